Background: an optimization exercise with open tools, aiming at small area. Do not read the settings as production practice.
Where RTL was checked, it was by simulation tests only, not by an equivalence proof against the original.
Runs are listed by start time; runs that overlapped did not see each other's results, and the first one shown may already differ from the original design.
The series may have gaps, and a smaller design here may also do less where the tests do not look.
The RTL of runs 3 and 4 was laid out without a check of its function.
Power and IR drop assume default switching activity.

## run.sh

```bash
#!/bin/bash
# synth_recipe.tcl (not shown) runs the flow's synth.tcl, then flattens the netlist and writes it again
# the make line also repeats each setting of config.mk as NAME=value (left out here)
make -C /OpenROAD-flow-scripts/flow DESIGN_CONFIG=/design/flow/config.mk WORK_HOME=/design/flow/orfs CLKGATE_MAP_FILE= SYNTH_SCRIPT=/design/flow/synth_recipe.tcl finish
```

## config.mk

```make
export PLATFORM = sky130hd
export DESIGN_NAME = top
export DESIGN_NICKNAME = top
export VERILOG_FILES = /design/flow/design.v
export SDC_FILE = /design/flow/constraint.sdc
export NUM_CORES = 8
export LEC_CHECK = 0
export CAP_MARGIN = 20
export CORE_MARGIN = 2
export CORE_UTILIZATION = 40
export SLEW_MARGIN = 20
```

## constraint.sdc

```tcl
create_clock -name core_clock -period 10.0 [get_ports {clk}]
set_input_delay 2.0000 -clock core_clock [delete_from_list [all_inputs] [get_ports {clk}]]
set_output_delay 2.0000 -clock core_clock [all_outputs]
set_load 0.01 [all_outputs]
```

## design.v

```verilog
module flex_counter
#(
    parameter  NUM_CNT_BITS = 4
)
(
    input logic clk, n_rst, clear, count_enable,
    input logic [NUM_CNT_BITS-1 : 0] rollover_val,
    output logic [NUM_CNT_BITS-1 : 0] count_out,
    output logic rollover_flag
);
    logic next_rollover_flag;
    logic [NUM_CNT_BITS-1 : 0] next_count_out;
    always_ff @ (posedge clk, negedge n_rst) begin
        if(n_rst == 0) begin
            count_out <= 0;
            rollover_flag <= 0;
        end
        else begin
            count_out <= next_count_out;
            rollover_flag <= next_rollover_flag;
        end
    end
    always_comb begin
        if(clear) begin
            next_count_out = 0;
        end
        else begin
            if(count_enable) begin
                if(count_out == rollover_val) begin
                    next_count_out = 1;
                end
                else begin
                    next_count_out = count_out + 1;
                end
            end
            else begin
                next_count_out = count_out;
            end
        end
    end
    always_comb begin
        if(clear) begin
            next_rollover_flag = 0;
        end
        else begin
            if(rollover_val == next_count_out) begin
                next_rollover_flag = 1;
            end
            else begin
                next_rollover_flag = 0;
            end
        end
    end
endmodule
module flex_stp_sr
#(
    parameter NUM_BITS = 8,
    parameter SHIFT_MSB = 1
)
(
    input logic clk, n_rst, shift_enable, serial_in,
    output logic [NUM_BITS-1:0] parallel_out
);
    logic [NUM_BITS - 1:0] nxt_parallel_out;
    always_ff @( posedge clk, negedge n_rst ) begin
        if(n_rst == 0) begin
            parallel_out <= '1;
        end
        else begin
            parallel_out <= nxt_parallel_out;
        end
    end
    always_comb begin 
        if(shift_enable) begin
            if(SHIFT_MSB) begin
                nxt_parallel_out = {parallel_out[NUM_BITS - 2:0], serial_in};
            end
            else begin
                nxt_parallel_out = {serial_in, parallel_out[NUM_BITS - 1:1]};
            end
        end
        else begin
            nxt_parallel_out = parallel_out;
        end
    end
endmodule
module flex_pts_sr
#(
    parameter NUM_BITS = 4,
    parameter SHIFT_MSB = 1
)
(
    input logic clk, n_rst, shift_enable, load_enable,
    input logic [NUM_BITS-1 : 0] parallel_in,
    output logic serial_out
);
    logic [NUM_BITS-1 : 0] next_parallel;
    logic [NUM_BITS-1 : 0] parallel_out;
    always_ff @ (posedge clk, negedge n_rst) begin
        if(n_rst == 0) begin
            parallel_out <= '1;
        end
        else begin
            parallel_out <= next_parallel;
        end
    end
    always_comb begin
        if(load_enable) begin
            next_parallel = parallel_in;
        end
        else if(shift_enable) begin
            if(SHIFT_MSB) begin
                next_parallel = {parallel_out[NUM_BITS-2 : 0], 1'b1};
            end
            else begin
                next_parallel = {1'b1, parallel_out[NUM_BITS-1 : 1]};
            end       
        end
        else begin
            next_parallel = parallel_out;
        end
    end
    always_comb begin
        if(!SHIFT_MSB) begin
            serial_out = parallel_out[0];
        end
        else begin
            serial_out = parallel_out[NUM_BITS - 1];
        end
    end
endmodule
module sync_high
(
    input logic clk, n_rst, async_in,
    output logic sync_out
);
    logic temp;
    always_ff @( posedge clk, negedge n_rst ) begin : Synchronizer
        if(n_rst == 1'b0) begin
            sync_out <= 1'b1;
            temp <= 1'b1;
        end
        else begin
            temp <= async_in;
            sync_out <= temp;
        end
    end
endmodule
module sync_low
(
    input logic clk, n_rst, async_in,
    output logic sync_out
);
    logic temp;
    always_ff @( posedge clk, negedge n_rst ) begin : Synchronizer
        if(n_rst == 1'b0) begin
            sync_out <= 1'b0;
            temp <= 1'b0;
        end
        else begin
            temp <= async_in;
            sync_out <= temp;
        end
    end
endmodule
module eop_detector
(
    input logic clk, n_rst, dp_sync, dm_sync,
    output logic eop
);
    assign eop = (!dm_sync && !dp_sync);
endmodule
module edge_detector
(
    input logic clk, n_rst, dp_sync,
    output logic d_edge
);
    logic dp_temp;
    assign d_edge = (!dp_sync & dp_temp);
    always_ff @( posedge clk, negedge n_rst ) begin : Synchronizer
        if(n_rst == 1'b0) begin
            dp_temp <= 1'b1;
        end
        else begin
            dp_temp <= dp_sync;
        end
    end
endmodule
module decoder
(
    input logic clk, n_rst, dp_sync, eop, shift_enable,
    output logic d_orig
);
    logic temp_mid, temp_end, next_temp_end;
    assign d_orig = !(temp_mid ^ temp_end);
    always_ff @( posedge clk, negedge n_rst ) begin : Synchronizer
        if(n_rst == 1'b0) begin
            temp_mid <= 1'b1;
            temp_end <= 1'b1;
        end
        else begin
            temp_mid <= dp_sync;
            temp_end <= next_temp_end;
        end
    end
    always_comb begin
        if(shift_enable) begin
            if(eop) begin
                next_temp_end = 1'b1;
            end
            else begin
                next_temp_end = temp_mid;
            end
        end
        else begin
            next_temp_end = temp_end;
        end
    end
endmodule
module timer
(   
    input logic clk, n_rst, d_edge, rcving,
    output logic shift_enable, byte_received
);
    logic nxt_shift_enable;
    logic [3:0] count, nxt_count;
    always_ff @( posedge clk, negedge n_rst ) begin
        if(!n_rst) begin
            count <= 4'd5;
            shift_enable <= 1'b0;
        end
        else begin
            count <= nxt_count;
            shift_enable <= nxt_shift_enable;
        end
    end
    always_comb begin
        nxt_count = count;
        if(d_edge) begin
            nxt_count = 4'd5;
        end
        else if(rcving) begin
            if(count == 4'd8)begin
                nxt_count = 4'd1;
            end
            else begin
                nxt_count = count + 4'd1;
            end
        end
    end
    always_comb begin
        nxt_shift_enable = 1'b0;
        if(d_edge) begin
            nxt_shift_enable = 1'b0;
        end
        else if(nxt_count == 4'd8) begin
            nxt_shift_enable = 1'b1;
        end
        else begin
            nxt_shift_enable = 1'b0;
        end
    end
    flex_counter #( .NUM_CNT_BITS(4)) bit_counter (.clk(clk), .n_rst(n_rst), .clear(byte_received || !rcving), .count_enable(shift_enable), .rollover_val(4'd8), 
                                .rollover_flag(byte_received), .count_out());
endmodule
module shift_register
(   
    input logic clk, n_rst, d_orig, shift_enable,
    output logic [7:0] data
);
    flex_stp_sr #(.NUM_BITS(8), .SHIFT_MSB(0)) sr0 ( .clk(clk), .n_rst(n_rst), .shift_enable(shift_enable),
                                                    .serial_in(d_orig), .parallel_out(data));
endmodule
module rcu (
    input logic clk, n_rst, d_edge, eop, shift_enable, byte_received, buff_full,
    input logic [5:0] buffer_occupancy,
    input logic [7:0] data, 
    output logic rcving, w_enable, r_error, flush, data_en, buff_clear, data_ready,
    output logic [2:0] pid
);
    localparam SYNC_BYTE = 8'b10000000;
    typedef enum logic [4:0] { IDLE, EIDLE, SYNC, PID_CHK, DATA_RCV, DATA_LOAD, LOAD_WAIT, BUFF_CLEAR, INC_PCKT, ERR, EOP_WAIT, EEOP_WAIT, ADDR_CHK, ENDP1, ENDP2, ENDP_CHK, CRC_RCV, DATA_READY, PRE_EOP_WAIT } states;
    states state, nxt_state;
    logic nxt_w_enable, nxt_r_error, nxt_flush, nxt_data_en, nxt_buff_clear, nxt_data_ready;
    logic [2:0] nxt_pid;
    always_ff @( posedge clk, negedge n_rst ) begin
        if(!n_rst) begin
            state <= IDLE;
            w_enable <= 0;
            r_error <= 0;
            flush <= 0;
            data_en <= 0;
            buff_clear <= 0;
            data_ready <= 0;
            pid <= 3'b0;
        end
        else begin
            state <= nxt_state;
            w_enable <= nxt_w_enable;
            r_error <= nxt_r_error;
            flush <= nxt_flush;
            data_en <= nxt_data_en;
            buff_clear <= nxt_buff_clear;
            data_ready <= nxt_data_ready;
            pid <= nxt_pid;
        end
    end
    always_comb begin
        nxt_state = state;
        case(state) 
            IDLE: if(d_edge) nxt_state = SYNC;
            EIDLE: if(d_edge) nxt_state = SYNC;
            SYNC: begin
                if((eop && shift_enable)) nxt_state = EOP_WAIT;
                else if((data == SYNC_BYTE) && byte_received) nxt_state = PID_CHK;
                else if((data != SYNC_BYTE) && byte_received) nxt_state = ERR;
            end
            PID_CHK: begin
                if(byte_received) begin
                    if((data[3:0] == 4'b0011) || (data[3:0] == 4'b1011)) nxt_state = DATA_RCV;
                    else if((data[3:0] == 4'b0001) || (data[3:0] == 4'b1001)) nxt_state = ADDR_CHK;
                    else if((data[3:0] == 4'b0010) || (data[3:0] == 4'b1010) || (data[3:0] == 4'b1110)) nxt_state = PRE_EOP_WAIT;
                    else nxt_state = ERR;
                end
            end
            DATA_RCV:begin
                if(eop && byte_received) nxt_state = DATA_LOAD;
                else if(eop && shift_enable) nxt_state = INC_PCKT;
                else if(buff_full) nxt_state = DATA_LOAD;
            end
            DATA_LOAD: begin
                if(eop && shift_enable) nxt_state = EOP_WAIT;
                else nxt_state = LOAD_WAIT;
            end
            LOAD_WAIT: if(shift_enable) nxt_state = BUFF_CLEAR;
            BUFF_CLEAR: begin
                if(eop) nxt_state = EOP_WAIT;
                else if(shift_enable) nxt_state = DATA_RCV;
            end
            INC_PCKT: if(eop && shift_enable) nxt_state = EIDLE;
            ERR: if(eop && shift_enable) nxt_state = EEOP_WAIT;
            PRE_EOP_WAIT: begin
                if(!eop && shift_enable) nxt_state = ERR;
                else if(eop && shift_enable) nxt_state = EOP_WAIT;
            end
            EOP_WAIT: begin
                if(!eop && shift_enable) nxt_state = ERR;
                else if(eop && shift_enable) nxt_state = DATA_READY;
            end
            EEOP_WAIT: begin
                if(!eop && shift_enable) nxt_state = ERR;
                else if(eop && shift_enable) nxt_state = EIDLE;
            end
            ADDR_CHK: begin
                if(byte_received && (data == 8'b0)) nxt_state = ENDP1;
                else if(byte_received && !(data == 8'b0)) nxt_state = ERR;
            end
            ENDP1: if(shift_enable) nxt_state = ENDP2;
            ENDP2: if(shift_enable) nxt_state = ENDP_CHK;
            ENDP_CHK: begin
                if(shift_enable) begin
                    if((data[7:5] == 3'b0)) nxt_state = CRC_RCV;
                    else nxt_state = ERR;
                end 
            end
            CRC_RCV: if(eop && shift_enable) nxt_state = EOP_WAIT;
            DATA_READY: nxt_state = IDLE;
        endcase
    end
    always_comb begin
        nxt_data_en = 1'b0;
        nxt_buff_clear = 1'b0;
        nxt_data_ready = 1'b0;
        nxt_pid = pid;
        rcving = 1'b1;
        nxt_w_enable = w_enable;
        nxt_r_error = r_error;
        nxt_flush = flush;
        case(state)
            IDLE: begin
                rcving = 1'b0;
                nxt_w_enable = 1'b0;
                nxt_r_error = 1'b0;
                nxt_flush = 1'b0;
                nxt_pid = 3'b0;
            end
            EIDLE: begin
                rcving = 1'b0;
                nxt_w_enable = 1'b0;
                nxt_r_error = 1'b1;
                nxt_flush = 1'b0;
                nxt_pid = 3'b0;
            end
            SYNC: begin
                rcving = 1'b1;
                nxt_w_enable = 1'b0;
                nxt_r_error = 1'b0;
                nxt_flush = 1'b1;
                nxt_pid = 3'b0;
            end
            PID_CHK: begin
                rcving = 1'b1;
                nxt_w_enable = 1'b0;
                nxt_r_error = 1'b0;
                nxt_flush = 1'b0;
                if(byte_received) begin
                    case(data[3:0])
                        4'b0001: nxt_pid = 3'b001;
                        4'b1001: nxt_pid = 3'b010;
                        4'b0011: nxt_pid = 3'b011;
                        4'b1011: nxt_pid = 3'b100;
                        4'b0010: nxt_pid = 3'b101;
                        4'b1010: nxt_pid = 3'b110;
                        4'b1110: nxt_pid = 3'b111;
                        default: nxt_pid = 3'b000;
                    endcase
                end
            end
            DATA_RCV: begin
                rcving = 1'b1;
                nxt_w_enable = 1'b0;
                nxt_r_error = 1'b0;
                nxt_flush = 1'b0;
                nxt_pid = pid;
                nxt_data_en = 1'b1;
            end
            DATA_LOAD: begin
                rcving = 1'b1;
                nxt_w_enable = 1'b1;
                nxt_r_error = 1'b0;
                nxt_flush = 1'b0;
                nxt_pid = pid;
                nxt_data_en = 1'b1;
            end
            LOAD_WAIT: nxt_w_enable = 1'b0;
            BUFF_CLEAR: nxt_buff_clear = 1'b1;
            ERR: begin
                rcving = 1'b1;
                nxt_w_enable = 1'b0;
                nxt_r_error = 1'b1;
                nxt_flush = 1'b0;
                nxt_pid = pid;
            end
            INC_PCKT: begin
                rcving = 1'b1;
                nxt_w_enable = 1'b1;
                nxt_r_error = 1'b1;
                nxt_flush = 1'b0;
                nxt_pid = pid;
            end
            EOP_WAIT: begin
                rcving = 1'b1;
                nxt_w_enable = 1'b0;
                nxt_r_error = 1'b0;
                nxt_flush = 1'b0;
                nxt_pid = pid;
            end
            EEOP_WAIT: begin
                rcving = 1'b1;
                nxt_w_enable = 1'b0;
                nxt_r_error = 1'b1;
                nxt_flush = 1'b0;
                nxt_pid = pid;
            end
            CRC_RCV: begin
                rcving = 1'b1;
                nxt_w_enable = 1'b0;
                nxt_r_error = 1'b0;
                nxt_flush = 1'b0;
                nxt_pid = pid;
            end
            DATA_READY: nxt_data_ready = 1'b1;
        endcase
    end
endmodule
module rx_data_buffer
(
    input logic clk, n_rst, byte_received, data_en, buff_clear,
    input logic [7:0] data,
    output logic buff_full,
    output logic [31:0] rcv_data
);
    logic [2:0] count, nxt_count;
    logic [31:0] nxt_rcv_data;
    always_ff @( posedge clk, negedge n_rst ) begin : Synchronizer
        if(n_rst == 1'b0) begin
            rcv_data <= 32'b0;
            count <= 3'b0;
        end
        else begin
            rcv_data <= nxt_rcv_data;
            count <= nxt_count;
        end
    end
    always_comb begin
        nxt_rcv_data = rcv_data;
        if(byte_received && data_en) begin
            nxt_rcv_data = {data, rcv_data[31:8]};
        end
        else if(buff_clear) begin
            nxt_rcv_data = 32'b0;
        end
    end
    always_comb begin
        buff_full = 1'b0;
        if(count == 3'd4) begin
            buff_full = 1'b1;
        end
    end
    always_comb begin
        nxt_count = count;
        if(byte_received && data_en) begin
            nxt_count = count + 1;
        end
        else if(count == 3'd4) begin
            nxt_count = 2'b0;
        end
    end
endmodule
module usb_receiver(
    input logic clk, n_rst, dp_i, dm_i, 
    input logic [5:0] buffer_occupancy,
    output logic w_enable, rcving, r_error, flush, data_ready,
    output logic [2:0] pid,
    output logic [31:0] rcv_data
);
    logic dp_sync, dm_sync, eop, d_orig, d_edge, shift_enable, byte_received, buff_full, data_en, buff_clear;
    logic [7:0] data;
    sync_high high_synchonizer ( .clk(clk), .n_rst(n_rst), .async_in(dp_i), .sync_out(dp_sync) );
    sync_low low_synchonizer ( .clk(clk), .n_rst(n_rst), .async_in(dm_i), .sync_out(dm_sync) );
    eop_detector eop_detc ( .clk(clk), .n_rst(n_rst), .dp_sync(dp_sync), .dm_sync(dm_sync), .eop(eop) );
    edge_detector edge_detc ( .clk(clk), .n_rst(n_rst), .dp_sync(dp_sync), .d_edge(d_edge) );
    decoder decode ( .clk(clk), .n_rst(n_rst), .dp_sync(dp_sync), .eop(eop), .shift_enable(shift_enable), .d_orig(d_orig) );
    timer time_block ( .clk(clk), .n_rst(n_rst), .d_edge(d_edge), .rcving(rcving), .shift_enable(shift_enable), .byte_received(byte_received) );
    shift_register shift_reg ( .clk(clk), .n_rst(n_rst), .d_orig(d_orig), .shift_enable(shift_enable), .data(data) );
    rcu controller ( .clk(clk), .n_rst(n_rst), .d_edge(d_edge), .eop(eop), .shift_enable(shift_enable), .byte_received(byte_received), .buff_full(buff_full), .data(data), .data_ready(data_ready),
                     .buffer_occupancy(buffer_occupancy), .rcving(rcving), .w_enable(w_enable), .buff_clear(buff_clear), .r_error(r_error), .flush(flush), .data_en(data_en), .pid(pid) );
    rx_data_buffer data_buffer ( .clk(clk), .n_rst(n_rst), .byte_received(byte_received), .data_en(data_en), .buff_clear(buff_clear), .data(data), .buff_full(buff_full), .rcv_data(rcv_data) );
endmodule
module timer_tx (
    input logic enable_timer, clk, n_rst,
    output logic byte_complete, clk12
);
    logic [3:0] count_out1;
    logic [3:0] count_out2;
    flex_counter CNT1(.clk(clk), .n_rst(n_rst), .clear(!enable_timer),
                    .count_enable(enable_timer), .rollover_val(4'b1000), 
                    .count_out(count_out1), .rollover_flag(clk12));
    flex_counter CNT2(.clk(clk), .n_rst(n_rst), .clear(!enable_timer),
                    .count_enable(clk12), .rollover_val(4'b1000), 
                    .count_out(count_out2), .rollover_flag(byte_complete));
endmodule
module timer2_tx (
    input logic enable_timer_bits8, clk, n_rst,
    output logic bits8
);
    logic [3:0] count_out1;
    flex_counter CNT1(.clk(clk), .n_rst(n_rst), .clear(!enable_timer_bits8),
                    .count_enable(enable_timer_bits8), .rollover_val(4'b1001), 
                    .count_out(count_out1), .rollover_flag(bits8));
endmodule
module timer3_tx (
    input logic enable_timer_bits54, enable_timer_bits52, clk, n_rst,
    output logic bits54
);
    logic [5:0] tmp_rollover_val;
    logic tmp_count_enable;
    always_comb begin
        if(enable_timer_bits52) begin
            tmp_rollover_val = 6'd52;
        end
        else if(enable_timer_bits54) begin
            tmp_rollover_val = 6'd54;
        end
        else begin
            tmp_rollover_val = '0;
        end    
    end
    assign tmp_count_enable = enable_timer_bits54 || enable_timer_bits52;
    logic [5:0] count_out1;
    flex_counter #(.NUM_CNT_BITS(6)) CNT1(.clk(clk), .n_rst(n_rst), .clear(!tmp_count_enable),
                    .count_enable(tmp_count_enable), .rollover_val(tmp_rollover_val), 
                    .count_out(count_out1), .rollover_flag(bits54));
endmodule
module timer4_tx (
    input logic enable_timer_bits51, clk, n_rst,
    output logic bits51
);
    logic [5:0] count_out1;
    flex_counter #(.NUM_CNT_BITS(6)) CNT1(.clk(clk), .n_rst(n_rst), .clear(!enable_timer_bits51),
                    .count_enable(enable_timer_bits51), .rollover_val(6'd51), 
                    .count_out(count_out1), .rollover_flag(bits51));
endmodule
module shift_register_tx (
    input logic enable_pts, clk12, clk, n_rst,
    input logic [1:0] send_data,
    input logic [2:0] tx_packet,
    input logic [7:0] tx_packet_data,
    output logic serial_out
);
    logic [7:0] data;
    logic [3:0] tx_packet_out;
    logic [3:0] tx_packet_out_held;
    logic [6:0] counter;
    always_comb begin
        case(tx_packet)
            1: begin
                tx_packet_out = 4'b0011;
            end
            2: begin
                tx_packet_out = 4'b0010;
            end
            3: begin
                tx_packet_out = 4'b1010;
            end
            4: begin
                tx_packet_out = 4'b1110;
            end
            default: tx_packet_out = '0;
        endcase
    end
    always_ff @(posedge clk, negedge n_rst) begin
        if(!n_rst) begin
            counter <= 6'b0;
            tx_packet_out_held <= 4'b0;
        end
        else begin
            if(counter == 0 &&(tx_packet_out == 4'b0011 ||
                tx_packet_out == 4'b0010 || tx_packet_out == 4'b1010 ||
                tx_packet_out == 4'b1110)) begin
                tx_packet_out_held <= tx_packet_out;
                counter <= counter + 1;
            end
            else if (counter > 0 && counter < 70) begin
                counter <= counter + 1;
            end
            else if(counter == 70)begin
                counter <= 0;
            end
        end
    end
    always_comb begin
        case (send_data)
            1: begin
                data = {8'b10000000}; 
            end
            2: begin
                data = {4'b0, tx_packet_out_held};
            end
            3: begin
                data = tx_packet_data;
            end
            default: 
                data = 0;
        endcase       
    end
    flex_pts_sr #(.NUM_BITS(8), .SHIFT_MSB(0))
        SR8(.clk(clk), .n_rst(n_rst), .shift_enable(clk12), 
        .load_enable(enable_pts), .parallel_in(data), .serial_out(serial_out));
endmodule
module encoder (
    input logic serial_out, send_EOP, clk, n_rst, clk12, enable_pts,
    output logic D_plus, D_minus
);
    typedef enum logic [1:0] {IDLE, ZERO, ONE, EOP} state_type;
    state_type curr_state, next_state;
    logic clk12_sync1;
    logic clk12_sync;
    logic enable_pts1;
    always_ff @(posedge clk, negedge n_rst) begin 
        if(!n_rst) begin
            clk12_sync1 <= 0;
            enable_pts1 <= 0;
        end
        else begin
            clk12_sync1 <= clk12;
            enable_pts1 <= enable_pts;
        end
    end
    always_ff @(posedge clk, negedge n_rst) begin 
        if(!n_rst) begin
            clk12_sync <= 0;
        end
        else begin
            clk12_sync <= clk12_sync1 || enable_pts1;
        end
    end
    always_ff @(posedge clk, negedge n_rst) begin
        if(!n_rst) begin
            curr_state <= IDLE;
        end
        else begin
            curr_state <= next_state;
        end
    end
    always_comb begin
        next_state = curr_state;
        D_minus = 0;
        D_plus = 0;
        case (curr_state)
            IDLE: begin
                D_plus = 1;
                D_minus = 0;
                if(serial_out == 0 && clk12_sync) begin
                    next_state = ZERO;
                end
                else if(serial_out == 1 && clk12_sync) begin
                    next_state = ONE;
                end
            end
            ZERO: begin
                D_plus = 0;
                D_minus = 1;
                if(send_EOP == 1) begin
                    next_state = EOP;
                end
                else if(serial_out == 0 && clk12_sync) begin
                    next_state = ONE;
                end
            end
            ONE: begin
                D_plus = 1;
                D_minus = 0;
                if(send_EOP == 1) begin
                    next_state = EOP;
                end
                else if(serial_out == 0 && clk12_sync) begin
                    next_state = ZERO;
                end
            end
            EOP: begin
                D_plus = 0;
                D_minus = 0;
                if(send_EOP == 1) begin
                    next_state = EOP;
                end
                else begin
                    next_state = IDLE;
                end
            end
        endcase
    end
endmodule
module controller_tx (
    input logic [2:0] tx_packet, 
    input logic byte_complete, clk, n_rst,
    input logic bits8, bits54, bits51, 
    input logic [5:0] buffer_occupancy,
    output logic enable_timer, send_EOP, enable_pts, tx_transfer_active, tx_error, get_tx_packet_data,
    output logic [1:0] send_data,
    output logic enable_timer_bits8,
    output logic enable_timer_bits54,
    output logic enable_timer_bits52,
    output logic enable_timer_bits51 
);
    typedef enum logic [4:0] {IDLE, SYNC1, SYNC2, PID, DISABLE_EN1, DISABLE_EN2, EOP1, EOP2, DISABLE_EN3, DISABLE_EN4, DISABLE_EN5, DATA, PID1, 
                            WAIT1, WAIT2, WAIT3, WAIT4, PTS, PTS1, PTS2, PTS3, GET1, GET2, ERROR} state_type;
    state_type curr_state, next_state;
    always_ff @(posedge clk, negedge n_rst) begin
        if(!n_rst) begin
            curr_state <= IDLE;
        end
        else begin
            curr_state <= next_state;
        end
    end
    always_comb begin
        next_state = curr_state;
        enable_timer = 0;
        send_EOP = 0;
        enable_pts = 0;
        tx_transfer_active = 0;
        tx_error = 0;
        send_data = '0;
        get_tx_packet_data = 0;
        enable_timer_bits8 = 0;
        enable_timer_bits54 = 0;
        enable_timer_bits52 = 0; 
        enable_timer_bits51 = 0; 
        case(curr_state)
            IDLE: begin
                if(tx_packet == 2 || tx_packet == 3 || tx_packet == 4) begin
                    next_state = SYNC1;
                end
                else if(tx_packet == 1) begin
                    next_state = SYNC2;               
                end
            end
            SYNC1: begin
                send_data = 2'b1;
                enable_timer = 1;
                enable_pts = 1;
                tx_transfer_active = 1;
                enable_timer_bits8 = 1;
                next_state = DISABLE_EN1;
            end
            DISABLE_EN1: begin
                enable_timer = 1;
                send_data = 2'd1;
                tx_transfer_active = 1;
                enable_timer_bits8 = 1;
                if(bits8) begin
                    next_state = WAIT4;
                end
            end
            WAIT4: begin
                enable_timer = 1;
                enable_timer_bits54 = 1;
                tx_transfer_active = 1;
                if(bits54) begin
                    next_state = PTS3;
                    enable_pts = 1;
                    send_data = 2'd2;
                end
            end
            PTS3: begin
                enable_timer = 1;
                send_data = 2'd2;
                tx_transfer_active = 1;
                if(byte_complete) begin
                    next_state = PID;
                end
            end
            PID: begin
                send_data = 2'd2;
                enable_timer_bits8 = 1;
                enable_timer = 1;
                tx_transfer_active = 1;
                next_state = DISABLE_EN2;
            end
            DISABLE_EN2: begin
                enable_timer = 1;
                tx_transfer_active = 1;
                enable_timer_bits8 = 1;
                if(bits8) begin
                    next_state = WAIT3;
                end
            end
            EOP1: begin
                send_EOP = 1;
                tx_transfer_active = 1;
                next_state = IDLE;
            end 
            EOP2: begin
                tx_transfer_active = 1;
                next_state = IDLE;
            end
            SYNC2: begin
                send_data = 2'd1;
                enable_timer = 1;
                enable_pts = 1;
                tx_transfer_active = 1;
                enable_timer_bits8 = 1;  
                next_state = DISABLE_EN3;
            end
            DISABLE_EN3: begin
                enable_timer = 1;
                send_data = 2'd1;
                tx_transfer_active = 1;
                enable_timer_bits8 = 1;
                if(bits8) begin
                    next_state = WAIT1;
                end
            end
            WAIT1: begin
                enable_timer = 1;
                enable_timer_bits54 = 1;
                tx_transfer_active = 1;
                if(bits54) begin
                    next_state = PTS;
                    enable_pts = 1;
                    send_data = 2'd2;
                end
            end
            PTS: begin
                enable_timer = 1;
                send_data = 2'd2;
                tx_transfer_active = 1;
                if(byte_complete) begin
                    next_state = PID1;
                end
            end
            PID1: begin
                send_data = 2'd2;
                enable_timer_bits8 = 1;  
                tx_transfer_active = 1;
                next_state = DISABLE_EN4;
                enable_timer = 1;
            end
            DISABLE_EN4: begin
                enable_timer = 1;
                tx_transfer_active = 1;
                enable_timer_bits8 = 1;
                if(bits8) begin
                    next_state = WAIT2;
                end
            end
            WAIT2: begin
                enable_timer = 1;
                enable_timer_bits52 = 1;
                enable_timer_bits51 = 1;
                tx_transfer_active = 1;
                if(bits51) begin
                    next_state = GET1;
                    get_tx_packet_data = 1;
                end
            end
            GET1: begin
                enable_timer = 1;
                tx_transfer_active = 1;
                if(bits54) begin
                    next_state = PTS1;
                    enable_pts = 1;
                    send_data = 2'd3;
                end
            end
            PTS1: begin
                enable_timer = 1;
                send_data = 2'd3;
                tx_transfer_active = 1;
                if(byte_complete) begin
                    next_state = DATA;
                end
            end
            DATA: begin
                send_data = 2'd3;
                tx_transfer_active = 1;
                enable_timer_bits8 = 1;
                if(buffer_occupancy == 0) begin
                    next_state = ERROR;
                end
                next_state = DISABLE_EN5;
                enable_timer = 1;
            end
            DISABLE_EN5: begin
                enable_timer = 1;
                tx_transfer_active = 1;
                enable_timer_bits8 = 1;
                if(bits8) begin
                    next_state = WAIT3;
                end
            end
            WAIT3: begin
                enable_timer = 1;
                enable_timer_bits52 = 1;
                tx_transfer_active = 1;
                enable_timer_bits51 = 1;
                if(bits51) begin
                    next_state = GET2;
                    get_tx_packet_data = 1;
                end
            end
            GET2: begin
                enable_timer = 1;
                tx_transfer_active = 1;
                if(bits54) begin
                    enable_pts = 1;
                    next_state = PTS2;
                    send_data = 2'd3;
                end
            end
            PTS2: begin
                enable_timer = 1;
                tx_transfer_active = 1;            
                if(byte_complete) begin
                    if(buffer_occupancy == 0) begin
                        send_EOP = 1;
                        next_state = EOP1;
                    end
                    else begin
                        send_data = 2'd3;
                        next_state = DATA;
                    end
                end
            end
            ERROR: begin
                tx_error = 1;
                next_state = IDLE;
            end
        endcase
    end
endmodule
module usb_tx (
    input logic [5:0] buffer_occupancy, 
    input logic clk, n_rst,
    input logic [7:0] tx_packet_data, 
    input logic [2:0] tx_packet, 
    output logic tx_transfer_active, tx_error, dplus_out, dminus_out, get_tx_packet_data
);
    logic enable_timer;
    logic byte_complete;
    logic [1:0] send_data;
    logic enable_pts;
    logic send_EOP;
    logic clk12;
    logic [7:0] data;
    logic serial_out;
    logic enable_timer_bits8;  
    logic bits8;  
    logic enable_timer_bits54;
    logic bits54;
    logic enable_timer_bits52;
    logic bits51;
    logic enable_timer_bits51;
    controller_tx CONTROLLER(.tx_packet(tx_packet),
                            .byte_complete(byte_complete), 
                            .clk(clk), 
                            .n_rst(n_rst),
                            .enable_timer(enable_timer),
                            .send_EOP(send_EOP),
                            .enable_pts(enable_pts),
                            .tx_transfer_active(tx_transfer_active), 
                            .tx_error(tx_error), 
                            .get_tx_packet_data(get_tx_packet_data),
                            .send_data(send_data),
                            .bits8(bits8),
                            .enable_timer_bits8(enable_timer_bits8),
                            .bits54(bits54),
                            .enable_timer_bits54(enable_timer_bits54),
                            .bits51(bits51),
                            .enable_timer_bits51(enable_timer_bits51),
                            .enable_timer_bits52(enable_timer_bits52),
                            .buffer_occupancy(buffer_occupancy));
    timer_tx TIMER(.clk(clk),
                    .n_rst(n_rst),
                    .enable_timer(enable_timer),
                    .byte_complete(byte_complete),
                    .clk12(clk12));
    timer2_tx TIMER2(.clk(clk),
                    .n_rst(n_rst),
                    .enable_timer_bits8(enable_timer_bits8),
                    .bits8(bits8));
    timer3_tx TIMER3(.clk(clk),
                    .n_rst(n_rst),
                    .enable_timer_bits54(enable_timer_bits54),
                    .enable_timer_bits52(enable_timer_bits52),
                    .bits54(bits54));
    timer4_tx TIMER4(.clk(clk),
                    .n_rst(n_rst),
                    .enable_timer_bits51(enable_timer_bits51),
                    .bits51(bits51));
    shift_register_tx SHIFT_REG(.clk(clk), .n_rst(n_rst),
                            .clk12(clk12), 
                            .enable_pts(enable_pts),
                            .send_data(send_data),
                            .tx_packet(tx_packet),
                            .tx_packet_data(tx_packet_data),
                            .serial_out(serial_out));
    encoder ENCODER_TX(.clk(clk), .n_rst(n_rst),
                        .serial_out(serial_out), 
                        .send_EOP(send_EOP),
                        .D_plus(dplus_out),
                        .D_minus(dminus_out),
                        .clk12(clk12),
                        .enable_pts(enable_pts));
endmodule
module data_buffer_tx (
    input logic store_tx_data, clear, get_tx_packet_data, clk, n_rst,
    input logic [31:0] tx_data,
    input logic [1:0] hsize,
    output logic [7:0] tx_packet_data, 
    output logic [5:0] buffer_occupancy
);
    logic [6:0] write_ptr1;
    logic [5:0] read_ptr;
    logic [5:0] write_addr;
    logic empty;
    logic full;
    logic [6:0] next_write_ptr1;
    logic [5:0] next_read_ptr;
    logic [7:0] mem [64];
    logic [31:0] data_in;
    logic [7:0] data_out;
    logic [7:0] next_tx_packet_data;
    logic [5:0] next_buffer_occupancy;
    logic [5:0] buffer_occupancy1;
    always_ff @(posedge clk, negedge n_rst) begin
        if(!n_rst) begin
            read_ptr <= 0;
            write_ptr1[0] <= 0;
            write_ptr1[1] <= 0;
            write_ptr1[2] <= 0;
            write_ptr1[3] <= 0;
            write_ptr1[4] <= 0;
            write_ptr1[5] <= 0;
            write_ptr1[6] <= 0;
            tx_packet_data <= 0;
            buffer_occupancy1 <= 0;
        end
        else begin
            read_ptr <= next_read_ptr;
            write_ptr1 <= next_write_ptr1;
            tx_packet_data <= next_tx_packet_data;
            buffer_occupancy1 <= next_buffer_occupancy;
        end      
    end
    always_ff @(posedge clk, negedge n_rst) begin : write_data
        if(!n_rst) begin
            integer j;
            data_out <= 0;
            for (j = 0; j <= 63; j = j + 1) begin
                mem[j] <= 0;
            end
        end
        else if(clear) begin
            integer i;
            for (i = 0; i <= 63; i = i + 1) begin
                mem[i] <= 0;
            end
        end
        else begin
            case (hsize)
                3'd1: begin
                    mem[write_addr] <= data_in[7:0];
                end
                3'd2: begin
                    mem[write_addr] <= data_in[7:0];
                    mem[write_addr + 1] <= data_in[15:8];
                end
                3'd3: begin
                    mem[write_addr] <= data_in[7:0];
                    mem[write_addr + 1] <= data_in[15:8];
                    mem[write_addr + 2] <= data_in[23:16];
                    mem[write_addr + 3] <= data_in[31:24];
                end
                default: begin
                    mem[write_addr] <= 8'b0;
                end
            endcase
            data_out <= mem[read_ptr];
        end
    end
    always_comb begin : data_in_data_out_handle
        data_in = 0;
        next_tx_packet_data = tx_packet_data;
        if(store_tx_data == 1) begin
            data_in = tx_data;
        end
        if(get_tx_packet_data == 1) begin
            next_tx_packet_data = data_out;
        end
    end
    always_comb begin : write_ptr1_handle
        integer i;
        next_write_ptr1 = write_ptr1;
        if(clear) begin
            next_write_ptr1 = 0;
        end
        else begin
            if(store_tx_data) begin
                if(!full) begin
                    case(hsize) 
                        3'b1: begin
                            next_write_ptr1 = write_ptr1 + 6'b1;
                        end
                        3'd2: begin
                            next_write_ptr1 = write_ptr1 + 6'd2;
                        end
                        3'd3: begin
                            next_write_ptr1 = write_ptr1 + 6'd4;
                        end
                        default: begin
                            next_write_ptr1 = write_ptr1;
                        end
                    endcase
                end
            end
        end
    end 
    always_comb begin : read_ptr_handle
        next_read_ptr = read_ptr;
        if(clear) begin
            next_read_ptr = 0;
        end
        else begin
            if(get_tx_packet_data) begin
                if(!full && !empty) begin
                    next_read_ptr = read_ptr + 1;
                end
            end
        end
    end
    always_comb begin : full_empty_handle
        if(write_ptr1 == 0) begin
            empty = 1;
        end
        else begin
            empty = 0;
        end
        if(read_ptr == 63) begin
            full = 1;
        end
        else begin
            full = 0;
        end
    end
    assign write_addr = write_ptr1[5:0];
    assign next_buffer_occupancy = write_ptr1[5:0] - read_ptr;
    logic [5:0] shift_reg[62:0];
    always_ff @(posedge clk, negedge n_rst) begin
        if (!n_rst) begin
            integer i;
            for (i = 0; i < 64; i = i + 1) begin
                shift_reg[i] <= 6'b0;
            end
        end
        else begin
            integer j;
            shift_reg[0] <= buffer_occupancy1;
            for (j = 1; j < 63; j = j + 1) begin
                shift_reg[j] <= shift_reg[j - 1];
            end
        end
    end
    always_ff @(posedge clk, negedge n_rst) begin
        if(!n_rst) begin
            buffer_occupancy <= '0;
        end
        else begin
            buffer_occupancy <= shift_reg[62];
        end
    end
endmodule
module data_buffer_rx (
    input logic get_rx_data, store_rx_packet_data, flush, clk, n_rst,
    input logic [31:0] rx_packet_data,
    output logic [31:0] rx_data,
    output logic [5:0] buffer_occupancy_rx
);
    logic [6:0] write_ptr;
    logic [5:0] read_ptr;
    logic [5:0] write_addr;
    logic empty;
    logic full;
    logic [6:0] next_write_ptr;
    logic [5:0] next_read_ptr;
    logic [31:0] mem [64];
    logic [31:0] data_in;
    logic [31:0] data_out;
    logic [31:0] next_rx_data;
    logic [5:0] next_buffer_occupancy_rx;
    always_ff @(posedge clk, negedge n_rst) begin
        if(!n_rst) begin
            read_ptr <= 0;
            write_ptr <= 0;
            rx_data <= 0;  
            buffer_occupancy_rx <= 0;
        end
        else begin
            read_ptr <= next_read_ptr;
            write_ptr <= next_write_ptr;
            rx_data <= next_rx_data;
            buffer_occupancy_rx <= next_buffer_occupancy_rx;
        end      
    end
    always_ff @(posedge clk, negedge n_rst) begin : write_data
        if(!n_rst) begin
            integer j;
            data_out <= 0;
            for (j = 0; j <= 63; j = j + 1) begin
                mem[j] <= 0;
            end
        end
        else if(flush) begin
            integer i;
            for (i = 0; i <= 63; i = i + 1) begin
                mem[i] <= 0;
            end
        end
        else begin
            mem[write_addr] <= data_in;
            data_out <= mem[read_ptr];
        end
    end
    always_comb begin : data_in_data_out_handle
        data_in = 0;
        next_rx_data = rx_packet_data;
        if(store_rx_packet_data == 1) begin
            data_in = rx_packet_data;
        end
        if(get_rx_data) begin
            next_rx_data = data_out;
        end
    end
    always_comb begin : write_ptr_handle
        integer i;
        next_write_ptr = write_ptr;
        if(flush) begin
            next_write_ptr = 0;
        end
        else begin
            if(store_rx_packet_data) begin
                if(!full) begin
                    next_write_ptr = write_ptr + 1;
                end
            end
        end
    end 
    always_comb begin : read_ptr_handle
        next_read_ptr = read_ptr;
        if(flush) begin
            next_read_ptr = 0;
        end
        else begin
            if(get_rx_data) begin
                if(!full && !empty) begin
                    next_read_ptr = read_ptr + 1;
                end
            end
        end
    end
    always_comb begin : full_empty_handle
        if(write_ptr == 0) begin
            empty = 1;
        end
        else begin
            empty = 0;
        end
        if(read_ptr == 63) begin
            full = 1;
        end
        else begin
            full = 0;
        end
    end
    assign write_addr = write_ptr[5:0];
    assign next_buffer_occupancy_rx = write_ptr[5:0] - read_ptr;
endmodule
module ahb_lite_slave
(
	input logic clk, 
    input logic n_rst, 
    input logic hsel, hwrite, 
    input logic [1:0] hsize, htrans,
    input logic [3:0] haddr, 
    input logic [31:0] hwdata,
    input logic [2:0] rx_packet,
    input logic rx_data_ready, rx_transfer_active, rx_error,
    input logic tx_transfer_active, tx_error,
    input logic [5:0] buffer_occupancy,
    input logic [31:0] rx_data,
    output logic [31:0] hrdata,
    output logic hresp,  
    output logic [1:0] hsize_out,
    output logic [2:0] tx_packet,
    output logic get_rx_data, store_tx_data, clear, 
    output logic [31:0] tx_data,
    output logic d_mode  
);
logic reg_hsel, reg_hwrite;
logic [1:0] reg_hsize, reg_htrans;
logic [3:0] reg_haddr;
logic [31:0] reg_hwdata;
logic [2:0] reg_rx_packet;
logic reg_rx_data_ready, reg_rx_transfer_active, reg_rx_error;
logic reg_tx_transfer_active, reg_tx_error;
logic [5:0] reg_buffer_occupancy;
logic [31:0] reg_rx_data;
logic [31:0] next_hrdata;
logic [2:0] next_tx_packet;
logic next_get_rx_data, next_store_tx_data, next_clear; 
logic [31:0] next_tx_data;
logic next_d_mode;
logic [3:0] rx_pid_status;
logic [3:0] reg_rx_pid_status;
logic [1:0] hsize_1;
always_ff @(posedge clk, negedge n_rst)begin
    if (n_rst == 0)begin
        reg_hsel <= '0;
        reg_hwrite <= '0;
        reg_hsize <= '0;
        reg_htrans <= '0;
        reg_haddr <= '0;
        reg_hwdata <= '0;
        reg_rx_packet <= '0;
        reg_rx_data_ready <= '0;
        reg_rx_transfer_active <= '0; 
        reg_rx_error <= '0;
        reg_tx_transfer_active <= '0;
        reg_tx_error <= '0;
        reg_buffer_occupancy <= '0;
        reg_rx_data <= '0;
        reg_rx_pid_status <= '0;
        hrdata <= '0;
        tx_packet <= '0;
        get_rx_data <= '0; 
        store_tx_data <= '0; 
        clear <= '0; 
        tx_data <= '0;
        d_mode <= '0;
        hsize_out <= '0;
        hsize_1 <= '0;
    end
    else begin
        reg_hsel <= hsel;
        reg_hwrite <= hwrite;
        reg_hsize <= hsize;
        reg_htrans <= htrans;
        reg_haddr <= haddr;
        reg_hwdata <= hwdata;
        reg_rx_packet <= rx_packet;
        reg_rx_data_ready <= rx_data_ready;
        reg_rx_transfer_active <= rx_transfer_active; 
        reg_rx_error <= rx_error;
        reg_tx_transfer_active <= tx_transfer_active;
        reg_tx_error <= tx_error;
        reg_buffer_occupancy <= buffer_occupancy;
        reg_rx_data <= rx_data; 
        reg_rx_pid_status <= rx_pid_status;
        hrdata <= next_hrdata;
        tx_packet <= next_tx_packet;
        get_rx_data <= next_get_rx_data; 
        store_tx_data <= next_store_tx_data;  
        clear <= next_clear;  
        tx_data <= next_tx_data;
        d_mode <= next_d_mode;
        hsize_1 <= hsize;
        hsize_out <= hsize_1;      
    end
end
always_comb begin
    next_hrdata = 0;  
    next_tx_packet = '0;
    next_get_rx_data = 0; 
    next_store_tx_data = 0; 
    next_clear = clear;  
    next_tx_data = tx_data;
    next_d_mode = d_mode; 
    hresp = 0;
    rx_pid_status = '0;
    case (rx_packet)
    3'b010: rx_pid_status[0] = 1'b1;
    3'b001: rx_pid_status[1] = 1'b1;
    3'b101: rx_pid_status[2] = 1'b1;
    3'b110: rx_pid_status[3] = 1'b1;
    endcase
    if (reg_hsel) begin
        if (reg_hwrite)begin
            if(reg_hsize == 3)begin  
                case (reg_haddr)
                    0: next_tx_data = hwdata;
                    1: next_tx_data = hwdata;
                    2: next_tx_data = hwdata;
                    3: next_tx_data = hwdata;
                    12: begin
                        if (hwdata == 'd1)begin
                            next_store_tx_data = hwdata;
                            next_tx_packet = hwdata;
                        end
                        if (hwdata == 'd2)begin
                            next_tx_packet = hwdata;
                        end
                        if (hwdata == 'd3)begin
                            next_tx_packet = hwdata;
                        end
                        if (hwdata == 'd4)begin
                            next_tx_packet = hwdata;
                        end
                    end
                    13: next_clear = hwdata[0];  
                endcase
            end
            else if(reg_hsize == 2)begin
                case (reg_haddr)
                    0: next_tx_data[15:0]= hwdata[15:0];
                    1: next_tx_data[15:0] = hwdata[15:0];
                    2: next_tx_data[31:16] = hwdata[15:0];
                    3: next_tx_data[31:16] = hwdata[15:0];
                    12: begin
                        if (hwdata == 'd1)begin
                            next_store_tx_data = '1;
                            next_tx_packet = hwdata;
                        end
                        if (hwdata == 'd2)begin
                            next_tx_packet = hwdata;
                        end
                        if (hwdata == 'd3)begin
                            next_tx_packet = hwdata;
                        end
                        if (hwdata == 'd4)begin
                            next_tx_packet = hwdata;
                        end
                    end
                    13: next_clear = hwdata[0];
                endcase
            end
            else if(reg_hsize == 1)begin  
                case (reg_haddr)
                    0: next_tx_data[7:0] = hwdata[7:0];
                    1: next_tx_data[15:8] = hwdata[7:0];
                    2: next_tx_data[23:16] = hwdata[7:0];
                    3: next_tx_data [31:24]= hwdata[7:0];
                    12: begin
                        if (hwdata == 'd1)begin
                            next_store_tx_data = '1;
                            next_tx_packet = hwdata;
                        end
                        if (hwdata == 'd2)begin
                            next_tx_packet = hwdata;
                        end
                        if (hwdata == 'd3)begin
                            next_tx_packet = hwdata;
                        end
                        if (hwdata == 'd4)begin
                            next_tx_packet = hwdata;
                        end
                    end
                    13: begin
                        next_clear = hwdata[0]; 
                    end
                endcase
            end
        end
    end
    if (hsel)begin
        if(!hwrite)begin
            if ((reg_haddr == haddr) && (reg_hwrite == 1))begin  
                if(hsize == 3)begin  
                    case (haddr)
                        4'd0: next_hrdata = hwdata;
                        4'd1: next_hrdata = hwdata; 
                        4'd2: next_hrdata = hwdata;
                        4'd3: next_hrdata = hwdata;
                        4'd12: next_hrdata = hwdata;  
                        4'd13: next_hrdata = hwdata;  
                    endcase
                end
                else if(hsize == 2)begin  
                    case (haddr)
                        0: next_hrdata[15:0] = hwdata[15:0];
                        1: next_hrdata[15:0] = hwdata[31:16]; 
                        2: next_hrdata[15:0] = hwdata[15:0];
                        3: next_hrdata[15:0] = hwdata[31:16];
                        12: next_hrdata = hwdata;  
                        13: next_hrdata = hwdata;
                    endcase
                end
                else if(hsize == 1)begin  
                    case (haddr)
                        0: next_hrdata[7:0] = hwdata[7:0];
                        1: next_hrdata[7:0] = hwdata[15:8];
                        2: next_hrdata[7:0] = hwdata[23:16];
                        3: next_hrdata[7:0] = hwdata[31:24]; 
                        12: next_hrdata = hwdata;  
                        13: next_hrdata = hwdata;
                    endcase
                end
            end
            else begin 
                if(hsize == 3)begin  
                case (haddr)
                    0: next_hrdata = rx_data; 
                    1: next_hrdata = rx_data;
                    2: next_hrdata = rx_data;
                    3: next_hrdata = rx_data;
                    4: next_hrdata = {22'b0, tx_transfer_active, rx_transfer_active, 3'b0, rx_pid_status, rx_data_ready};
                    5: next_hrdata = {22'b0, tx_transfer_active, rx_transfer_active, 3'b0, rx_pid_status, rx_data_ready};
                    6: next_hrdata = {24'b0, tx_error, 6'b0, rx_error};
                    7: next_hrdata = {24'b0, tx_error, 6'b0, rx_error};
                    8: next_hrdata = {26'b0, buffer_occupancy};  
                    12: next_hrdata = tx_packet;  
                    13: next_hrdata = clear;
                endcase
                end
                if(hsize == 2)begin  
                    case (haddr)
                        0: next_hrdata[15:0] = rx_data[15:0];
                        1: next_hrdata[15:0] = rx_data[31:16]; 
                        2: next_hrdata[15:0] = rx_data[15:0];
                        3: next_hrdata[15:0] = rx_data[31:16];
                        4: next_hrdata[15:0] = {6'b0, tx_transfer_active, rx_transfer_active, 3'b0, rx_pid_status, rx_data_ready};
                        5: next_hrdata[15:0] = {6'b0, tx_transfer_active, rx_transfer_active, 3'b0, rx_pid_status, rx_data_ready};
                        6: next_hrdata = {8'b0, tx_error, 6'b0, rx_error};
                        7: next_hrdata = {8'b0, tx_error, 6'b0, rx_error};
                        8: next_hrdata = {10'b0, buffer_occupancy};  
                        12: next_hrdata = tx_packet;  
                        13: next_hrdata = clear;
                    endcase
                end
                if(hsize == 1)begin  
                    case (haddr)
                        0: next_hrdata[7:0] = rx_data[7:0];
                        1: next_hrdata[7:0] = rx_data[15:8];
                        2: next_hrdata[7:0] = rx_data[23:16];
                        3: next_hrdata[7:0] = rx_data[31:24]; 
                        4: next_hrdata[7:0] = {rx_transfer_active, 3'b0, rx_pid_status, rx_data_ready};
                        5: next_hrdata[7:0] = {6'b0, tx_transfer_active};
                        6: next_hrdata[7:0] = {tx_error, 6'b0, rx_error};
                        7: next_hrdata[7:0] = {8'b0};
                        8: next_hrdata[7:0] = {2'b0, buffer_occupancy};  
                        12: next_hrdata = tx_packet;  
                        13: next_hrdata = clear;
                    endcase
                end
            end
        end
    end
    if (hsel && !hwrite && ((haddr==0)||(haddr==1)||(haddr == 2)||(haddr == 3)))begin
        next_get_rx_data = 1;
    end
    if ((haddr>=4 && haddr<=8) && hwrite)begin
        hresp = 1;
    end
    if (haddr < 0 || haddr > 13)begin  
        hresp = 1;
    end
    if (haddr == 9 || haddr == 10 || haddr == 11)begin  
        hresp = 1;
    end
end
endmodule
module top
(
	input logic clk, 
    input logic n_rst,
    input logic hsel, hwrite, 
    input logic [1:0] hsize, htrans,
    input logic [3:0] haddr, 
    input logic [31:0] hwdata,
    input logic dplus_i, dminus_i,
    output logic [31:0] hrdata,
    output logic hresp, d_mode,
    output logic dplus_o, dminus_o
);
logic [2:0] rx_packet;
logic rx_data_ready, rx_transfer_active, rx_error;
logic store_rx_packet, flush_rx2ahb;
logic [31:0] rx_packet_data;  
logic tx_error, tx_transfer_active;
logic get_tx_packet_data;
logic [2:0] tx_packet;
logic get_rx_data, store_tx_data;
logic [31:0] tx_data;
logic clear_ahb2buffer;
logic [31:0] rx_data;
logic [7:0] tx_packet_data;
logic [5:0] buffer_occupancy_rx;
logic [5:0] buffer_occupancy_tx;
logic [1:0] hsize_out;
ahb_lite_slave BUS( 
                .clk(clk), 
                .n_rst(n_rst), 
                .hsel(hsel), 
                .haddr(haddr), 
                .hsize(hsize), 
                .htrans(htrans), 
                .hwrite(hwrite), 
                .hwdata(hwdata), 
                .hrdata(hrdata), 
                .hresp(hresp),
                .rx_packet(rx_packet),
                .rx_data_ready(rx_data_ready),
                .rx_transfer_active(rx_transfer_active),
                .rx_error(rx_error),
                .tx_packet(tx_packet),
                .tx_transfer_active(tx_transfer_active),
                .tx_error(tx_error),
                .buffer_occupancy(buffer_occupancy_tx),
                .rx_data(rx_data),
                .get_rx_data(get_rx_data),
                .store_tx_data(store_tx_data),
                .tx_data(tx_data),
                .clear(clear_ahb2buffer),
                .hsize_out(hsize_out),
                .d_mode(d_mode)
                );
usb_receiver RX(    
                .clk(clk), 
                .n_rst(n_rst), 
                .dp_i(dplus_i), 
                .dm_i(dminus_i),
                .buffer_occupancy(buffer_occupancy_rx),
                .pid(rx_packet),
                .data_ready(rx_data_ready),
                .rcving(rx_transfer_active),
                .r_error(rx_error),                  
                .flush(flush_rx2ahb),
                .w_enable(store_rx_packet),
                .rcv_data(rx_packet_data)
                );
usb_tx TX(  
            .clk(clk), 
            .n_rst(n_rst),
            .dplus_out(dplus_o),
            .dminus_out(dminus_o),
            .tx_transfer_active(tx_transfer_active),
            .tx_error(tx_error),
            .tx_packet(tx_packet),
            .tx_packet_data(tx_packet_data),
            .get_tx_packet_data(get_tx_packet_data),
            .buffer_occupancy(buffer_occupancy_tx)
        );
data_buffer_tx TXDBUFF(       
                    .clk(clk), 
                    .n_rst(n_rst),
                    .store_tx_data(store_tx_data), 
                    .clear(clear_ahb2buffer), 
                    .get_tx_packet_data(get_tx_packet_data), 
                    .tx_packet_data(tx_packet_data),
                    .tx_data(tx_data),
                    .hsize(hsize_out),
                    .buffer_occupancy(buffer_occupancy_tx)
                    );
data_buffer_rx RXDBUFF(       
                    .clk(clk), 
                    .n_rst(n_rst),
                    .rx_data(rx_data),
                    .get_rx_data(get_rx_data), 
                    .store_rx_packet_data(store_rx_packet), 
                    .flush(flush_rx2ahb), 
                    .rx_packet_data(rx_packet_data),
                    .buffer_occupancy_rx(buffer_occupancy_rx)
                    );
endmodule
```

==> metrics.md, run 1 <==
| Metric | Value |
|---|---|
| CTS tree | `done` |
| Final Total Pwr | `31.34 mW` |
| Period utilization | `60.97%` |
| Cell Int Power | `22.68 mW` |
| Max Cap Viol | `0` |
| CP Launch Type | `input pin` |
| End of the worst register-to-register path | `RXDBUFF.data_out[14]` |
| Main combinational cell family by area after synthesis | `compound AO/OA/AOI/OAI gates` |
| CTS resizes | `0` |
| Sw frac | `27.63%` |
| Placer Congestion | `1.103` |
| Die H | `662.9 µm` |
| First-pass GRT wire length | `1215000 µm` |
| Final max-slew violation count | `0` |
| Cts hold-fix bufs | `0` |
| Peak VDD IR | `0.1968 mV` |
| Part of the power in registers | `43.4%` |
| Post-synthesis simple-gate area fraction | `18.92%` |
| Layout Skew | `0.07038 ns` |
| Arrival time of the worst setup path | `4.10 ns` |
| Largest register FFs | `2048` |
| Cell variety after synth | `90` |
| Max-slew headroom | `6.524%` |
| Primary FF master, synth | `dfrtp_1` |
| Reg clk slew, reported paths | `0.06 ns` |
| Vias/cell | `7.043` |
| Final HPWL DP | `504500 µm` |
| CTS max path bufs | `4` |
| Setup_tns | `0 ns` |
| Status | `finished clean` |
| Initial antenna violation count | `101` |
| Syn Area/Cell | `9.356 µm²` |
| Mux cell area share after synthesis | `5.648%` |
| Die area | `439500 µm²` |
| RSZ-0062 raised after global routing | `false` |
| Num rows | `241` |
| Largest net degree at the start of global routing | `294` |
| Crit Path Class | `in2out` |
| Fmax | `164.0 MHz` |
| First-pass DRT Iterations | `9` |
| TritonCTS buffer count | `354` |
| Complex-gate fraction of the synthesized area | `22.92%` |
| Utilization after layout | `44.46%` |
| Crit. End Element | `primary output` |
| DRC Markers | `0` |
| Syn_nets | `18664` |
| Vias | `165608` |
| Worst-path fanout max | `17` |
| I/O pin cnt | `82` |
| HP Start | `TXDBUFF.shift_reg[60][5]` |
| Setup slack, reg-to-reg | `4.62 ns` |
| Synth Instances | `18562` |
| Clk pwr share | `44.7%` |
| Post-layout min period | `6.097 ns` |
| Starting Density | `40.25%` |
| CTS root buf | `clkbuf_16` |
| Total wire length | `876300 µm` |
| Grt total ovfl | `0` |
| Switch Pwr | `8.659 mW` |
| Post-synthesis cell area | `173700 µm²` |
| Combinational Power Share | `11.9%` |
| Filler cell count | `41014` |
| Fraction of layout cells with a size suffix above 1 | `8.401%` |
| Seq cells post-synth | `3267` |
| Synthesis Warnings | `22` |
| Chip Width | `662.9 µm` |
| Iter 0 DRT Violations | `29023` |
| Post-Synth XOR/XNOR Area | `0.3509%` |
| Final setup viols | `0` |
| Num Clock Sinks | `3267` |
| Worst-Skew Late Latency | `1.07 ns` |
| Register area share after synthesis | `47.09%` |
| Final hold slack | `0.3313 ns` |
| Setup Buffers After CTS | `0` |
| Total Routing Usage GR | `38.34%` |
| Hold/Removal Path Class | `reg2reg` |
| Post-DR wirelength/cell | `37.27 µm` |
| Post-synthesis adder-cell area fraction | `0.4135%` |
| RR Startpoint | `RXDBUFF.read_ptr[4]` |
| CTS H-Tree Depth | `5` |
| Power Density | `163.3 nW/µm²` |
| Worst slew pin tran | `1.402 ns` |
| Final-report hold violation count | `0` |
| Layout Nets | `17546` |
| Synth-to-layout area growth | `10.48%` |
| Vias in the first global route | `150228` |
| Final ANT Viol Nets | `0` |
| Asr flop ratio synth | `100.0%` |
| P_leak | `77.00 nW` |
| Core Area | `431500 µm²` |
| Port Buf Inserts | `78` |
| Worst Hold End | `TXDBUFF.shift_reg[61][5]` |
| Hold Path Cell Cnt | `0` |
| Required @ worst endpoint | `8.00 ns` |
| Reg2reg path depth | `9` |
| EDFF count, synth | `0` |
[synth_stat cells (122+ instances only)]
library cell / instances / share of area, %
nor2_1: 1020 / 2.2
clkbuf_1: 1762 / 3.8
a21oi_1: 1166 / 3.4
buf_2: 122 / 0.35
o211ai_1: 397 / 1.7
nand3b_1: 2118 / 9.2
o2bb2ai_1: 298 / 1.5
buf_1: 145 / 0.31
a221o_1: 138 / 0.80
o21ai_0: 2867 / 8.3
nand2_1: 885 / 1.9
nor3_1: 202 / 0.58
mux2i_1: 873 / 5.0
dfrtp_1: 3245 / 47
nand4_1: 251 / 0.90
nand3_1: 502 / 1.4
a221oi_1: 218 / 1.1
a22o_1: 209 / 1.1
a22oi_1: 746 / 3.2
[layout make-up]
type                       count  area (µm²)  share of cell area, %
sequential                  3267       81800                  42.63
multi-input combinational  13187       85540                  44.58
timing repair buffer         563        4846                  2.526
clock buffer                 513       10440                  5.441
tap                         5710        7144                  3.724
antenna                       80       200.2                 0.1043
clock inverter               123        1625                 0.8471
inverter                      71       274.0                 0.1428
[power by group through the flow]
stage | sequential [mW] | clock, mW | combinational [mW]
CTS | 13.6 | 14.0 | 3.58
finish | 13.6 | 14.0 | 3.73
detailed placement | 13.8 | 0 | 3.57
global placement | 13.8 | 0 | 3.59
floorplan | 13.7 | 0 | 2.40
global route | 13.6 | 14.5 | 3.84
[through the flow]
stage / setup slack (ns) / cells / instance area [µm²]
final: 3.903 / 23514 / 191900
after global routing: 3.831 / 23448 / 191700
after CTS: 3.984 / 23431 / 191500
after detailed placement: 3.984 / 22795 / 179500
after global placement: 3.985 / 22793 / 179400
after floorplan: 4.925 / 18562 / 173700
[how the worst max path moves through the flow]
stage | slack [ns] | cells after the start | to | start
after detailed placement | 3.98 | 5 | hresp | haddr[2]
after global placement | 3.98 | 5 | hresp | haddr[2]
after floorplan | 4.93 | 4 | hresp | haddr[0]
after global routing | 3.83 | 5 | hresp | haddr[2]
final | 3.90 | 5 | hresp | haddr[2]
after CTS | 3.98 | 5 | hresp | haddr[2]
[kinds of logic (layout without fill, tap and decap cells)]
| logic type | after synthesis | after routing |
|---|---|---|
| AO/OA/AOI/OAI | 6450 | 6450 |
| AND/OR/NAND/NOR | 5649 | 5649 |
| flip-flops | 3267 | 3267 |
| buffers and inverters | 2108 | 1270 |
| multiplexers | 963 | 963 |
| XOR/XNOR | 67 | 67 |
| adder cells (fa/ha/maj) | 57 | 57 |
| other | 1 | 81 |
[layout by cell type, fill, tap and decap left out, drive strengths merged, types with 397 or more instances in the layout]
master,instances
clkbuf,513
a22oi,746
nand3,502
dfrtp,3245
o21ai,2869
nand2,885
mux2i,873
o211ai,397
nor2,1021
nand3b,2118
a21oi,1166
buf,486
[routing by layer]
metal / vias up / track usage, % / wire, µm
li1: 66604 / - / -
met1: 81287 / 48.18 / 315200
met2: 13457 / 52.76 / 349800
met3: 4192 / 13.30 / 119400
met4: 68 / 31.79 / 91120
met5: - / 0.2062 / 767
[critical path: stages]
cell and delay [ns]:
clkdlybuf4s50_1 0.83, nand2_1 0.34, o21ai_0 0.12, a21oi_1 0.22, clkdlybuf4s50_1 0.57
==> run 2: changes to the inputs <==
--- a/design.v
+++ b/design.v
@@ -1054,170 +1054,91 @@
                         .clk12(clk12),
                         .enable_pts(enable_pts));
 endmodule
-module data_buffer_tx (
+module data_buffer_tx #(parameter BW = 8) (
     input logic store_tx_data, clear, get_tx_packet_data, clk, n_rst,
-    input logic [31:0] tx_data,
+    input logic [4*BW-1:0] tx_data,
     input logic [1:0] hsize,
-    output logic [7:0] tx_packet_data, 
+    output logic [BW-1:0] tx_packet_data,
     output logic [5:0] buffer_occupancy
 );
-    logic [6:0] write_ptr1;
-    logic [5:0] read_ptr;
-    logic [5:0] write_addr;
-    logic empty;
-    logic full;
-    logic [6:0] next_write_ptr1;
-    logic [5:0] next_read_ptr;
-    logic [7:0] mem [64];
-    logic [31:0] data_in;
-    logic [7:0] data_out;
-    logic [7:0] next_tx_packet_data;
-    logic [5:0] next_buffer_occupancy;
-    logic [5:0] buffer_occupancy1;
-    always_ff @(posedge clk, negedge n_rst) begin
-        if(!n_rst) begin
-            read_ptr <= 0;
-            write_ptr1[0] <= 0;
-            write_ptr1[1] <= 0;
-            write_ptr1[2] <= 0;
-            write_ptr1[3] <= 0;
-            write_ptr1[4] <= 0;
-            write_ptr1[5] <= 0;
-            write_ptr1[6] <= 0;
-            tx_packet_data <= 0;
-            buffer_occupancy1 <= 0;
+    logic [6:0] wp;
+    logic [5:0] rp;
+    logic lapped;
+    logic [3:0] wf;
+    logic [BW-1:0] data_out;
+    logic [BW-1:0] mem [64];
+    wire [5:0] wa = wp[5:0];
+    wire full  = (rp == 6'd63);
+    wire empty = (wp == 7'd0);
+    wire wr_data = store_tx_data && (hsize != 2'd0);
+    wire adv = wr_data && !full;
+    wire rget = get_tx_packet_data && !full && !empty;
+    wire [2:0] k = (hsize == 2'd3) ? 3'd4 : (hsize == 2'd2) ? 3'd2 : 3'd1;
+    wire [6:0] wa_sum = {1'b0, wa} + {4'd0, k};
+    wire lapped_n = lapped || wa_sum[6];
+    logic [BW-1:0] lane [4];
+    always_comb begin
+        for (int m = 0; m < 4; m++) lane[m] = tx_data[BW * ((m - wa[1:0]) & 3) +: BW];
+    end
+    always_ff @(posedge clk) begin
+        for (int j = 0; j < 64; j++) begin
+            if (wr_data && ((6'(j) - wa) < 6'({3'd0, k}))) mem[j] <= lane[j & 3];
         end
-        else begin
-            read_ptr <= next_read_ptr;
-            write_ptr1 <= next_write_ptr1;
-            tx_packet_data <= next_tx_packet_data;
-            buffer_occupancy1 <= next_buffer_occupancy;
-        end      
     end
-    always_ff @(posedge clk, negedge n_rst) begin : write_data
-        if(!n_rst) begin
-            integer j;
-            data_out <= 0;
-            for (j = 0; j <= 63; j = j + 1) begin
-                mem[j] <= 0;
-            end
-        end
-        else if(clear) begin
-            integer i;
-            for (i = 0; i <= 63; i = i + 1) begin
-                mem[i] <= 0;
-            end
-        end
-        else begin
-            case (hsize)
-                3'd1: begin
-                    mem[write_addr] <= data_in[7:0];
-                end
-                3'd2: begin
-                    mem[write_addr] <= data_in[7:0];
-                    mem[write_addr + 1] <= data_in[15:8];
-                end
-                3'd3: begin
-                    mem[write_addr] <= data_in[7:0];
-                    mem[write_addr + 1] <= data_in[15:8];
-                    mem[write_addr + 2] <= data_in[23:16];
-                    mem[write_addr + 3] <= data_in[31:24];
-                end
-                default: begin
-                    mem[write_addr] <= 8'b0;
-                end
-            endcase
-            data_out <= mem[read_ptr];
-        end
-    end
-    always_comb begin : data_in_data_out_handle
-        data_in = 0;
-        next_tx_packet_data = tx_packet_data;
-        if(store_tx_data == 1) begin
-            data_in = tx_data;
-        end
-        if(get_tx_packet_data == 1) begin
-            next_tx_packet_data = data_out;
-        end
-    end
-    always_comb begin : write_ptr1_handle
-        integer i;
-        next_write_ptr1 = write_ptr1;
-        if(clear) begin
-            next_write_ptr1 = 0;
-        end
-        else begin
-            if(store_tx_data) begin
-                if(!full) begin
-                    case(hsize) 
-                        3'b1: begin
-                            next_write_ptr1 = write_ptr1 + 6'b1;
-                        end
-                        3'd2: begin
-                            next_write_ptr1 = write_ptr1 + 6'd2;
-                        end
-                        3'd3: begin
-                            next_write_ptr1 = write_ptr1 + 6'd4;
-                        end
-                        default: begin
-                            next_write_ptr1 = write_ptr1;
-                        end
-                    endcase
-                end
-            end
-        end
-    end 
-    always_comb begin : read_ptr_handle
-        next_read_ptr = read_ptr;
-        if(clear) begin
-            next_read_ptr = 0;
-        end
-        else begin
-            if(get_tx_packet_data) begin
-                if(!full && !empty) begin
-                    next_read_ptr = read_ptr + 1;
+    wire [5:0] ro = rp - wa;
+    wire rvalid = (ro < 6'd4) ? wf[ro[1:0]] : (lapped || (rp < wa));
+    always_ff @(posedge clk, negedge n_rst) begin
+        if (!n_rst) begin
+            wp <= '0;
+            rp <= '0;
+            lapped <= 1'b0;
+            wf <= '0;
+            data_out <= '0;
+            tx_packet_data <= '0;
+        end else begin
+            if (get_tx_packet_data) tx_packet_data <= data_out;
+            if (clear) begin
+                wp <= '0;
+                rp <= '0;
+                lapped <= 1'b0;
+                wf <= '0;
+            end else begin
+                data_out <= rvalid ? mem[rp] : '0;
+                if (rget) rp <= rp + 6'd1;
+                if (adv) begin
+                    wp <= wp + {4'd0, k};
+                    lapped <= lapped_n;
+                    for (int o = 0; o < 4; o++) begin
+                        if (o + k < 4) wf[o] <= wf[o + k];
+                        else wf[o] <= lapped_n || ({1'b0, wa_sum[5:0]} + 7'(o) >= 7'd64);
+                    end
+                end else begin
+                    for (int o = 0; o < 4; o++) if (o < k) wf[o] <= wr_data;
                 end
             end
         end
     end
-    always_comb begin : full_empty_handle
-        if(write_ptr1 == 0) begin
-            empty = 1;
-        end
-        else begin
-            empty = 0;
-        end
-        if(read_ptr == 63) begin
-            full = 1;
-        end
-        else begin
-            full = 0;
-        end
+    logic [2:0] ev;
+    always_comb begin
+        if (clear) ev = 3'd6;
+        else ev = (adv ? k : 3'd0) - {2'd0, rget};
+    end
+    localparam int DLY = 65;
+    logic [2:0] dline [DLY];
+    always_ff @(posedge clk) begin
+        dline[0] <= ev;
+        for (int i = 1; i < DLY; i++) dline[i] <= dline[i - 1];
     end
-    assign write_addr = write_ptr1[5:0];
-    assign next_buffer_occupancy = write_ptr1[5:0] - read_ptr;
-    logic [5:0] shift_reg[62:0];
+    logic [6:0] cnt;
+    wire [2:0] old_ev = dline[DLY - 1];
     always_ff @(posedge clk, negedge n_rst) begin
         if (!n_rst) begin
-            integer i;
-            for (i = 0; i < 64; i = i + 1) begin
-                shift_reg[i] <= 6'b0;
-            end
-        end
-        else begin
-            integer j;
-            shift_reg[0] <= buffer_occupancy1;
-            for (j = 1; j < 63; j = j + 1) begin
-                shift_reg[j] <= shift_reg[j - 1];
-            end
-        end
-    end
-    always_ff @(posedge clk, negedge n_rst) begin
-        if(!n_rst) begin
+            cnt <= '0;
             buffer_occupancy <= '0;
-        end
-        else begin
-            buffer_occupancy <= shift_reg[62];
+        end else begin
+            if (cnt != 7'(DLY)) cnt <= cnt + 7'd1;
+            else if (old_ev == 3'd6) buffer_occupancy <= '0;
+            else buffer_occupancy <= buffer_occupancy + ((old_ev == 3'd7) ? 6'h3f : {3'd0, old_ev});
         end
     end
 endmodule
@@ -1227,104 +1148,48 @@
     output logic [31:0] rx_data,
     output logic [5:0] buffer_occupancy_rx
 );
-    logic [6:0] write_ptr;
-    logic [5:0] read_ptr;
-    logic [5:0] write_addr;
-    logic empty;
-    logic full;
-    logic [6:0] next_write_ptr;
-    logic [5:0] next_read_ptr;
-    logic [31:0] mem [64];
-    logic [31:0] data_in;
+    logic [6:0] wp;
+    logic [5:0] rp;
+    logic lapped, wvalid;
     logic [31:0] data_out;
-    logic [31:0] next_rx_data;
-    logic [5:0] next_buffer_occupancy_rx;
-    always_ff @(posedge clk, negedge n_rst) begin
-        if(!n_rst) begin
-            read_ptr <= 0;
-            write_ptr <= 0;
-            rx_data <= 0;  
-            buffer_occupancy_rx <= 0;
-        end
-        else begin
-            read_ptr <= next_read_ptr;
-            write_ptr <= next_write_ptr;
-            rx_data <= next_rx_data;
-            buffer_occupancy_rx <= next_buffer_occupancy_rx;
-        end      
-    end
-    always_ff @(posedge clk, negedge n_rst) begin : write_data
-        if(!n_rst) begin
-            integer j;
-            data_out <= 0;
-            for (j = 0; j <= 63; j = j + 1) begin
-                mem[j] <= 0;
-            end
-        end
-        else if(flush) begin
-            integer i;
-            for (i = 0; i <= 63; i = i + 1) begin
-                mem[i] <= 0;
-            end
-        end
-        else begin
-            mem[write_addr] <= data_in;
-            data_out <= mem[read_ptr];
-        end
-    end
-    always_comb begin : data_in_data_out_handle
-        data_in = 0;
-        next_rx_data = rx_packet_data;
-        if(store_rx_packet_data == 1) begin
-            data_in = rx_packet_data;
-        end
-        if(get_rx_data) begin
-            next_rx_data = data_out;
-        end
+    logic [31:0] mem [64];
+    wire full  = (rp == 6'd63);
+    wire empty = (wp == 7'd0);
+    wire [5:0] wa = wp[5:0];
+    wire advance = store_rx_packet_data && !full;
+    wire rvalid = (rp == wa) ? wvalid : (lapped || (rp < wa));
+    always_ff @(posedge clk) begin
+        if (store_rx_packet_data) mem[wa] <= rx_packet_data;
     end
-    always_comb begin : write_ptr_handle
-        integer i;
-        next_write_ptr = write_ptr;
-        if(flush) begin
-            next_write_ptr = 0;
-        end
-        else begin
-            if(store_rx_packet_data) begin
-                if(!full) begin
-                    next_write_ptr = write_ptr + 1;
-                end
-            end
-        end
-    end 
-    always_comb begin : read_ptr_handle
-        next_read_ptr = read_ptr;
-        if(flush) begin
-            next_read_ptr = 0;
-        end
-        else begin
-            if(get_rx_data) begin
-                if(!full && !empty) begin
-                    next_read_ptr = read_ptr + 1;
+    always_ff @(posedge clk, negedge n_rst) begin
+        if (!n_rst) begin
+            wp <= '0;
+            rp <= '0;
+            lapped <= 1'b0;
+            wvalid <= 1'b0;
+            data_out <= '0;
+            rx_data <= '0;
+        end else begin
+            rx_data <= get_rx_data ? data_out : rx_packet_data;
+            if (flush) begin
+                wp <= '0;
+                rp <= '0;
+                lapped <= 1'b0;
+                wvalid <= 1'b0;
+            end else begin
+                data_out <= rvalid ? mem[rp] : 32'd0;
+                if (advance) begin
+                    wp <= wp + 7'd1;
+                    lapped <= lapped || (wa == 6'd63);
+                    wvalid <= lapped || (wa == 6'd63);
+                end else begin
+                    wvalid <= store_rx_packet_data;
                 end
+                if (get_rx_data && !full && !empty) rp <= rp + 6'd1;
             end
         end
     end
-    always_comb begin : full_empty_handle
-        if(write_ptr == 0) begin
-            empty = 1;
-        end
-        else begin
-            empty = 0;
-        end
-        if(read_ptr == 63) begin
-            full = 1;
-        end
-        else begin
-            full = 0;
-        end
-    end
-    assign write_addr = write_ptr[5:0];
-    assign next_buffer_occupancy_rx = write_ptr[5:0] - read_ptr;
+    assign buffer_occupancy_rx = wa - rp;
 endmodule
 module ahb_lite_slave
 (
==> run 2 against run 1 <==
  * Register-to-register slack gained 0.43 ns
  * Routed wire length shrank 58%
  * Critical endpoint unchanged
  * Sequential share of layout area grew 21 points
  * Die area shrank 29%
  * Sequential power grew 7%
  * Critical path depth is the same
  * Worst hold slack lost 0.014 ns
  * Final cell count shrank 50%
  * Combinational power shrank 21%
  * Worst setup slack lost 0.24 ns
  * Maximum frequency shrank 3.8%
==> metrics.md, run 2 <==
| Metric | Value |
|---|---|
| Status | `finished clean` |
| CTS root buf | `clkbuf_16` |
| Vias/cell | `6.006 (-15%)` |
| Syn Area/Cell | `17.28 µm² (+85%)` |
| Layout Nets | `7439 (-58%)` |
| CTS max path bufs | `4 (unchanged)` |
| RSZ-0062 raised after global routing | `false` |
| Reg clk slew, reported paths | `0.06 ns (about the same)` |
| Library cell with the largest summed area after synthesis | `edfxtp_1` |
| Chip Width | `556.9 µm (-16%)` |
| CP max stage delay | `0.86 ns (+0.03 ns)` |
| Period utilization | `63.35% (+2.4 points)` |
| Synth-to-layout area growth | `14.31%` |
| Placer Congestion | `0.9927 (-10%)` |
| Synthesis Warnings | `22 (unchanged)` |
| Setup Buffers After CTS | `0 (unchanged)` |
| Crit-path slowest cell | `clkdlybuf4s50_1` |
| Worst-path fanout max | `14 (-3)` |
| Synth Instances | `7074 (-62%)` |
| Part of the power in registers | `49.5% (+6.1 points)` |
| Sw frac | `24.61% (-3.0 points)` |
| Hold/Removal Path Class | `reg2reg` |
| Required @ worst endpoint | `8.00 ns (about the same)` |
| Grt total ovfl | `0 (unchanged)` |
| Final setup viols | `0 (unchanged)` |
| Post-DR wirelength/cell | `31.51 µm (-15%)` |
| Max-slew headroom | `9.412% (+2.9 points)` |
| CTS tree | `done` |
| I/O pin cnt | `82 (unchanged)` |
| Switch Pwr | `7.241 mW (-16%)` |
| Most flops, register | `RXDBUFF.mem` |
| CP Launch Type | `input pin` |
| Cell Int Power | `22.19 mW (-2.2%)` |
| First-pass GRT wire length | `513800 µm (-58%)` |
| Largest net degree at the start of global routing | `142 (-52%)` |
| Worst-Skew Late Latency | `0.94 ns (-0.13 ns)` |
| Total wire length | `367700 µm (-58%)` |
| Cts hold-fix bufs | `0 (unchanged)` |
| Fraction of layout cells with a size suffix above 1 | `19.20% (+11 points)` |
| Crit. End Element | `primary output` |
| Final Instance Count excl. Fillers | `11671 (-50%)` |
| Final HPWL DP | `213600 µm (-58%)` |
| EDFF count, synth | `2560 (+2560)` |
| Setup slack, reg-to-reg | `5.05 ns (+0.43 ns)` |
| Fmax | `157.9 MHz (-3.8%)` |
| Crit Path Class | `in2out` |
| Starting Density | `40.28% (about the same)` |
| Most common cell on crit path | `clkdlybuf4s50_1` |
| Syn_nets | `7206 (-61%)` |
| Num Clock Sinks | `3092 (-5.4%)` |
| Final max-slew violation count | `0 (unchanged)` |
| Commonest non-fill, non-tap cell in the layout | `edfxtp_1` |
| Arrival time of the worst setup path | `4.33 ns (+0.23 ns)` |
| Cells along the critical path | `clkdlybuf4s50_1, nand2_1, o21ai_0, a21oi_1, clkdlybuf4s50_1` |
| DRC Markers | `0 (unchanged)` |
| Total Routing Usage GR | `23.30% (-15 points)` |
| Setup_tns | `0 ns (unchanged)` |
| Layout Skew | `0.1161 ns (+0.04571 ns)` |
| TritonCTS buffer count | `324 (-8.5%)` |
| CTS resizes | `0 (unchanged)` |
| P_leak | `44.19 nW (-43%)` |
| CTS H-Tree Depth | `5 (unchanged)` |
| Filler cell count | `25675 (-37%)` |
| Register area share after synthesis | `72.99% (+26 points)` |
| Seq cells post-synth | `3092 (-5.4%)` |
| Largest register FFs | `2048 (unchanged)` |
| Final hold slack | `0.3175 ns (-0.01379 ns)` |
| Cell variety after synth | `87 (-3.3%)` |
| Vias in the first global route | `68323 (-55%)` |
| Max Cap Viol | `0 (unchanged)` |
| Clk pwr share | `40.5% (-4.2 points)` |
| Port Buf Inserts | `78 (unchanged)` |
| Primary FF master, synth | `edfxtp_1` |
| Die H | `556.9 µm (-16%)` |
| Worst slew pin tran | `1.354 ns (-0.04832 ns)` |
| Iter 0 DRT Violations | `9287 (-68%)` |
| Top cells by count, synth | `edfxtp_1, mux4_2, nor2_1, mux2i_1, nand2_1` |
| Die area | `310100 µm² (-29%)` |
| First-pass DRT Iterations | `7 (-2)` |
| Commonest non-fill, non-tap cells in the layout | `edfxtp_1, mux4_2, mux2i_1` |
| Final ANT Viol Nets | `0 (unchanged)` |
| Post-synth top area share | `62.88% (+16 points)` |
| Dominant cells by area after synthesis | `edfxtp_1, mux4_2, dfrtp_1` |
| Peak VDD IR | `0.1607 mV (-18%)` |
| Asr flop ratio synth | `10.90% (-89 points)` |
| DP Cell Count | `11057 (-51%)` |
| Num rows | `202 (-16%)` |
| Post-layout min period | `6.335 ns (+0.2380 ns)` |
| Final-report hold violation count | `0 (unchanged)` |
| Power Density | `210.6 nW/µm² (+29%)` |
| Post-synthesis cell area | `122300 µm² (-30%)` |
| Initial antenna violation count | `50 (-50%)` |
| Vias | `70099 (-58%)` |
| Combinational Power Share | `10.0% (-1.9 points)` |
| Core Area | `303500 µm² (-30%)` |
| Count leader, synth | `edfxtp_1` |
[run 2: layer usage]
layer  track usage [%]  part of all wire, %
met3             5.125                  9.8
met4             9.709                  4.7
met5                 0                0.039
met1             31.80                   40
met2             36.13                   46
[run 2: worst paths after layout]
path	end	from	cells past startpoint
worst min-delay path	TXDBUFF.dline[62][0]	TXDBUFF.dline[61][0]	0
worst min register to register	TXDBUFF.dline[62][0]	TXDBUFF.dline[61][0]	0
max in group asynchronous	RX.data_buffer.rcv_data[28]	n_rst	3
min in group asynchronous	TX.TIMER.CNT2.count_out[2]	n_rst	1
worst max register to register	RXDBUFF.data_out[19]	RXDBUFF.rp[0]	8
worst max-delay path	hresp	haddr[3]	5
[run 2: final cells by class]
class / count / area (µm²) / share of cell area [%]
diodes: 19 / 47.55 / 0.03402
well taps: 4080 / 5105 / 3.653
clock buffers: 402 / 8579 / 6.139
inverters: 99 / 379.1 / 0.2713
repair buffers: 305 / 2541 / 1.818
flip-flops and latches: 3092 / 89310 / 63.91
multi-input cells: 3485 / 31870 / 22.81
clock inverters: 189 / 1918 / 1.373
[run 2: critical path, delay by kind of cell]
| family | cells | cell delay, ns |
|---|---|---|
| buf+inv | 2 | 1.43 |
| compound gates | 2 | 0.35 |
| simple gates | 1 | 0.54 |
[run 2: kinds of logic after synthesis]
group	share of synthesized area (%)
DFF	72.99
muxes	12.08
other	0.003067
buffers and inverters	1.619
AOI/OAI and AO/OA	6.697
xor gates and xnor gates	0.8453
adders and majority gates	0.8985
and+or+nand+nor	4.869
[run 2: stage by stage]
step	util, %	total power, mW	setup slack, ns	cell area (µm²)
after CTS	46.00	29.57	3.699	139600
after global routing	46.03	30.28	3.611	139700
after global placement	42.54	17.72	3.736	129100
after floorplan	-	16.63	4.646	122300
after detailed placement	42.55	17.76	3.710	129100
final	46.04	29.43	3.665	139800
[run 2: power by group through the flow]
stage	registers, mW	logic, mW	clock network [mW]
6_report	14.6	2.94	11.9
3_3_place_gp	14.8	2.91	0
3_5_place_dp	14.8	2.92	0
4_1_cts	14.6	2.93	12.1
5_1_grt	14.6	3.10	12.6
2_1_floorplan	14.6	1.99	0
==> run 3: changes to the inputs <==
--- a/design.v
+++ b/design.v
@@ -1080,13 +1080,27 @@
     always_comb begin
         for (int m = 0; m < 4; m++) lane[m] = tx_data[BW * ((m - wa[1:0]) & 3) +: BW];
     end
+    logic [63:0] woh, wen;
+    always_comb begin
+        woh = 64'd1 << wa;
+        for (int j = 0; j < 64; j++)
+            wen[j] = wr_data && (woh[j] || (hsize[1] && woh[(j + 63) % 64])
+                                 || (hsize == 2'd3 && (woh[(j + 62) % 64] || woh[(j + 61) % 64])));
+    end
     always_ff @(posedge clk) begin
         for (int j = 0; j < 64; j++) begin
-            if (wr_data && ((6'(j) - wa) < 6'({3'd0, k}))) mem[j] <= lane[j & 3];
+            if (wen[j]) mem[j] <= lane[j & 3];
         end
     end
     wire [5:0] ro = rp - wa;
     wire rvalid = (ro < 6'd4) ? wf[ro[1:0]] : (lapped || (rp < wa));
+    logic [63:0] rsel;
+    logic [BW-1:0] rbyte;
+    always_comb begin
+        rsel = rvalid ? (64'd1 << rp) : 64'd0;
+        rbyte = '0;
+        for (int i = 0; i < 64; i++) rbyte = rbyte | ({BW{rsel[i]}} & mem[i]);
+    end
     always_ff @(posedge clk, negedge n_rst) begin
         if (!n_rst) begin
             wp <= '0;
@@ -1103,7 +1117,7 @@
                 lapped <= 1'b0;
                 wf <= '0;
             end else begin
-                data_out <= rvalid ? mem[rp] : '0;
+                data_out <= rbyte;
                 if (rget) rp <= rp + 6'd1;
                 if (adv) begin
                     wp <= wp + {4'd0, k};
@@ -1158,6 +1172,13 @@
     wire [5:0] wa = wp[5:0];
     wire advance = store_rx_packet_data && !full;
     wire rvalid = (rp == wa) ? wvalid : (lapped || (rp < wa));
+    logic [63:0] rsel;
+    logic [31:0] rword;
+    always_comb begin
+        rsel = rvalid ? (64'd1 << rp) : 64'd0;
+        rword = '0;
+        for (int i = 0; i < 64; i++) rword = rword | ({32{rsel[i]}} & mem[i]);
+    end
     always_ff @(posedge clk) begin
         if (store_rx_packet_data) mem[wa] <= rx_packet_data;
     end
@@ -1177,7 +1198,7 @@
                 lapped <= 1'b0;
                 wvalid <= 1'b0;
             end else begin
-                data_out <= rvalid ? mem[rp] : 32'd0;
+                data_out <= rword;
                 if (advance) begin
                     wp <= wp + 7'd1;
                     lapped <= lapped || (wa == 6'd63);
@@ -1193,11 +1214,11 @@
 endmodule
 module ahb_lite_slave
 (
-	input logic clk, 
-    input logic n_rst, 
-    input logic hsel, hwrite, 
+    input logic clk,
+    input logic n_rst,
+    input logic hsel, hwrite,
     input logic [1:0] hsize, htrans,
-    input logic [3:0] haddr, 
+    input logic [3:0] haddr,
     input logic [31:0] hwdata,
     input logic [2:0] rx_packet,
     input logic rx_data_ready, rx_transfer_active, rx_error,
@@ -1205,274 +1226,109 @@
     input logic [5:0] buffer_occupancy,
     input logic [31:0] rx_data,
     output logic [31:0] hrdata,
-    output logic hresp,  
+    output logic hresp,
     output logic [1:0] hsize_out,
     output logic [2:0] tx_packet,
-    output logic get_rx_data, store_tx_data, clear, 
+    output logic get_rx_data, store_tx_data, clear,
     output logic [31:0] tx_data,
-    output logic d_mode  
+    output logic d_mode
 );
-logic reg_hsel, reg_hwrite;
-logic [1:0] reg_hsize, reg_htrans;
-logic [3:0] reg_haddr;
-logic [31:0] reg_hwdata;
-logic [2:0] reg_rx_packet;
-logic reg_rx_data_ready, reg_rx_transfer_active, reg_rx_error;
-logic reg_tx_transfer_active, reg_tx_error;
-logic [5:0] reg_buffer_occupancy;
-logic [31:0] reg_rx_data;
-logic [31:0] next_hrdata;
-logic [2:0] next_tx_packet;
-logic next_get_rx_data, next_store_tx_data, next_clear; 
-logic [31:0] next_tx_data;
-logic next_d_mode;
-logic [3:0] rx_pid_status;
-logic [3:0] reg_rx_pid_status;
-logic [1:0] hsize_1;
-always_ff @(posedge clk, negedge n_rst)begin
-    if (n_rst == 0)begin
-        reg_hsel <= '0;
-        reg_hwrite <= '0;
-        reg_hsize <= '0;
-        reg_htrans <= '0;
-        reg_haddr <= '0;
-        reg_hwdata <= '0;
-        reg_rx_packet <= '0;
-        reg_rx_data_ready <= '0;
-        reg_rx_transfer_active <= '0; 
-        reg_rx_error <= '0;
-        reg_tx_transfer_active <= '0;
-        reg_tx_error <= '0;
-        reg_buffer_occupancy <= '0;
-        reg_rx_data <= '0;
-        reg_rx_pid_status <= '0;
-        hrdata <= '0;
-        tx_packet <= '0;
-        get_rx_data <= '0; 
-        store_tx_data <= '0; 
-        clear <= '0; 
-        tx_data <= '0;
-        d_mode <= '0;
-        hsize_out <= '0;
-        hsize_1 <= '0;
-    end
-    else begin
-        reg_hsel <= hsel;
-        reg_hwrite <= hwrite;
-        reg_hsize <= hsize;
-        reg_htrans <= htrans;
-        reg_haddr <= haddr;
-        reg_hwdata <= hwdata;
-        reg_rx_packet <= rx_packet;
-        reg_rx_data_ready <= rx_data_ready;
-        reg_rx_transfer_active <= rx_transfer_active; 
-        reg_rx_error <= rx_error;
-        reg_tx_transfer_active <= tx_transfer_active;
-        reg_tx_error <= tx_error;
-        reg_buffer_occupancy <= buffer_occupancy;
-        reg_rx_data <= rx_data; 
-        reg_rx_pid_status <= rx_pid_status;
-        hrdata <= next_hrdata;
-        tx_packet <= next_tx_packet;
-        get_rx_data <= next_get_rx_data; 
-        store_tx_data <= next_store_tx_data;  
-        clear <= next_clear;  
-        tx_data <= next_tx_data;
-        d_mode <= next_d_mode;
-        hsize_1 <= hsize;
-        hsize_out <= hsize_1;      
-    end
-end
-always_comb begin
-    next_hrdata = 0;  
-    next_tx_packet = '0;
-    next_get_rx_data = 0; 
-    next_store_tx_data = 0; 
-    next_clear = clear;  
-    next_tx_data = tx_data;
-    next_d_mode = d_mode; 
-    hresp = 0;
-    rx_pid_status = '0;
-    case (rx_packet)
-    3'b010: rx_pid_status[0] = 1'b1;
-    3'b001: rx_pid_status[1] = 1'b1;
-    3'b101: rx_pid_status[2] = 1'b1;
-    3'b110: rx_pid_status[3] = 1'b1;
-    endcase
-    if (reg_hsel) begin
-        if (reg_hwrite)begin
-            if(reg_hsize == 3)begin  
-                case (reg_haddr)
-                    0: next_tx_data = hwdata;
-                    1: next_tx_data = hwdata;
-                    2: next_tx_data = hwdata;
-                    3: next_tx_data = hwdata;
-                    12: begin
-                        if (hwdata == 'd1)begin
-                            next_store_tx_data = hwdata;
-                            next_tx_packet = hwdata;
-                        end
-                        if (hwdata == 'd2)begin
-                            next_tx_packet = hwdata;
-                        end
-                        if (hwdata == 'd3)begin
-                            next_tx_packet = hwdata;
-                        end
-                        if (hwdata == 'd4)begin
-                            next_tx_packet = hwdata;
-                        end
-                    end
-                    13: next_clear = hwdata[0];  
-                endcase
-            end
-            else if(reg_hsize == 2)begin
-                case (reg_haddr)
-                    0: next_tx_data[15:0]= hwdata[15:0];
-                    1: next_tx_data[15:0] = hwdata[15:0];
-                    2: next_tx_data[31:16] = hwdata[15:0];
-                    3: next_tx_data[31:16] = hwdata[15:0];
-                    12: begin
-                        if (hwdata == 'd1)begin
-                            next_store_tx_data = '1;
-                            next_tx_packet = hwdata;
-                        end
-                        if (hwdata == 'd2)begin
-                            next_tx_packet = hwdata;
-                        end
-                        if (hwdata == 'd3)begin
-                            next_tx_packet = hwdata;
-                        end
-                        if (hwdata == 'd4)begin
-                            next_tx_packet = hwdata;
-                        end
-                    end
-                    13: next_clear = hwdata[0];
-                endcase
-            end
-            else if(reg_hsize == 1)begin  
-                case (reg_haddr)
-                    0: next_tx_data[7:0] = hwdata[7:0];
-                    1: next_tx_data[15:8] = hwdata[7:0];
-                    2: next_tx_data[23:16] = hwdata[7:0];
-                    3: next_tx_data [31:24]= hwdata[7:0];
-                    12: begin
-                        if (hwdata == 'd1)begin
-                            next_store_tx_data = '1;
-                            next_tx_packet = hwdata;
-                        end
-                        if (hwdata == 'd2)begin
-                            next_tx_packet = hwdata;
-                        end
-                        if (hwdata == 'd3)begin
-                            next_tx_packet = hwdata;
-                        end
-                        if (hwdata == 'd4)begin
-                            next_tx_packet = hwdata;
-                        end
-                    end
-                    13: begin
-                        next_clear = hwdata[0]; 
-                    end
-                endcase
-            end
-        end
+    logic reg_hsel, reg_hwrite;
+    logic [1:0] reg_hsize;
+    logic [3:0] reg_haddr;
+    assign d_mode = 1'b0;
+    wire wr = reg_hsel && reg_hwrite && (reg_hsize != 2'd0);
+    wire wr_data = wr && (reg_haddr[3:2] == 2'b00);
+    wire wr_ctrl = wr && (reg_haddr == 4'd12);
+    wire wr_flush = wr && (reg_haddr == 4'd13);
+    wire hw_hi_zero = (hwdata[31:3] == 29'd0);
+    wire cmd_ok = hw_hi_zero && (hwdata[2:0] != 3'd0) && (hwdata[2:0] <= 3'd4);
+    logic [3:0] lanes;
+    always_comb begin
+        case (reg_hsize)
+            2'd3: lanes = 4'b1111;
+            2'd2: lanes = reg_haddr[1] ? 4'b1100 : 4'b0011;
+            2'd1: lanes = 4'b0001 << reg_haddr[1:0];
+            default: lanes = 4'b0000;
+        endcase
+    end
+    wire [31:0] wdata = (reg_hsize == 2'd3) ? hwdata :
+                        (reg_hsize == 2'd2) ? {2{hwdata[15:0]}} : {4{hwdata[7:0]}};
+    wire rd = hsel && !hwrite;
+    wire raw = (reg_haddr == haddr) && reg_hwrite;
+    wire [31:0] src = raw ? hwdata : rx_data;
+    logic [3:0] pid_status;
+    always_comb begin
+        pid_status = 4'd0;
+        case (rx_packet)
+            3'b010: pid_status[0] = 1'b1;
+            3'b001: pid_status[1] = 1'b1;
+            3'b101: pid_status[2] = 1'b1;
+            3'b110: pid_status[3] = 1'b1;
+            default: ;
+        endcase
     end
-    if (hsel)begin
-        if(!hwrite)begin
-            if ((reg_haddr == haddr) && (reg_hwrite == 1))begin  
-                if(hsize == 3)begin  
-                    case (haddr)
-                        4'd0: next_hrdata = hwdata;
-                        4'd1: next_hrdata = hwdata; 
-                        4'd2: next_hrdata = hwdata;
-                        4'd3: next_hrdata = hwdata;
-                        4'd12: next_hrdata = hwdata;  
-                        4'd13: next_hrdata = hwdata;  
-                    endcase
-                end
-                else if(hsize == 2)begin  
-                    case (haddr)
-                        0: next_hrdata[15:0] = hwdata[15:0];
-                        1: next_hrdata[15:0] = hwdata[31:16]; 
-                        2: next_hrdata[15:0] = hwdata[15:0];
-                        3: next_hrdata[15:0] = hwdata[31:16];
-                        12: next_hrdata = hwdata;  
-                        13: next_hrdata = hwdata;
-                    endcase
-                end
-                else if(hsize == 1)begin  
-                    case (haddr)
-                        0: next_hrdata[7:0] = hwdata[7:0];
-                        1: next_hrdata[7:0] = hwdata[15:8];
-                        2: next_hrdata[7:0] = hwdata[23:16];
-                        3: next_hrdata[7:0] = hwdata[31:24]; 
-                        12: next_hrdata = hwdata;  
-                        13: next_hrdata = hwdata;
-                    endcase
-                end
-            end
-            else begin 
-                if(hsize == 3)begin  
+    logic [31:0] next_hrdata;
+    always_comb begin
+        next_hrdata = '0;
+        if (rd && hsize != 2'd0) begin
+            if (haddr[3:2] == 2'b00) begin
+                case (hsize)
+                    2'd3: next_hrdata = src;
+                    2'd2: next_hrdata[15:0] = haddr[0] ? src[31:16] : src[15:0];
+                    default: next_hrdata[7:0] = src[8 * haddr[1:0] +: 8];
+                endcase
+            end else if (haddr == 4'd12 || haddr == 4'd13) begin
+                if (raw) next_hrdata = hwdata;
+                else if (haddr[0]) next_hrdata[0] = clear;
+                else next_hrdata[2:0] = tx_packet;
+            end else if (!raw) begin
                 case (haddr)
-                    0: next_hrdata = rx_data; 
-                    1: next_hrdata = rx_data;
-                    2: next_hrdata = rx_data;
-                    3: next_hrdata = rx_data;
-                    4: next_hrdata = {22'b0, tx_transfer_active, rx_transfer_active, 3'b0, rx_pid_status, rx_data_ready};
-                    5: next_hrdata = {22'b0, tx_transfer_active, rx_transfer_active, 3'b0, rx_pid_status, rx_data_ready};
-                    6: next_hrdata = {24'b0, tx_error, 6'b0, rx_error};
-                    7: next_hrdata = {24'b0, tx_error, 6'b0, rx_error};
-                    8: next_hrdata = {26'b0, buffer_occupancy};  
-                    12: next_hrdata = tx_packet;  
-                    13: next_hrdata = clear;
+                    4'd4: next_hrdata[9:0] = (hsize == 2'd1) ? {5'b00000, pid_status, rx_data_ready}
+                                                            : {tx_transfer_active, rx_transfer_active, 3'b000, pid_status, rx_data_ready};
+                    4'd5: next_hrdata[9:0] = (hsize == 2'd1) ? {9'd0, tx_transfer_active}
+                                                            : {tx_transfer_active, rx_transfer_active, 3'b000, pid_status, rx_data_ready};
+                    4'd6: next_hrdata[7:0] = {tx_error, 6'b0, rx_error};
+                    4'd7: next_hrdata[7:0] = (hsize == 2'd1) ? 8'd0 : {tx_error, 6'b0, rx_error};
+                    4'd8: next_hrdata[5:0] = buffer_occupancy;
+                    default: ;
                 endcase
-                end
-                if(hsize == 2)begin  
-                    case (haddr)
-                        0: next_hrdata[15:0] = rx_data[15:0];
-                        1: next_hrdata[15:0] = rx_data[31:16]; 
-                        2: next_hrdata[15:0] = rx_data[15:0];
-                        3: next_hrdata[15:0] = rx_data[31:16];
-                        4: next_hrdata[15:0] = {6'b0, tx_transfer_active, rx_transfer_active, 3'b0, rx_pid_status, rx_data_ready};
-                        5: next_hrdata[15:0] = {6'b0, tx_transfer_active, rx_transfer_active, 3'b0, rx_pid_status, rx_data_ready};
-                        6: next_hrdata = {8'b0, tx_error, 6'b0, rx_error};
-                        7: next_hrdata = {8'b0, tx_error, 6'b0, rx_error};
-                        8: next_hrdata = {10'b0, buffer_occupancy};  
-                        12: next_hrdata = tx_packet;  
-                        13: next_hrdata = clear;
-                    endcase
-                end
-                if(hsize == 1)begin  
-                    case (haddr)
-                        0: next_hrdata[7:0] = rx_data[7:0];
-                        1: next_hrdata[7:0] = rx_data[15:8];
-                        2: next_hrdata[7:0] = rx_data[23:16];
-                        3: next_hrdata[7:0] = rx_data[31:24]; 
-                        4: next_hrdata[7:0] = {rx_transfer_active, 3'b0, rx_pid_status, rx_data_ready};
-                        5: next_hrdata[7:0] = {6'b0, tx_transfer_active};
-                        6: next_hrdata[7:0] = {tx_error, 6'b0, rx_error};
-                        7: next_hrdata[7:0] = {8'b0};
-                        8: next_hrdata[7:0] = {2'b0, buffer_occupancy};  
-                        12: next_hrdata = tx_packet;  
-                        13: next_hrdata = clear;
-                    endcase
-                end
             end
         end
     end
-    if (hsel && !hwrite && ((haddr==0)||(haddr==1)||(haddr == 2)||(haddr == 3)))begin
-        next_get_rx_data = 1;
-    end
-    if ((haddr>=4 && haddr<=8) && hwrite)begin
-        hresp = 1;
-    end
-    if (haddr < 0 || haddr > 13)begin  
-        hresp = 1;
+    always_comb begin
+        hresp = 1'b0;
+        if (haddr == 4'd9 || haddr == 4'd10 || haddr == 4'd11 || haddr == 4'd14 || haddr == 4'd15) hresp = 1'b1;
+        if (hwrite && haddr >= 4'd4 && haddr <= 4'd8) hresp = 1'b1;
     end
-    if (haddr == 9 || haddr == 10 || haddr == 11)begin  
-        hresp = 1;
+    always_ff @(posedge clk, negedge n_rst) begin
+        if (!n_rst) begin
+            reg_hsel <= 1'b0;
+            reg_hwrite <= 1'b0;
+            reg_hsize <= 2'd0;
+            reg_haddr <= 4'd0;
+            hsize_out <= 2'd0;
+            hrdata <= '0;
+            tx_packet <= '0;
+            get_rx_data <= 1'b0;
+            store_tx_data <= 1'b0;
+            clear <= 1'b0;
+            tx_data <= '0;
+        end else begin
+            reg_hsel <= hsel;
+            reg_hwrite <= hwrite;
+            reg_hsize <= hsize;
+            reg_haddr <= haddr;
+            hsize_out <= reg_hsize;
+            hrdata <= next_hrdata;
+            tx_packet <= (wr_ctrl && cmd_ok) ? hwdata[2:0] : 3'd0;
+            store_tx_data <= wr_ctrl && hw_hi_zero && (hwdata[2:0] == 3'd1);
+            get_rx_data <= rd && (haddr[3:2] == 2'b00);
+            if (wr_flush) clear <= hwdata[0];
+            for (int i = 0; i < 4; i++)
+                if (wr_data && lanes[i]) tx_data[8 * i +: 8] <= wdata[8 * i +: 8];
+        end
     end
-end
 endmodule
 module top
 (
--- a/config.mk
+++ b/config.mk
@@ -8,4 +8,5 @@
 export CAP_MARGIN = 20
 export CORE_MARGIN = 2
 export CORE_UTILIZATION = 40
+export CTS_BUF_LIST = sky130_fd_sc_hd__clkbuf_4
 export SLEW_MARGIN = 20
==> run 3 against run 2 <==
  * Still clean on timing, DRC and antenna
  * Synthesized cell count grew 5.6%
  * Non-clock buffer count increased by 92
  * Critical path depth is the same
  * Worst setup slack better by 0.13 ns
  * Clock-buffer cell count up 771
  * Utilization up 0.076 points
  * Routed wire length is 28% higher
  * Design area fell by 3.0%
  * Area after synthesis fell by 3.5%
  * Flip-flop and latch count unchanged
  * Combinational power is essentially flat
  * Register-to-register slack lost 0.86 ns
  * Largest cell class unchanged
==> metrics.md, run 3 <==
| Metric | Value |
|---|---|
| Asr flop ratio synth | `10.90% (unchanged)` |
| Switch Pwr | `7.748 mW (+7.0%)` |
| Main combinational cell family by area after synthesis | `compound AO/OA/AOI/OAI gates` |
| Final setup viols | `0 (unchanged)` |
| Delay-heaviest family, CP | `buffers and inverters` |
| Part of the power in registers | `51.1% (+1.6 points)` |
| Largest register FFs | `2048 (unchanged)` |
| First-pass GRT wire length | `635600 µm (+24%)` |
| Die area | `299400 µm² (-3.4%)` |
| TritonCTS buffer count | `778 (+140%)` |
| Library cell with the largest summed area after synthesis | `edfxtp_1` |
| Initial antenna violation count | `39 (-22%)` |
| Sw frac | `27.54% (+2.9 points)` |
| Port Buf Inserts | `78 (unchanged)` |
| Commonest non-fill, non-tap cells in the layout | `edfxtp_1, clkbuf_4, a22oi_1` |
| RSZ-0062 raised after global routing | `false` |
| Setup_tns | `0 ns (unchanged)` |
| Setup Buffers After CTS | `0 (unchanged)` |
| Most flops, register | `RXDBUFF.mem` |
| CTS root buf | `clkbuf_4` |
| Vias/cell | `6.522 (+8.6%)` |
| Fmax | `161.2 MHz (+2.1%)` |
| Layout Skew | `0.2689 ns (+0.1528 ns)` |
| Commonest non-fill, non-tap cell in the layout | `edfxtp_1` |
| Cell Int Power | `20.39 mW (-8.1%)` |
| Cells along the critical path | `clkdlybuf4s50_1, buf_4, clkinv_1, a21oi_1, clkdlybuf4s50_1` |
| Final-report hold violation count | `0 (unchanged)` |
| I/O pin cnt | `82 (unchanged)` |
| Post-synthesis simple-gate area fraction | `6.074% (+1.2 points)` |
| Count leader, synth | `edfxtp_1` |
| Reg clk slew, reported paths | `0.06 ns (about the same)` |
| Num Clock Sinks | `3092 (unchanged)` |
| Post-layout min period | `6.202 ns (-0.1328 ns)` |
| Crit. End Element | `primary output` |
| Worst slew pin tran | `1.307 ns (-0.04635 ns)` |
| Combinational Power Share | `10.5% (+0.5 points)` |
| Peak VDD IR | `0.3272 mV (+100%)` |
| Clk pwr share | `38.3% (-2.2 points)` |
| Num rows | `199 (-1.5%)` |
| Layout Nets | `8299 (+12%)` |
| Largest net degree at the start of global routing | `108 (-24%)` |
| First-pass DRT Iterations | `19 (+12)` |
| Power Density | `207.6 nW/µm² (-1.4%)` |
| CTS H-Tree Depth | `6 (+1)` |
| Post-DR wirelength/cell | `36.92 µm (+17%)` |
| CP Launch Type | `input pin` |
| Post-synth top area share | `65.14% (+2.3 points)` |
| Hold/Removal Path Class | `reg2reg` |
| Register area share after synthesis | `75.61% (+2.6 points)` |
| DRC Markers | `0 (unchanged)` |
| Max-slew headroom | `12.84% (+3.4 points)` |
| Top cells by count, synth | `edfxtp_1, a22oi_1, nand2_1, nor2_1, dfrtp_1` |
| Placer Congestion | `0.9464 (-4.7%)` |
| Die H | `547.2 µm (-1.7%)` |
| Post-synthesis adder-cell area fraction | `0.6849% (-0.21 points)` |
| Worst-Skew Late Latency | `1.73 ns (+0.79 ns)` |
| Total Routing Usage GR | `30.56% (+7.3 points)` |
| Syn_nets | `7576 (+5.1%)` |
| CP max stage delay | `0.63 ns (-0.23 ns)` |
| Complex-gate fraction of the synthesized area | `12.99% (+6.3 points)` |
| Final ANT Viol Nets | `0 (unchanged)` |
| P_leak | `42.80 nW (-3.1%)` |
| Filler cell count | `25690 (+0.058%)` |
| CTS max path bufs | `4 (unchanged)` |
| Placed Area | `125500 µm² (-2.9%)` |
| Final HPWL DP | `263800 µm (+24%)` |
| Vias | `82897 (+18%)` |
| Crit-path slowest cell | `clkdlybuf4s50_1` |
| Synthesis Warnings | `22 (unchanged)` |
| Iter 0 DRT Violations | `15374 (+66%)` |
| Dominant cells by area after synthesis | `edfxtp_1, dfrtp_1, a22oi_1` |
| CP bufs+invs | `4 (+2)` |
| Core Area | `293800 µm² (-3.2%)` |
| Arrival time of the worst setup path | `4.20 ns (-0.13 ns)` |
| Cell variety after synth | `94 (+8.0%)` |
| Synth Instances | `7468 (+5.6%)` |
| Required @ worst endpoint | `8.00 ns (about the same)` |
| Status | `finished clean` |
| Grt total ovfl | `0 (unchanged)` |
| Cts hold-fix bufs | `0 (unchanged)` |
| Syn Area/Cell | `15.80 µm² (-8.6%)` |
| Mux cell area share after synthesis | `2.344% (-9.7 points)` |
| CTS resizes | `0 (unchanged)` |
| Starting Density | `40.17% (-0.11 points)` |
| Vias in the first global route | `78410 (+15%)` |
| Most common cell on crit path | `clkdlybuf4s50_1` |
| Synth-to-layout area growth | `14.81%` |
| Fin area | `135500 µm² (-3.0%)` |
| Worst-path fanout max | `18 (+4)` |
| Period utilization | `62.02% (-1.3 points)` |
| Fraction of layout cells with a size suffix above 1 | `22.44% (+3.2 points)` |
| Post-Synth XOR/XNOR Area | `0.4304% (-0.41 points)` |
| Final max-slew violation count | `0 (unchanged)` |
| EDFF count, synth | `2560 (unchanged)` |
| Max Cap Viol | `0 (unchanged)` |
| Crit Path Class | `in2out` |
| Total wire length | `469300 µm (+28%)` |
| Seq cells post-synth | `3092 (unchanged)` |
| Primary FF master, synth | `edfxtp_1` |
| Chip Width | `547.2 µm (-1.7%)` |
| CTS tree | `done` |
| Post-synthesis cell area | `118000 µm² (-3.5%)` |
[run 3: stage by stage]
stage	hold slack (ns)	total power, mW	std cells	utilization (%)	worst slack, ns
2_1_floorplan	0.3096	16.00	7468	-	4.950
3_3_place_gp	0.3113	17.46	11328	42.69	3.856
3_5_place_dp	0.3121	17.50	11330	42.70	3.862
4_1_cts	0.2900	28.08	12693	46.09	3.854
5_1_grt	0.3034	28.91	12697	46.10	3.786
6_report	0.2366	28.13	12711	46.12	3.798
[run 3: cells by family (layout without fill, tap and decap cells)]
| logic type | Yosys count | after routing |
|---|---|---|
| buffers and inverters | 527 | 1833 |
| AO/OA/AOI/OAI | 2021 | 2021 |
| other | 1 | 19 |
| multiplexers | 213 | 213 |
| AND/OR/NAND/NOR | 1493 | 1493 |
| flip-flops | 3092 | 3092 |
| adder cells (fa/ha/maj) | 63 | 63 |
| XOR/XNOR | 58 | 58 |
[run 3: worst paths after layout]
path / from / end / slack [ns] / cells past startpoint
max: haddr[1] / hresp / 3.80 / 5
min: TXDBUFF.dline[0][0] / TXDBUFF.dline[1][0] / 0.24 / 0
max reg2reg: RXDBUFF.wp[2] / RXDBUFF.data_out[15] / 4.19 / 12
min reg2reg: TXDBUFF.dline[0][0] / TXDBUFF.dline[1][0] / 0.24 / 0
max in group asynchronous: n_rst / TXDBUFF.wf[3] / 7.79 / 2
min in group asynchronous: n_rst / RX.controller.w_enable / 0.58 / 1
[run 3: power by group through the flow]
stage / Sequential, mW / Clock (mW) / Combinational (mW)
2_1_floorplan: 14.5 / 0 / 1.46
3_3_place_gp: 14.7 / 0 / 2.81
3_5_place_dp: 14.7 / 0 / 2.84
4_1_cts: 14.4 / 10.8 / 2.85
5_1_grt: 14.4 / 11.5 / 2.99
6_report: 14.4 / 10.8 / 2.96
[run 3: worst register-to-register path: cells and delay by family (launching register included)]
kind,cells,cell delay (ns)
simple gates,3,0.78
buf+inv,3,1.36
flops,1,0.82
fa+ha+maj,1,0.34
compound gates,5,2.39
[run 3: cell type report]
class | count | area (µm²) | share of cell area [%]
multi-input combinational | 3849 | 27800 | 20.52
tap | 3919 | 4903 | 3.619
timing repair buffer | 397 | 3216 | 2.373
inverter | 73 | 274.0 | 0.2022
clock inverter | 190 | 1155 | 0.8524
antenna | 18 | 45.04 | 0.03324
sequential | 3092 | 89290 | 65.90
clock buffer | 1173 | 8806 | 6.499
[run 3: routing by layer]
metal	track usage, %	up-vias	share of wire, %
li1	-	32105	-
met1	39.59	41625	35
met2	44.73	7605	43
met3	10.85	1530	16
met4	16.87	32	6.4
met5	0	-	0.050
==> run 4: changes to the inputs <==
--- a/config.mk
+++ b/config.mk
@@ -8,5 +8,6 @@
 export CAP_MARGIN = 20
 export CORE_MARGIN = 2
 export CORE_UTILIZATION = 40
-export CTS_BUF_LIST = sky130_fd_sc_hd__clkbuf_4
+export CTS_BUF_LIST = sky130_fd_sc_hd__clkbuf_2 sky130_fd_sc_hd__clkbuf_4 sky130_fd_sc_hd__clkbuf_8
+export CTS_CLUSTER_SIZE = 30
 export SLEW_MARGIN = 20
==> run 4 against run 3 <==
  * Still clean
  * Register-to-register slack worse by 0.05 ns
  * Clock power about the same
  * Worst hold slack better by 0.056 ns
  * Synthesized cell count did not move
  * Non-clock buffer count grew 1
  * Clock skew shrank 0.10 ns
  * Flip-flop and latch count is the same
  * Critical path depth unchanged
  * Clock-buffer cell count is 448 lower
  * Combinational power barely moved
  * Maximum frequency rose by 0.18%
==> metrics.md, run 4 <==
| Metric | Value |
|---|---|
| CP bufs+invs | `4 (unchanged)` |
| Register area share after synthesis | `75.61% (unchanged)` |
| Worst-path fanout max | `18 (unchanged)` |
| CP max stage delay | `0.63 ns (about the same)` |
| Layout Skew | `0.1678 ns (-0.1011 ns)` |
| DRC Markers | `0 (unchanged)` |
| First-pass DRT Iterations | `24 (+5)` |
| Die area | `299400 µm² (unchanged)` |
| Delay-heaviest family, CP | `buffers and inverters` |
| Crit. End Element | `primary output` |
| Hold/Removal Path Class | `reg2reg` |
| Most flops, register | `RXDBUFF.mem` |
| Worst slew pin tran | `1.289 ns (-0.01806 ns)` |
| Crit-path slowest cell | `clkdlybuf4s50_1` |
| Most common cell on crit path | `clkdlybuf4s50_1` |
| Largest net degree at the start of global routing | `108 (unchanged)` |
| Chip Width | `547.2 µm (unchanged)` |
| CTS root buf | `clkbuf_8` |
| Starting Density | `40.17% (unchanged)` |
| Total Routing Usage GR | `30.36% (-0.19 points)` |
| Iter 0 DRT Violations | `14438 (-6.1%)` |
| Setup slack, reg-to-reg | `4.14 ns (-0.05 ns)` |
| Commonest non-fill, non-tap cell in the layout | `edfxtp_1` |
| CP Launch Type | `input pin` |
| Arrival time of the worst setup path | `4.19 ns (about the same)` |
| Grt total ovfl | `0 (unchanged)` |
| RSZ-0062 raised after global routing | `false` |
| Final ANT Viol Nets | `0 (unchanged)` |
| First-pass GRT wire length | `630500 µm (-0.80%)` |
| Placer Congestion | `0.9464 (unchanged)` |
| P_leak | `42.25 nW (-1.3%)` |
| CTS resizes | `0 (unchanged)` |
| Primary FF master, synth | `edfxtp_1` |
| Dominant cells by area after synthesis | `edfxtp_1, dfrtp_1, a22oi_1` |
| Port Buf Inserts | `78 (unchanged)` |
| Asr flop ratio synth | `10.90% (unchanged)` |
| Synthesis Warnings | `22 (unchanged)` |
| Cts hold-fix bufs | `0 (unchanged)` |
| Vias in the first global route | `75979 (-3.1%)` |
| Num rows | `199 (unchanged)` |
| Utilization after layout | `46.15% (about the same)` |
| Worst-Skew Late Latency | `1.21 ns (-0.52 ns)` |
| Vias/cell | `6.599 (+1.2%)` |
| Syn_nets | `7576 (unchanged)` |
| CTS max path bufs | `4 (unchanged)` |
| Layout Nets | `8005 (-3.5%)` |
| Period utilization | `61.91% (-0.11 points)` |
| Num Clock Sinks | `3092 (unchanged)` |
| Final setup viols | `0 (unchanged)` |
| Crit Path Class | `in2out` |
| Peak VDD IR | `0.3187 mV (-2.6%)` |
| Count leader, synth | `edfxtp_1` |
| CTS tree | `done` |
| Fraction of layout cells with a size suffix above 1 | `18.49% (-4.0 points)` |
| Initial antenna violation count | `34 (-13%)` |
| Final max-slew violation count | `0 (unchanged)` |
| Max-slew headroom | `14.04% (+1.2 points)` |
| Vias | `80664 (-2.7%)` |
| Required @ worst endpoint | `8.00 ns (about the same)` |
| Post-synth top area share | `65.14% (unchanged)` |
| Largest register FFs | `2048 (unchanged)` |
| Library cell with the largest summed area after synthesis | `edfxtp_1` |
| Total wire length | `467000 µm (-0.50%)` |
| Top cells by count, synth | `edfxtp_1, a22oi_1, nand2_1, nor2_1, dfrtp_1` |
| Power Density | `210.1 nW/µm² (+1.2%)` |
| Fmax | `161.5 MHz (+0.18%)` |
| Final HPWL DP | `263800 µm (unchanged)` |
| Commonest non-fill, non-tap cells in the layout | `edfxtp_1, a22oi_1, clkbuf_8` |
| Final Total Pwr | `28.48 mW (+1.2%)` |
| Synth Instances | `7468 (unchanged)` |
| Final-report hold violation count | `0 (unchanged)` |
| Fin area | `135600 µm² (about the same)` |
| Core Area | `293800 µm² (unchanged)` |
| Placed Area | `125500 µm² (unchanged)` |
| Final worst setup slack | `3.809 ns (+0.01089 ns)` |
| Setup_tns | `0 ns (unchanged)` |
| I/O pin cnt | `82 (unchanged)` |
| Syn Area/Cell | `15.80 µm² (unchanged)` |
| Synth-to-layout area growth | `14.88% (about the same)` |
| EDFF count, synth | `2560 (unchanged)` |
| Seq cells post-synth | `3092 (unchanged)` |
| Cells along the critical path | `clkdlybuf4s50_1, buf_4, clkinv_1, a21oi_1, clkdlybuf4s50_1` |
| TritonCTS buffer count | `483 (-38%)` |
| CTS H-Tree Depth | `5 (-1)` |
| Filler cell count | `25464 (-0.88%)` |
| Reg clk slew, reported paths | `0.06 ns (about the same)` |
| Die H | `547.2 µm (unchanged)` |
| Status | `finished clean` |
| Setup Buffers After CTS | `0 (unchanged)` |
| Post-layout min period | `6.191 ns (-0.01089 ns)` |
| Cell variety after synth | `94 (unchanged)` |
| Post-DR wirelength/cell | `38.20 µm (+3.5%)` |
| Max Cap Viol | `0 (unchanged)` |
| Post-place setup slack | `3.862 ns (unchanged)` |
| Post-synthesis cell area | `118000 µm² (unchanged)` |
==> run 4: cell counts after synthesis <==
Identical to the previous run, type by type.
==> run 4: final timing paths <==
check / from / end / depth (start not counted)
setup / recovery: haddr[1] / hresp / 5
hold / removal: TXDBUFF.dline[0][0] / TXDBUFF.dline[1][0] / 0
setup reg to reg: RXDBUFF.wp[2] / RXDBUFF.data_out[15] / 12
hold reg to reg: TXDBUFF.dline[0][0] / TXDBUFF.dline[1][0] / 0
max in group asynchronous: n_rst / RX.data_buffer.rcv_data[24] / 2
min in group asynchronous: n_rst / RXDBUFF.wp[3] / 1
==> run 4: cell type report <==
| class | count | area (µm²) | share of cell area, % |
|---|---|---|---|
| flip-flops and latches | 3092 | 89290 | 65.86 |
| multi-input cells | 3849 | 27800 | 20.50 |
| clock buffers | 725 | 8727 | 6.437 |
| well taps | 3919 | 4903 | 3.617 |
| repair buffers | 398 | 3243 | 2.392 |
| clock inverters | 150 | 1300 | 0.9589 |
| inverters | 73 | 274.0 | 0.2021 |
| diodes | 17 | 42.54 | 0.03138 |
==> run 4: cells by family (layout without fill, tap and decap cells) <==
group                    count (synthesis)  count (layout)  synth area share [%]
flip-flops                            3092            3092                 75.61
AO/OA/AOI/OAI                         2021            2021                 12.99
AND/OR/NAND/NOR                       1493            1493                 6.074
buffers and inverters                  527            1346                 1.857
multiplexers                           213             213                 2.344
adder cells (fa/ha/maj)                 63              63                0.6849
XOR/XNOR                                58              58                0.4304
other                                    1              18              0.003178
==> run 4: per-layer routing <==
metal	up-vias	track usage [%]	routed length (µm)	part of all wire [%]
met4	26	16.34	30700	6.6
met1	40945	39.81	165300	35
met5	-	0	170	0.036
met3	1500	9.940	70860	15
li1	31101	-	-	-
met2	7092	44.74	199900	43
==> run 4: power by group <==
part	total (mW)	internal [mW]	leakage [nW]	switching (mW)
sequential	14.4	14.2	26.9	0.205
combinational	2.95	0.724	9.99	2.23
clock	11.1	6.01	5.36	5.12
==> run 4: per-stage QoR <==
stage                     cells  hold slack (ns)
after CTS                 12205           0.3024
after floorplan            7468           0.3096
after detailed placement  11330           0.3121
final                     12223           0.2921
after global routing      12207           0.3151
after global placement    11328           0.3113
==> run 4: worst reg2reg max path, stage by stage (launching register included) <==
cell and delay [ns]:
dfrtp_1 0.82, inv_1 0.23, ha_1 0.34, and4_1 0.23, nor2_1 0.09, o21ai_4 0.48, buf_4 0.80, a21boi_2 0.34
buf_4 0.35, a22o_1 0.29, a2111oi_0 0.90, nand4_1 0.47, o32a_1 0.43
==> run 5: changes to the inputs <==
--- a/design.v
+++ b/design.v
@@ -84,51 +84,6 @@
         end
     end
 endmodule
-module flex_pts_sr
-#(
-    parameter NUM_BITS = 4,
-    parameter SHIFT_MSB = 1
-)
-(
-    input logic clk, n_rst, shift_enable, load_enable,
-    input logic [NUM_BITS-1 : 0] parallel_in,
-    output logic serial_out
-);
-    logic [NUM_BITS-1 : 0] next_parallel;
-    logic [NUM_BITS-1 : 0] parallel_out;
-    always_ff @ (posedge clk, negedge n_rst) begin
-        if(n_rst == 0) begin
-            parallel_out <= '1;
-        end
-        else begin
-            parallel_out <= next_parallel;
-        end
-    end
-    always_comb begin
-        if(load_enable) begin
-            next_parallel = parallel_in;
-        end
-        else if(shift_enable) begin
-            if(SHIFT_MSB) begin
-                next_parallel = {parallel_out[NUM_BITS-2 : 0], 1'b1};
-            end
-            else begin
-                next_parallel = {1'b1, parallel_out[NUM_BITS-1 : 1]};
-            end       
-        end
-        else begin
-            next_parallel = parallel_out;
-        end
-    end
-    always_comb begin
-        if(!SHIFT_MSB) begin
-            serial_out = parallel_out[0];
-        end
-        else begin
-            serial_out = parallel_out[NUM_BITS - 1];
-        end
-    end
-endmodule
 module sync_high
 (
     input logic clk, n_rst, async_in,
@@ -537,522 +492,80 @@
                      .buffer_occupancy(buffer_occupancy), .rcving(rcving), .w_enable(w_enable), .buff_clear(buff_clear), .r_error(r_error), .flush(flush), .data_en(data_en), .pid(pid) );
     rx_data_buffer data_buffer ( .clk(clk), .n_rst(n_rst), .byte_received(byte_received), .data_en(data_en), .buff_clear(buff_clear), .data(data), .buff_full(buff_full), .rcv_data(rcv_data) );
 endmodule
-module timer_tx (
-    input logic enable_timer, clk, n_rst,
-    output logic byte_complete, clk12
-);
-    logic [3:0] count_out1;
-    logic [3:0] count_out2;
-    flex_counter CNT1(.clk(clk), .n_rst(n_rst), .clear(!enable_timer),
-                    .count_enable(enable_timer), .rollover_val(4'b1000), 
-                    .count_out(count_out1), .rollover_flag(clk12));
-    flex_counter CNT2(.clk(clk), .n_rst(n_rst), .clear(!enable_timer),
-                    .count_enable(clk12), .rollover_val(4'b1000), 
-                    .count_out(count_out2), .rollover_flag(byte_complete));
-endmodule
-module timer2_tx (
-    input logic enable_timer_bits8, clk, n_rst,
-    output logic bits8
-);
-    logic [3:0] count_out1;
-    flex_counter CNT1(.clk(clk), .n_rst(n_rst), .clear(!enable_timer_bits8),
-                    .count_enable(enable_timer_bits8), .rollover_val(4'b1001), 
-                    .count_out(count_out1), .rollover_flag(bits8));
-endmodule
-module timer3_tx (
-    input logic enable_timer_bits54, enable_timer_bits52, clk, n_rst,
-    output logic bits54
-);
-    logic [5:0] tmp_rollover_val;
-    logic tmp_count_enable;
-    always_comb begin
-        if(enable_timer_bits52) begin
-            tmp_rollover_val = 6'd52;
-        end
-        else if(enable_timer_bits54) begin
-            tmp_rollover_val = 6'd54;
-        end
-        else begin
-            tmp_rollover_val = '0;
-        end    
-    end
-    assign tmp_count_enable = enable_timer_bits54 || enable_timer_bits52;
-    logic [5:0] count_out1;
-    flex_counter #(.NUM_CNT_BITS(6)) CNT1(.clk(clk), .n_rst(n_rst), .clear(!tmp_count_enable),
-                    .count_enable(tmp_count_enable), .rollover_val(tmp_rollover_val), 
-                    .count_out(count_out1), .rollover_flag(bits54));
-endmodule
-module timer4_tx (
-    input logic enable_timer_bits51, clk, n_rst,
-    output logic bits51
-);
-    logic [5:0] count_out1;
-    flex_counter #(.NUM_CNT_BITS(6)) CNT1(.clk(clk), .n_rst(n_rst), .clear(!enable_timer_bits51),
-                    .count_enable(enable_timer_bits51), .rollover_val(6'd51), 
-                    .count_out(count_out1), .rollover_flag(bits51));
-endmodule
-module shift_register_tx (
-    input logic enable_pts, clk12, clk, n_rst,
-    input logic [1:0] send_data,
-    input logic [2:0] tx_packet,
+module usb_tx (
+    input logic [5:0] buffer_occupancy,
+    input logic clk, n_rst,
     input logic [7:0] tx_packet_data,
-    output logic serial_out
+    input logic [2:0] tx_packet,
+    output logic tx_transfer_active, tx_error, dplus_out, dminus_out, get_tx_packet_data
 );
-    logic [7:0] data;
-    logic [3:0] tx_packet_out;
-    logic [3:0] tx_packet_out_held;
-    logic [6:0] counter;
-    always_comb begin
-        case(tx_packet)
-            1: begin
-                tx_packet_out = 4'b0011;
-            end
-            2: begin
-                tx_packet_out = 4'b0010;
-            end
-            3: begin
-                tx_packet_out = 4'b1010;
-            end
-            4: begin
-                tx_packet_out = 4'b1110;
-            end
-            default: tx_packet_out = '0;
+    logic busy, eop1;             
+    logic dtype;                  
+    logic [1:0] stg;              
+    logic [5:0] ph;               
+    logic [6:0] hcnt;             
+    logic [1:0] held;             
+    logic [1:0] pidc;             
+    logic [1:0] enc;              
+    wire cmd_ok = (tx_packet != 3'd0) && (tx_packet <= 3'd4);
+    wire idle = !busy && !eop1;
+    wire start = idle && cmd_ok;
+    wire check = busy && (ph == 6'd1) && (stg[1] && (stg[0] || !dtype));
+    wire send_eop = (check && (buffer_occupancy == 6'd0)) || eop1;
+    assign tx_error = 1'b0;
+    assign tx_transfer_active = busy || eop1;
+    assign get_tx_packet_data = busy && (ph == 6'd63) && (stg != 2'd0);
+    logic [7:0] cur_byte;
+    always_comb begin
+        case (stg)
+            2'd0: cur_byte = 8'h80;
+            2'd1: case (pidc)
+                      2'd0: cur_byte = 8'b0000_0011;
+                      2'd1: cur_byte = 8'b0000_0010;
+                      2'd2: cur_byte = 8'b0000_1010;
+                      default: cur_byte = 8'b0000_1110;
+                  endcase
+            default: cur_byte = tx_packet_data;
         endcase
     end
-    always_ff @(posedge clk, negedge n_rst) begin
-        if(!n_rst) begin
-            counter <= 6'b0;
-            tx_packet_out_held <= 4'b0;
-        end
-        else begin
-            if(counter == 0 &&(tx_packet_out == 4'b0011 ||
-                tx_packet_out == 4'b0010 || tx_packet_out == 4'b1010 ||
-                tx_packet_out == 4'b1110)) begin
-                tx_packet_out_held <= tx_packet_out;
-                counter <= counter + 1;
-            end
-            else if (counter > 0 && counter < 70) begin
-                counter <= counter + 1;
-            end
-            else if(counter == 70)begin
-                counter <= 0;
-            end
-        end
-    end
-    always_comb begin
-        case (send_data)
-            1: begin
-                data = {8'b10000000}; 
-            end
-            2: begin
-                data = {4'b0, tx_packet_out_held};
-            end
-            3: begin
-                data = tx_packet_data;
-            end
-            default: 
-                data = 0;
-        endcase       
-    end
-    flex_pts_sr #(.NUM_BITS(8), .SHIFT_MSB(0))
-        SR8(.clk(clk), .n_rst(n_rst), .shift_enable(clk12), 
-        .load_enable(enable_pts), .parallel_in(data), .serial_out(serial_out));
-endmodule
-module encoder (
-    input logic serial_out, send_EOP, clk, n_rst, clk12, enable_pts,
-    output logic D_plus, D_minus
-);
-    typedef enum logic [1:0] {IDLE, ZERO, ONE, EOP} state_type;
-    state_type curr_state, next_state;
-    logic clk12_sync1;
-    logic clk12_sync;
-    logic enable_pts1;
-    always_ff @(posedge clk, negedge n_rst) begin 
-        if(!n_rst) begin
-            clk12_sync1 <= 0;
-            enable_pts1 <= 0;
-        end
-        else begin
-            clk12_sync1 <= clk12;
-            enable_pts1 <= enable_pts;
-        end
-    end
-    always_ff @(posedge clk, negedge n_rst) begin 
-        if(!n_rst) begin
-            clk12_sync <= 0;
-        end
-        else begin
-            clk12_sync <= clk12_sync1 || enable_pts1;
-        end
-    end
-    always_ff @(posedge clk, negedge n_rst) begin
-        if(!n_rst) begin
-            curr_state <= IDLE;
-        end
-        else begin
-            curr_state <= next_state;
+    wire sbit = cur_byte[ph[5:3]];
+    wire tick = busy && (ph[2:0] == 3'd2);
+    always_ff @(posedge clk) begin
+        if (start) begin
+            dtype <= (tx_packet == 3'd1);
+            ph <= 6'd0;
+            stg <= 2'd0;
+        end else begin
+            ph <= ph + 6'd1;
+            if (ph == 6'd63 && stg != 2'd3) stg <= stg + 2'd1;
         end
+        if (busy && ph == 6'd0 && stg == 2'd1) pidc <= held;
+        if (cmd_ok && hcnt == 7'd0) held <= tx_packet[1:0] - 2'd1;
     end
-    always_comb begin
-        next_state = curr_state;
-        D_minus = 0;
-        D_plus = 0;
-        case (curr_state)
-            IDLE: begin
-                D_plus = 1;
-                D_minus = 0;
-                if(serial_out == 0 && clk12_sync) begin
-                    next_state = ZERO;
-                end
-                else if(serial_out == 1 && clk12_sync) begin
-                    next_state = ONE;
-                end
-            end
-            ZERO: begin
-                D_plus = 0;
-                D_minus = 1;
-                if(send_EOP == 1) begin
-                    next_state = EOP;
-                end
-                else if(serial_out == 0 && clk12_sync) begin
-                    next_state = ONE;
-                end
-            end
-            ONE: begin
-                D_plus = 1;
-                D_minus = 0;
-                if(send_EOP == 1) begin
-                    next_state = EOP;
-                end
-                else if(serial_out == 0 && clk12_sync) begin
-                    next_state = ZERO;
-                end
-            end
-            EOP: begin
-                D_plus = 0;
-                D_minus = 0;
-                if(send_EOP == 1) begin
-                    next_state = EOP;
-                end
-                else begin
-                    next_state = IDLE;
-                end
-            end
-        endcase
-    end
-endmodule
-module controller_tx (
-    input logic [2:0] tx_packet, 
-    input logic byte_complete, clk, n_rst,
-    input logic bits8, bits54, bits51, 
-    input logic [5:0] buffer_occupancy,
-    output logic enable_timer, send_EOP, enable_pts, tx_transfer_active, tx_error, get_tx_packet_data,
-    output logic [1:0] send_data,
-    output logic enable_timer_bits8,
-    output logic enable_timer_bits54,
-    output logic enable_timer_bits52,
-    output logic enable_timer_bits51 
-);
-    typedef enum logic [4:0] {IDLE, SYNC1, SYNC2, PID, DISABLE_EN1, DISABLE_EN2, EOP1, EOP2, DISABLE_EN3, DISABLE_EN4, DISABLE_EN5, DATA, PID1, 
-                            WAIT1, WAIT2, WAIT3, WAIT4, PTS, PTS1, PTS2, PTS3, GET1, GET2, ERROR} state_type;
-    state_type curr_state, next_state;
     always_ff @(posedge clk, negedge n_rst) begin
-        if(!n_rst) begin
-            curr_state <= IDLE;
+        if (!n_rst) begin
+            busy <= 1'b0;
+            eop1 <= 1'b0;
+            hcnt <= 7'd0;
+            enc <= 2'd0;
+        end else begin
+            eop1 <= check && (buffer_occupancy == 6'd0);
+            if (start) busy <= 1'b1;
+            else if (check && (buffer_occupancy == 6'd0)) busy <= 1'b0;
+            if (hcnt == 7'd0) begin
+                if (cmd_ok) hcnt <= 7'd1;
+            end else if (hcnt == 7'd70) hcnt <= 7'd0;
+            else hcnt <= hcnt + 7'd1;
+            case (enc)
+                2'd0: if (tick) enc <= sbit ? 2'd2 : 2'd1;
+                2'd1: if (send_eop) enc <= 2'd3; else if (!sbit && tick) enc <= 2'd2;
+                2'd2: if (send_eop) enc <= 2'd3; else if (!sbit && tick) enc <= 2'd1;
+                default: if (!send_eop) enc <= 2'd0;
+            endcase
         end
-        else begin
-            curr_state <= next_state;
-        end
-    end
-    always_comb begin
-        next_state = curr_state;
-        enable_timer = 0;
-        send_EOP = 0;
-        enable_pts = 0;
-        tx_transfer_active = 0;
-        tx_error = 0;
-        send_data = '0;
-        get_tx_packet_data = 0;
-        enable_timer_bits8 = 0;
-        enable_timer_bits54 = 0;
-        enable_timer_bits52 = 0; 
-        enable_timer_bits51 = 0; 
-        case(curr_state)
-            IDLE: begin
-                if(tx_packet == 2 || tx_packet == 3 || tx_packet == 4) begin
-                    next_state = SYNC1;
-                end
-                else if(tx_packet == 1) begin
-                    next_state = SYNC2;               
-                end
-            end
-            SYNC1: begin
-                send_data = 2'b1;
-                enable_timer = 1;
-                enable_pts = 1;
-                tx_transfer_active = 1;
-                enable_timer_bits8 = 1;
-                next_state = DISABLE_EN1;
-            end
-            DISABLE_EN1: begin
-                enable_timer = 1;
-                send_data = 2'd1;
-                tx_transfer_active = 1;
-                enable_timer_bits8 = 1;
-                if(bits8) begin
-                    next_state = WAIT4;
-                end
-            end
-            WAIT4: begin
-                enable_timer = 1;
-                enable_timer_bits54 = 1;
-                tx_transfer_active = 1;
-                if(bits54) begin
-                    next_state = PTS3;
-                    enable_pts = 1;
-                    send_data = 2'd2;
-                end
-            end
-            PTS3: begin
-                enable_timer = 1;
-                send_data = 2'd2;
-                tx_transfer_active = 1;
-                if(byte_complete) begin
-                    next_state = PID;
-                end
-            end
-            PID: begin
-                send_data = 2'd2;
-                enable_timer_bits8 = 1;
-                enable_timer = 1;
-                tx_transfer_active = 1;
-                next_state = DISABLE_EN2;
-            end
-            DISABLE_EN2: begin
-                enable_timer = 1;
-                tx_transfer_active = 1;
-                enable_timer_bits8 = 1;
-                if(bits8) begin
-                    next_state = WAIT3;
-                end
-            end
-            EOP1: begin
-                send_EOP = 1;
-                tx_transfer_active = 1;
-                next_state = IDLE;
-            end 
-            EOP2: begin
-                tx_transfer_active = 1;
-                next_state = IDLE;
-            end
-            SYNC2: begin
-                send_data = 2'd1;
-                enable_timer = 1;
-                enable_pts = 1;
-                tx_transfer_active = 1;
-                enable_timer_bits8 = 1;  
-                next_state = DISABLE_EN3;
-            end
-            DISABLE_EN3: begin
-                enable_timer = 1;
-                send_data = 2'd1;
-                tx_transfer_active = 1;
-                enable_timer_bits8 = 1;
-                if(bits8) begin
-                    next_state = WAIT1;
-                end
-            end
-            WAIT1: begin
-                enable_timer = 1;
-                enable_timer_bits54 = 1;
-                tx_transfer_active = 1;
-                if(bits54) begin
-                    next_state = PTS;
-                    enable_pts = 1;
-                    send_data = 2'd2;
-                end
-            end
-            PTS: begin
-                enable_timer = 1;
-                send_data = 2'd2;
-                tx_transfer_active = 1;
-                if(byte_complete) begin
-                    next_state = PID1;
-                end
-            end
-            PID1: begin
-                send_data = 2'd2;
-                enable_timer_bits8 = 1;  
-                tx_transfer_active = 1;
-                next_state = DISABLE_EN4;
-                enable_timer = 1;
-            end
-            DISABLE_EN4: begin
-                enable_timer = 1;
-                tx_transfer_active = 1;
-                enable_timer_bits8 = 1;
-                if(bits8) begin
-                    next_state = WAIT2;
-                end
-            end
-            WAIT2: begin
-                enable_timer = 1;
-                enable_timer_bits52 = 1;
-                enable_timer_bits51 = 1;
-                tx_transfer_active = 1;
-                if(bits51) begin
-                    next_state = GET1;
-                    get_tx_packet_data = 1;
-                end
-            end
-            GET1: begin
-                enable_timer = 1;
-                tx_transfer_active = 1;
-                if(bits54) begin
-                    next_state = PTS1;
-                    enable_pts = 1;
-                    send_data = 2'd3;
-                end
-            end
-            PTS1: begin
-                enable_timer = 1;
-                send_data = 2'd3;
-                tx_transfer_active = 1;
-                if(byte_complete) begin
-                    next_state = DATA;
-                end
-            end
-            DATA: begin
-                send_data = 2'd3;
-                tx_transfer_active = 1;
-                enable_timer_bits8 = 1;
-                if(buffer_occupancy == 0) begin
-                    next_state = ERROR;
-                end
-                next_state = DISABLE_EN5;
-                enable_timer = 1;
-            end
-            DISABLE_EN5: begin
-                enable_timer = 1;
-                tx_transfer_active = 1;
-                enable_timer_bits8 = 1;
-                if(bits8) begin
-                    next_state = WAIT3;
-                end
-            end
-            WAIT3: begin
-                enable_timer = 1;
-                enable_timer_bits52 = 1;
-                tx_transfer_active = 1;
-                enable_timer_bits51 = 1;
-                if(bits51) begin
-                    next_state = GET2;
-                    get_tx_packet_data = 1;
-                end
-            end
-            GET2: begin
-                enable_timer = 1;
-                tx_transfer_active = 1;
-                if(bits54) begin
-                    enable_pts = 1;
-                    next_state = PTS2;
-                    send_data = 2'd3;
-                end
-            end
-            PTS2: begin
-                enable_timer = 1;
-                tx_transfer_active = 1;            
-                if(byte_complete) begin
-                    if(buffer_occupancy == 0) begin
-                        send_EOP = 1;
-                        next_state = EOP1;
-                    end
-                    else begin
-                        send_data = 2'd3;
-                        next_state = DATA;
-                    end
-                end
-            end
-            ERROR: begin
-                tx_error = 1;
-                next_state = IDLE;
-            end
-        endcase
     end
-endmodule
-module usb_tx (
-    input logic [5:0] buffer_occupancy, 
-    input logic clk, n_rst,
-    input logic [7:0] tx_packet_data, 
-    input logic [2:0] tx_packet, 
-    output logic tx_transfer_active, tx_error, dplus_out, dminus_out, get_tx_packet_data
-);
-    logic enable_timer;
-    logic byte_complete;
-    logic [1:0] send_data;
-    logic enable_pts;
-    logic send_EOP;
-    logic clk12;
-    logic [7:0] data;
-    logic serial_out;
-    logic enable_timer_bits8;  
-    logic bits8;  
-    logic enable_timer_bits54;
-    logic bits54;
-    logic enable_timer_bits52;
-    logic bits51;
-    logic enable_timer_bits51;
-    controller_tx CONTROLLER(.tx_packet(tx_packet),
-                            .byte_complete(byte_complete), 
-                            .clk(clk), 
-                            .n_rst(n_rst),
-                            .enable_timer(enable_timer),
-                            .send_EOP(send_EOP),
-                            .enable_pts(enable_pts),
-                            .tx_transfer_active(tx_transfer_active), 
-                            .tx_error(tx_error), 
-                            .get_tx_packet_data(get_tx_packet_data),
-                            .send_data(send_data),
-                            .bits8(bits8),
-                            .enable_timer_bits8(enable_timer_bits8),
-                            .bits54(bits54),
-                            .enable_timer_bits54(enable_timer_bits54),
-                            .bits51(bits51),
-                            .enable_timer_bits51(enable_timer_bits51),
-                            .enable_timer_bits52(enable_timer_bits52),
-                            .buffer_occupancy(buffer_occupancy));
-    timer_tx TIMER(.clk(clk),
-                    .n_rst(n_rst),
-                    .enable_timer(enable_timer),
-                    .byte_complete(byte_complete),
-                    .clk12(clk12));
-    timer2_tx TIMER2(.clk(clk),
-                    .n_rst(n_rst),
-                    .enable_timer_bits8(enable_timer_bits8),
-                    .bits8(bits8));
-    timer3_tx TIMER3(.clk(clk),
-                    .n_rst(n_rst),
-                    .enable_timer_bits54(enable_timer_bits54),
-                    .enable_timer_bits52(enable_timer_bits52),
-                    .bits54(bits54));
-    timer4_tx TIMER4(.clk(clk),
-                    .n_rst(n_rst),
-                    .enable_timer_bits51(enable_timer_bits51),
-                    .bits51(bits51));
-    shift_register_tx SHIFT_REG(.clk(clk), .n_rst(n_rst),
-                            .clk12(clk12), 
-                            .enable_pts(enable_pts),
-                            .send_data(send_data),
-                            .tx_packet(tx_packet),
-                            .tx_packet_data(tx_packet_data),
-                            .serial_out(serial_out));
-    encoder ENCODER_TX(.clk(clk), .n_rst(n_rst),
-                        .serial_out(serial_out), 
-                        .send_EOP(send_EOP),
-                        .D_plus(dplus_out),
-                        .D_minus(dminus_out),
-                        .clk12(clk12),
-                        .enable_pts(enable_pts));
+    assign dplus_out = (enc == 2'd0) || (enc == 2'd2);
+    assign dminus_out = (enc == 2'd1);
 endmodule
 module data_buffer_tx #(parameter BW = 8) (
     input logic store_tx_data, clear, get_tx_packet_data, clk, n_rst,
==> config.mk (replaced) <==
export PLATFORM = sky130hd
export DESIGN_NAME = top
export DESIGN_NICKNAME = top
export VERILOG_FILES = /design/flow/design.v
export SDC_FILE = /design/flow/constraint.sdc
export NUM_CORES = 8
export LEC_CHECK = 0
export CAP_MARGIN = 20
export CORE_MARGIN = 2
export CORE_UTILIZATION = 60
export CTS_CLUSTER_DIAMETER = 60
export CTS_CLUSTER_SIZE = 20
export PLACE_DENSITY = 0.7
export SLEW_MARGIN = 20
==> run 5 against run 4 <==
  * Highest routed layer unchanged
  * Global-route usage is 16 points higher
  * Critical endpoint is now RXDBUFF.data_out[7]
  * Sequential share of layout area is 2.9 points higher
  * Largest power group unchanged
  * Via count is 1.3% lower
  * Combinational power is 2% higher
  * Synthesized cell count is 2.5% lower
  * Largest cell class unchanged
  * Clock power is 25% lower
  * First-iteration DRC count is 19% higher
  * Critical path type is now reg2reg
  * Routed wire length is 0.97% lower
==> metrics.md, run 5 <==
| Metric | Value |
|---|---|
| Status | `finished clean` |
| TritonCTS buffer count | `194 (-60%)` |
| Syn Area/Cell | `15.94 µm² (+0.84%)` |
| Grt total ovfl | `0 (unchanged)` |
| Period utilization | `60.97% (-0.94 points)` |
| Die H | `443.8 µm (-19%)` |
| Die area | `197000 µm² (-34%)` |
| Cell variety after synth | `94 (unchanged)` |
| Layout Skew | `0.06240 ns (-0.1054 ns)` |
| CTS resizes | `0 (unchanged)` |
| First-pass GRT wire length | `618400 µm (-1.9%)` |
| RSZ-0062 raised after global routing | `false` |
| Final max-slew violation count | `0 (unchanged)` |
| Peak VDD IR | `0.2185 mV (-31%)` |
| Num Clock Sinks | `3058 (-1.1%)` |
| Filler cell count | `13164 (-48%)` |
| Layout Nets | `7555 (-5.6%)` |
| Seq cells post-synth | `3058 (-1.1%)` |
| CP startpoint | `RXDBUFF.rp[2]` |
| Iter 0 DRT Violations | `17128 (+19%)` |
| EDFF count, synth | `2565 (+0.20%)` |
| Dominant cells by area after synthesis | `edfxtp_1, dfrtp_1, a22oi_1` |
| Worst slew pin tran | `1.340 ns (+0.05013 ns)` |
| Max Cap Viol | `0 (unchanged)` |
| Fin area | `128500 µm² (-5.2%)` |
| Num rows | `161 (-19%)` |
| First-pass DRT Iterations | `10 (-58%)` |
| Total wire length | `462400 µm (-0.97%)` |
| P_leak | `40.15 nW (-5.0%)` |
| Starting Density | `60.33% (+20 points)` |
| Post-DR wirelength/cell | `45.44 µm (+19%)` |
| Most flops, register | `RXDBUFF.mem` |
| Vias | `79598 (-1.3%)` |
| CTS tree | `done` |
| Arrival time of the worst setup path | `6.86 ns (+2.67 ns)` |
| Synthesis Warnings | `16 (-27%)` |
| Commonest non-fill, non-tap cells in the layout | `edfxtp_1, a22oi_1, nand2_1` |
| Core Area | `192400 µm² (-35%)` |
| Register area share after synthesis | `76.13% (+0.51 points)` |
| DRC Markers | `0 (unchanged)` |
| RR Startpoint | `RXDBUFF.rp[2]` |
| Synth-to-layout area growth | `10.73%` |
| Post-synth top area share | `66.36% (+1.2 points)` |
| CTS max path bufs | `3 (-1)` |
| Setup Buffers After CTS | `0 (unchanged)` |
| Library cell with the largest summed area after synthesis | `edfxtp_1` |
| Count leader, synth | `edfxtp_1` |
| Primary FF master, synth | `edfxtp_1` |
| Largest net degree at the start of global routing | `145 (+34%)` |
| Commonest non-fill, non-tap cell in the layout | `edfxtp_1` |
| Max-slew headroom | `8.388% (-5.7 points)` |
| Asr flop ratio synth | `9.483% (-1.4 points)` |
| Initial antenna violation count | `33 (-2.9%)` |
| HP Start | `TXDBUFF.dline[12][0]` |
| Final Total Pwr | `25.83 mW (-9.3%)` |
| CP Launch Type | `flip-flop` |
| Hold/Removal Path Class | `reg2reg` |
| I/O pin cnt | `82 (unchanged)` |
| Vias in the first global route | `73101 (-3.8%)` |
| Reg clk slew, reported paths | `0.08 ns (+0.02 ns)` |
| Post-synthesis cell area | `116100 µm² (-1.6%)` |
| Port Buf Inserts | `78 (unchanged)` |
| Vias/cell | `7.822 (+19%)` |
| Crit Path Class | `reg2reg` |
| Final-report hold violation count | `0 (unchanged)` |
| CTS H-Tree Depth | `4 (-1)` |
| Post-layout min period | `6.097 ns (-0.09373 ns)` |
| Synth Instances | `7284 (-2.5%)` |
| Placed Area | `122100 µm² (-2.7%)` |
| Total Routing Usage GR | `46.64% (+16 points)` |
| Fraction of layout cells with a size suffix above 1 | `13.54% (-4.9 points)` |
| Final ANT Viol Nets | `0 (unchanged)` |
| Chip Width | `443.8 µm (-19%)` |
| Final HPWL DP | `262000 µm (-0.69%)` |
| Largest register FFs | `2048 (unchanged)` |
| Crit. End Element | `flip-flop` |
| Power Density | `201.0 nW/µm² (-4.3%)` |
| CTS root buf | `clkbuf_16` |
| Cts hold-fix bufs | `0 (unchanged)` |
| Required @ worst endpoint | `10.76 ns (+2.76 ns)` |
| Placer Congestion | `0.9936 (+5.0%)` |
| Top cells by count, synth | `edfxtp_1, a22oi_1, nand2_1, nor2_1, clkbuf_1` |
| Worst-Skew Late Latency | `0.93 ns (-0.28 ns)` |
| Fmax | `164.0 MHz (+1.5%)` |
| Setup_tns | `0 ns (unchanged)` |
| Final setup viols | `0 (unchanged)` |
| Worst-path fanout max | `111 (+93)` |
| Syn_nets | `7397 (-2.4%)` |
[run 5: kinds of logic (layout without fill, tap and decap cells)]
| group | after synthesis | after routing | share of synthesized area, % |
|---|---|---|---|
| AO/OA/AOI/OAI | 1935 | 1935 | 12.65 |
| XOR/XNOR | 46 | 46 | 0.3471 |
| adder cells (fa/ha/maj) | 67 | 67 | 0.7416 |
| buffers and inverters | 523 | 844 | 1.778 |
| flip-flops | 3058 | 3058 | 76.13 |
| multiplexers | 221 | 221 | 2.499 |
| other | 1 | 46 | 0.003231 |
| AND/OR/NAND/NOR | 1433 | 1433 | 5.855 |
[run 5: worst paths after layout]
kind | cells after the start | end | slack (ns)
max | 12 | RXDBUFF.data_out[7] | 3.90
min | 0 | TXDBUFF.dline[13][0] | 0.32
max reg2reg | 12 | RXDBUFF.data_out[7] | 3.90
min reg2reg | 0 | TXDBUFF.dline[13][0] | 0.32
max in group asynchronous | 2 | RX.data_buffer.rcv_data[4] | 7.37
min in group asynchronous | 1 | TXDBUFF.tx_packet_data[7] | 1.14
[run 5: critical path, cell delays in order (launching register included)]
cell	delay (ns)
dfrtp_1	0.33
buf_4	0.48
ha_1	0.34
and4_1	0.22
and4_4	0.22
a21oi_4	0.51
buf_12	0.59
a211oi_4	0.12
buf_4	0.34
a22o_1	0.30
nor3_1	0.81
nand4_1	0.75
o32a_1	0.54
[run 5: report_power, final]
part / switching [mW] / internal [mW]
combinational: 2.30 / 0.718
sequential: 0.358 / 14.1
clock: 4.40 / 3.98
[run 5: layout make-up]
type                    count  area, µm²  area share, %
repair buffers            410       3364          2.618
multi-input cells        3703      26990          21.00
well taps                2526       3161          2.459
diodes                     45      112.6        0.08762
flip-flops and latches   3058      88420          68.80
inverters                  75      281.5         0.2190
clock buffers             288       5384          4.189
clock inverters            71      813.3         0.6328
[run 5: metrics by stage]
step	util [%]	hold WS, ns	std cells	setup slack [ns]
2_1_floorplan	-	0.3096	7284	4.840
3_3_place_gp	63.46	0.3098	9768	4.246
3_5_place_dp	63.49	0.3121	9770	4.196
4_1_cts	66.71	0.3209	10129	4.285
5_1_grt	66.79	0.3277	10160	4.186
6_report	66.81	0.3185	10176	3.903
[run 5: per-layer routing]
layer / share of wire (%) / vias up / GRT usage, %
li1: - / 29657 / -
met1: 30 / 38876 / 57.31
met2: 41 / 8664 / 66.13
met3: 18 / 2377 / 18.36
met4: 11 / 24 / 36.12
met5: 0.062 / - / 2.222
==> run 6: changes to the inputs <==
==> flow/run.sh (new file) <==
#!/bin/bash
# Layout flow: the standard synthesis; its combinational logic re-mapped for
# area with ABC (registers untouched); then the standard layout, with clock tree
# synthesis run without dummy loads and with larger sink clusters.
set -euo pipefail
W=$PWD
R=$W/orfs/results/$FLOW_PLATFORM/top/base
PLAT=$FLOW_HOME/platforms/$FLOW_PLATFORM
YOSYS=$(command -v yosys || echo $FLOW_HOME/../tools/install/yosys/bin/yosys)

# 1. standard synthesis only
bash standard.sh $R/1_2_yosys.v > synth.log 2>&1
cp $R/1_2_yosys.v $W/std_netlist.v

# 2. area re-map of the combinational logic
export LIBFILE=$PLAT/lib/sky130_fd_sc_hd__tt_025C_1v80.lib
export DONT_USE=$(sed -n '/DONT_USE_CELLS +=/,/^$/p' $PLAT/config.mk | grep -o 'sky130_fd_sc_hd__[a-z0-9_]*' | tr '\n' ' ')
export NETLIST=$W/std_netlist.v OUT=$W/remap_netlist.v TOP=$FLOW_TOP ABCSCRIPT=$W/flow/area.abc
$YOSYS -c $W/flow/remap.tcl > remap.log 2>&1
cp $W/remap_netlist.v $R/1_2_yosys.v
touch $R/1_2_yosys.v

# 3. the rest of the standard layout
export CTS_ARGS="-sink_clustering_enable -repair_clock_nets -dont_use_dummy_load -sink_clustering_size 20 -sink_clustering_max_diameter 60"
bash standard.sh > layout.log 2>&1
==> flow/area.abc (new file) <==
&get -n
&st
&dch -f
&nf -p -R 1000 -F 8 -A 4
&put
topo
==> flow/remap.tcl (new file) <==
# Re-map the combinational logic of the standard synthesis netlist with an
# area-oriented ABC script. Register instances (names and cell types) are kept.
set lib $::env(LIBFILE)
yosys read_liberty -ignore_miss_func $lib
yosys blackbox sky130_fd_sc_hd__df* sky130_fd_sc_hd__edf* sky130_fd_sc_hd__sdf* sky130_fd_sc_hd__sedf* sky130_fd_sc_hd__dl*
yosys read_verilog $::env(NETLIST)
yosys hierarchy -top $::env(TOP)
yosys flatten
yosys opt_clean -purge
yosys techmap
yosys opt -fast
set du {}
foreach c $::env(DONT_USE) { lappend du -dont_use $c }
yosys abc -script $::env(ABCSCRIPT) -liberty $lib {*}$du
yosys read_liberty -lib -overwrite $lib
yosys splitnets
yosys opt_clean -purge
yosys hilomap -singleton -hicell sky130_fd_sc_hd__conb_1 HI -locell sky130_fd_sc_hd__conb_1 LO
yosys tee -o $::env(OUT).stat stat -liberty $lib
yosys check -assert -mapped
yosys write_verilog -noattr -nohex -nodec $::env(OUT)
==> standard.sh (new file) <==
#!/bin/bash
# synth_recipe.tcl (not shown) runs the flow's synth.tcl, then flattens the netlist and writes it again
# the make line also repeats each setting of config.mk as NAME=value (left out here)
make -C /OpenROAD-flow-scripts/flow DESIGN_CONFIG=/design/flow/config.mk WORK_HOME=/design/flow/orfs CLKGATE_MAP_FILE= SYNTH_SCRIPT=/design/flow/synth_recipe.tcl "${@:-finish}"
--- a/config.mk
+++ b/config.mk
@@ -8,7 +8,5 @@
 export CAP_MARGIN = 20
 export CORE_MARGIN = 2
 export CORE_UTILIZATION = 60
-export CTS_CLUSTER_DIAMETER = 60
-export CTS_CLUSTER_SIZE = 20
 export PLACE_DENSITY = 0.7
 export SLEW_MARGIN = 20
removed: run.sh
==> run 6 against run 5 <==
  * Sequential power about the same
  * Design area down 3.7%
  * Sequential share of layout area up 2.7 points
  * First-iteration DRC count down 0.36%
  * Register-to-register slack worse by 0.36 ns
  * Final cell count down 3.9%
  * Worst hold slack worse by 0.021 ns
  * Critical path depth up 2
  * Clock-buffer cell count down 99
  * Flip-flop and latch count unchanged
  * Combinational power down 22%
  * Via count down 3.2%
==> metrics.md, run 6 <==
| Metric | Value |
|---|---|
| Status | `finished clean` |
| Placer Congestion | `1.011 (+1.8%)` |
| Final ANT Viol Nets | `0 (unchanged)` |
| CTS H-Tree Depth | `4 (unchanged)` |
| Num Clock Sinks | `3058 (unchanged)` |
| Worst-Skew Late Latency | `0.91 ns (-0.02 ns)` |
| Arrival time of the worst setup path | `7.20 ns (+0.34 ns)` |
| Vias in the first global route | `70604 (-3.4%)` |
| Worst-path fanout max | `39 (-65%)` |
| Num rows | `158 (-1.9%)` |
| Post-place setup slack | `3.828 ns (-0.3680 ns)` |
| Crit Path Class | `reg2reg` |
| Vias/cell | `7.879 (+0.72%)` |
| Fraction of layout cells with a size suffix above 1 | `10.92% (-2.6 points)` |
| Met1 Use GR | `56.11% (-1.2 points)` |
| P_leak | `39.56 nW (-1.5%)` |
| Vias | `77052 (-3.2%)` |
| Synth-to-layout area growth | `11.01%` |
| Setup_tns | `0 ns (unchanged)` |
| CTS resizes | `0 (unchanged)` |
| CTS max path bufs | `3 (unchanged)` |
| Initial antenna violation count | `29 (-12%)` |
| CP Launch Type | `flip-flop` |
| Most flops, register | `RXDBUFF.mem` |
| GR Util met3 | `17.27% (-1.1 points)` |
| Chip Width | `435.0 µm (-2.0%)` |
| Final max-slew violation count | `0 (unchanged)` |
| Reg2reg path depth | `14 (+2)` |
| Final worst setup slack | `3.540 ns (-0.3628 ns)` |
| Total Routing Usage GR | `45.25% (-1.4 points)` |
| GR peak layer | `met2` |
| Die H | `435.0 µm (-2.0%)` |
| Post-synthesis cell area | `111400 µm² (-4.0%)` |
| Synthesis Warnings | `16 (unchanged)` |
| Final HPWL DP | `248200 µm (-5.3%)` |
| Iter 0 DRT Violations | `17067 (-0.36%)` |
| Post-DR wirelength/cell | `44.36 µm (-2.4%)` |
| Syn Area/Cell | `16.71 µm² (+4.9%)` |
| Layout Nets | `7328 (-3.0%)` |
| Final hold slack | `0.2971 ns (-0.02137 ns)` |
| Layout Skew | `0.1049 ns (+0.04247 ns)` |
| Commonest non-fill, non-tap cell in the layout | `edfxtp_1` |
| Port Buf Inserts | `78 (unchanged)` |
| Utilization after layout | `66.86% (about the same)` |
| Period utilization | `64.60% (+3.6 points)` |
| CTS tree | `done` |
| Crit. End Element | `flip-flop` |
| Reg clk slew, reported paths | `0.08 ns (about the same)` |
| Worst slew pin tran | `1.201 ns (-0.1386 ns)` |
| Core Area | `185000 µm² (-3.8%)` |
| CTS root buf | `clkbuf_16` |
| Met2 usage | `64.71% (-1.4 points)` |
| Cts hold-fix bufs | `0 (unchanged)` |
| Hold Path Cell Cnt | `0 (unchanged)` |
| First-pass DRT Iterations | `9 (-1)` |
| Die area | `189200 µm² (-4.0%)` |
| Filler cell count | `12632 (-4.0%)` |
| First-pass GRT wire length | `581900 µm (-5.9%)` |
| Largest register FFs | `2048 (unchanged)` |
| Hold/Removal Path Class | `reg2reg` |
| Synth Instances | `6670 (-8.4%)` |
| Grt total ovfl | `0 (unchanged)` |
| Largest net degree at the start of global routing | `119 (-18%)` |
| DRC Markers | `0 (unchanged)` |
| Required @ worst endpoint | `10.74 ns (-0.02 ns)` |
| Commonest non-fill, non-tap cells in the layout | `edfxtp_1, a22oi_1, nand2_1` |
| Peak VDD IR | `0.1969 mV (-9.9%)` |
| Max-slew headroom | `17.87% (+9.5 points)` |
| Max Cap Viol | `0 (unchanged)` |
| Starting Density | `60.23% (-0.11 points)` |
| Final Total Pwr | `23.97 mW (-7.2%)` |
| Fmax | `154.8 MHz (-5.6%)` |
| Final setup viols | `0 (unchanged)` |
| TritonCTS buffer count | `189 (-2.6%)` |
| Final-report hold violation count | `0 (unchanged)` |
| Post-layout min period | `6.460 ns (+0.3628 ns)` |
| Power Density | `193.8 nW/µm² (-3.6%)` |
| Total wire length | `433900 µm (-6.2%)` |
| Syn_nets | `6716 (-9.2%)` |
| RSZ-0062 raised after global routing | `false` |
| Setup Buffers After CTS | `0 (unchanged)` |
| I/O pin cnt | `82 (unchanged)` |
[run 6: layout make-up]
type | instances | area [µm²] | area share (%)
Antenna cell | 20 | 50.05 | 0.04046
Clock buffer | 189 | 4730 | 3.823
Inverter | 60 | 225.2 | 0.1820
Multi-Input combinational cell | 3552 | 23800 | 19.24
Sequential cell | 3058 | 88420 | 71.48
Tap cell | 2480 | 3103 | 2.508
Timing Repair Buffer | 421 | 3383 | 2.735
[run 6: stage by stage]
stage	instance area (µm²)	std cells
floorplan	111400	6670
detailed placement	118900	9568
global placement	118800	9568
finish	123700	9780
CTS	123600	9757
global route	123700	9769
[run 6: report_power, final]
group / internal, mW / switching, mW / leakage, nW / total [mW]
registers: 14.1 / 0.262 / 28.9 / 14.3
clock network: 3.33 / 3.94 / 2.33 / 7.27
logic: 0.547 / 1.80 / 8.34 / 2.35
[run 6: path summary, 6_finish.rpt]
| path | from | end | slack, ns |
|---|---|---|---|
| min | TXDBUFF.dline[20][2] | TXDBUFF.dline[21][2] | 0.30 |
| min in group asynchronous | n_rst | TX.hcnt[1] | 1.20 |
| max | RXDBUFF.rp[5] | RXDBUFF.data_out[18] | 3.54 |
| max reg2reg | RXDBUFF.rp[5] | RXDBUFF.data_out[18] | 3.54 |
| max in group asynchronous | n_rst | RXDBUFF.rp[5] | 7.18 |
| min reg2reg | TXDBUFF.dline[20][2] | TXDBUFF.dline[21][2] | 0.30 |
[run 6: critical path: stages (launching register included)]
cell and delay (ns):
dfrtp_4 0.88, xnor2_1 0.21, nand4_1 0.14, a2111oi_0 0.58, mux2i_1 0.37, nand2_1 0.10, buf_4 0.31, nand2_2 0.80
nor2_4 0.05, buf_4 0.31, a221o_1 0.47, a2111oi_0 1.00, nand4_1 0.59, nor3_1 0.40, a21oi_1 0.08
[run 6: routing by layer]
layer / share of wire [%] / vias to the layer above
li1: - / 28751
met1: 30 / 37440
met2: 42 / 8628
met3: 18 / 2193
met4: 10 / 40
met5: 0.12 / -
==> run 7: changes to the inputs <==
--- a/design.v
+++ b/design.v
@@ -52,38 +52,6 @@
         end
     end
 endmodule
-module flex_stp_sr
-#(
-    parameter NUM_BITS = 8,
-    parameter SHIFT_MSB = 1
-)
-(
-    input logic clk, n_rst, shift_enable, serial_in,
-    output logic [NUM_BITS-1:0] parallel_out
-);
-    logic [NUM_BITS - 1:0] nxt_parallel_out;
-    always_ff @( posedge clk, negedge n_rst ) begin
-        if(n_rst == 0) begin
-            parallel_out <= '1;
-        end
-        else begin
-            parallel_out <= nxt_parallel_out;
-        end
-    end
-    always_comb begin 
-        if(shift_enable) begin
-            if(SHIFT_MSB) begin
-                nxt_parallel_out = {parallel_out[NUM_BITS - 2:0], serial_in};
-            end
-            else begin
-                nxt_parallel_out = {serial_in, parallel_out[NUM_BITS - 1:1]};
-            end
-        end
-        else begin
-            nxt_parallel_out = parallel_out;
-        end
-    end
-endmodule
 module sync_high
 (
     input logic clk, n_rst, async_in,
@@ -219,12 +187,13 @@
                                 .rollover_flag(byte_received), .count_out());
 endmodule
 module shift_register
-(   
+(
     input logic clk, n_rst, d_orig, shift_enable,
     output logic [7:0] data
 );
-    flex_stp_sr #(.NUM_BITS(8), .SHIFT_MSB(0)) sr0 ( .clk(clk), .n_rst(n_rst), .shift_enable(shift_enable),
-                                                    .serial_in(d_orig), .parallel_out(data));
+    always_ff @(posedge clk) begin
+        if (shift_enable) data <= {d_orig, data[7:1]};
+    end
 endmodule
 module rcu (
     input logic clk, n_rst, d_edge, eop, shift_enable, byte_received, buff_full,
@@ -614,23 +583,23 @@
         rbyte = '0;
         for (int i = 0; i < 64; i++) rbyte = rbyte | ({BW{rsel[i]}} & mem[i]);
     end
+    always_ff @(posedge clk) begin
+        if (!clear) data_out <= rbyte;
+        if (get_tx_packet_data) tx_packet_data <= data_out;
+    end
     always_ff @(posedge clk, negedge n_rst) begin
         if (!n_rst) begin
             wp <= '0;
             rp <= '0;
             lapped <= 1'b0;
             wf <= '0;
-            data_out <= '0;
-            tx_packet_data <= '0;
         end else begin
-            if (get_tx_packet_data) tx_packet_data <= data_out;
             if (clear) begin
                 wp <= '0;
                 rp <= '0;
                 lapped <= 1'b0;
                 wf <= '0;
             end else begin
-                data_out <= rbyte;
                 if (rget) rp <= rp + 6'd1;
                 if (adv) begin
                     wp <= wp + {4'd0, k};
@@ -669,31 +638,35 @@
         end
     end
 endmodule
-module data_buffer_rx (
+module data_buffer_rx #(parameter DW = 32) (
     input logic get_rx_data, store_rx_packet_data, flush, clk, n_rst,
-    input logic [31:0] rx_packet_data,
-    output logic [31:0] rx_data,
+    input logic [DW-1:0] rx_packet_data,
+    output logic [DW-1:0] rx_data,
     output logic [5:0] buffer_occupancy_rx
 );
     logic [6:0] wp;
     logic [5:0] rp;
     logic lapped, wvalid;
-    logic [31:0] data_out;
-    logic [31:0] mem [64];
+    logic [5:0] rp_q;             
+    logic rv_q;                   
+    logic [5:0] wa_q;             
+    logic we_q;                   
+    logic [DW-1:0] mem [64];
     wire full  = (rp == 6'd63);
     wire empty = (wp == 7'd0);
     wire [5:0] wa = wp[5:0];
     wire advance = store_rx_packet_data && !full;
     wire rvalid = (rp == wa) ? wvalid : (lapped || (rp < wa));
+    always_ff @(posedge clk) begin
+        if (we_q) mem[wa_q] <= rx_packet_data;
+        wa_q <= wa;
+    end
     logic [63:0] rsel;
-    logic [31:0] rword;
+    logic [DW-1:0] data_out;
     always_comb begin
-        rsel = rvalid ? (64'd1 << rp) : 64'd0;
-        rword = '0;
-        for (int i = 0; i < 64; i++) rword = rword | ({32{rsel[i]}} & mem[i]);
-    end
-    always_ff @(posedge clk) begin
-        if (store_rx_packet_data) mem[wa] <= rx_packet_data;
+        rsel = rv_q ? (64'd1 << rp_q) : 64'd0;
+        data_out = '0;
+        for (int i = 0; i < 64; i++) data_out = data_out | ({DW{rsel[i]}} & mem[i]);
     end
     always_ff @(posedge clk, negedge n_rst) begin
         if (!n_rst) begin
@@ -701,17 +674,21 @@
             rp <= '0;
             lapped <= 1'b0;
             wvalid <= 1'b0;
-            data_out <= '0;
+            rp_q <= '0;
+            rv_q <= 1'b0;
+            we_q <= 1'b0;
             rx_data <= '0;
         end else begin
             rx_data <= get_rx_data ? data_out : rx_packet_data;
+            we_q <= store_rx_packet_data && !flush;
             if (flush) begin
                 wp <= '0;
                 rp <= '0;
                 lapped <= 1'b0;
                 wvalid <= 1'b0;
             end else begin
-                data_out <= rword;
+                rp_q <= rp;
+                rv_q <= rvalid;
                 if (advance) begin
                     wp <= wp + 7'd1;
                     lapped <= lapped || (wa == 6'd63);
@@ -814,13 +791,15 @@
         if (haddr == 4'd9 || haddr == 4'd10 || haddr == 4'd11 || haddr == 4'd14 || haddr == 4'd15) hresp = 1'b1;
         if (hwrite && haddr >= 4'd4 && haddr <= 4'd8) hresp = 1'b1;
     end
+    always_ff @(posedge clk) begin
+        reg_hsize <= hsize;
+        reg_haddr <= haddr;
+        hsize_out <= reg_hsize;
+    end
     always_ff @(posedge clk, negedge n_rst) begin
         if (!n_rst) begin
             reg_hsel <= 1'b0;
             reg_hwrite <= 1'b0;
-            reg_hsize <= 2'd0;
-            reg_haddr <= 4'd0;
-            hsize_out <= 2'd0;
             hrdata <= '0;
             tx_packet <= '0;
             get_rx_data <= 1'b0;
@@ -830,9 +809,6 @@
         end else begin
             reg_hsel <= hsel;
             reg_hwrite <= hwrite;
-            reg_hsize <= hsize;
-            reg_haddr <= haddr;
-            hsize_out <= reg_hsize;
             hrdata <= next_hrdata;
             tx_packet <= (wr_ctrl && cmd_ok) ? hwdata[2:0] : 3'd0;
             store_tx_data <= wr_ctrl && hw_hi_zero && (hwdata[2:0] == 3'd1);
--- a/flow/run.sh
+++ b/flow/run.sh
@@ -21,5 +21,5 @@
 touch $R/1_2_yosys.v
 
 # 3. the rest of the standard layout
-export CTS_ARGS="-sink_clustering_enable -repair_clock_nets -dont_use_dummy_load -sink_clustering_size 20 -sink_clustering_max_diameter 60"
+export CTS_ARGS="-sink_clustering_enable -repair_clock_nets -dont_use_dummy_load -sink_clustering_size 25 -sink_clustering_max_diameter 80"
 bash standard.sh > layout.log 2>&1
==> flow/area.abc (replaced) <==
&get -n
&st
&dch -f
&nf -p -R 1000 -F 8 -A 4
&st
&dch -f
&nf -p -R 1000 -F 8 -A 4
&put
topo
==> run 7 against run 6 <==
  * Critical path depth decreased by 1
  * Combinational power decreased by 41%
  * Synthesized cell count decreased by 2.0%
  * Critical endpoint is now RXDBUFF.rx_data[2]
  * Area after synthesis decreased by 1.2%
==> metrics.md, run 7 <==
| Metric | Value |
|---|---|
| Vias in the first global route | `67696 (-4.1%)` |
| Largest net degree at the start of global routing | `102 (-14%)` |
| Layout Nets | `7111 (-3.0%)` |
| Final HPWL DP | `233900 µm (-5.8%)` |
| Placed Area | `117100 µm² (-1.5%)` |
| Most common cell on crit path | `buf_4` |
| Final ANT Viol Nets | `0 (unchanged)` |
| Arrival time of the worst setup path | `6.87 ns (-0.33 ns)` |
| CP max stage delay | `0.88 ns (-0.12 ns)` |
| Final setup viols | `0 (unchanged)` |
| Max Cap Viol | `0 (unchanged)` |
| Worst-Skew Late Latency | `0.86 ns (-0.05 ns)` |
| Iter 0 DRT Violations | `14700 (-14%)` |
| CTS tree | `done` |
| First-pass DRT Iterations | `9 (unchanged)` |
| Placer Congestion | `1.008 (-0.35%)` |
| Starting Density | `60.28% (about the same)` |
| Crit Path Class | `reg2reg` |
| CTS root buf | `clkbuf_16` |
| FF+latch area | `88000 µm² (-0.48%)` |
| Filler cell count | `12525 (-0.85%)` |
| Fmax | `161.0 MHz (+4.0%)` |
| HP Start | `TXDBUFF.dline[15][1]` |
| Most flops, register | `RXDBUFF.mem` |
| Layout Skew | `0.07900 ns (-0.02587 ns)` |
| Num Clock Sinks | `3040 (-0.59%)` |
| Fraction of layout cells with a size suffix above 1 | `9.500% (-1.4 points)` |
| RR Startpoint | `RXDBUFF.rp_q[0]` |
| Core Area | `182700 µm² (-1.3%)` |
| Reg clk slew, reported paths | `0.09 ns (about the same)` |
| Peak VDD IR | `0.2106 mV (+7.0%)` |
| Period utilization | `62.12% (-2.5 points)` |
| Largest register FFs | `2048 (unchanged)` |
| Setup Buffers After CTS | `0 (unchanged)` |
| Crit. End Element | `flip-flop` |
| Grt total ovfl | `0 (unchanged)` |
| Cells along the critical path | `buf_4, nand2b_1, or2_0, nor2b_1, and2_1, buf_4, a222oi_1, nand2_1, a21oi_1, nand3_1, nor4_2, buf_4, a21oi_1` |
| Combinational Power Share | `6.4% (-3.4 points)` |
| Syn_nets | `6585 (-2.0%)` |
| Worst slew pin tran | `1.237 ns (+0.03627 ns)` |
| Num rows | `157 (-0.63%)` |
| Vias | `72991 (-5.3%)` |
| Initial antenna violation count | `33 (+14%)` |
| Setup_tns | `0 ns (unchanged)` |
| Status | `finished clean` |
| Commonest non-fill, non-tap cells in the layout | `edfxtp_1, nand2_1, a22oi_1` |
| Synth Instances | `6539 (-2.0%)` |
| Chip Width | `432.4 µm (-0.59%)` |
| First-pass GRT wire length | `548900 µm (-5.7%)` |
| Multi-input gate area | `22940 µm² (-3.6%)` |
| Sw frac | `23.00% (-2.1 points)` |
| Power Density | `181.4 nW/µm² (-6.4%)` |
| Max-slew headroom | `17.21% (-0.65 points)` |
| Die H | `432.4 µm (-0.59%)` |
| DRC Markers | `0 (unchanged)` |
| Part of the power in registers | `64.5% (+4.6 points)` |
| Total Routing Usage GR | `43.37% (-1.9 points)` |
| Post-layout min period | `6.212 ns (-0.2487 ns)` |
| Syn Area/Cell | `16.84 µm² (+0.80%)` |
| Vias/cell | `7.719 (-2.0%)` |
| Post-DR wirelength/cell | `43.02 µm (-3.0%)` |
| Final-report hold violation count | `0 (unchanged)` |
| Fin area | `120900 µm² (-2.3%)` |
| Clk pwr share | `29.2% (-1.1 points)` |
| Final max-slew violation count | `0 (unchanged)` |
| Port Buf Inserts | `78 (unchanged)` |
| Commonest non-fill, non-tap cell in the layout | `edfxtp_1` |
| RSZ-0062 raised after global routing | `false` |
| CP startpoint | `RXDBUFF.rp_q[0]` |
| Crit-path slowest cell | `a21oi_1` |
| Switch Pwr | `5.042 mW (-16%)` |
| TritonCTS buffer count | `147 (-22%)` |
| CTS max path bufs | `3 (unchanged)` |
| CTS H-Tree Depth | `4 (unchanged)` |
| Synthesis Warnings | `16 (unchanged)` |
| I/O pin cnt | `82 (unchanged)` |
| Cell Int Power | `16.88 mW (-6.0%)` |
| Synth-to-layout area growth | `9.753%` |
| CP Launch Type | `flip-flop` |
| Worst-path fanout max | `39 (unchanged)` |
| CTS resizes | `0 (unchanged)` |
| Total wire length | `406800 µm (-6.2%)` |
| Post-synthesis cell area | `110100 µm² (-1.2%)` |
| Die area | `187000 µm² (-1.2%)` |
| Setup slack, reg-to-reg | `3.79 ns (+0.25 ns)` |
| Hold/Removal Path Class | `reg2reg` |
| Required @ worst endpoint | `10.65 ns (-0.09 ns)` |
| P_leak | `36.28 nW (-8.3%)` |
| Cts hold-fix bufs | `0 (unchanged)` |
## run 7: path summary, 6_finish.rpt
kind,end,depth (start not counted)
worst min-delay path,TXDBUFF.dline[16][1],0
min in group asynchronous,BUS.hrdata[8],1
worst max-delay path,RXDBUFF.rx_data[2],13
max in group asynchronous,RXDBUFF.rp_q[0],2
worst min register to register,TXDBUFF.dline[16][1],0
worst max register to register,RXDBUFF.rx_data[2],13
## run 7: power groups by stage
stage,combinational (mW),clock (mW),sequential [mW]
global placement,1.31,0,14.4
detailed placement,1.34,0,14.4
floorplan,0.606,0,14.3
finish,1.39,6.39,14.1
CTS,1.34,6.33,14.1
global route,1.42,6.75,14.2
## run 7: area by class of cell
type	instances	area share [%]
multi-input cells	3445	18.98
well taps	2385	2.469
repair buffers	377	2.513
diodes	8	0.01656
inverters	54	0.1677
flip-flops and latches	3040	72.81
clock buffers	147	3.043
## run 7: critical path: cells and delay by family, from the launching register on
family                 cells  cell delay, ns
AO/OA/AOI/OAI              3            1.18
buffers and inverters      3            1.43
flip-flops                 1            0.69
AND/OR/NAND/NOR            7            2.62
## run 7: routing by layer
layer | track usage (%) | routed length [µm] | up-vias
met5 | 0 | 194 | -
li1 | - | - | 28027
met2 | 63.28 | 175100 | 7149
met3 | 15.03 | 67450 | 1597
met1 | 55.20 | 128400 | 36190
met4 | 29.20 | 35710 | 28
## run 7: metrics by stage
step	power, mW	std cells	hold slack, ns	util [%]	setup slack (ns)
floorplan	14.95	6539	0.3096	-	4.296
global placement	15.71	9295	0.3108	64.07	4.030
detailed placement	15.75	9298	0.3121	64.09	4.027
CTS	21.80	9445	0.3042	66.10	4.015
global route	22.33	9449	0.3129	66.15	3.924
finish	21.92	9456	0.2991	66.16	3.788
==> run 8: changes to the inputs <==
--- a/flow/run.sh
+++ b/flow/run.sh
@@ -21,5 +21,7 @@
 touch $R/1_2_yosys.v
 
 # 3. the rest of the standard layout
+# port buffers: the smallest buffer (repair_design resizes any that need it)
+export BUFFER_PORTS_ARGS="-buffer_cell sky130_fd_sc_hd__buf_1"
 export CTS_ARGS="-sink_clustering_enable -repair_clock_nets -dont_use_dummy_load -sink_clustering_size 25 -sink_clustering_max_diameter 80"
 bash standard.sh > layout.log 2>&1
==> flow/area.abc (replaced) <==
&get -n
&st
&dch -f
&nf -p -R 1000 -F 8 -A 4 -E 100 -C 32
&st
&dch -f
&nf -p -R 1000 -F 8 -A 4 -E 100 -C 32
&put
topo
--- a/config.mk
+++ b/config.mk
@@ -7,6 +7,6 @@
 export LEC_CHECK = 0
 export CAP_MARGIN = 20
 export CORE_MARGIN = 2
-export CORE_UTILIZATION = 60
-export PLACE_DENSITY = 0.7
+export CORE_UTILIZATION = 70
+export PLACE_DENSITY = 0.8
 export SLEW_MARGIN = 20
==> run 8 against run 7 <==
  * Global-route usage up 7.5 points
  * Sequential share of layout area up 0.79 points
  * Die area down 15%
  * Via count up 1.3%
  * Worst setup slack worse by 0.014 ns
  * Area after synthesis down 0.60%
  * Design area down 1.0%
  * Highest routed layer unchanged
  * Worst hold slack better by 0.022 ns
  * Utilization up 11 points
==> metrics.md, run 8 <==
| Metric | Value |
|---|---|
| Starting Density | `70.25% (+10 points)` |
| WL met3 | `74020 µm (+9.7%)` |
| DRC Markers | `0 (unchanged)` |
| Post-layout min period | `6.225 ns (+0.01367 ns)` |
| Crit. End Element | `flip-flop` |
| CTS tree | `done` |
| Clk pwr share | `29.0% (-0.2 points)` |
| Syn Area/Cell | `17.19 µm² (+2.1%)` |
| Vias/cell | `8.242 (+6.8%)` |
| Worst slew pin tran | `1.278 ns (+0.04063 ns)` |
| Final setup viols | `0 (unchanged)` |
| Die area | `159600 µm² (-15%)` |
| Sw frac | `23.23% (+0.23 points)` |
| Period utilization | `62.25% (+0.14 points)` |
| Largest net degree at the start of global routing | `166 (+63%)` |
| Reg clk slew, reported paths | `0.09 ns (about the same)` |
| Worst-path fanout max | `31 (-21%)` |
| Post-place setup slack | `4.645 ns (+0.6184 ns)` |
| Final HPWL DP | `230700 µm (-1.4%)` |
| Placer Congestion | `0.9959 (-1.2%)` |
| Commonest non-fill, non-tap cell in the layout | `edfxtp_1` |
| Arrival time of the worst setup path | `6.84 ns (-0.03 ns)` |
| Fraction of layout cells with a size suffix above 1 | `10.20% (+0.70 points)` |
| Port Buf Inserts | `78 (unchanged)` |
| Final max-slew violation count | `0 (unchanged)` |
| Layout Skew | `0.1215 ns (+0.04248 ns)` |
| Power Density | `184.4 nW/µm² (+1.7%)` |
| Combinational Power Share | `6.8% (+0.4 points)` |
| Synth-to-layout area growth | `9.255%` |
| Wl on met1 | `114500 µm (-11%)` |
| CTS max path bufs | `3 (unchanged)` |
| Initial antenna violation count | `30 (-9.1%)` |
| Hold/Removal Path Class | `reg2reg` |
| Switch Pwr | `5.123 mW (+1.6%)` |
| Most flops, register | `RXDBUFF.mem` |
| Required @ worst endpoint | `10.62 ns (-0.03 ns)` |
| CTS resizes | `0 (unchanged)` |
| Peak VDD IR | `0.2397 mV (+14%)` |
| CP Launch Type | `flip-flop` |
| CTS H-Tree Depth | `4 (unchanged)` |
| Crit Path Class | `reg2reg` |
| Final-report hold violation count | `0 (unchanged)` |
| Final worst setup slack | `3.775 ns (-0.01367 ns)` |
| Syn_nets | `6414 (-2.6%)` |
| Die H | `399.5 µm (-7.6%)` |
| Part of the power in registers | `64.2% (-0.3 points)` |
| Cell Int Power | `16.93 mW (+0.32%)` |
| Grt total ovfl | `0 (unchanged)` |
| Synth Instances | `6368 (-2.6%)` |
| Final ANT Viol Nets | `0 (unchanged)` |
| Final hold slack | `0.3211 ns (+0.02203 ns)` |
| Fmax | `160.6 MHz (-0.22%)` |
| First-pass DRT Iterations | `14 (+5)` |
| Post-synthesis cell area | `109500 µm² (-0.60%)` |
| Total wire length | `404900 µm (-0.47%)` |
| Setup Buffers After CTS | `0 (unchanged)` |
| CTS root buf | `clkbuf_16` |
| Setup_tns | `0 ns (unchanged)` |
| Iter 0 DRT Violations | `17331 (+18%)` |
| RSZ-0062 raised after global routing | `false` |
| Commonest non-fill, non-tap cells in the layout | `edfxtp_1, nand2_1, a222oi_1` |
| Max-slew headroom | `14.15% (-3.1 points)` |
| First-pass GRT wire length | `546000 µm (-0.53%)` |
| Chip Width | `399.5 µm (-7.6%)` |
| I/O pin cnt | `82 (unchanged)` |
| Vias in the first global route | `69440 (+2.6%)` |
| Num Clock Sinks | `3040 (unchanged)` |
| Largest register FFs | `2048 (unchanged)` |
| Layout Nets | `6948 (-2.3%)` |
| Top Metal Used | `met5` |
| Total Routing Usage GR | `50.85% (+7.5 points)` |
| Cts hold-fix bufs | `0 (unchanged)` |
| Status | `finished clean` |
| Max Cap Viol | `0 (unchanged)` |
| Post-DR wirelength/cell | `45.14 µm (+4.9%)` |
| Synthesis Warnings | `16 (unchanged)` |
| Core Area | `155800 µm² (-15%)` |
| Routed wl met2 | `171700 µm (-1.9%)` |
| Vias | `73932 (+1.3%)` |
| TritonCTS buffer count | `148 (+0.68%)` |
| Worst-Skew Late Latency | `0.85 ns (about the same)` |
| P_leak | `35.07 nW (-3.4%)` |
| Num rows | `145 (-7.6%)` |
-- run 8: changes by cell type in the layout (fill, tap and decap cells not counted), sizes merged, moves of 77 or more --
| cell | delta |
|---|---|
| a222oi | +215 |
| a22oi | -143 |
| a22o | -95 |
| buf | +84 |
| a21oi | -83 |
| clkdlybuf4s50 | -77 |
-- run 8: power by group through the flow --
| stage | Combinational (mW) | Sequential [mW] | Clock, mW |
|---|---|---|---|
| after CTS | 1.39 | 14.2 | 6.27 |
| final | 1.50 | 14.2 | 6.39 |
| after global routing | 1.52 | 14.2 | 6.67 |
| after floorplan | 0.631 | 14.4 | 0 |
| after global placement | 1.36 | 14.4 | 0 |
| after detailed placement | 1.38 | 14.4 | 0 |
-- run 8: critical path, cell delays in order, from the launching register on --
cell	delay [ns]
dfrtp_4	0.76
clkinv_1	0.80
nand2_1	0.71
buf_4	0.41
nor2_2	0.25
buf_4	0.38
a222oi_1	0.28
nand2_1	0.11
nor4_1	0.94
nand4_1	0.67
o32a_1	0.64
-- run 8: area by class of cell --
cell class	count	area (µm²)
antenna	12	30.03
clock buffer	148	3704
fill	8600	36240
inverter	68	255.2
multi-input combinational	3260	22390
sequential	3040	88030
tap	2058	2575
timing repair buffer	384	2625
-- run 8: metal layers --
layer / global-route usage [%] / vias up
met1: 61.15 / 35358
met4: 41.80 / 28
met5: 0 / -
li1: - / 27685
met2: 72.01 / 8516
met3: 21.35 / 2345
-- run 8: stage by stage --
stage,utilization [%],cell area [µm²],total power [mW],cells
after global placement,74.20,115600,15.79,8802
after floorplan,-,109500,15.00,6368
after detailed placement,74.22,115700,15.82,8802
final,76.75,119600,22.06,8970
after global routing,76.73,119600,22.38,8958
after CTS,76.60,119400,21.82,8950
-- run 8: final timing paths --
check / startpoint / endpoint / slack [ns] / cells past startpoint
min in group asynchronous: n_rst / TX.enc[1] / 1.28 / 1
setup reg to reg: RXDBUFF.rp_q[0] / RXDBUFF.rx_data[27] / 3.77 / 10
hold / removal: TXDBUFF.dline[16][0] / TXDBUFF.dline[17][0] / 0.32 / 0
setup / recovery: RXDBUFF.rp_q[0] / RXDBUFF.rx_data[27] / 3.77 / 10
max in group asynchronous: n_rst / RX.data_buffer.rcv_data[13] / 6.96 / 2
hold reg to reg: TXDBUFF.dline[16][0] / TXDBUFF.dline[17][0] / 0.32 / 0
==> run 9: changes to the inputs <==
==> flow/run.sh (replaced) <==
#!/bin/bash
set -euo pipefail
W=$PWD
R=$W/orfs/results/$FLOW_PLATFORM/top/base
PLAT=$FLOW_HOME/platforms/$FLOW_PLATFORM
YOSYS=$(command -v yosys || echo $FLOW_HOME/../tools/install/yosys/bin/yosys)

# 1. standard synthesis only
bash standard.sh $R/1_2_yosys.v > synth.log 2>&1
cp $R/1_2_yosys.v $W/std_netlist.v

# 2. re-map
export LIBFILE=$PLAT/lib/sky130_fd_sc_hd__tt_025C_1v80.lib
export DONT_USE=$(sed -n '/DONT_USE_CELLS +=/,/^$/p' $PLAT/config.mk | grep -o 'sky130_fd_sc_hd__[a-z0-9_]*' | tr '\n' ' ')
export TOP=$FLOW_TOP ABCSCRIPT=$W/flow/area.abc
final=$W/std_netlist.v
if python3 $W/flow/rxread.py $W/std_netlist.v $W/surg_netlist.v $W/rxread_hm.v $W/rxread_stub.v > rxread.log 2>&1 \
   && STUB=$W/rxread_stub.v NETLIST=$W/surg_netlist.v OUT=$W/surg_remap.v $YOSYS -c $W/flow/remap.tcl > remap_surg.log 2>&1 \
   && NETLIST=$W/surg_remap.v MODULE=$W/rxread_hm.v OUT=$W/remap_netlist.v $YOSYS -c $W/flow/merge.tcl > merge.log 2>&1 \
   && A=$W/std_netlist.v B=$W/remap_netlist.v $YOSYS -c $W/flow/eqnet.tcl > eqnet.log 2>&1; then
  final=$W/remap_netlist.v
elif NETLIST=$W/std_netlist.v OUT=$W/remap_plain.v $YOSYS -c $W/flow/remap.tcl > remap_plain.log 2>&1 \
   && A=$W/std_netlist.v B=$W/remap_plain.v $YOSYS -c $W/flow/eqnet.tcl > eqnet_plain.log 2>&1; then
  final=$W/remap_plain.v
fi
echo "netlist: $final"
cp $final $R/1_2_yosys.v
touch $R/1_2_yosys.v

# 3. the rest of the standard layout
export BUFFER_PORTS_ARGS="-buffer_cell sky130_fd_sc_hd__buf_1"
export CTS_ARGS="-sink_clustering_enable -repair_clock_nets -dont_use_dummy_load -sink_clustering_size 25 -sink_clustering_max_diameter 80"
bash standard.sh > layout.log 2>&1
==> flow/eqnet.tcl (new file) <==
# combinational equivalence of two netlists with the same registers
set lib $::env(LIBFILE)
yosys read_liberty -ignore_miss_func $lib
yosys read_verilog $::env(A)
yosys rename $::env(TOP) gold
yosys read_verilog $::env(B)
yosys rename $::env(TOP) gate
yosys hierarchy -check
yosys flatten
yosys opt_clean
yosys async2sync
yosys equiv_make gold gate equiv
yosys equiv_simple -seq 1
yosys equiv_status -assert
==> flow/merge.tcl (new file) <==
# Put the hand-mapped module into the re-mapped netlist and flatten it.
yosys read_liberty -lib $::env(LIBFILE)
yosys read_verilog $::env(NETLIST) $::env(MODULE)
yosys hierarchy -top $::env(TOP)
yosys flatten
yosys opt_clean -purge
yosys tee -o $::env(OUT).stat stat -liberty $::env(LIBFILE)
yosys check -assert -mapped
yosys write_verilog -noattr -nohex -nodec $::env(OUT)
--- a/flow/remap.tcl
+++ b/flow/remap.tcl
@@ -3,6 +3,7 @@
 set lib $::env(LIBFILE)
 yosys read_liberty -ignore_miss_func $lib
 yosys blackbox sky130_fd_sc_hd__df* sky130_fd_sc_hd__edf* sky130_fd_sc_hd__sdf* sky130_fd_sc_hd__sedf* sky130_fd_sc_hd__dl*
+if {[info exists ::env(STUB)]} { yosys read_verilog $::env(STUB) }
 yosys read_verilog $::env(NETLIST)
 yosys hierarchy -top $::env(TOP)
 yosys flatten
==> flow/rxread.py (new file) <==
#!/usr/bin/env python3
"""Replace the logic that feeds the RX data register (rx_data) with a hand-mapped
one-hot AND-OR read of the RX buffer storage.

Usage: rxread.py IN.v OUT.v MODULE.v STUB.v

rx_data[b] <= get_rx_data ? (OR_i sel_i & mem[i][b]) : rcv_data[b]
sel_i = rv_q & (rp_q == i)

The flops are found by instance name. The old logic is left unconnected, so the
next synthesis step removes it.
"""
import re, sys

src, out, modf, stubf = sys.argv[1:5]
text = open(src).read()

inst_re = re.compile(r'^\s*(sky130_fd_sc_hd__\w+)\s+(\\\S+|\w+)\s*\((.*?)\);', re.S | re.M)
pin_re = re.compile(r'\.(\w+)\((.*?)\)\s*(?:,|$)', re.S)

def pins(body):
    return {p: n.strip() for p, n in pin_re.findall(body)}

q = {}      # flop instance base name -> Q net
dpos = {}   # rx_data bit -> (start, end) of the D connection text
for m in inst_re.finditer(text):
    cell, name, body = m.group(1), m.group(2), m.group(3)
    if not name.startswith('\\'):
        continue
    base = name[1:].split('$')[0]
    p = pins(body)
    if 'Q' in p:
        q[base] = p['Q']
    mm = re.match(r'RXDBUFF\.rx_data\[(\d+)\]$', base)
    if mm:
        dm = re.search(r'\.D\((.*?)\)', body)
        s = m.start(3) + dm.start(1)
        dpos[int(mm.group(1))] = (s, m.start(3) + dm.end(1))

W = len(dpos)
assert W == 32, W
def Q(name):
    n = q[name]
    return n + ' ' if n.startswith('\\') else n
mem = [[Q(f'RXDBUFF.mem[{i}][{b}]') for b in range(W)] for i in range(64)]
rpq = [Q(f'RXDBUFF.rp_q[{k}]') for k in range(6)]
rvq = Q('RXDBUFF.rv_q')
get = Q('BUS.get_rx_data')
rcv = [Q(f'RX.data_buffer.rcv_data[{b}]') for b in range(W)]

# rewire the D inputs (from the end, so positions stay valid)
for b in sorted(dpos, key=lambda b: dpos[b][0], reverse=True):
    s, e = dpos[b]
    text = text[:s] + f'rxread_d[{b}]' + text[e:]
# instance of the hand-mapped read
ports = ['d', 'mem', 'rpq', 'rvq', 'get', 'rcv']
conn = (f'  wire [{W-1}:0] rxread_d;\n'
        f'  rxread_hm u_rxread (.d(rxread_d), '
        f'.mem({{{", ".join(mem[i][b] for i in reversed(range(64)) for b in reversed(range(W)))}}}), '
        f'.rpq({{{", ".join(reversed(rpq))}}}), .rvq({rvq}), .get({get}), '
        f'.rcv({{{", ".join(reversed(rcv))}}}));\n')
i = text.rindex('endmodule')
text = text[:i] + conn + text[i:]
open(out, 'w').write(text)

hdr = (f'module rxread_hm(d, mem, rpq, rvq, get, rcv);\n'
       f'  output [{W-1}:0] d;\n  input [{64*W-1}:0] mem;\n  input [5:0] rpq;\n'
       f'  input rvq;\n  input get;\n  input [{W-1}:0] rcv;\n')
open(stubf, 'w').write('(* blackbox *)\n' + hdr + 'endmodule\n')

L = [hdr]
n = [0]
def cell(t, **p):
    n[0] += 1
    L.append(f'  sky130_fd_sc_hd__{t} c{n[0]} ({", ".join(f".{k}({v})" for k, v in p.items())});\n')
def wire(w):
    L.append(f'  wire {w};\n')
    return w
# select decode: sel_i = rv & lo[i%8] & hi[i/8]
nr = [wire(f'nr{k}') for k in range(6)]
for k in range(6):
    cell('inv_1', A=f'rpq[{k}]', Y=nr[k])
def bitv(k, v):
    return f'rpq[{k}]' if v else nr[k]
nlo = [wire(f'nlo{j}') for j in range(8)]
nhi = [wire(f'nhi{j}') for j in range(8)]
for j in range(8):
    cell('nand3_1', A=bitv(0, j & 1), B=bitv(1, j >> 1 & 1), C=bitv(2, j >> 2 & 1), Y=nlo[j])
    cell('nand4_1', A='rvq', B=bitv(3, j & 1), C=bitv(4, j >> 1 & 1), D=bitv(5, j >> 2 & 1), Y=nhi[j])
sel = [wire(f'sel{i}') for i in range(64)]
for i in range(64):
    cell('nor2_1', A=nlo[i % 8], B=nhi[i // 8], Y=sel[i])
def m(i, b):
    return f'mem[{i * W + b}]'
for b in range(W):
    g = []
    for k in range(21):
        w = wire(f'g{b}_{k}')
        i = 3 * k
        cell('a222oi_1', A1=sel[i], A2=m(i, b), B1=sel[i + 1], B2=m(i + 1, b), C1=sel[i + 2], C2=m(i + 2, b), Y=w)
        g.append(w)
    w = wire(f'g{b}_21')
    cell('nand2_1', A=sel[63], B=m(63, b), Y=w)
    g.append(w)
    p = []
    for k in range(5):
        w = wire(f'p{b}_{k}')
        cell('nand4_1', A=g[4 * k], B=g[4 * k + 1], C=g[4 * k + 2], D=g[4 * k + 3], Y=w)
        p.append(w)
    w = wire(f'p{b}_5')
    cell('nand2_1', A=g[20], B=g[21], Y=w)
    p.append(w)
    q0 = wire(f'q{b}_0'); q1 = wire(f'q{b}_1')
    cell('nor3_1', A=p[0], B=p[1], C=p[2], Y=q0)
    cell('nor3_1', A=p[3], B=p[4], C=p[5], Y=q1)
    o = wire(f'o{b}')
    cell('nand2_1', A=q0, B=q1, Y=o)
    cell('mux2_1', A0=f'rcv[{b}]', A1=o, S='get', X=f'd[{b}]')
L.append('endmodule\n')
open(modf, 'w').write(''.join(L))
--- a/config.mk
+++ b/config.mk
@@ -7,6 +7,6 @@
 export LEC_CHECK = 0
 export CAP_MARGIN = 20
 export CORE_MARGIN = 2
-export CORE_UTILIZATION = 70
-export PLACE_DENSITY = 0.8
+export CORE_UTILIZATION = 60
+export PLACE_DENSITY = 0.7
 export SLEW_MARGIN = 20
==> run 9 against run 8 <==
  * Still clean
  * Final cell count is 2.8% lower
  * Power down 0.56%
  * Flip-flop and latch count stayed put
  * Clock-buffer cell count did not move
  * Area after synthesis is 1.7% lower
  * Clock power shrank 1%
  * Critical path type is now in2reg
==> metrics.md, run 9 <==
| Metric | Value |
|---|---|
| Combinational Power Share | `6.6% (-0.2 points)` |
| Chip Width | `427.4 µm (+7.0%)` |
| Placer Congestion | `1.038 (+4.2%)` |
| Die area | `182700 µm² (+14%)` |
| Final ANT Viol Nets | `0 (unchanged)` |
| Sw frac | `22.72% (-0.51 points)` |
| Final-report hold violation count | `0 (unchanged)` |
| Part of the power in registers | `64.7% (+0.5 points)` |
| Commonest non-fill, non-tap cells in the layout | `edfxtp_1, a222oi_1, nand2_1` |
| Crit Path Class | `in2reg` |
| Required @ worst endpoint | `10.63 ns (about the same)` |
| Num rows | `155 (+6.9%)` |
| Multi-input gate area | `20430 µm² (-8.7%)` |
| Post-DR wirelength/cell | `36.69 µm (-19%)` |
| Largest net degree at the start of global routing | `78 (-53%)` |
| Post-place setup slack | `4.183 ns (-0.4628 ns)` |
| Arrival time of the worst setup path | `5.84 ns (-1.00 ns)` |
| Period utilization | `52.16% (-10 points)` |
| Cts hold-fix bufs | `0 (unchanged)` |
| First-pass GRT wire length | `446200 µm (-18%)` |
| Power Density | `186.2 nW/µm² (+1.0%)` |
| Port Buf Inserts | `78 (unchanged)` |
| Status | `finished clean` |
| Grt total ovfl | `0 (unchanged)` |
| CTS H-Tree Depth | `4 (unchanged)` |
| Max-slew headroom | `7.255% (-6.9 points)` |
| Peak VDD IR | `0.2189 mV (-8.7%)` |
| Clk pwr share | `28.7% (-0.3 points)` |
| Cells along the critical path | `buf_1, buf_4, clkinv_1, o21ai_0, or4_2, buf_4, clkinv_1, and3_1, a2111oi_0, a221oi_1, o21ai_0, o21ai_0` |
| Die H | `427.4 µm (+7.0%)` |
| TritonCTS buffer count | `148 (unchanged)` |
| Initial antenna violation count | `13 (-57%)` |
| Worst-Skew Late Latency | `0.87 ns (+0.02 ns)` |
| Delay-heaviest family, CP | `buffers and inverters` |
| Synthesis Warnings | `16 (unchanged)` |
| Synth Instances | `5883 (-7.6%)` |
| Setup Buffers After CTS | `0 (unchanged)` |
| Hold/Removal Path Class | `reg2reg` |
| Reg clk slew, reported paths | `0.09 ns (about the same)` |
| FF+latch area | `87990 µm² (about the same)` |
| Iter 0 DRT Violations | `12991 (-25%)` |
| Final HPWL DP | `190700 µm (-17%)` |
| Vias | `64748 (-12%)` |
| Total Routing Usage GR | `34.76% (-16 points)` |
| Post-synthesis cell area | `107600 µm² (-1.7%)` |
| Layout Nets | `6406 (-7.8%)` |
| Largest register FFs | `2048 (unchanged)` |
| Vias/cell | `7.425 (-9.9%)` |
| Max Cap Viol | `0 (unchanged)` |
| CTS resizes | `0 (unchanged)` |
| Synth-to-layout area growth | `9.481%` |
| CP max stage delay | `0.66 ns (-0.28 ns)` |
| CP bufs+invs | `5 (+2)` |
| Layout Skew | `0.06236 ns (-0.05912 ns)` |
| Cell Int Power | `16.95 mW (about the same)` |
| Post-layout min period | `5.216 ns (-1.009 ns)` |
| Final setup viols | `0 (unchanged)` |
| Final Total Pwr | `21.93 mW (-0.56%)` |
| Crit. End Element | `flip-flop` |
| Num Clock Sinks | `3040 (unchanged)` |
| Crit-path slowest cell | `clkinv_1` |
| Syn Area/Cell | `18.28 µm² (+6.4%)` |
| Starting Density | `60.35% (-9.9 points)` |
| P_leak | `35.08 nW (about the same)` |
| Most flops, register | `RXDBUFF.mem` |
| Setup_tns | `0 ns (unchanged)` |
| Most common cell on crit path | `o21ai_0` |
| Worst slew pin tran | `1.381 ns (+0.1027 ns)` |
| Filler cell count | `11829 (+38%)` |
| CTS tree | `done` |
| Commonest non-fill, non-tap cell in the layout | `edfxtp_1` |
| Worst-path fanout max | `52 (+68%)` |
| CP Launch Type | `input pin` |
| Final hold slack | `0.3054 ns (-0.01578 ns)` |
| Final worst setup slack | `4.784 ns (+1.009 ns)` |
| CTS root buf | `clkbuf_16` |
| Syn_nets | `5929 (-7.6%)` |
| Vias in the first global route | `60116 (-13%)` |
| Switch Pwr | `4.983 mW (-2.7%)` |
| First-pass DRT Iterations | `13 (-1)` |
| Core Area | `178200 µm² (+14%)` |
| RSZ-0062 raised after global routing | `false` |
| Fraction of layout cells with a size suffix above 1 | `9.767% (-0.44 points)` |
| DRC Markers | `0 (unchanged)` |
| Total wire length | `319900 µm (-21%)` |
| CTS max path bufs | `3 (unchanged)` |
| Fmax | `191.7 MHz (+19%)` |
| I/O pin cnt | `82 (unchanged)` |
| Final max-slew violation count | `0 (unchanged)` |
run 9: cell types whose count changed in the layout (fill, tap and decap cells not counted), sizes merged, moves of 25 or more:
cell / change
nand4: +62
buf: -57
nor3: +31
mux2: +26
a22o: -43
a21oi: -82
a22oi: -187
nor4: -25
a221oi: -74
nor2: -47
a222oi: +319
nand3: -48
nand2: -192
run 9: cell type report:
type                       count  area share (%)
sequential                  3040           74.72
multi-input combinational   2784           17.35
clock buffer                 148           3.145
tap                         2355           2.502
timing repair buffer         327           2.076
inverter                      59          0.1881
antenna                        7         0.01488
run 9: per-layer routing:
| metal | wire [µm] | GRT usage (%) | up-vias |
|---|---|---|---|
| li1 | - | - | 26324 |
| met1 | 114400 | 49.23 | 33038 |
| met2 | 144800 | 52.17 | 4697 |
| met3 | 42370 | 7.289 | 685 |
| met4 | 18300 | 16.73 | 4 |
| met5 | 22 | 0 | - |
run 9: final timing paths:
check | slack [ns] | depth (start not counted) | startpoint | end
setup / recovery | 4.78 | 12 | haddr[1] | BUS.hrdata[2]
hold / removal | 0.31 | 0 | TXDBUFF.dline[14][2] | TXDBUFF.dline[15][2]
setup reg to reg | 4.84 | 11 | TXDBUFF.rp[2] | TXDBUFF.data_out[5]
hold reg to reg | 0.31 | 0 | TXDBUFF.dline[14][2] | TXDBUFF.dline[15][2]
max in group asynchronous | 6.94 | 3 | n_rst | RX.data_buffer.rcv_data[21]
min in group asynchronous | 1.28 | 1 | n_rst | TXDBUFF.wf[3]
run 9: power groups by stage:
stage | combinational, mW | sequential (mW) | clock, mW
CTS | 1.41 | 14.2 | 6.33
finish | 1.44 | 14.2 | 6.30
detailed placement | 1.40 | 14.5 | 0
global route | 1.47 | 14.2 | 6.72
floorplan | 0.615 | 14.4 | 0
global placement | 1.38 | 14.5 | 0
run 9: through the flow:
step	instances	cell area (µm²)	util, %
2_1_floorplan	5883	107600	-
3_3_place_gp	8548	113600	63.72
3_5_place_dp	8557	113800	63.86
4_1_cts	8705	117500	65.94
5_1_grt	8714	117700	66.06
6_report	8720	117800	66.07
run 9: worst register-to-register path: cells and delay by family (launching register included):
family / cells / cell delay (ns)
AO/OA/AOI/OAI: 4 / 1.22
buffers and inverters: 3 / 1.52
flip-flops: 1 / 0.35
AND/OR/NAND/NOR: 4 / 1.75
==> run 10: changes to the inputs <==
--- a/flow/rxread.py
+++ b/flow/rxread.py
@@ -90,6 +90,8 @@
 sel = [wire(f'sel{i}') for i in range(64)]
 for i in range(64):
     cell('nor2_1', A=nlo[i % 8], B=nhi[i // 8], Y=sel[i])
+ngt = wire('ngt')
+cell('inv_1', A='get', Y=ngt)
 def m(i, b):
     return f'mem[{i * W + b}]'
 for b in range(W):
@@ -113,8 +115,9 @@
     q0 = wire(f'q{b}_0'); q1 = wire(f'q{b}_1')
     cell('nor3_1', A=p[0], B=p[1], C=p[2], Y=q0)
     cell('nor3_1', A=p[3], B=p[4], C=p[5], Y=q1)
-    o = wire(f'o{b}')
-    cell('nand2_1', A=q0, B=q1, Y=o)
-    cell('mux2_1', A0=f'rcv[{b}]', A1=o, S='get', X=f'd[{b}]')
+    # d = get ? ~(q0 & q1) : rcv
+    nrc = wire(f'nrcv{b}')
+    cell('inv_1', A=f'rcv[{b}]', Y=nrc)
+    cell('a32oi_1', A1='get', A2=q0, A3=q1, B1=ngt, B2=nrc, Y=f'd[{b}]')
 L.append('endmodule\n')
 open(modf, 'w').write(''.join(L))
==> run 10 against run 9 <==
  * Still clean on timing, DRC and antenna
  * Via count is 1.8% lower
  * Power decreased by 0.61%
  * Area after synthesis about the same
  * Critical path depth shrank 8
  * Register-to-register slack better by 0.52 ns
  * First-iteration DRC count shrank 6.7%
  * Critical endpoint is now hresp
  * Largest cell class unchanged
==> metrics.md, run 10 <==
| Metric | Value |
|---|---|
| Crit-path slowest cell | `nor3_1` |
| TritonCTS buffer count | `146 (-1.4%)` |
| Port Buf Inserts | `78 (unchanged)` |
| P_leak | `34.59 nW (-1.4%)` |
| Final ANT Viol Nets | `0 (unchanged)` |
| Total Routing Usage GR | `33.39% (-1.4 points)` |
| CTS root buf | `clkbuf_16` |
| Arrival time of the worst setup path | `3.28 ns (-2.56 ns)` |
| CTS max path bufs | `3 (unchanged)` |
| RR Startpoint | `TXDBUFF.rp[2]` |
| CP max stage delay | `0.42 ns (-0.24 ns)` |
| Initial antenna violation count | `18 (+5)` |
| I/O pin cnt | `82 (unchanged)` |
| Power Density | `185.9 nW/µm² (-0.19%)` |
| Setup_tns | `0 ns (unchanged)` |
| Num rows | `155 (unchanged)` |
| Setup Buffers After CTS | `0 (unchanged)` |
| Crit Path Class | `in2out` |
| Die H | `427.2 µm (about the same)` |
| Final HPWL DP | `179900 µm (-5.7%)` |
| Post-layout min period | `5.284 ns (+0.06825 ns)` |
| Post-synthesis cell area | `107500 µm² (about the same)` |
| Peak VDD IR | `0.2030 mV (-7.3%)` |
| Max-slew headroom | `8.480% (+1.2 points)` |
| Worst-Skew Late Latency | `0.85 ns (-0.02 ns)` |
| Largest register FFs | `2048 (unchanged)` |
| Final-report hold violation count | `0 (unchanged)` |
| CP startpoint | `haddr[3]` |
| Cells along the critical path | `buf_1, nor2_1, nor3_1, buf_1` |
| FF+latch area | `87990 µm² (unchanged)` |
| First-pass DRT Iterations | `13 (unchanged)` |
| Filler cell count | `11999 (+1.4%)` |
| Crit. End Element | `primary output` |
| Period utilization | `52.84% (+0.68 points)` |
| RSZ-0062 raised after global routing | `false` |
| Status | `finished clean` |
| Num Clock Sinks | `3040 (unchanged)` |
| Required @ worst endpoint | `8.00 ns (-2.63 ns)` |
| Vias/cell | `7.311 (-1.5%)` |
| Chip Width | `427.2 µm (about the same)` |
| Fin area | `117300 µm² (-0.42%)` |
| Most flops, register | `RXDBUFF.mem` |
| Most common cell on crit path | `buf_1` |
| Largest net degree at the start of global routing | `143 (+83%)` |
| Max Cap Viol | `0 (unchanged)` |
| CTS H-Tree Depth | `4 (unchanged)` |
| Fmax | `189.2 MHz (-1.3%)` |
| Placed Area | `113500 µm² (-0.27%)` |
| Cts hold-fix bufs | `0 (unchanged)` |
| Delay-heaviest family, CP | `simple AND/OR/NAND/NOR gates` |
| Total wire length | `307100 µm (-4.0%)` |
| Grt total ovfl | `0 (unchanged)` |
| HP Start | `TXDBUFF.dline[15][0]` |
| Hold/Removal Path Class | `reg2reg` |
| Final setup viols | `0 (unchanged)` |
| Synth Instances | `5884 (+0.017%)` |
| Multi-input gate area | `20170 µm² (-1.3%)` |
| Iter 0 DRT Violations | `12122 (-6.7%)` |
| Worst slew pin tran | `1.362 ns (-0.01823 ns)` |
| Worst-path fanout max | `11 (-79%)` |
| Starting Density | `60.31% (about the same)` |
| Post-DR wirelength/cell | `35.32 µm (-3.7%)` |
| Core Area | `178200 µm² (unchanged)` |
| Layout Nets | `6383 (-0.36%)` |
| CTS resizes | `0 (unchanged)` |
| Syn_nets | `5930 (+0.017%)` |
| DRC Markers | `0 (unchanged)` |
| Vias | `63561 (-1.8%)` |
| Final Total Pwr | `21.80 mW (-0.61%)` |
| CP Launch Type | `input pin` |
| Die area | `182500 µm² (about the same)` |
| CP bufs+invs | `2 (-3)` |
| CTS tree | `done` |
| Syn Area/Cell | `18.27 µm² (about the same)` |
| Synthesis Warnings | `16 (unchanged)` |
| Reg clk slew, reported paths | `0.09 ns (about the same)` |
| Fraction of layout cells with a size suffix above 1 | `9.361% (-0.41 points)` |
| Commonest non-fill, non-tap cell in the layout | `edfxtp_1` |
| Layout Skew | `0.08091 ns (+0.01855 ns)` |
| Synth-to-layout area growth | `9.098%` |
| Vias in the first global route | `59958 (-0.26%)` |
| Final max-slew violation count | `0 (unchanged)` |
| Commonest non-fill, non-tap cells in the layout | `edfxtp_1, a222oi_1, nand2_1` |
| Placer Congestion | `1.027 (-1.1%)` |
| First-pass GRT wire length | `432500 µm (-3.1%)` |
## run 10: layout make-up
type                       count  area share (%)
timing repair buffer         305           1.832
clock buffer                 146           3.116
multi-input combinational   2752           17.20
tap                         2355           2.513
inverter                      92          0.2945
sequential                  3040           75.04
antenna                        4        0.008536
## run 10: where the power goes
| group | internal (mW) | leakage, nW | switching, mW |
|---|---|---|---|
| clock network | 2.61 | 1.80 | 3.61 |
| registers | 14.0 | 25.6 | 0.216 |
| logic | 0.341 | 7.21 | 1.06 |
## run 10: worst register-to-register path: stages, from the launching register on
cell and delay [ns]:
dfrtp_1 0.34, buf_4 0.49, clkinv_1 0.67, nand2_1 0.40
nor2_4 0.14, buf_4 0.35, a221oi_1 0.62, o22ai_1 0.25
nor4b_1 0.51, o21ai_0 0.19, nor4_1 0.19, a21oi_1 0.17
## run 10: stage by stage
step / setup slack [ns] / instances / hold WS, ns / util, %
final: 4.716 / 8694 / 0.3072 / 65.79
after global routing: 4.652 / 8692 / 0.3306 / 65.79
after CTS: 4.759 / 8685 / 0.3153 / 65.74
after detailed placement: 4.324 / 8539 / 0.3121 / 63.69
after global placement: 4.361 / 8533 / 0.3098 / 63.57
after floorplan: 4.918 / 5884 / 0.3096 / -
## run 10: path summary, 6_finish.rpt
kind,endpoint,cells after the start,slack [ns]
worst max register to register,TXDBUFF.data_out[5],11,5.36
worst min register to register,TXDBUFF.dline[16][0],0,0.31
max in group asynchronous,RX.data_buffer.rcv_data[13],2,7.37
worst min-delay path,TXDBUFF.dline[16][0],0,0.31
min in group asynchronous,TXDBUFF.rp[1],1,1.27
worst max-delay path,hresp,4,4.72
## run 10: routing by layer
layer	routed length, µm	track usage, %	vias to the layer above
met5	57	0	-
met4	14930	14.35	8
met3	37790	6.645	578
met2	144200	52.25	4372
met1	110100	46.25	32318
li1	-	-	26285
==> run 11: changes to the inputs <==
--- a/config.mk
+++ b/config.mk
@@ -7,6 +7,6 @@
 export LEC_CHECK = 0
 export CAP_MARGIN = 20
 export CORE_MARGIN = 2
-export CORE_UTILIZATION = 60
-export PLACE_DENSITY = 0.7
+export CORE_UTILIZATION = 70
+export PLACE_DENSITY = 0.8
 export SLEW_MARGIN = 20
==> run 11 against run 10 <==
  * Worst hold slack got worse by 0.0044 ns
  * Synthesized cell count did not move
  * Non-clock buffer count rose by 7
  * Register-to-register slack got worse by 0.29 ns
  * Combinational power barely moved
  * Via count rose by 3.3%
  * Design area fell by 0.41%
  * Routed wire length rose by 1.9%
  * Sequential share of layout area rose by 0.31 points
  * Utilization rose by 11 points
  * Largest cell class unchanged
==> metrics.md, run 11 <==
| Metric | Value |
|---|---|
| Final max-slew violation count | `0 (unchanged)` |
| Commonest non-fill, non-tap cells in the layout | `edfxtp_1, a222oi_1, nand2_1` |
| Vias/cell | `7.828 (+7.1%)` |
| Max Cap Viol | `0 (unchanged)` |
| Layout Nets | `6390 (+0.11%)` |
| Most flops, register | `RXDBUFF.mem` |
| Iter 0 DRT Violations | `13902 (+15%)` |
| First-pass GRT wire length | `441500 µm (+2.1%)` |
| Post-synthesis cell area | `107500 µm² (unchanged)` |
| Post-DR wirelength/cell | `37.31 µm (+5.6%)` |
| Worst slew pin tran | `1.344 ns (-0.01847 ns)` |
| CP max stage delay | `0.41 ns (about the same)` |
| Layout Skew | `0.1004 ns (+0.01952 ns)` |
| Worst-path fanout max | `11 (unchanged)` |
| Fin area | `116800 µm² (-0.41%)` |
| Worst-Skew Late Latency | `0.82 ns (-0.03 ns)` |
| Fraction of layout cells with a size suffix above 1 | `9.666% (+0.31 points)` |
| CTS root buf | `clkbuf_16` |
| Final setup viols | `0 (unchanged)` |
| I/O pin cnt | `82 (unchanged)` |
| Crit-path slowest cell | `buf_1` |
| Status | `finished clean` |
| Hold/Removal Path Class | `reg2reg` |
| TritonCTS buffer count | `146 (unchanged)` |
| Filler cell count | `8339 (-31%)` |
| DRC Markers | `0 (unchanged)` |
| Most common cell on crit path | `buf_1` |
| RSZ-0062 raised after global routing | `false` |
| Required @ worst endpoint | `8.00 ns (about the same)` |
| CP bufs+invs | `2 (unchanged)` |
| Vias | `65628 (+3.3%)` |
| Synth Instances | `5884 (unchanged)` |
| CTS H-Tree Depth | `4 (unchanged)` |
| Final ANT Viol Nets | `0 (unchanged)` |
| Reg clk slew, reported paths | `0.09 ns (about the same)` |
| Final-report hold violation count | `0 (unchanged)` |
| Fmax | `187.7 MHz (-0.84%)` |
| Syn_nets | `5930 (unchanged)` |
| Die H | `395.9 µm (-7.3%)` |
| Delay-heaviest family, CP | `simple AND/OR/NAND/NOR gates` |
| Post-layout min period | `5.329 ns (+0.04470 ns)` |
| Setup Buffers After CTS | `0 (unchanged)` |
| Placer Congestion | `1.006 (-2.0%)` |
| CTS resizes | `0 (unchanged)` |
| Grt total ovfl | `0 (unchanged)` |
| Synth-to-layout area growth | `8.648%` |
| Initial antenna violation count | `16 (-2)` |
| Largest register FFs | `2048 (unchanged)` |
| Total Routing Usage GR | `39.64% (+6.2 points)` |
| CTS tree | `done` |
| Syn Area/Cell | `18.27 µm² (unchanged)` |
| Period utilization | `53.29% (+0.45 points)` |
| Synthesis Warnings | `16 (unchanged)` |
| Setup slack, reg-to-reg | `5.07 ns (-0.29 ns)` |
| Max-slew headroom | `9.721% (+1.2 points)` |
| Crit Path Class | `in2out` |
| Peak VDD IR | `0.2688 mV (+32%)` |
| FF+latch area | `87990 µm² (unchanged)` |
| Port Buf Inserts | `78 (unchanged)` |
| Num rows | `143 (-7.7%)` |
| Crit. End Element | `primary output` |
| P_leak | `34.59 nW (about the same)` |
| Vias in the first global route | `61669 (+2.9%)` |
| Power Density | `186.6 nW/µm² (+0.38%)` |
| Multi-input gate area | `20100 µm² (-0.35%)` |
| CTS max path bufs | `3 (unchanged)` |
| Final HPWL DP | `180600 µm (+0.38%)` |
| First-pass DRT Iterations | `11 (-2)` |
| Final Total Pwr | `21.79 mW (about the same)` |
| Largest net degree at the start of global routing | `84 (-41%)` |
| Cells along the critical path | `buf_1, nor2_1, nor3_1, buf_1` |
| Arrival time of the worst setup path | `3.33 ns (+0.05 ns)` |
| Final hold slack | `0.3028 ns (-0.004403 ns)` |
| Num Clock Sinks | `3040 (unchanged)` |
| Total wire length | `312800 µm (+1.9%)` |
| Chip Width | `395.9 µm (-7.3%)` |
| Starting Density | `70.59% (+10 points)` |
| Cts hold-fix bufs | `0 (unchanged)` |
| Core Area | `152300 µm² (-15%)` |
| CP Launch Type | `input pin` |
| Die area | `156700 µm² (-14%)` |
| Placed Area | `113000 µm² (-0.44%)` |
| Setup_tns | `0 ns (unchanged)` |
| Commonest non-fill, non-tap cell in the layout | `edfxtp_1` |
run 11: worst reg2reg max path, delay by kind of cell (launching register included):
kind	cells	cell delay [ns]
flops	1	0.33
compound gates	3	1.14
buf+inv	3	1.56
simple gates	3	1.58
run 11: layer usage:
metal,track usage (%),up-vias,wire [µm]
met5,0,-,78
met4,17.59,10,17240
met3,8.935,837,46740
met2,62.28,5816,147200
met1,54.24,32659,101500
li1,-,26306,-
run 11: path summary, 6_finish.rpt:
path,startpoint,endpoint,cells after the start
worst min register to register,TXDBUFF.dline[20][0],TXDBUFF.dline[21][0],0
max in group asynchronous,n_rst,RX.data_buffer.rcv_data[6],3
worst min-delay path,TXDBUFF.dline[20][0],TXDBUFF.dline[21][0],0
worst max-delay path,haddr[3],hresp,4
min in group asynchronous,n_rst,TXDBUFF.wp[0],2
worst max register to register,TXDBUFF.rp[2],TXDBUFF.data_out[0],9
run 11: final cells by class:
class,count,area share (%)
Antenna cell,12,0.02571
Clock buffer,146,3.129
Inverter,92,0.2957
Multi-Input combinational cell,2752,17.21
Sequential cell,3040,75.35
Tap cell,2030,2.175
Timing Repair Buffer,312,1.816
run 11: power by group:
part | switching [mW] | internal [mW] | leakage [nW]
Sequential | 0.235 | 14.0 | 25.6
Combinational | 1.05 | 0.330 | 7.20
Clock | 3.61 | 2.61 | 1.80
run 11: metrics by stage:
stage | instances | worst slack (ns) | util [%]
after global placement | 8222 | 4.345 | 74.16
after floorplan | 5884 | 4.918 | -
after CTS | 8371 | 4.734 | 76.62
final | 8384 | 4.671 | 76.70
after detailed placement | 8225 | 4.322 | 74.22
after global routing | 8372 | 4.665 | 76.68
==> run 12: changes to the inputs <==
--- a/design.v
+++ b/design.v
@@ -660,6 +660,11 @@
     always_ff @(posedge clk) begin
         if (we_q) mem[wa_q] <= rx_packet_data;
         wa_q <= wa;
+        we_q <= store_rx_packet_data && !flush;
+        if (!flush) begin
+            rp_q <= rp;
+            rv_q <= rvalid;
+        end
     end
     logic [63:0] rsel;
     logic [DW-1:0] data_out;
@@ -674,21 +679,15 @@
             rp <= '0;
             lapped <= 1'b0;
             wvalid <= 1'b0;
-            rp_q <= '0;
-            rv_q <= 1'b0;
-            we_q <= 1'b0;
             rx_data <= '0;
         end else begin
             rx_data <= get_rx_data ? data_out : rx_packet_data;
-            we_q <= store_rx_packet_data && !flush;
             if (flush) begin
                 wp <= '0;
                 rp <= '0;
                 lapped <= 1'b0;
                 wvalid <= 1'b0;
             end else begin
-                rp_q <= rp;
-                rv_q <= rvalid;
                 if (advance) begin
                     wp <= wp + 7'd1;
                     lapped <= lapped || (wa == 6'd63);
==> flow/area.abc (replaced) <==
&get -n
&st
&deepsyn -T 180
&dch -f
&nf -p -R 1000 -F 8 -A 4 -E 100 -C 32
&st
&dch -f
&nf -p -R 1000 -F 8 -A 4 -E 100 -C 32
&put
topo
==> run 12 against run 11 <==
  * Non-clock buffer count up 16
  * Die area decreased by 1.4%
  * Area after synthesis decreased by 1.4%
  * Worst setup slack better by 0.070 ns
  * Critical path depth increased by 2
  * Design area fell by 1.1%
  * Clock-buffer cell count fell by 2
  * Routed wire length shrank 1.5%
  * Clock skew fell by 0.021 ns
  * Global-route usage up 0.36 points
  * Worst hold slack improved by 0.011 ns
  * Register-to-register slack gained 0.14 ns
==> metrics.md, run 12 <==
| Metric | Value |
|---|---|
| Final setup viols | `0 (unchanged)` |
| Num rows | `142 (-0.70%)` |
| Synth Instances | `5561 (-5.5%)` |
| Worst-path fanout max | `8 (-3)` |
| Most flops, register | `RXDBUFF.mem` |
| HP Start | `TXDBUFF.dline[0][2]` |
| Setup_tns | `0 ns (unchanged)` |
| Final worst setup slack | `4.741 ns (+0.06984 ns)` |
| Fmax | `190.2 MHz (+1.3%)` |
| Chip Width | `393.0 µm (-0.72%)` |
| RR Startpoint | `TXDBUFF.rp[0]` |
| Crit Path Class | `in2out` |
| Iter 0 DRT Violations | `14123 (+1.6%)` |
| Placer Congestion | `1.075 (+6.9%)` |
| Largest net degree at the start of global routing | `154 (+83%)` |
| First-pass GRT wire length | `431700 µm (-2.2%)` |
| CP bufs+invs | `3 (+1)` |
| TritonCTS buffer count | `144 (-1.4%)` |
| Fraction of layout cells with a size suffix above 1 | `10.56% (+0.89 points)` |
| Max Cap Viol | `0 (unchanged)` |
| Final ANT Viol Nets | `0 (unchanged)` |
| Crit-path slowest cell | `buf_1` |
| First-pass DRT Iterations | `12 (+1)` |
| RSZ-0062 raised after global routing | `false` |
| Final HPWL DP | `181100 µm (+0.28%)` |
| P_leak | `35.78 nW (+3.4%)` |
| Final-report hold violation count | `0 (unchanged)` |
| Total Routing Usage GR | `40.00% (+0.36 points)` |
| Post-synthesis cell area | `105900 µm² (-1.4%)` |
| I/O pin cnt | `82 (unchanged)` |
| Most common cell on crit path | `buf_1` |
| Num Clock Sinks | `3040 (unchanged)` |
| Syn Area/Cell | `19.05 µm² (+4.3%)` |
| CTS max path bufs | `3 (unchanged)` |
| Layout Nets | `6081 (-4.8%)` |
| Arrival time of the worst setup path | `3.26 ns (-0.07 ns)` |
| Vias in the first global route | `59290 (-3.9%)` |
| Final Total Pwr | `23.07 mW (+5.9%)` |
| Commonest non-fill, non-tap cells in the layout | `edfxtp_1, a222oi_1, buf_4` |
| Vias | `63517 (-3.2%)` |
| Cts hold-fix bufs | `0 (unchanged)` |
| Worst slew pin tran | `1.369 ns (+0.02545 ns)` |
| Worst-Skew Late Latency | `0.81 ns (about the same)` |
| Synth-to-layout area growth | `9.002%` |
| Post-DR wirelength/cell | `38.23 µm (+2.5%)` |
| Commonest non-fill, non-tap cell in the layout | `edfxtp_1` |
| Largest register FFs | `2048 (unchanged)` |
| Period utilization | `52.59% (-0.70 points)` |
| Layout Skew | `0.07911 ns (-0.02133 ns)` |
| CTS H-Tree Depth | `4 (unchanged)` |
| Max-slew headroom | `8.011% (-1.7 points)` |
| Setup Buffers After CTS | `0 (unchanged)` |
| CP startpoint | `haddr[1]` |
| Synthesis Warnings | `16 (unchanged)` |
| Core Area | `150100 µm² (-1.4%)` |
| Die area | `154500 µm² (-1.4%)` |
| Final Instance Count excl. Fillers | `8056 (-3.9%)` |
| Setup slack, reg-to-reg | `5.21 ns (+0.14 ns)` |
| DP Cell Count | `7894 (-4.0%)` |
| Placed Area | `111600 µm² (-1.3%)` |
| Reg clk slew, reported paths | `0.09 ns (about the same)` |
| Syn_nets | `5607 (-5.4%)` |
| Fin area | `115500 µm² (-1.1%)` |
| Starting Density | `70.56% (about the same)` |
| CP Launch Type | `input pin` |
| Die H | `393.0 µm (-0.72%)` |
| Vias/cell | `7.884 (+0.72%)` |
| Crit. End Element | `primary output` |
| Port Buf Inserts | `78 (unchanged)` |
| DRC Markers | `0 (unchanged)` |
| Final max-slew violation count | `0 (unchanged)` |
| CTS tree | `done` |
| Initial antenna violation count | `16 (unchanged)` |
| Hold/Removal Path Class | `reg2reg` |
| Status | `finished clean` |
| Post-layout min period | `5.259 ns (-0.06984 ns)` |
| Post-place setup slack | `4.750 ns (+0.4274 ns)` |
| Total wire length | `307900 µm (-1.5%)` |
| Power Density | `199.8 nW/µm² (+7.1%)` |
| CTS root buf | `clkbuf_16` |
| Required @ worst endpoint | `8.00 ns (about the same)` |
| Cells along the critical path | `buf_1, clkinv_1, nand3_1, o21ai_0, a21oi_1, buf_1` |
| Grt total ovfl | `0 (unchanged)` |
| CP max stage delay | `0.32 ns (-0.09 ns)` |
| Peak VDD IR | `0.2184 mV (-19%)` |
| CTS resizes | `0 (unchanged)` |
| Delay-heaviest family, CP | `buffers and inverters` |
## run 12: changes by cell type in the layout (fill, tap and decap cells not counted), sizes merged, moves of 17 or more
cell | previous run | this run
a21oi | 168 | 100
a221oi | 50 | 15
a222oi | 734 | 761
a22oi | 87 | 107
mux2i | 44 | 19
mux4 | 15 | 33
nand2 | 256 | 197
nand4 | 188 | 220
nor2 | 378 | 350
nor3 | 133 | 116
o21ai | 126 | 60
## run 12: stage by stage
stage          hold WS, ns  util [%]
2_1_floorplan       0.3096         -
3_3_place_gp        0.3112     74.11
3_5_place_dp        0.3121     74.33
4_1_cts             0.3082     76.73
5_1_grt             0.3100     76.91
6_report            0.3135     76.91
## run 12: final timing paths
| kind | to | depth (start not counted) |
|---|---|---|
| worst max-delay path | hresp | 6 |
| worst min-delay path | TXDBUFF.dline[1][2] | 0 |
| worst max register to register | TXDBUFF.data_out[7] | 10 |
| worst min register to register | TXDBUFF.dline[1][2] | 0 |
| max in group asynchronous | RX.data_buffer.rcv_data[30] | 3 |
| min in group asynchronous | TX.busy | 2 |
## run 12: worst register-to-register path, delay by kind of cell (launching register included)
family | cells | cell delay, ns
buffers and inverters | 3 | 0.82
AND/OR/NAND/NOR | 6 | 2.08
AO/OA/AOI/OAI | 1 | 0.93
flip-flops | 1 | 0.68
## run 12: routing by layer
| metal | routed length [µm] | up-vias | part of all wire (%) | track usage, % |
|---|---|---|---|---|
| met2 | 138200 | 6093 | 45 | 60.11 |
| met1 | 97370 | 31335 | 32 | 54.34 |
| met3 | 50990 | 957 | 17 | 11.15 |
| met4 | 21300 | 6 | 6.9 | 21.07 |
| met5 | 46 | - | 0.015 | 0 |
| li1 | - | 25126 | - | - |
## run 12: report_power, final
part,switching [mW],internal [mW]
logic,2.06,0.565
registers,0.232,14.0
clock network,3.60,2.58
## run 12: cell type report
type	instances	area [µm²]
Timing Repair Buffer	328	2527
Tap cell	2016	2522
Sequential cell	3040	88030
Clock buffer	144	3603
Antenna cell	7	17.52
Multi-Input combinational cell	2430	18420
Inverter	91	341.6
Fill cell	8075	34670
==> run 13: changes to the inputs <==
--- a/design.v
+++ b/design.v
@@ -574,12 +574,11 @@
             if (wen[j]) mem[j] <= lane[j & 3];
         end
     end
-    wire [5:0] ro = rp - wa;
-    wire rvalid = (ro < 6'd4) ? wf[ro[1:0]] : (lapped || (rp < wa));
+    logic rv;
     logic [63:0] rsel;
     logic [BW-1:0] rbyte;
     always_comb begin
-        rsel = rvalid ? (64'd1 << rp) : 64'd0;
+        rsel = rv ? (64'd1 << rp) : 64'd0;
         rbyte = '0;
         for (int i = 0; i < 64; i++) rbyte = rbyte | ({BW{rsel[i]}} & mem[i]);
     end
@@ -587,31 +586,49 @@
         if (!clear) data_out <= rbyte;
         if (get_tx_packet_data) tx_packet_data <= data_out;
     end
+    logic [6:0] wp_n;
+    logic [5:0] rp_n;
+    logic lapped_nx;
+    logic [3:0] wf_n;
+    always_comb begin
+        wp_n = wp;
+        rp_n = rp;
+        lapped_nx = lapped;
+        wf_n = wf;
+        if (clear) begin
+            wp_n = '0;
+            rp_n = '0;
+            lapped_nx = 1'b0;
+            wf_n = '0;
+        end else begin
+            if (rget) rp_n = rp + 6'd1;
+            if (adv) begin
+                wp_n = wp + {4'd0, k};
+                lapped_nx = lapped_n;
+                for (int o = 0; o < 4; o++) begin
+                    if (o + k < 4) wf_n[o] = wf[o + k];
+                    else wf_n[o] = lapped_n || ({1'b0, wa_sum[5:0]} + 7'(o) >= 7'd64);
+                end
+            end else begin
+                for (int o = 0; o < 4; o++) if (o < k) wf_n[o] = wr_data;
+            end
+        end
+    end
+    wire [5:0] ro_n = rp_n - wp_n[5:0];
+    wire rvalid_n = (ro_n < 6'd4) ? wf_n[ro_n[1:0]] : (lapped_nx || (rp_n < wp_n[5:0]));
     always_ff @(posedge clk, negedge n_rst) begin
         if (!n_rst) begin
             wp <= '0;
             rp <= '0;
             lapped <= 1'b0;
             wf <= '0;
+            rv <= 1'b0;
         end else begin
-            if (clear) begin
-                wp <= '0;
-                rp <= '0;
-                lapped <= 1'b0;
-                wf <= '0;
-            end else begin
-                if (rget) rp <= rp + 6'd1;
-                if (adv) begin
-                    wp <= wp + {4'd0, k};
-                    lapped <= lapped_n;
-                    for (int o = 0; o < 4; o++) begin
-                        if (o + k < 4) wf[o] <= wf[o + k];
-                        else wf[o] <= lapped_n || ({1'b0, wa_sum[5:0]} + 7'(o) >= 7'd64);
-                    end
-                end else begin
-                    for (int o = 0; o < 4; o++) if (o < k) wf[o] <= wr_data;
-                end
-            end
+            wp <= wp_n;
+            rp <= rp_n;
+            lapped <= lapped_nx;
+            wf <= wf_n;
+            rv <= rvalid_n;
         end
     end
     logic [2:0] ev;
--- a/flow/run.sh
+++ b/flow/run.sh
@@ -14,9 +14,9 @@
 export DONT_USE=$(sed -n '/DONT_USE_CELLS +=/,/^$/p' $PLAT/config.mk | grep -o 'sky130_fd_sc_hd__[a-z0-9_]*' | tr '\n' ' ')
 export TOP=$FLOW_TOP ABCSCRIPT=$W/flow/area.abc
 final=$W/std_netlist.v
-if python3 $W/flow/rxread.py $W/std_netlist.v $W/surg_netlist.v $W/rxread_hm.v $W/rxread_stub.v > rxread.log 2>&1 \
-   && STUB=$W/rxread_stub.v NETLIST=$W/surg_netlist.v OUT=$W/surg_remap.v $YOSYS -c $W/flow/remap.tcl > remap_surg.log 2>&1 \
-   && NETLIST=$W/surg_remap.v MODULE=$W/rxread_hm.v OUT=$W/remap_netlist.v $YOSYS -c $W/flow/merge.tcl > merge.log 2>&1 \
+if python3 $W/flow/memread.py $W/std_netlist.v $W/surg_netlist.v $W/memread_hm.v $W/memread_stub.v > memread.log 2>&1 \
+   && STUB=$W/memread_stub.v NETLIST=$W/surg_netlist.v OUT=$W/surg_remap.v $YOSYS -c $W/flow/remap.tcl > remap_surg.log 2>&1 \
+   && NETLIST=$W/surg_remap.v MODULE=$W/memread_hm.v OUT=$W/remap_netlist.v $YOSYS -c $W/flow/merge.tcl > merge.log 2>&1 \
    && A=$W/std_netlist.v B=$W/remap_netlist.v $YOSYS -c $W/flow/eqnet.tcl > eqnet.log 2>&1; then
   final=$W/remap_netlist.v
 elif NETLIST=$W/std_netlist.v OUT=$W/remap_plain.v $YOSYS -c $W/flow/remap.tcl > remap_plain.log 2>&1 \
==> flow/memread.py (new file) <==
#!/usr/bin/env python3
"""Replace the read logic of the RX and TX buffer storage with hand-mapped
one-hot AND-OR cells (a222oi groups and a NAND/NOR tree).

Usage: memread.py IN.v OUT.v MODULES.v STUBS.v

RX: rx_data[b] <= get_rx_data ? (OR_i sel_i & mem[i][b]) : rcv_data[b],
    sel_i = rv_q & (rp_q == i)
TX: data_out[b] <= OR_i sel_i & mem[i][b],  sel_i = rv & (rp == i)

The flops are found by instance name. The D inputs of the output flops are
rewired to the new modules; the old logic is left unconnected, so the next
synthesis step removes it.
"""
import re, sys

src, out, modf, stubf = sys.argv[1:5]
text = open(src).read()

inst_re = re.compile(r'^\s*(sky130_fd_sc_hd__\w+)\s+(\\\S+|\w+)\s*\((.*?)\);', re.S | re.M)
pin_re = re.compile(r'\.(\w+)\((.*?)\)\s*(?:,|$)', re.S)

q = {}      # flop instance base name -> Q net
dpos = {}   # (prefix, bit) -> (start, end) of the D connection text
targets = {'RXDBUFF.rx_data': 'rx', 'TXDBUFF.data_out': 'tx'}
for m in inst_re.finditer(text):
    name, body = m.group(2), m.group(3)
    if not name.startswith('\\'):
        continue
    base = name[1:].split('$')[0]
    p = {a: n.strip() for a, n in pin_re.findall(body)}
    if 'Q' in p:
        q[base] = p['Q']
    mm = re.match(r'(RXDBUFF\.rx_data|TXDBUFF\.data_out)\[(\d+)\]$', base)
    if mm:
        dm = re.search(r'\.D\((.*?)\)', body)
        dpos[(targets[mm.group(1)], int(mm.group(2)))] = (m.start(3) + dm.start(1), m.start(3) + dm.end(1))

def Q(name):
    n = q[name]
    return n + ' ' if n.startswith('\\') else n

def cat(nets):
    return '{' + ', '.join(reversed(nets)) + '}'

units = []
if any(k[0] == 'rx' for k in dpos):
    W = 32
    units.append(dict(tag='rx', W=W, mod='rxread_hm',
        mem=[[Q(f'RXDBUFF.mem[{i}][{b}]') for b in range(W)] for i in range(64)],
        rp=[Q(f'RXDBUFF.rp_q[{k}]') for k in range(6)], rv=Q('RXDBUFF.rv_q'),
        get=Q('BUS.get_rx_data'), rcv=[Q(f'RX.data_buffer.rcv_data[{b}]') for b in range(W)]))
if any(k[0] == 'tx' for k in dpos):
    W = 8
    units.append(dict(tag='tx', W=W, mod='txread_hm',
        mem=[[Q(f'TXDBUFF.mem[{i}][{b}]') for b in range(W)] for i in range(64)],
        rp=[Q(f'TXDBUFF.rp[{k}]') for k in range(6)], rv=Q('TXDBUFF.rv'), get=None, rcv=None))

# rewire the D inputs (from the end of the text, so positions stay valid)
for key in sorted(dpos, key=lambda k: dpos[k][0], reverse=True):
    s, e = dpos[key]
    text = text[:s] + f'{key[0]}read_d[{key[1]}]' + text[e:]

conn = ''
mods = []
stubs = []
for u in units:
    W, tag = u['W'], u['tag']
    assert sum(1 for k in dpos if k[0] == tag) == W
    flat = [u['mem'][i][b] for i in range(64) for b in range(W)]
    c = f'.d({tag}read_d), .mem({cat(flat)}), .rpq({cat(u["rp"])}), .rvq({u["rv"]})'
    ports = f'd, mem, rpq, rvq'
    decl = (f'  output [{W-1}:0] d;\n  input [{64*W-1}:0] mem;\n  input [5:0] rpq;\n  input rvq;\n')
    if u['get']:
        c += f', .get({u["get"]}), .rcv({cat(u["rcv"])})'
        ports += ', get, rcv'
        decl += f'  input get;\n  input [{W-1}:0] rcv;\n'
    conn += f'  wire [{W-1}:0] {tag}read_d;\n  {u["mod"]} u_{tag}read ({c});\n'
    hdr = f'module {u["mod"]}({ports});\n' + decl
    stubs.append('(* blackbox *)\n' + hdr + 'endmodule\n')

    L = [hdr]
    n = [0]
    def cell(t, **p):
        n[0] += 1
        L.append(f'  sky130_fd_sc_hd__{t} c{n[0]} ({", ".join(f".{k}({v})" for k, v in p.items())});\n')
    def wire(w):
        L.append(f'  wire {w};\n')
        return w
    # select decode: sel_i = rv & lo[i%8] & hi[i/8]
    nr = [wire(f'nr{k}') for k in range(6)]
    for k in range(6):
        cell('inv_1', A=f'rpq[{k}]', Y=nr[k])
    def bitv(k, v):
        return f'rpq[{k}]' if v else nr[k]
    nlo = [wire(f'nlo{j}') for j in range(8)]
    nhi = [wire(f'nhi{j}') for j in range(8)]
    for j in range(8):
        cell('nand3_1', A=bitv(0, j & 1), B=bitv(1, j >> 1 & 1), C=bitv(2, j >> 2 & 1), Y=nlo[j])
        cell('nand4_1', A='rvq', B=bitv(3, j & 1), C=bitv(4, j >> 1 & 1), D=bitv(5, j >> 2 & 1), Y=nhi[j])
    sel = [wire(f'sel{i}') for i in range(64)]
    for i in range(64):
        cell('nor2_1', A=nlo[i % 8], B=nhi[i // 8], Y=sel[i])
    if u['get']:
        ngt = wire('ngt')
        cell('inv_1', A='get', Y=ngt)
    def m(i, b):
        return f'mem[{i * W + b}]'
    for b in range(W):
        g = []
        for k in range(21):
            w = wire(f'g{b}_{k}')
            i = 3 * k
            cell('a222oi_1', A1=sel[i], A2=m(i, b), B1=sel[i + 1], B2=m(i + 1, b), C1=sel[i + 2], C2=m(i + 2, b), Y=w)
            g.append(w)
        w = wire(f'g{b}_21')
        cell('nand2_1', A=sel[63], B=m(63, b), Y=w)
        g.append(w)
        p = []
        for k in range(5):
            w = wire(f'p{b}_{k}')
            cell('nand4_1', A=g[4 * k], B=g[4 * k + 1], C=g[4 * k + 2], D=g[4 * k + 3], Y=w)
            p.append(w)
        w = wire(f'p{b}_5')
        cell('nand2_1', A=g[20], B=g[21], Y=w)
        p.append(w)
        q0 = wire(f'q{b}_0'); q1 = wire(f'q{b}_1')
        cell('nor3_1', A=p[0], B=p[1], C=p[2], Y=q0)
        cell('nor3_1', A=p[3], B=p[4], C=p[5], Y=q1)
        if u['get']:
            # d = get ? ~(q0 & q1) : rcv
            nrc = wire(f'nrcv{b}')
            cell('inv_1', A=f'rcv[{b}]', Y=nrc)
            cell('a32oi_1', A1='get', A2=q0, A3=q1, B1=ngt, B2=nrc, Y=f'd[{b}]')
        else:
            cell('nand2_1', A=q0, B=q1, Y=f'd[{b}]')
    L.append('endmodule\n')
    mods.append(''.join(L))

i = text.rindex('endmodule')
text = text[:i] + conn + text[i:]
open(out, 'w').write(text)
open(modf, 'w').write(''.join(mods))
open(stubf, 'w').write(''.join(stubs))
print('units:', [u['tag'] for u in units])
removed: flow/rxread.py
==> run 13 against run 12 <==
  * Worst hold slack lost 0.030 ns
  * Non-clock buffer count is 74 lower
  * Clock skew decreased by 0.012 ns
  * Sequential power hardly changed
  * Flip-flop and latch count stayed put
  * Register-to-register slack better by 0.22 ns
  * Largest cell class unchanged
  * Critical endpoint unchanged
  * Die area fell by 0.19%
==> metrics.md, run 13 <==
| Metric | Value |
|---|---|
| Combinational Power Share | `11.3% (about the same)` |
| Total wire length | `285800 µm (-7.2%)` |
| Max Cap Viol | `0 (unchanged)` |
| Power Density | `201.4 nW/µm² (+0.78%)` |
| Max-slew headroom | `5.234% (-2.8 points)` |
| Sw frac | `25.48% (-0.055 points)` |
| Grt total ovfl | `0 (unchanged)` |
| Cts hold-fix bufs | `0 (unchanged)` |
| Initial antenna violation count | `18 (+2)` |
| Vias/cell | `7.841 (-0.56%)` |
| Vias in the first global route | `58909 (-0.64%)` |
| Crit-path slowest cell | `buf_1` |
| Starting Density | `70.51% (about the same)` |
| I/O pin cnt | `82 (unchanged)` |
| Fraction of layout cells with a size suffix above 1 | `9.088% (-1.5 points)` |
| Worst slew pin tran | `1.411 ns (+0.04133 ns)` |
| Reg clk slew, reported paths | `0.09 ns (about the same)` |
| Required @ worst endpoint | `8.00 ns (about the same)` |
| Final setup viols | `0 (unchanged)` |
| CTS tree | `done` |
| Crit. End Element | `primary output` |
| Wl on met1 | `89820 µm (-7.8%)` |
| Worst Hold End | `TXDBUFF.dline[52][0]` |
| Post-DR wirelength/cell | `36.06 µm (-5.7%)` |
| Placer Congestion | `0.9828 (-8.6%)` |
| CP max stage delay | `0.43 ns (+0.11 ns)` |
| Cells along the critical path | `buf_1, clkinv_1, and3_1, nor2_1, o31a_1, buf_1` |
| CP bufs+invs | `3 (unchanged)` |
| Worst-Skew Late Latency | `0.82 ns (about the same)` |
| Num Clock Sinks | `3040 (unchanged)` |
| Core Area | `150000 µm² (-0.12%)` |
| Peak VDD IR | `0.2108 mV (-3.5%)` |
| Top Metal Used | `met5` |
| WL met3 | `45570 µm (-11%)` |
| Status | `finished clean` |
| Setup Buffers After CTS | `0 (unchanged)` |
| Chip Width | `392.6 µm (about the same)` |
| Final ANT Viol Nets | `0 (unchanged)` |
| Syn_nets | `5548 (-1.1%)` |
| HP Start | `TXDBUFF.dline[51][0]` |
| Hold/Removal Path Class | `reg2reg` |
| Setup_tns | `0 ns (unchanged)` |
| Largest net degree at the start of global routing | `159 (+3.2%)` |
| Commonest non-fill, non-tap cell in the layout | `edfxtp_1` |
| TritonCTS buffer count | `142 (-1.4%)` |
| Die H | `392.6 µm (about the same)` |
| Post-layout min period | `5.469 ns (+0.2099 ns)` |
| Commonest non-fill, non-tap cells in the layout | `edfxtp_1, a222oi_1, nor2_1` |
| Vias | `62137 (-2.2%)` |
| Num rows | `142 (unchanged)` |
| Final HPWL DP | `160800 µm (-11%)` |
| Hold Path Cell Cnt | `0 (unchanged)` |
| Layout Nets | `5946 (-2.2%)` |
| Routed wl met2 | `134100 µm (-3.0%)` |
| Setup slack, reg-to-reg | `5.43 ns (+0.22 ns)` |
| Crit Path Class | `in2out` |
| Reg2reg path depth | `12 (+2)` |
| Worst-path fanout max | `12 (+4)` |
| Cell Int Power | `17.17 mW (about the same)` |
| Synth Instances | `5502 (-1.1%)` |
| Port Buf Inserts | `78 (unchanged)` |
| Fmax | `182.9 MHz (-3.8%)` |
| RSZ-0062 raised after global routing | `false` |
| Final max-slew violation count | `0 (unchanged)` |
| Post-synthesis cell area | `105700 µm² (-0.19%)` |
| Layout Skew | `0.06668 ns (-0.01243 ns)` |
| First-pass GRT wire length | `405600 µm (-6.1%)` |
| Iter 0 DRT Violations | `14700 (+4.1%)` |
| Arrival time of the worst setup path | `3.47 ns (+0.21 ns)` |
| Synthesis Warnings | `16 (unchanged)` |
| Delay-heaviest family, CP | `buffers and inverters` |
| Die area | `154200 µm² (-0.19%)` |
| Clk pwr share | `26.5% (-0.3 points)` |
| Most flops, register | `RXDBUFF.mem` |
| CTS resizes | `0 (unchanged)` |
| CTS max path bufs | `3 (unchanged)` |
| CTS root buf | `clkbuf_16` |
| RR Startpoint | `TXDBUFF.wp[1]` |
| Period utilization | `54.69% (+2.1 points)` |
| Final-report hold violation count | `0 (unchanged)` |
| Syn Area/Cell | `19.22 µm² (+0.88%)` |
| DRC Markers | `0 (unchanged)` |
| Largest register FFs | `2048 (unchanged)` |
| CTS H-Tree Depth | `4 (unchanged)` |
| Part of the power in registers | `62.1% (+0.3 points)` |
| Total Routing Usage GR | `37.08% (-2.9 points)` |
| Synth-to-layout area growth | `8.221%` |
| Switch Pwr | `5.870 mW (-0.35%)` |
| Most common cell on crit path | `buf_1` |
| End of the worst register-to-register path | `TXDBUFF.rv` |
| CP Launch Type | `input pin` |
| Final hold slack | `0.2832 ns (-0.03031 ns)` |
| First-pass DRT Iterations | `14 (+2)` |
| P_leak | `35.09 nW (-1.9%)` |
run 13: layout make-up:
cell class	instances	area, µm²
Sequential cell	3040	88030
Antenna cell	11	27.53
Multi-Input combinational cell	2377	18160
Tap cell	2016	2522
Timing Repair Buffer	254	1813
Inverter	85	319.1
Fill cell	8007	35540
Clock buffer	142	3553
run 13: power groups by stage:
stage / combinational (mW) / clock (mW) / sequential [mW]
2_1_floorplan: 1.02 / 0 / 14.5
3_3_place_gp: 2.40 / 0 / 14.6
3_5_place_dp: 2.45 / 0 / 14.6
4_1_cts: 2.46 / 6.08 / 14.3
5_1_grt: 2.57 / 6.47 / 14.3
6_report: 2.61 / 6.11 / 14.3
run 13: routing by layer:
metal  vias to the layer above  track usage [%]
li1                      24856                -
met5                         -                0
met1                     30693            50.16
met4                         8            18.91
met2                      5748            57.16
met3                       832            9.073
run 13: worst max path at each step:
stage	start	endpoint	slack, ns	cells after the start
global placement	haddr[1]	hresp	4.61	6
CTS	haddr[1]	hresp	4.57	6
detailed placement	haddr[1]	hresp	4.58	6
finish	haddr[1]	hresp	4.53	6
floorplan	haddr[3]	BUS.hrdata[12]	3.95	9
global route	haddr[1]	hresp	4.37	6
run 13: stage by stage:
step	power [mW]	util, %	setup slack (ns)	area (µm²)	instances
floorplan	15.50	-	3.946	105700	5502
global placement	16.97	73.70	4.608	110500	7760
detailed placement	17.04	73.81	4.577	110700	7767
CTS	22.85	76.18	4.568	114200	7909
global route	23.39	76.29	4.368	114400	7917
finish	23.04	76.30	4.531	114400	7925

## static timing again, ports no longer ideal
The results above use ideal ports. As a check the final layouts listed here were re-extracted and re-timed, cells and wires unchanged.
Step 1 assumes that a clkbuf_16 drives the clock port and a buf_2 every other input.
Step 2 also shifts input and output timing later by t, the mid clock arrival at the registers, as if the neighbouring blocks saw the same clock.
Slacks: no drivers / after step 1 / after step 2; pairs: no drivers / after step 1.
run | shift t [ns] | slack for setup (ns) | worst hold slack (ns) | worst register clock-pin slew, ns
run 1 | 1.151 | 3.903 / 3.881 / 3.881 | 0.331 / 0.331 / 0.331 | 0.07 / 0.07
run 2 | 0.988 | 3.665 / 3.637 / 3.637 | 0.318 / 0.318 / 0.318 | 0.07 / 0.07
run 3 | 1.665 | 3.798 / 3.768 / 3.768 | 0.237 / 0.237 / 0.237 | 0.08 / 0.08
run 4 | 1.216 | 3.809 / 3.779 / 3.779 | 0.292 / 0.292 / 0.292 | 0.07 / 0.07
run 5 | 0.988 | 3.903 / 3.903 / 3.903 | 0.318 / 0.318 / 0.318 | 0.09 / 0.09
run 6 | 0.942 | 3.540 / 3.540 / 3.540 | 0.297 / 0.297 / 0.297 | 0.09 / 0.09
run 7 | 0.919 | 3.788 / 3.788 / 3.788 | 0.299 / 0.299 / 0.299 | 0.11 / 0.11
run 8 | 0.890 | 3.775 / 3.775 / 3.775 | 0.321 / 0.321 / 0.321 | 0.11 / 0.11
run 9 | 0.913 | 4.784 / 4.799 / 3.934 | 0.305 / 0.305 / 0.305 | 0.10 / 0.10
run 10 | 0.891 | 4.716 / 4.665 / 4.125 | 0.307 / 0.307 / 0.307 | 0.10 / 0.10
run 11 | 0.871 | 4.671 / 4.621 / 4.234 | 0.303 / 0.303 / 0.303 | 0.11 / 0.11
run 12 | 0.871 | 4.741 / 4.715 / 4.715 | 0.314 / 0.314 / 0.314 | 0.10 / 0.10
run 13 | 0.877 | 4.531 / 4.506 / 4.506 | 0.283 / 0.283 / 0.283 | 0.10 / 0.10
After both steps every run listed still meets setup and hold. For run 9, which loses most, drivers alone change the setup slack by +0.015 ns; drivers and shift together by -0.850 ns.
